What follows belongs to an exercise in optimizing a design on an open flow for small area, a short achievable clock period and few clock cycles; a production flow would make more cautious choices.
At most, simulation tests tie the RTL to the original design; equivalence was not proved.
Runs are listed by start time; runs that overlapped did not see each other's results, and the first one shown may already differ from the original design.
The series may have gaps, and a smaller design here may also do less where the tests do not look.
Function not checked in run 9: the RTL went through the layout flow alone.

==> design.v <==
`timescale 1ns/1ps
module rsa_core #(
    parameter WIDTH = 32
)(
    input  wire                 clk,
    input  wire                 rst,
    input  wire                 start,     
    input  wire [WIDTH-1:0]     m_in,      
    input  wire [WIDTH-1:0]     e_in,      
    input  wire [WIDTH-1:0]     n_in,      
    output reg  [WIDTH-1:0]     out,       
    output reg                  busy,
    output reg                  done
);
reg [WIDTH-1:0] base;
reg [WIDTH-1:0] exp;
reg [WIDTH-1:0] result;
reg [WIDTH-1:0] n_r;   
reg [7:0] state;  
localparam IDLE = 0, RUN = 1, FIN = 2;
wire [2*WIDTH-1:0] n_ext   = {{WIDTH{1'b0}}, n_r};
wire [2*WIDTH-1:0] prod_rb = result * base;
wire [2*WIDTH-1:0] prod_bb = base * base;
wire [2*WIDTH-1:0] mod_rb  = prod_rb % n_ext;
wire [2*WIDTH-1:0] mod_bb  = prod_bb % n_ext;
always @(posedge clk) begin
    if (rst) begin
        state <= IDLE;
        busy <= 0;
        done <= 0;
        out <= 0;
    end else begin
        case (state)
            IDLE: begin
                done <= 0;
                busy <= 0;
                if (start) begin
                    n_r <= n_in;
                    base <= m_in % n_in;
                    exp <= e_in;
                    result <= 1 % n_in;
                    busy <= 1;
                    state <= RUN;
                end
            end
            RUN: begin
                if (exp == 0) begin
                    out <= result;
                    busy <= 0;
                    done <= 1;
                    state <= FIN;
                end else begin
                    if (exp[0]) begin
                        result <= mod_rb[WIDTH-1:0];
                    end
                    base <= mod_bb[WIDTH-1:0];
                    exp <= exp >> 1;
                end
            end
            FIN: begin
                if (!start) begin
                    done <= 0;
                    state <= IDLE;
                end
            end
            default: state <= IDLE;
        endcase
    end
end
endmodule
==> run.sh <==
#!/bin/bash
# synth_recipe.tcl (not shown) runs the flow's synth.tcl, then flattens the netlist and writes it again
# the make line also repeats each setting of config.mk as NAME=value (left out here)
make -C /OpenROAD-flow-scripts/flow DESIGN_CONFIG=/design/flow/config.mk WORK_HOME=/design/flow/orfs CLKGATE_MAP_FILE= SYNTH_SCRIPT=/design/flow/synth_recipe.tcl finish
==> config.mk <==
export PLATFORM = sky130hd
export DESIGN_NAME = rsa_core
export DESIGN_NICKNAME = rsa_core
export VERILOG_FILES = /design/flow/design.v
export SDC_FILE = /design/flow/constraint.sdc
export NUM_CORES = 8
export LEC_CHECK = 0
export CAP_MARGIN = 30
export CORE_MARGIN = 2
export CORE_UTILIZATION = 40
export SETUP_SLACK_MARGIN = 5
export SLEW_MARGIN = 30
==> constraint.sdc <==
create_clock -name core_clock -period 375.0 [get_ports {clk}]
set_input_delay 75.0000 -clock core_clock [delete_from_list [all_inputs] [get_ports {clk}]]
set_output_delay 75.0000 -clock core_clock [all_outputs]
set_load 0.01 [all_outputs]
==> impl_metrics.yaml, run 1 <==
grt:
  gr-total-overflow: 0
  grt_usage: 0.3087
  grt_pass1_vias: 309800
  antenna_found_initial: 81
  grt_pass1_wl_um: 1881000
  grt_max_degree: 110
floorplanning:
  die_y_um: 882.5
  start_util: 0.4013
  die_w_um: 882.5
  ios: 133
  die-area_sq_um: 778700
  num_rows: 322
  core_region_area_sq_um: 769100
flow_run:
  max_cap_violations: 0
min_path:
  hold_depth: 2
  hold_path_end: "out[4]$_SDFFE_PP0P_"
  hold_class: "reg -> reg"
  min_from: "out[4]$_SDFFE_PP0P_"
logic_synthesis:
  ys.flop_type: "edfxtp_1"
  yosysSeqAreaShare: 0.01479
  synth_cell_types: 214
  synth_cells: 42540
  async_reset_ff_frac: 0
  synth_top_cell_area_share: 0.1893
  avgSynthCellArea_sq_um: 7.256
  yosys_warnings: 1
  yosys-top-cells-area: "ha_1 (19%), fa_1 (11%), a21oi_1 (5.8%)"
  synth_seq_cells: 164
  synth_edf_count: 128
  synth_area_sq_um: 308700
  yosysTopAreaCell: "ha_1"
critical_path:
  path_class: "reg -> reg"
  cp.depth: 756
  reg2reg_from: "base[4]$_DFFE_PP_"
  cp_slowest_cell: "mux2i_2"
  path_delay_family: "compound AO/OA/AOI/OAI gates"
  endpoint: "result[21]$_DFFE_PP_"
  reg2reg_slack_ns: 27.93
  r2r_end: "result[21]$_DFFE_PP_"
  cp-end-kind: "flip-flop"
  crit_buf_inv: 44
  cp-start-kind: "flip-flop"
  crit_start: "base[4]$_DFFE_PP_"
  crit_top_cell: "o21a_1"
  cp_max_fo: 57
  max_stage_delay_ns: 1.03
  reg2reg_depth: 1458
  worstPathRequired_ns: 375.25
  crit_arrival_ns: 347.33
detailed_routing:
  post-route-drc-count: 0
  drt_iter0_drc: 26650
  vias: 320300
  wl_per_cell_um: 24.07
  ant_nets: 0
  routed_wl_um: 1255000
  drt-pass1-iter-count: 6
  vias_per_cell: 6.143
clock_network:
  clk_pin_slew_worst_paths_ns: 0.08
  clk_latency_ns: 0.63
  clock-root-buffer: "clkbuf_16"
  h-tree-depth: 4
  tritoncts: "done"
  cts.sinks: 164
  cts_inserted_buffers: 25
  cts_max_path_buffers: 3
  cts_setup_buffers: 0
  cts_hold_buffers: 0
timing:
  min_period_over_period: 0.9255
  fin_setup_tns_ns: 0
  slew_viol_final: 0
  fmax_mhz: 2.881
  setup_viol: 0
  rsz0062_at_grt: "false"
  worst_pin_slew_ns: 1.258
  hold_viol: 0
  slew_headroom: 0.1607
  period_needed_ns: 347.07
  fin_skew_ns: 0.06650
final_layout:
  final_nets: 48360
  multi_input_area_sq_um: 286300
  nFillCells: 79050
  syn_to_final_growth_pct: 4.654
  final_common_cell: "ha_1"
  regArea_sq_um: 4564
  drive_above_1_share: 0.08176
  layout_common_cells: "ha_1 (4671), nor2_1 (3992), nand2_1 (3768)"
placement:
  hpwl_um: 1028000
  globalplace.congestion: 1.027
  portBuffers: 132
outcome:
  outcome: "no timing/DRC/antenna violations"
## per-layer routing
metal | up-vias | part of all wire | global-route usage
met1 | 154900 | 0.42 | 0.3980
met3 | 2275 | 0.073 | 0.04365
met2 | 11250 | 0.45 | 0.5051
li1 | 151900 | - | -
met5 | - | 0.00022 | 0
met4 | 40 | 0.059 | 0.1516
## area by class of cell
| cell class | count | area share |
|---|---|---|
| inverters | 3140 | 0.03711 |
| clock inverters | 7 | 0.0001859 |
| flip-flops and latches | 164 | 0.01413 |
| well taps | 10210 | 0.03953 |
| repair buffers | 804 | 0.02038 |
| multi-input cells | 37740 | 0.8862 |
| diodes | 52 | 0.0004028 |
| clock buffers | 26 | 0.002014 |
## sequential cells by signal (all words and copies together) (netlist names), named ones only
name and flops:
exp 32, n_r 32, out 32, result 32, base 31, state 2
busy 1, done 1
## logic make-up after synthesis
logic type      share of synthesized area
flops                             0.01479
buf+inv                           0.06326
fa+ha+maj                          0.3009
xor+xnor                          0.07250
compound gates                     0.2619
other cells                    0.00001215
simple gates                       0.2499
mux                               0.03677
## synth_stat cells, types with 89 or more instances
cell type,number
a41oi_1,93
a21boi_0,93
mux2_2,765
o21a_1,2141
a21o_1,861
nor4_1,211
o21bai_1,223
a31oi_1,338
nor2_1,4013
buf_6,89
edfxtp_1,128
inv_1,3134
or2_2,705
and3_1,213
o21ai_0,1696
o2111ai_1,113
and2_1,1054
clkbuf_1,998
nand4_1,534
a21oi_1,3570
mux2i_1,254
xor2_1,1182
nand2_1,3778
a211oi_1,297
xnor2_1,1335
o211ai_1,241
buf_1,165
nor3_1,2223
o22ai_1,98
nand3_1,779
nand2b_1,473
o31ai_1,835
nor2b_1,445
ha_1,4671
fa_1,1717
or3_1,282
## timing repair
action | 4_1_cts | 5_1_grt
endpoints found under the setup margin | 0 | 1
hold endpoints to repair | 0 | 0
gates resized for setup | 0 | 1
## per-stage QoR
stage	hold slack, ns	utilization	std cells	setup slack [ns]	instance area (sq um)
after floorplan	0.4761	-	42540	63.95	308700
after global placement	0.4383	0.4181	52040	38.43	321500
after detailed placement	0.4479	0.4186	52050	36.23	322000
after CTS	0.4562	0.4196	52080	34.42	322700
after global routing	0.4687	0.4198	52090	5.073	322900
final	0.4548	0.4200	52140	27.93	323000
Testbench counts, summed over its fixed seeds: cycles 8,698.
Power of run 1 is not shown: the default activity estimate is doubtful for this run.
==> run 2, diff against run 1 <==
==> design.v (replaced) <==
`timescale 1ns/1ps
module rsa_core #(
    parameter WIDTH = 32
)(
    input  wire                 clk,
    input  wire                 rst,
    input  wire                 start,
    input  wire [WIDTH-1:0]     m_in,
    input  wire [WIDTH-1:0]     e_in,
    input  wire [WIDTH-1:0]     n_in,
    output reg  [WIDTH-1:0]     out,
    output reg                  busy,
    output reg                  done
);
localparam [3:0] IDLE = 4'd0, DBL = 4'd1, CHAIN = 4'd2, CONV = 4'd3,
                 SKIP = 4'd4, P1 = 4'd5, P2 = 4'd6, SQ = 4'd7, SQ2 = 4'd8,
                 MUL = 4'd9, MUL3 = 4'd10, FIN = 4'd11;
reg [3:0]  state;
reg [31:0] m3_r;     
reg [31:0] n_r;      
reg [31:0] m_r;      
reg [32:0] ex;       
reg [5:0]  cnt;
wire last = (ex[31:0] == 32'd0);    
wire pair = ex[31] & (ex[30:0] != 31'd0);
wire fin_op = ((state == SQ) | (state == P1)) & last;
wire sel_r = ((state == CHAIN) | (state == SQ) | (state == SQ2) | (state == P1)) & ~fin_op;
wire sel_m = (state == CONV) | (state == MUL) | (state == P2);
wire sel_3 = (state == MUL3);
wire [31:0] A = ({32{sel_r}} & out) | ({32{sel_m}} & m_r) | ({32{sel_3}} & m3_r) |
                {31'd0, fin_op};
wire [31:0] B = out;
wire [31:0] N = n_r;
wire [32:0] D;
wire [32:0] dc;
assign D[0]  = ~B[0];           
assign dc[1] = B[0];
genvar i, j;
generate
    for (j = 1; j < 32; j = j + 1) begin : g_d
        assign D[j]    = B[j] ^ N[j] ^ dc[j];
        assign dc[j+1] = (B[j] & N[j]) | ((B[j] ^ N[j]) & dc[j]);
    end
endgenerate
assign D[32] = dc[32];
wire [32:0] nS [0:32];
assign nS[0] = {33{1'b1}};
generate
    for (i = 0; i < 32; i = i + 1) begin : g_row
        wire q  = ~nS[i][0] ^ (A[i] & B[0]);
        wire sb = A[i] & ~q;
        wire sn = ~A[i] & q;
        wire sd = A[i] & q;
        wire [32:0] nX;
        wire [33:0] nc;
        wire [33:0] nT;
        rsa_sel u_sel (.sb(sb), .sn(sn), .sd(sd), .B(B), .N(N), .D(D), .nX(nX));
        assign nT[0] = 1'b1;
        assign nc[1] = nS[i][0];
        for (j = 1; j < 33; j = j + 1) begin : g_fa
            assign nT[j]   = (nS[i][j] ^ nX[j]) ^ nc[j];
            assign nc[j+1] = (nS[i][j] & nX[j]) | ((nS[i][j] ^ nX[j]) & nc[j]);
        end
        assign nT[33] = nc[33];
        assign nS[i+1] = nT[33:1];
    end
endgenerate
wire [32:0] nV = (state == DBL)  ? ~{out, 1'b0} :
                 (state == SKIP) ? ~33'd1 :
                                   nS[32];
wire [33:0] unc;
wire [32:0] nU;
wire [32:0] Nx = {1'b0, N};
assign unc[0] = 1'b0;
generate
    for (j = 0; j < 33; j = j + 1) begin : g_sub
        assign nU[j]    = nV[j] ^ Nx[j] ^ unc[j];
        assign unc[j+1] = (nV[j] & Nx[j]) | ((nV[j] ^ Nx[j]) & unc[j]);
    end
endgenerate
wire [31:0] red = unc[33] ? ~nV[31:0] : ~nU[31:0];
wire shift_skip = ~ex[32];
always @(posedge clk) begin
    if (rst) begin
        state <= IDLE;
        busy  <= 1'b0;
        done  <= 1'b0;
    end else begin
        case (state)
            IDLE:  if (start) begin
                       busy  <= 1'b1;
                       state <= DBL;
                   end
            DBL:   if (cnt == 6'd0) state <= CHAIN;
            CHAIN: if (cnt == 6'd0) state <= CONV;
            CONV:  state <= (ex[32] && !last) ? P1 : SKIP;
            SKIP:  if (ex[32]) begin
                       if (last) begin
                           busy  <= 1'b0;
                           done  <= 1'b1;
                           state <= FIN;
                       end else begin
                           state <= P1;
                       end
                   end
            P1:    if (last) begin
                       busy  <= 1'b0;
                       done  <= 1'b1;
                       state <= FIN;
                   end else begin
                       state <= P2;
                   end
            P2:    state <= SQ;
            SQ:    if (last) begin
                       busy  <= 1'b0;
                       done  <= 1'b1;
                       state <= FIN;
                   end else if (ex[32]) begin
                       state <= pair ? SQ2 : MUL;
                   end
            SQ2:   state <= MUL3;
            MUL:   state <= SQ;
            MUL3:  state <= SQ;
            FIN:   if (!start) begin
                       done  <= 1'b0;
                       state <= IDLE;
                   end
            default: state <= IDLE;
        endcase
    end
end
always @(posedge clk) begin
    case (state)
        IDLE: begin
            n_r <= n_in;
            m_r <= m_in;
            ex  <= {e_in, 1'b1};
            out <= n_in[31] ? {~n_in[31:1], 1'b1} : 32'd1;
            cnt <= n_in[31] ? 6'd0 : 6'd32;
        end
        DBL: begin
            out <= red;
            if (shift_skip) ex <= {ex[31:0], 1'b0};
            cnt <= (cnt == 6'd0) ? 6'd4 : cnt - 6'd1;
        end
        CHAIN: begin
            out <= red;
            if (shift_skip) ex <= {ex[31:0], 1'b0};
            cnt <= cnt - 6'd1;
        end
        CONV: begin
            out <= red;
            m_r <= red;
            if (shift_skip || !last) ex <= {ex[31:0], 1'b0};
        end
        SKIP: begin
            if (ex[32] && last) out <= red;      
            if (shift_skip || !last) ex <= {ex[31:0], 1'b0};
        end
        P1: begin
            out <= red;
        end
        P2: begin
            m3_r <= red;
            if (ex[32]) out <= red;
            ex <= {ex[31:0], 1'b0};
        end
        SQ: begin
            out <= red;
            if (!ex[32] || pair) ex <= {ex[31:0], 1'b0};
        end
        SQ2: begin
            out <= red;
        end
        MUL, MUL3: begin
            out <= red;
            ex  <= {ex[31:0], 1'b0};
        end
        default: ;
    endcase
end
endmodule
module rsa_sel (
    input  wire        sb,
    input  wire        sn,
    input  wire        sd,
    input  wire [31:0] B,
    input  wire [31:0] N,
    input  wire [32:0] D,
    output wire [32:0] nX
);
assign nX[0] = 1'b1;
genvar j;
generate
    for (j = 1; j < 32; j = j + 1) begin : g_x
        assign nX[j] = ~((sb & B[j]) | (sn & N[j]) | (sd & D[j]));
    end
endgenerate
assign nX[32] = ~(sd & D[32]);
endmodule
--- a/config.mk
+++ b/config.mk
@@ -11,2 +11,3 @@
 export SETUP_SLACK_MARGIN = 5
 export SLEW_MARGIN = 30
+export SYNTH_HIERARCHICAL = 1
==> run 2 against run 1 <==
Maximum frequency grew to 4.5 times the previous value. Sequential share of layout area grew 9.6 points. Global-route usage shrank 1.3 points. Worst setup slack gained 270 ns. Clock skew shrank 0.055 ns. Die area shrank 86%. Utilization grew 1.0 points. Register-to-register slack gained 270 ns. Via count shrank 88%. Critical endpoint is now out[14].
==> impl_metrics.yaml, run 2 <==
outcome:
  outcome: "no timing/DRC/antenna violations"
critical_path:
  crit_start: "out[14]$_DFFE_PP_"
  crit_arrival_ns: 2.16
  cp.depth: 2
  worstPathCellList: "buf_4, clkdlybuf4s50_1"
  path_class: "reg -> out"
  worstPathRequired_ns: 300.00
  max_stage_delay_ns: 0.69
  reg2reg_from: "state[2]$_SDFFE_PP0P_"
  reg2reg_slack_ns: 300.58
  r2r_end: "m_r[10]$_DFFE_PP_"
  path_delay_family: "buffers and inverters"
  cp-end-kind: "output port"
  cp-start-kind: "flip-flop"
  endpoint: "out[14]"
  cp_max_fo: 12
  cp_slowest_cell: "edfxtp_1"
  reg2reg_depth: 174
  crit_buf_inv: 2
grt:
  grt_pass1_vias: 40010
  grt_max_degree: 66
  antenna_found_initial: 2
  grt_usage: 0.2957
  grt_pass1_wl_um: 251200
  gr-total-overflow: 0
final_layout:
  final_nets: 4542
  largest_register_ffs: 33
  finish.utilization: 0.4303
  nFillCells: 9972
  stdcell_area_sq_um: 46710
  layout_common_cells: "fa_1 (1052), a222oi_1 (1023), buf_4 (217)"
  drive_above_1_share: 0.1086
  top_register: "ex"
  final_common_cell: "fa_1"
  syn_to_final_growth_pct: 7.107
detailed_routing:
  post-route-drc-count: 0
  vias: 37520
  routed_wl_um: 165800
  drt_iter0_drc: 9042
  wl_per_cell_um: 34.44
  drt-pass1-iter-count: 20
  vias_per_cell: 7.795
  ant_nets: 0
placement:
  globalplace.congestion: 0.9929
  dpl_cell_area_sq_um: 46060
  portBuffers: 132
  hpwl_um: 120100
  pre_cts_ws_ns: 298.24
floorplanning:
  die-area_sq_um: 111700
  die_w_um: 334.2
  start_util: 0.4017
  ios: 133
  die_y_um: 334.2
  num_rows: 121
  core_region_area_sq_um: 108600
timing:
  fin_ws_ns: 297.84
  hold_viol: 0
  slew_viol_final: 0
  period_needed_ns: 77.16
  fin_setup_tns_ns: 0
  rsz0062_at_grt: "false"
  fmax_mhz: 12.96
  worst_pin_slew_ns: 0.9643
  min_period_over_period: 0.2058
  setup_viol: 0
  slew_headroom: 0.3564
  fin_skew_ns: 0.01122
min_path:
  hold_class: "reg -> reg"
clock_network:
  cts_hold_buffers: 0
  cts_setup_buffers: 0
  postCtsResizedCells: 0
  clock-root-buffer: "clkbuf_16"
  tritoncts: "done"
  cts.sinks: 173
  cts_max_path_buffers: 2
  cts_inserted_buffers: 17
  h-tree-depth: 4
  clk_latency_ns: 0.47
  clk_pin_slew_worst_paths_ns: 0.07
flow_run:
  max_cap_violations: 0
logic_synthesis:
  synth_area_sq_um: 43610
  yosys_warnings: 7
  synth_cells: 3362
  avgSynthCellArea_sq_um: 12.97
-- run 2: final cells by class --
class / count / area (sq um) / area share
clock buffer: 20 / 456.7 / 0.009778
inverter: 207 / 777.0 / 0.01664
sequential: 173 / 5135 / 0.1099
multi-input combinational: 2631 / 35390 / 0.7578
tap: 1414 / 1769 / 0.03788
antenna: 1 / 2.502 / 0.00005358
clock inverter: 12 / 180.2 / 0.003858
timing repair buffer: 356 / 2992 / 0.06405
-- run 2: through the flow --
step                      std cells  hold WS, ns
after global placement         4773       0.5361
after detailed placement       4781       0.5250
final                          4814       0.5253
after global routing           4813       0.5723
after CTS                      4813       0.5394
after floorplan                3365       0.5175
-- run 2: how the worst min path moves through the flow --
stage | startpoint | to | slack, ns | depth (start not counted)
floorplan | done$_SDFFE_PP0P_ | done$_SDFFE_PP0P_ | 0.52 | 2
global route | done$_SDFFE_PP0P_ | done$_SDFFE_PP0P_ | 0.57 | 2
detailed placement | done$_SDFFE_PP0P_ | done$_SDFFE_PP0P_ | 0.52 | 2
global placement | done$_SDFFE_PP0P_ | done$_SDFFE_PP0P_ | 0.54 | 2
finish | done$_SDFFE_PP0P_ | done$_SDFFE_PP0P_ | 0.53 | 2
CTS | done$_SDFFE_PP0P_ | done$_SDFFE_PP0P_ | 0.54 | 2
-- run 2: worst min-delay path, delay by kind of cell (launching register included) --
kind,cells,cell delay [ns]
DFF,1,0.33
and+or+nand+nor,2,0.15
-- run 2: routing by layer --
layer	wire length [um]	global-route usage	vias up	part of all wire
li1	-	-	14350	-
met1	53630	0.3420	19660	0.32
met2	82980	0.5047	2880	0.50
met3	17170	0.05503	627	0.10
met4	11970	0.1897	2	0.072
met5	20	0	-	0.00012
Testbench counts for the RTL of run 2, summed over its fixed seeds: cycles 12,946.
Power of run 2 is left out: the tool's default activity adds up to more than one toggle a clock period on the data nets, which glitch-free logic cannot reach.
==> run 3, diff against run 2 <==
--- a/design.v
+++ b/design.v
@@ -17,5 +17,5 @@
                  MUL = 4'd9, MUL3 = 4'd10, FIN = 4'd11;
 reg [3:0]  state;
-reg [31:0] m3_r;     
+reg [31:0] r;        
 reg [31:0] n_r;      
 reg [31:0] m_r;      
@@ -28,7 +28,7 @@
 wire sel_m = (state == CONV) | (state == MUL) | (state == P2);
 wire sel_3 = (state == MUL3);
-wire [31:0] A = ({32{sel_r}} & out) | ({32{sel_m}} & m_r) | ({32{sel_3}} & m3_r) |
+wire [31:0] A = ({32{sel_r}} & r) | ({32{sel_m}} & m_r) | ({32{sel_3}} & out) |
                 {31'd0, fin_op};
-wire [31:0] B = out;
+wire [31:0] B = r;
 wire [31:0] N = n_r;
 wire [32:0] D;
@@ -48,12 +48,15 @@
 generate
     for (i = 0; i < 32; i = i + 1) begin : g_row
-        wire q  = ~nS[i][0] ^ (A[i] & B[0]);
-        wire sb = A[i] & ~q;
-        wire sn = ~A[i] & q;
-        wire sd = A[i] & q;
+        wire sb, sn, sd;
         wire [32:0] nX;
         wire [33:0] nc;
         wire [33:0] nT;
-        rsa_sel u_sel (.sb(sb), .sn(sn), .sd(sd), .B(B), .N(N), .D(D), .nX(nX));
+        rsa_ctl  u_ctl  (.ns0(nS[i][0]), .a(A[i]), .b0(B[0]),
+                         .sb(sb), .sn(sn), .sd(sd));
+        rsa_sel1 u_sel1 (.ns0(nS[i][0]), .a(A[i]), .b0(B[0]),
+                         .b(B[1]), .n(N[1]), .d(D[1]), .nx(nX[1]));
+        rsa_sel  u_sel  (.sb(sb), .sn(sn), .sd(sd), .B(B[31:2]), .N(N[31:2]),
+                         .D(D[32:2]), .nX(nX[32:2]));
+        assign nX[0] = 1'b1;            
         assign nT[0] = 1'b1;
         assign nc[1] = nS[i][0];
@@ -66,5 +69,5 @@
     end
 endgenerate
-wire [32:0] nV = (state == DBL)  ? ~{out, 1'b0} :
+wire [32:0] nV = (state == DBL)  ? ~{r, 1'b0} :
                  (state == SKIP) ? ~33'd1 :
                                    nS[32];
@@ -130,49 +133,51 @@
     end
 end
+always @(posedge clk) n_r <= n_in;
 always @(posedge clk) begin
     case (state)
         IDLE: begin
-            n_r <= n_in;
             m_r <= m_in;
             ex  <= {e_in, 1'b1};
-            out <= n_in[31] ? {~n_in[31:1], 1'b1} : 32'd1;
+            r   <= n_in[31] ? {~n_in[31:1], 1'b1} : 32'd1;
             cnt <= n_in[31] ? 6'd0 : 6'd32;
         end
         DBL: begin
-            out <= red;
+            r <= red;
             if (shift_skip) ex <= {ex[31:0], 1'b0};
             cnt <= (cnt == 6'd0) ? 6'd4 : cnt - 6'd1;
         end
         CHAIN: begin
-            out <= red;
+            r <= red;
             if (shift_skip) ex <= {ex[31:0], 1'b0};
             cnt <= cnt - 6'd1;
         end
         CONV: begin
-            out <= red;
+            r <= red;
             m_r <= red;
             if (shift_skip || !last) ex <= {ex[31:0], 1'b0};
         end
         SKIP: begin
-            if (ex[32] && last) out <= red;      
+            if (ex[32] && last) out <= red;    
             if (shift_skip || !last) ex <= {ex[31:0], 1'b0};
         end
         P1: begin
+            if (last) out <= red;            
+            else      r   <= red;
+        end
+        P2: begin
             out <= red;
-        end
-        P2: begin
-            m3_r <= red;
-            if (ex[32]) out <= red;
+            if (ex[32]) r <= red;
             ex <= {ex[31:0], 1'b0};
         end
         SQ: begin
-            out <= red;
+            if (last) out <= red;            
+            else      r   <= red;
             if (!ex[32] || pair) ex <= {ex[31:0], 1'b0};
         end
         SQ2: begin
-            out <= red;
+            r <= red;
         end
         MUL, MUL3: begin
-            out <= red;
+            r <= red;
             ex  <= {ex[31:0], 1'b0};
         end
@@ -180,4 +185,17 @@
     endcase
 end
+endmodule
+module rsa_ctl (
+    input  wire ns0,    
+    input  wire a,      
+    input  wire b0,     
+    output wire sb,
+    output wire sn,
+    output wire sd
+);
+wire q = ~ns0 ^ (a & b0);
+assign sb = a & ~q;
+assign sn = ~a & q;
+assign sd = a & q;
 endmodule
 module rsa_sel (
@@ -185,13 +203,12 @@
     input  wire        sn,
     input  wire        sd,
-    input  wire [31:0] B,
-    input  wire [31:0] N,
-    input  wire [32:0] D,
-    output wire [32:0] nX
-);
-assign nX[0] = 1'b1;
+    input  wire [31:2] B,
+    input  wire [31:2] N,
+    input  wire [32:2] D,
+    output wire [32:2] nX
+);
 genvar j;
 generate
-    for (j = 1; j < 32; j = j + 1) begin : g_x
+    for (j = 2; j < 32; j = j + 1) begin : g_x
         assign nX[j] = ~((sb & B[j]) | (sn & N[j]) | (sd & D[j]));
     end
@@ -199,2 +216,14 @@
 assign nX[32] = ~(sd & D[32]);
 endmodule
+module rsa_sel1 (
+    input  wire ns0,
+    input  wire a,
+    input  wire b0,
+    input  wire b,
+    input  wire n,
+    input  wire d,
+    output wire nx
+);
+wire q = ~ns0 ^ (a & b0);
+assign nx = ~(q ? (a ? d : n) : (a & b));
+endmodule
==> run 3 against run 2 <==
Count of clock-buffer cells in the layout shrank 3. Final cell count grew 2.8%. Hold slack lost 0.056 ns. Sequential share of layout area shrank 0.74 points. Largest cell class unchanged. Now fails the layout checks on max-slew violations. Critical path type unchanged. Cell area grew 0.55%. Non-clock buffer count shrank 4. Worst setup slack gained 0.76 ns.
==> impl_metrics.yaml, run 3 <==
grt:
  grt_pass1_wl_um: 219100
  grt_pass1_vias: 36780
  gr-total-overflow: 0
  grt_usage: 0.2421
  antenna_found_initial: 3
  grt_max_degree: 66
critical_path:
  worstPathCellList: "clkdlybuf4s50_1"
  path_class: "reg -> out"
  crit_buf_inv: 1
  cp-end-kind: "output port"
  worstPathRequired_ns: 300.00
  reg2reg_from: "state[3]$_SDFFE_PP0P_"
  cp_slowest_cell: "clkdlybuf4s50_1"
  reg2reg_slack_ns: 315.20
  r2r_end: "m_r[31]$_DFFE_PP_"
  endpoint: "out[5]"
  reg2reg_depth: 169
  cp.depth: 1
  crit_start: "out[5]$_DFFE_PP_"
  path_delay_family: "buffers and inverters"
  crit_arrival_ns: 1.40
  cp_max_fo: 2
  max_stage_delay_ns: 0.55
  cp-start-kind: "flip-flop"
floorplanning:
  ios: 133
  die_w_um: 333.4
  die-area_sq_um: 111200
  start_util: 0.4043
  die_y_um: 333.4
  num_rows: 120
  core_region_area_sq_um: 107400
final_layout:
  drive_above_1_share: 0.1098
  stdcell_area_sq_um: 46960
  final_nets: 4686
  syn_to_final_growth_pct: 8.207
  finalNonFillerCells: 4947
  top_register: "ex"
  layout_common_cells: "fa_1 (1052), a222oi_1 (960), inv_1 (240)"
  largest_register_ffs: 33
  nFillCells: 10050
  final_common_cell: "fa_1"
clock_network:
  h-tree-depth: 4
  cts_max_path_buffers: 2
  postCtsResizedCells: 0
  clk_pin_slew_worst_paths_ns: 0.08
  tritoncts: "done"
  clk_latency_ns: 0.47
  cts_inserted_buffers: 17
  cts_hold_buffers: 0
  clock-root-buffer: "clkbuf_16"
  cts.sinks: 173
  cts_setup_buffers: 0
timing:
  rsz0062_at_grt: "false"
  slew_viol_final: 31
  hold_viol: 0
  min_period_over_period: 0.2037
  worst_pin_slew_ns: 2.651
  fin_skew_ns: 0.01457
  fmax_mhz: 13.09
  period_needed_ns: 76.40
  fin_setup_tns_ns: 0
  setup_viol: 0
  slew_headroom: -0.7742
logic_synthesis:
  yosys_warnings: 7
  ys.flop_type: "edfxtp_1"
  yosys-top-cells-area: "fa_1 (49%), a222oi_1 (22%), edfxtp_1 (9.3%)"
  yosysMostFrequentCell: "fa_1"
  yosysTopAreaCell: "fa_1"
  synth_seq_cells: 173
  synth_area_sq_um: 43400
  avgSynthCellArea_sq_um: 12.41
  yosys-top-cells-count: "fa_1 (1053), a222oi_1 (960), inv_1 (241), buf_2 (207), edfxtp_1 (135)"
  async_reset_ff_frac: 0
  synth_cell_types: 65
  synth_cells: 3497
  yosysSeqAreaShare: 0.1109
  synth_top_cell_area_share: 0.4857
  synth_edf_count: 135
detailed_routing:
  vias: 34990
  drt_iter0_drc: 8173
  wl_per_cell_um: 27.06
  post-route-drc-count: 0
  drt-pass1-iter-count: 20
  ant_nets: 0
  vias_per_cell: 7.073
  routed_wl_um: 133900
flow_run:
  max_cap_violations: 0
placement:
  portBuffers: 132
  hpwl_um: 108900
  globalplace.congestion: 0.9261
  dpl_cell_area_sq_um: 46380
  dp.cells: 4914
outcome:
  outcome: "failed layout checks"
  failed_checks: "max-slew violations"
min_path:
  hold_class: "reg -> reg"
  hold_depth: 1
[run 3: cell count changes in the layout (fill, tap and decap cells not counted), moves of 30 or more]
cell      change
edfxtp_1     -32
dfxtp_1      +32
inv_1        +33
a22o_1       +30
nor2_2       +49
nor2b_4      -39
mux2_1       +32
xor2_1       +32
a22oi_1      +33
o21ai_1      +46
a221oi_1     -30
o21ai_0      -45
a222oi_1     -63
[run 3: how the worst min path moves through the flow]
stage	from	to	slack, ns
2_1_floorplan	busy$_SDFFE_PP0P_	busy$_SDFFE_PP0P_	0.51
3_3_place_gp	busy$_SDFFE_PP0P_	busy$_SDFFE_PP0P_	0.46
3_5_place_dp	busy$_SDFFE_PP0P_	busy$_SDFFE_PP0P_	0.45
4_1_cts	busy$_SDFFE_PP0P_	busy$_SDFFE_PP0P_	0.47
5_1_grt	busy$_SDFFE_PP0P_	busy$_SDFFE_PP0P_	0.50
6_report	busy$_SDFFE_PP0P_	busy$_SDFFE_PP0P_	0.47
[run 3: cell type report]
type,instances,area [sq um],share of cell area
Multi-Input combinational cell,2745,35940,0.7653
Sequential cell,173,4815,0.1025
Timing Repair Buffer,352,2973,0.06330
Tap cell,1403,1755,0.03738
Inverter,241,904.6,0.01926
Clock buffer,17,425.4,0.009058
Clock inverter,15,148.9,0.003170
Antenna cell,1,2.502,0.00005328
[run 3: stage by stage]
stage	util	hold WS (ns)	setup slack, ns
after floorplan	-	0.5091	299.08
after global placement	0.4314	0.4629	298.53
after detailed placement	0.4320	0.4541	298.50
after CTS	0.4374	0.4726	298.57
after global routing	0.4374	0.4974	298.55
final	0.4375	0.4691	298.60
[run 3: cell families after synthesis]
| kind of cell | share of synthesized area |
|---|---|
| adders and majority gates | 0.4869 |
| DFF | 0.1109 |
| AOI/OAI and AO/OA | 0.2669 |
| and+or+nand+nor | 0.03405 |
| buffers and inverters | 0.06789 |
| muxes | 0.01920 |
| other | 0.00008640 |
| xor gates and xnor gates | 0.01413 |
[run 3: per-module statistics from Yosys, one instance, submodules excluded]
module | cells inside | flops+latches
rsa_sel1 | 4 | 0
rsa_core | 1929 | 173
rsa_ctl | 5 | 0
rsa_sel | 40 | 0
[run 3: per-layer routing]
layer / vias up / routed length, um / global-route usage
met5: - / 0 / 0
met4: 0 / 4713 / 0.07663
met3: 178 / 11220 / 0.03279
met2: 1811 / 63230 / 0.3937
met1: 18410 / 54700 / 0.3357
li1: 14590 / - / -
Testbench counts for the RTL of run 3, summed over its fixed seeds: cycles 12,946.
Power of run 3 is left out for the same reason.
==> run 4, diff against run 3 <==
--- a/design.v
+++ b/design.v
@@ -83,4 +83,15 @@
 endgenerate
 wire [31:0] red = unc[33] ? ~nV[31:0] : ~nU[31:0];
+wire n_16 = &n_in[31:27];                               
+wire n_4  = n_in[31] & n_in[30] & (n_in[29] | n_in[28]);  
+wire n_2  = n_in[31] & (n_in[30] | n_in[29]);           
+wire n_big = n_2;
+wire [31:0] r_init = n_16 ? {~n_in[27:1], 1'b1, 4'd0} :    
+                     n_4  ? {~n_in[29:1], 1'b1, 2'd0} :    
+                     n_2  ? {~n_in[30:1], 1'b1, 1'b0} :    
+                     n_in[31] ? {~n_in[31:1], 1'b1} :      
+                                32'd1;
+wire [5:0] cnt_init = n_16 ? 6'd2 : n_4 ? 6'd3 : n_2 ? 6'd4 :
+                      n_in[31] ? 6'd0 : 6'd32;
 wire shift_skip = ~ex[32];
 always @(posedge clk) begin
@@ -93,5 +104,5 @@
             IDLE:  if (start) begin
                        busy  <= 1'b1;
-                       state <= DBL;
+                       state <= n_big ? CHAIN : DBL;
                    end
             DBL:   if (cnt == 6'd0) state <= CHAIN;
@@ -139,6 +150,6 @@
             m_r <= m_in;
             ex  <= {e_in, 1'b1};
-            r   <= n_in[31] ? {~n_in[31:1], 1'b1} : 32'd1;
-            cnt <= n_in[31] ? 6'd0 : 6'd32;
+            r   <= r_init;
+            cnt <= cnt_init;
         end
         DBL: begin
==> run 4 against run 3 <==
Still fails the layout checks on max-slew violations. Synthesized cell count up 3.3%. Die area up 1.3%. Utilization down 0.34 points. Critical endpoint is now r[6]$_DFFE_PP_.
==> impl_metrics.yaml, run 4 <==
clock_network:
  clock-root-buffer: "clkbuf_16"
  postCtsResizedCells: 0
  cts_setup_buffers: 0
  cts_max_path_buffers: 2
  cts_inserted_buffers: 17
  clk_pin_slew_worst_paths_ns: 0.07
  clk_latency_ns: 0.45
  cts.sinks: 173
  h-tree-depth: 4
  tritoncts: "done"
  cts_hold_buffers: 0
timing:
  min_period_over_period: 0.2055
  setup_viol: 0
  period_needed_ns: 77.06
  slew_viol_final: 31
  hold_viol: 0
  fin_setup_tns_ns: 0
  fin_skew_ns: 0.01397
  rsz0062_at_grt: "false"
  fmax_mhz: 12.98
  worst_pin_slew_ns: 2.467
  slew_headroom: -0.6508
detailed_routing:
  routed_wl_um: 138500
  drt-pass1-iter-count: 19
  wl_per_cell_um: 27.56
  post-route-drc-count: 0
  vias: 35770
  ant_nets: 0
  vias_per_cell: 7.118
  drt_iter0_drc: 8042
final_layout:
  final_nets: 4752
  regArea_sq_um: 4815
  syn_to_final_growth_pct: 7.617
  multi_input_area_sq_um: 36580
  layout_common_cells: "fa_1 (1053), a222oi_1 (960), inv_1 (222)"
  largest_register_ffs: 33
  stdcell_area_sq_um: 47320
  drive_above_1_share: 0.1000
  nFillCells: 10300
  final_common_cell: "fa_1"
  top_register: "ex"
grt:
  grt_max_degree: 55
  grt_pass1_wl_um: 225400
  grt_usage: 0.2478
  grt_pass1_vias: 37300
  gr-total-overflow: 0
  antenna_found_initial: 2
critical_path:
  cp-start-kind: "primary input"
  worstPathRequired_ns: 375.17
  worstPathCellList: "clkdlybuf4s50_1, or2_2, nand3_1, o22ai_1, a2111oi_0, a21oi_1"
  path_class: "in -> reg"
  crit_arrival_ns: 77.23
  cp_max_fo: 19
  cp_slowest_cell: "clkdlybuf4s50_1"
  max_stage_delay_ns: 0.61
  cp-end-kind: "flip-flop"
floorplanning:
  core_region_area_sq_um: 109000
  die-area_sq_um: 112600
  ios: 133
  die_w_um: 335.6
  num_rows: 121
  die_y_um: 335.6
  start_util: 0.4034
outcome:
  failed_checks: "max-slew violations"
  outcome: "failed layout checks"
flow_run:
  max_cap_violations: 0
logic_synthesis:
  synth_area_sq_um: 43970
  async_reset_ff_frac: 0
  synth_cell_types: 70
  synth_seq_cells: 173
  yosysSeqAreaShare: 0.1095
  yosysTopAreaCell: "fa_1"
  synth_cells: 3613
  yosys-top-cells-area: "fa_1 (48%), a222oi_1 (22%), edfxtp_1 (9.2%)"
  yosys-top-cells-count: "fa_1 (1053), a222oi_1 (960), inv_1 (222), buf_2 (207), nor2_1 (176)"
  yosys_warnings: 7
  ys.flop_type: "edfxtp_1"
  synth_edf_count: 135
  synth_top_cell_area_share: 0.4794
  avgSynthCellArea_sq_um: 12.17
  yosysMostFrequentCell: "fa_1"
placement:
  portBuffers: 132
  dpl_cell_area_sq_um: 46690
  hpwl_um: 111300
  globalplace.congestion: 0.8691
min_path:
  hold_class: "reg -> reg"
-- run 4: critical path: cells and delay by family --
kind	cells	cell delay [ns]
AND/OR/NAND/NOR	2	1.04
buffers and inverters	1	0.61
AO/OA/AOI/OAI	3	0.58
-- run 4: area by class of cell --
class                           count  area share
Clock buffer                       18    0.009281
Inverter                          223     0.01769
Timing Repair Buffer              315     0.05703
Antenna cell                        1  0.00005288
Multi-Input combinational cell   2867      0.7729
Sequential cell                   173      0.1017
Tap cell                         1414     0.03739
Clock inverter                     14    0.003887
-- run 4: path summary, 6_finish.rpt --
path / startpoint / end / slack, ns / depth (start not counted)
hold reg to reg: done$_SDFFE_PP0P_ / done$_SDFFE_PP0P_ / 0.55 / 2
setup reg to reg: state[1]$_SDFFE_PP0P_ / m_r[2]$_DFFE_PP_ / 316.36 / 169
setup / recovery: n_in[29] / r[6]$_DFFE_PP_ / 297.94 / 6
hold / removal: done$_SDFFE_PP0P_ / done$_SDFFE_PP0P_ / 0.55 / 2
-- run 4: metrics by stage --
stage	hold WS (ns)	worst slack [ns]	utilization	cells
after floorplan	0.5378	298.32	-	3616
after global placement	0.5460	297.55	0.4275	4991
after detailed placement	0.5471	297.53	0.4283	4992
after CTS	0.5603	298.01	0.4340	5024
after global routing	0.5918	297.78	0.4341	5024
final	0.5537	297.94	0.4341	5025
-- run 4: metal layers --
| metal | track usage | routed length (um) | vias to the layer above |
|---|---|---|---|
| met1 | 0.3504 | 56190 | 18800 |
| met4 | 0.06889 | 4233 | 0 |
| met2 | 0.4066 | 67020 | 1814 |
| met5 | 0 | 0 | - |
| li1 | - | - | 14960 |
| met3 | 0.02333 | 11060 | 193 |
-- run 4: cells by family (layout without fill, tap and decap cells) --
logic type                 count (synthesis)  count (layout)  synth area share
buffers and inverters                    576             570           0.06624
and+or+nand+nor                          400             400           0.04191
DFF                                      173             173            0.1095
adders and majority gates               1056            1056            0.4803
AOI/OAI and AO/OA                       1256            1256            0.2677
muxes                                     80              80           0.02003
xor gates and xnor gates                  71              71           0.01431
other                                      1               5        0.00008528
-- run 4: Yosys stat by module (local to each module, per instance) --
module | flip-flops and latches | times used | cell area, sq um
rsa_sel1 | 0 | 32 | 31.28
rsa_sel | 0 | 32 | 360.3
rsa_ctl | 0 | 32 | 26.28
rsa_core | 173 | 1 | 30600
Testbench counts for the RTL of run 4, summed over its fixed seeds: cycles 12,652.
Power of run 4 is left out for the same reason.
==> run 5, diff against run 4 <==
--- a/design.v
+++ b/design.v
@@ -34,18 +34,26 @@
 wire [32:0] D;
 wire [32:0] dc;
-assign D[0]  = ~B[0];           
+assign D[0]  = ~B[0];
 assign dc[1] = B[0];
 genvar i, j;
 generate
     for (j = 1; j < 32; j = j + 1) begin : g_d
-        assign D[j]    = B[j] ^ N[j] ^ dc[j];
-        assign dc[j+1] = (B[j] & N[j]) | ((B[j] ^ N[j]) & dc[j]);
+        rsa_fa u_fa (.a(B[j]), .b(N[j]), .c(dc[j]), .s(D[j]), .co(dc[j+1]));
     end
 endgenerate
 assign D[32] = dc[32];
 wire [32:0] nS [0:32];
-assign nS[0] = {33{1'b1}};
-generate
-    for (i = 0; i < 32; i = i + 1) begin : g_row
+generate
+    if (1) begin : g_row0
+        wire sb0 = A[0] & ~B[0];
+        wire sd0 = A[0] & B[0];
+        wire [32:1] nX0;
+        for (j = 1; j < 32; j = j + 1) begin : g_x
+            assign nX0[j] = ~((sb0 & B[j]) | (sd0 & D[j]));
+        end
+        assign nX0[32] = ~(sd0 & D[32]);
+        assign nS[1] = {1'b1, nX0[32:1]};
+    end
+    for (i = 1; i < 32; i = i + 1) begin : g_row
         wire sb, sn, sd;
         wire [32:0] nX;
@@ -59,12 +67,20 @@
                          .D(D[32:2]), .nX(nX[32:2]));
         assign nX[0] = 1'b1;            
-        assign nT[0] = 1'b1;
-        assign nc[1] = nS[i][0];
-        for (j = 1; j < 33; j = j + 1) begin : g_fa
-            assign nT[j]   = (nS[i][j] ^ nX[j]) ^ nc[j];
-            assign nc[j+1] = (nS[i][j] & nX[j]) | ((nS[i][j] ^ nX[j]) & nc[j]);
-        end
-        assign nT[33] = nc[33];
-        assign nS[i+1] = nT[33:1];
+        if (1) begin : g_add
+            assign nc[1] = nS[i][0];    
+            for (j = 1; j < 32; j = j + 1) begin : g_fa
+                rsa_fa u_fa (.a(nS[i][j]), .b(nX[j]), .c(nc[j]),
+                             .s(nT[j]), .co(nc[j+1]));
+            end
+            if (i == 1) begin : g_top1
+                assign nT[32] = ~(nX[32] ^ nc[32]);
+                assign nc[33] = nX[32] | nc[32];
+            end else begin : g_top
+                rsa_fa u_fa (.a(nS[i][32]), .b(nX[32]), .c(nc[32]),
+                             .s(nT[32]), .co(nc[33]));
+            end
+            assign nT[33] = nc[33];
+            assign nS[i+1] = nT[33:1];
+        end
     end
 endgenerate
@@ -74,12 +90,13 @@
 wire [33:0] unc;
 wire [32:0] nU;
-wire [32:0] Nx = {1'b0, N};
-assign unc[0] = 1'b0;
-generate
-    for (j = 0; j < 33; j = j + 1) begin : g_sub
-        assign nU[j]    = nV[j] ^ Nx[j] ^ unc[j];
-        assign unc[j+1] = (nV[j] & Nx[j]) | ((nV[j] ^ Nx[j]) & unc[j]);
-    end
-endgenerate
+assign nU[0]  = ~nV[0];          
+assign unc[1] = nV[0];
+generate
+    for (j = 1; j < 32; j = j + 1) begin : g_sub
+        rsa_fa u_fa (.a(nV[j]), .b(N[j]), .c(unc[j]), .s(nU[j]), .co(unc[j+1]));
+    end
+endgenerate
+assign nU[32]  = nV[32] ^ unc[32];
+assign unc[33] = nV[32] & unc[32];
 wire [31:0] red = unc[33] ? ~nV[31:0] : ~nU[31:0];
 wire n_16 = &n_in[31:27];                               
@@ -239,2 +256,12 @@
 assign nx = ~(q ? (a ? d : n) : (a & b));
 endmodule
+module rsa_fa (
+    input  wire a,
+    input  wire b,
+    input  wire c,
+    output wire s,
+    output wire co
+);
+assign s  = (a ^ b) ^ c;
+assign co = (a & b) | ((a ^ b) & c);
+endmodule
==> run 5 against run 4 <==
Now clean on timing, DRC and antenna. First-iteration DRC count down 16%. Highest routed layer is now met5. Worst setup slack worse by 0.26 ns. Wire length down 11%. Critical endpoint is now r[5]$_DFFE_PP_. Clock skew is essentially flat. Maximum frequency decreased by 0.34%. Cell area fell by 1.6%. Count of clock-buffer cells in the layout grew 1.
==> impl_metrics.yaml, run 5 <==
timing:
  fin_skew_ns: 0.01446
  slew_viol_final: 0
  hold_viol: 0
  worst_pin_slew_ns: 0.9669
  fin_ws_ns: 297.68
  fin_setup_tns_ns: 0
  min_period_over_period: 0.2062
  hold_ws_ns: 0.5233
  period_needed_ns: 77.32
  rsz0062_at_grt: "false"
  fmax_mhz: 12.93
  setup_viol: 0
  slew_headroom: 0.3538
placement:
  pre_cts_ws_ns: 297.34
  globalplace.congestion: 0.8920
  hpwl_um: 107400
  portBuffers: 131
final_layout:
  final_common_cell: "fa_1"
  top_register: "ex"
  final_nets: 4604
  nFillCells: 9915
  finish.utilization: 0.4351
  syn_to_final_growth_pct: 7.845
  drive_above_1_share: 0.1040
  largest_register_ffs: 33
  layout_common_cells: "fa_1 (1037), a222oi_1 (930), buf_4 (178)"
grt:
  grt_max_degree: 64
  grt_pass1_wl_um: 198500
  grt_usage: 0.2197
  antenna_found_initial: 3
  grt_pass1_vias: 35080
  gr-total-overflow: 0
flow_run:
  max_cap_violations: 0
critical_path:
  worstPathRequired_ns: 375.19
  cp-start-kind: "primary input"
  cp_max_fo: 24
  reg2reg_depth: 167
  max_stage_delay_ns: 0.86
  cp-end-kind: "flip-flop"
  cp_slowest_cell: "clkdlybuf4s50_1"
  path_class: "in -> reg"
  crit_arrival_ns: 77.51
  reg2reg_slack_ns: 315.38
  worstPathCellList: "clkdlybuf4s50_1, nor2_1, nand2_1, o22ai_1, nor4_1, a21oi_1"
logic_synthesis:
  post_synth_and_or_nand_nor_area_fraction: 0.04896
  synth_compound_area_frac: 0.2664
  synthXorXnorAreaFrac: 0.01399
  synth_area_sq_um: 43190
  synth_top_family_by_area: "adder cells"
  ys.flop_type: "edfxtp_1"
  synth_cell_types: 68
  synthAdderAreaFrac: 0.4887
  yosys-top-cells-area: "fa_1 (49%), a222oi_1 (22%), edfxtp_1 (9.4%)"
  synth_cells: 3468
  yosysTopAreaCell: "fa_1"
  yosys_warnings: 7
  yosysSeqAreaShare: 0.1110
  synth_edf_count: 135
  yosys-top-cells-count: "fa_1 (1053), a222oi_1 (930), buf_2 (197), nor2_1 (163), nand2_1 (157)"
  muxShareOfSynthArea: 0.01796
  synth_seq_cells: 172
  yosysMostFrequentCell: "fa_1"
  async_reset_ff_frac: 0
  avgSynthCellArea_sq_um: 12.45
  synth_top_cell_area_share: 0.4881
floorplanning:
  die_w_um: 332.6
  num_rows: 120
  start_util: 0.4034
  ios: 133
  die_y_um: 332.6
  core_region_area_sq_um: 107100
  die-area_sq_um: 110600
detailed_routing:
  ant_nets: 0
  drt_iter0_drc: 6722
  vias_per_cell: 6.890
  highest_layer: "met5"
  met2_length_um: 62850
  vias: 33530
  post-route-drc-count: 0
  met3_length_um: 7440
  drt-pass1-iter-count: 14
  routed_wl_um: 122800
  wl_met1_um: 48280
  wl_per_cell_um: 25.24
clock_network:
  postCtsResizedCells: 0
  cts.sinks: 172
  h-tree-depth: 4
  clk_pin_slew_worst_paths_ns: 0.07
  cts_inserted_buffers: 17
  cts_hold_buffers: 0
  clk_latency_ns: 0.46
  tritoncts: "done"
  cts_max_path_buffers: 2
  clock-root-buffer: "clkbuf_16"
  cts_setup_buffers: 0
min_path:
  hold_depth: 2
  hold_class: "reg -> reg"
outcome:
  outcome: "no timing/DRC/antenna violations"
==> run 5: cell types whose count changed after synthesis, moves of 13 or more <==
cell       delta
nor2_1       -13
a21o_1       -14
mux2_2       -23
o311ai_0     +13
a222oi_1     -30
a21oi_1      +16
o21ai_0      -34
nand2_1      +76
inv_1       -162
a2bb2oi_1    +15
==> run 5: cell families (layout without fill, tap and decap cells) <==
logic type | Yosys count | in the layout
other | 0 | 1
XOR/XNOR | 69 | 69
multiplexers | 68 | 68
AND/OR/NAND/NOR | 465 | 465
AO/OA/AOI/OAI | 1229 | 1229
flip-flops | 172 | 172
buffers and inverters | 410 | 405
adder cells (fa/ha/maj) | 1055 | 1055
==> run 5: cell type report <==
type | count | area (sq um) | area share
Antenna cell | 1 | 2.502 | 0.00005373
Clock buffer | 19 | 442.9 | 0.009509
Clock inverter | 13 | 131.4 | 0.002821
Inverter | 62 | 235.2 | 0.005050
Multi-Input combinational cell | 2886 | 36540 | 0.7844
Sequential cell | 172 | 4795 | 0.1029
Tap cell | 1403 | 1755 | 0.03769
Timing Repair Buffer | 311 | 2679 | 0.05751
==> run 5: metal layers <==
layer  global-route usage  up-vias
li1                     -    14600
met1               0.2755    17650
met2               0.3912     1166
met3              0.02787      106
met4              0.07215        6
met5                    0        -
==> run 5: modules after synthesis, one instance, submodules excluded <==
module | area [sq um] | cells | copies in the design | flip-flops and latches
rsa_sel | 360.3 | 40 | 31 | 0
rsa_ctl | 26.28 | 5 | 31 | 0
rsa_core | 9154 | 896 | 1 | 172
rsa_sel1 | 31.28 | 4 | 31 | 0
rsa_fa | 20.02 | 1 | 1053 | 0
==> run 5: through the flow <==
stage	area, sq um	cells
after global routing	46570	4866
after floorplan	43190	3468
after global placement	45800	4833
after detailed placement	45970	4834
after CTS	46540	4866
final	46580	4867
==> run 5: final timing paths <==
check	from	endpoint
setup / recovery	n_in[30]	r[5]$_DFFE_PP_
hold / removal	done$_SDFFE_PP0P_	done$_SDFFE_PP0P_
setup reg to reg	ex[7]$_DFFE_PP_	m_r[3]$_DFFE_PP_
hold reg to reg	done$_SDFFE_PP0P_	done$_SDFFE_PP0P_
==> run 5: worst max-delay path: cells and delay by family <==
| family | cells | cell delay, ns |
|---|---|---|
| AND/OR/NAND/NOR | 3 | 1.40 |
| AO/OA/AOI/OAI | 2 | 0.22 |
| buffers and inverters | 1 | 0.86 |
Testbench counts for the RTL of run 5, summed over its fixed seeds: cycles 12,652.
Power of run 5 is left out for the same reason.
==> run 6, diff against run 5 <==
==> flow/run.sh (new file) <==
#!/bin/bash
set -euo pipefail
export BUFFER_PORTS_ARGS="-buffer_cell sky130_fd_sc_hd__buf_1"
bash standard.sh synth > synth.log 2>&1
bash standard.sh finish > layout.log 2>&1
==> standard.sh (new file) <==
#!/bin/bash
# synth_recipe.tcl (not shown) runs the flow's synth.tcl, then flattens the netlist and writes it again
# the make line also repeats each setting of config.mk as NAME=value (left out here)
make -C /OpenROAD-flow-scripts/flow DESIGN_CONFIG=/design/flow/config.mk WORK_HOME=/design/flow/orfs CLKGATE_MAP_FILE= SYNTH_SCRIPT=/design/flow/synth_recipe.tcl "${@:-finish}"
removed: run.sh
==> run 6 against run 5 <==
Still clean on timing, DRC and antenna. Die area stayed put. Via count down 0.37%. Global-route usage fell by 0.51 points. Synthesized cell count is the same. Critical path depth unchanged. Final cell count about the same. Area after synthesis unchanged. Flip-flop and latch count did not move. Largest cell class unchanged.
==> impl_metrics.yaml, run 6 <==
critical_path:
  cp_max_fo: 24
  max_stage_delay_ns: 0.74
  path_class: "in -> reg"
  worstPathCellList: "buf_1, nor2_1, nand2_1, o22ai_1, nor4_1, a21oi_1"
  cp-end-kind: "flip-flop"
  path_delay_family: "simple AND/OR/NAND/NOR gates"
  worstPathRequired_ns: 375.17
  reg2reg_from: "ex[7]$_DFFE_PP_"
  crit_start: "n_in[30]"
  cp-start-kind: "primary input"
  crit_buf_inv: 1
  crit_arrival_ns: 77.21
  cp_slowest_cell: "nand2_1"
logic_synthesis:
  yosys-top-cells-count: "fa_1 (1053), a222oi_1 (930), buf_2 (197), nor2_1 (163), nand2_1 (157)"
  yosysTopAreaCell: "fa_1"
  yosysSeqAreaShare: 0.1110
  synth_edf_count: 135
  synth_cells: 3468
  ys.flop_type: "edfxtp_1"
  yosys_warnings: 7
  async_reset_ff_frac: 0
  yosysMostFrequentCell: "fa_1"
  synth_seq_cells: 172
  synth_area_sq_um: 43190
  avgSynthCellArea_sq_um: 12.45
  synth_cell_types: 68
  synth_top_cell_area_share: 0.4881
  yosys-top-cells-area: "fa_1 (49%), a222oi_1 (22%), edfxtp_1 (9.4%)"
timing:
  period_needed_ns: 77.05
  fin_skew_ns: 0.01251
  setup_viol: 0
  hold_viol: 0
  fin_setup_tns_ns: 0
  slew_viol_final: 0
  slew_headroom: 0.3809
  min_period_over_period: 0.2055
  rsz0062_at_grt: "false"
  worst_pin_slew_ns: 0.9264
  fmax_mhz: 12.98
clock_network:
  cts.sinks: 172
  cts_hold_buffers: 0
  clk_pin_slew_worst_paths_ns: 0.07
  cts_max_path_buffers: 2
  cts_setup_buffers: 0
  clock-root-buffer: "clkbuf_16"
  clk_latency_ns: 0.43
  h-tree-depth: 4
  postCtsResizedCells: 0
  cts_inserted_buffers: 17
  tritoncts: "done"
final_layout:
  nFillCells: 9968
  finish.utilization: 0.4275
  regArea_sq_um: 4796
  final_nets: 4607
  syn_to_final_growth_pct: 5.968
  largest_register_ffs: 33
  multi_input_area_sq_um: 36540
  final_common_cell: "fa_1"
  layout_common_cells: "fa_1 (1038), a222oi_1 (930), buf_4 (178)"
  drive_above_1_share: 0.1021
  top_register: "ex"
detailed_routing:
  post-route-drc-count: 0
  routed_wl_um: 121700
  vias_per_cell: 6.860
  drt_iter0_drc: 6594
  ant_nets: 0
  wl_per_cell_um: 24.99
  vias: 33410
  drt-pass1-iter-count: 15
placement:
  portBuffers: 131
  hpwl_um: 107100
  globalplace.congestion: 0.9084
floorplanning:
  start_util: 0.4034
  die-area_sq_um: 110600
  die_w_um: 332.6
  core_region_area_sq_um: 107100
  ios: 133
  die_y_um: 332.6
  num_rows: 120
outcome:
  outcome: "no timing/DRC/antenna violations"
flow_run:
  max_cap_violations: 0
grt:
  antenna_found_initial: 0
  gr-total-overflow: 0
  grt_max_degree: 51
  grt_pass1_vias: 34330
  grt_usage: 0.2146
  grt_pass1_wl_um: 194300
min_path:
  min_from: "busy$_SDFFE_PP0P_"
  hold_class: "reg -> reg"
## run 6: cells by family after synthesis
| group | Yosys count | synth area share |
|---|---|---|
| buffers and inverters | 410 | 0.05305 |
| muxes | 68 | 0.01796 |
| adders and majority gates | 1055 | 0.4887 |
| DFF | 172 | 0.1110 |
| and+or+nand+nor | 465 | 0.04896 |
| AOI/OAI and AO/OA | 1229 | 0.2664 |
| xor gates and xnor gates | 69 | 0.01399 |
## run 6: metrics by stage
stage	hold WS, ns	setup WS [ns]	instance area (sq um)	cells
3_3_place_gp	0.5046	297.76	44960	4832
4_1_cts	0.5283	298.12	45730	4869
2_1_floorplan	0.5044	298.34	43190	3468
6_report	0.5223	297.95	45770	4870
3_5_place_dp	0.5183	297.66	45190	4837
5_1_grt	0.5639	297.86	45760	4869
## run 6: final cells by class
type / instances / share of cell area
multi-input combinational: 2886 / 0.7983
antenna: 1 / 0.00005468
timing repair buffer: 314 / 0.04153
sequential: 172 / 0.1048
clock buffer: 25 / 0.01039
tap: 1403 / 0.03836
clock inverter: 7 / 0.001449
inverter: 62 / 0.005140
## run 6: per-layer routing
metal	vias to the layer above	GRT usage	share of wire
li1	14600	-	-
met1	17540	0.2742	0.40
met2	1160	0.3745	0.50
met3	109	0.01802	0.054
met4	0	0.08926	0.046
met5	-	0	0
## run 6: worst min-delay path: stages (launching register included)
cell      delay [ns]
dfxtp_1         0.34
inv_1           0.06
a221oi_1        0.06
## run 6: modules after synthesis (local to each module, per instance)
module | cells inside | area [sq um] | flops+latches
rsa_ctl | 5 | 26.28 | 0
rsa_sel | 40 | 360.3 | 0
rsa_core | 896 | 9154 | 172
rsa_fa | 1 | 20.02 | 0
rsa_sel1 | 4 | 31.28 | 0
## run 6: worst paths after layout
path,slack [ns],cells past startpoint,to
min reg2reg,0.52,2,busy$_SDFFE_PP0P_
max reg2reg,315.44,168,m_r[3]$_DFFE_PP_
max,297.95,6,r[5]$_DFFE_PP_
min,0.52,2,busy$_SDFFE_PP0P_
Power of run 6 is left out for the same reason.
==> run 7, diff against run 6 <==
--- a/design.v
+++ b/design.v
@@ -20,8 +20,10 @@
 reg [31:0] n_r;      
 reg [31:0] m_r;      
-reg [32:0] ex;       
+reg [5:0]  p;
+reg        cb, nb;
 reg [5:0]  cnt;
-wire last = (ex[31:0] == 32'd0);    
-wire pair = ex[31] & (ex[30:0] != 31'd0);
+wire last = p[5];                   
+wire cur  = cb | last;              
+wire pair = nb;                     
 wire fin_op = ((state == SQ) | (state == P1)) & last;
 wire sel_r = ((state == CHAIN) | (state == SQ) | (state == SQ2) | (state == P1)) & ~fin_op;
@@ -100,16 +102,26 @@
 assign unc[33] = nV[32] & unc[32];
 wire [31:0] red = unc[33] ? ~nV[31:0] : ~nU[31:0];
-wire n_16 = &n_in[31:27];                               
-wire n_4  = n_in[31] & n_in[30] & (n_in[29] | n_in[28]);  
-wire n_2  = n_in[31] & (n_in[30] | n_in[29]);           
+wire n_16 = &n_in[31:27];                                  
+wire n_4  = n_in[31] & n_in[30] & (n_in[29] | n_in[28]);   
+wire n_2  = n_in[31] & (n_in[30] | n_in[29]);              
 wire n_big = n_2;
-wire [31:0] r_init = n_16 ? {~n_in[27:1], 1'b1, 4'd0} :    
-                     n_4  ? {~n_in[29:1], 1'b1, 2'd0} :    
-                     n_2  ? {~n_in[30:1], 1'b1, 1'b0} :    
-                     n_in[31] ? {~n_in[31:1], 1'b1} :      
-                                32'd1;
+wire s16 = n_16;                     
+wire s4  = n_4 & ~n_in[27] |         
+           n_4 & ~(n_in[29] & n_in[28]);
+wire s2  = n_2 & ~n_4;               
+wire s1  = n_in[31] & ~n_2;          
+wire s0  = ~n_in[31];                
+wire [35:0] cx = {~n_in[31:1], 1'b1, 4'd0};    
+wire [31:0] r_init;
+generate
+    for (j = 0; j < 32; j = j + 1) begin : g_init
+        assign r_init[j] = (s16 & cx[j])     | (s4 & cx[j + 2]) |
+                           (s2 & cx[j + 3])  | (s1 & cx[j + 4]) |
+                           ((j == 0) ? s0 : 1'b0);
+    end
+endgenerate
 wire [5:0] cnt_init = n_16 ? 6'd2 : n_4 ? 6'd3 : n_2 ? 6'd4 :
                       n_in[31] ? 6'd0 : 6'd32;
-wire shift_skip = ~ex[32];
+wire shift_skip = ~cur;
 always @(posedge clk) begin
     if (rst) begin
@@ -125,6 +137,6 @@
             DBL:   if (cnt == 6'd0) state <= CHAIN;
             CHAIN: if (cnt == 6'd0) state <= CONV;
-            CONV:  state <= (ex[32] && !last) ? P1 : SKIP;
-            SKIP:  if (ex[32]) begin
+            CONV:  state <= (cur && !last) ? P1 : SKIP;
+            SKIP:  if (cur) begin
                        if (last) begin
                            busy  <= 1'b0;
@@ -147,5 +159,5 @@
                        done  <= 1'b1;
                        state <= FIN;
-                   end else if (ex[32]) begin
+                   end else if (cur) begin
                        state <= pair ? SQ2 : MUL;
                    end
@@ -162,9 +174,25 @@
 end
 always @(posedge clk) n_r <= n_in;
+wire shift = ((state == DBL) | (state == CHAIN)) & shift_skip |
+             ((state == CONV) | (state == SKIP)) & (shift_skip | ~last) |
+             (state == P2) | (state == MUL) | (state == MUL3) |
+             (state == SQ) & (shift_skip | pair);
+wire [4:0] p2 = p[4:0] - 5'd2;
+wire nb_next = e_in[p2] & ~p[5] & (p[4:1] != 4'd0);    
+always @(posedge clk) begin
+    if (state == IDLE) begin
+        p  <= 6'd31;
+        cb <= e_in[31];
+        nb <= e_in[30];
+    end else if (shift) begin
+        p  <= p - 6'd1;
+        cb <= nb;
+        nb <= nb_next;
+    end
+end
 always @(posedge clk) begin
     case (state)
         IDLE: begin
             m_r <= m_in;
-            ex  <= {e_in, 1'b1};
             r   <= r_init;
             cnt <= cnt_init;
@@ -172,10 +200,8 @@
         DBL: begin
             r <= red;
-            if (shift_skip) ex <= {ex[31:0], 1'b0};
             cnt <= (cnt == 6'd0) ? 6'd4 : cnt - 6'd1;
         end
         CHAIN: begin
             r <= red;
-            if (shift_skip) ex <= {ex[31:0], 1'b0};
             cnt <= cnt - 6'd1;
         end
@@ -183,9 +209,7 @@
             r <= red;
             m_r <= red;
-            if (shift_skip || !last) ex <= {ex[31:0], 1'b0};
         end
         SKIP: begin
-            if (ex[32] && last) out <= red;    
-            if (shift_skip || !last) ex <= {ex[31:0], 1'b0};
+            if (cur && last) out <= red;    
         end
         P1: begin
@@ -195,11 +219,9 @@
         P2: begin
             out <= red;
-            if (ex[32]) r <= red;
-            ex <= {ex[31:0], 1'b0};
+            if (cur) r <= red;
         end
         SQ: begin
             if (last) out <= red;            
             else      r   <= red;
-            if (!ex[32] || pair) ex <= {ex[31:0], 1'b0};
         end
         SQ2: begin
@@ -208,5 +230,4 @@
         MUL, MUL3: begin
             r <= red;
-            ex  <= {ex[31:0], 1'b0};
         end
         default: ;
==> flow/run.sh (replaced) <==
#!/bin/bash
set -euo pipefail
export BUFFER_PORTS_ARGS="-buffer_cell sky130_fd_sc_hd__buf_2"
bash standard.sh synth > synth.log 2>&1
bash standard.sh finish > layout.log 2>&1
==> run 7 against run 6 <==
Critical endpoint unchanged. Sequential share of layout area down 1.7 points. First-iteration DRC count up 0.53%. Maximum frequency up 0.65%. Utilization about the same. Final cell count down 0.25%. Wire length down 3.4%. Hold slack worse by 0.023 ns.
==> impl_metrics.yaml, run 7 <==
clock_network:
  clk_pin_slew_worst_paths_ns: 0.07
  cts_max_path_buffers: 2
  cts.sinks: 147
  clock-root-buffer: "clkbuf_16"
  cts_inserted_buffers: 17
  clk_latency_ns: 0.43
  cts_hold_buffers: 0
  postCtsResizedCells: 0
  h-tree-depth: 4
  cts_setup_buffers: 0
  tritoncts: "done"
critical_path:
  reg2reg_from: "state[0]$_SDFFE_PP0P_"
  reg2reg_depth: 167
  worstPathRequired_ns: 375.15
  cp_max_fo: 28
  cp-start-kind: "primary input"
  path_delay_family: "simple AND/OR/NAND/NOR gates"
  cp-end-kind: "flip-flop"
  crit_buf_inv: 1
  cp_slowest_cell: "or2_2"
  r2r_end: "m_r[7]$_DFFE_PP_"
  reg2reg_slack_ns: 314.59
  path_class: "in -> reg"
  crit_start: "n_in[29]"
  max_stage_delay_ns: 0.63
  crit_arrival_ns: 76.70
  cp.depth: 6
  worstPathCellList: "buf_2, o211ai_1, or2_2, o22ai_1, nor4_1, a21oi_1"
  endpoint: "r[5]$_DFFE_PP_"
timing:
  setup_viol: 0
  hold_ws_ns: 0.4993
  fin_setup_tns_ns: 0
  min_period_over_period: 0.2041
  fmax_mhz: 13.06
  hold_viol: 0
  period_needed_ns: 76.55
  worst_pin_slew_ns: 0.9425
  slew_headroom: 0.3708
  rsz0062_at_grt: "false"
  fin_skew_ns: 0.01184
  slew_viol_final: 0
logic_synthesis:
  synth_cells: 3508
  synth_cell_types: 66
  yosys-top-cells-count: "fa_1 (1053), a222oi_1 (931), buf_2 (221), nor2_1 (163), nand2_1 (148)"
  synth_top_cell_area_share: 0.4943
  yosys_warnings: 7
  yosysTopAreaCell: "fa_1"
  yosysSeqAreaShare: 0.09342
  yosysMostFrequentCell: "fa_1"
  async_reset_ff_frac: 0
  avgSynthCellArea_sq_um: 12.16
  ys.flop_type: "edfxtp_1"
  synth_edf_count: 104
  synth_area_sq_um: 42640
  synth_seq_cells: 147
  yosys-top-cells-area: "fa_1 (49%), a222oi_1 (22%), edfxtp_1 (7.3%)"
detailed_routing:
  vias: 33130
  post-route-drc-count: 0
  vias_per_cell: 6.821
  wl_per_cell_um: 24.20
  ant_nets: 0
  drt_iter0_drc: 6629
  routed_wl_um: 117600
  drt-pass1-iter-count: 20
final_layout:
  layout_common_cells: "fa_1 (1029), a222oi_1 (931), buf_4 (149)"
  num_antenna_cells: 0
  final_common_cell: "fa_1"
  finish.utilization: 0.4278
  drive_above_1_share: 0.1324
  syn_to_final_growth_pct: 5.889
  top_regs: "m_r x32, out x32, r x32"
  final_nets: 4611
grt:
  grt_pass1_wl_um: 188900
  gr-total-overflow: 0
  grt_usage: 0.2119
  grt_pass1_vias: 34810
  grt_max_degree: 65
  antenna_found_initial: 0
min_path:
  hold_class: "reg -> reg"
  hold_depth: 1
placement:
  globalplace.congestion: 0.8628
  hpwl_um: 103200
  portBuffers: 131
floorplanning:
  start_util: 0.4040
  num_rows: 119
  die_w_um: 330.5
  ios: 133
  core_region_area_sq_um: 105600
  die_y_um: 330.5
  die-area_sq_um: 109200
outcome:
  outcome: "no timing/DRC/antenna violations"
flow_run:
  max_cap_violations: 0
[run 7: cell count changes in the layout (fill, tap and decap cells not counted), moves of 17 or more]
cell,previous run,this run
nor2b_1,40,5
a221o_1,31,0
mux2i_1,19,46
a22o_1,32,5
a22oi_1,63,93
buf_4,178,149
buf_2,0,131
buf_1,131,0
inv_1,60,138
o22ai_1,28,60
a2bb2oi_1,15,32
edfxtp_1,135,104
[run 7: area by class of cell]
class / instances / area, sq um
multi-input combinational: 2869 / 36490
tap: 1391 / 1740
sequential: 147 / 3985
timing repair buffer: 281 / 1785
inverter: 138 / 518.0
fill: 9825 / 60410
clock inverter: 7 / 77.57
clock buffer: 25 / 560.5
[run 7: logic make-up after synthesis]
group           share of synthesized area
compound gates                     0.2688
xor+xnor                          0.01479
fa+ha+maj                          0.4958
buf+inv                           0.06185
flops                             0.09342
mux                               0.02242
simple gates                      0.04290
[run 7: metal layers]
layer | vias up | track usage | routed length (um)
li1 | 14530 | - | -
met1 | 17470 | 0.2529 | 45340
met2 | 1042 | 0.3959 | 62180
met3 | 96 | 0.02138 | 5824
met4 | 0 | 0.07210 | 4222
met5 | - | 0 | 0
[run 7: Yosys stat by module (local to each module, per instance)]
| module | cell area (sq um) | flip-flops and latches |
|---|---|---|
| rsa_core | 8610 | 147 |
| rsa_ctl | 26.28 | 0 |
| rsa_fa | 20.02 | 0 |
| rsa_sel | 360.3 | 0 |
| rsa_sel1 | 31.28 | 0 |
[run 7: worst register-to-register path: cells and delay by family (launching register included)]
kind / cells / cell delay, ns
DFF: 1 / 0.84
and+or+nand+nor: 2 / 0.53
muxes: 31 / 10.57
AOI/OAI and AO/OA: 38 / 10.08
xor gates and xnor gates: 31 / 6.97
adders and majority gates: 62 / 30.05
buffers and inverters: 3 / 1.04
[run 7: how the worst min path moves through the flow]
stage	start	to
CTS	p[2]$_SDFFE_PP1P_	p[2]$_SDFFE_PP1P_
detailed placement	p[2]$_SDFFE_PP1P_	p[2]$_SDFFE_PP1P_
finish	p[2]$_SDFFE_PP1P_	p[2]$_SDFFE_PP1P_
global placement	p[4]$_SDFFE_PP1P_	p[4]$_SDFFE_PP1P_
global route	p[4]$_SDFFE_PP1P_	p[4]$_SDFFE_PP1P_
floorplan	p[4]$_SDFFE_PP1P_	p[4]$_SDFFE_PP1P_
[run 7: through the flow]
stage | setup slack, ns | cell area [sq um] | cells
floorplan | 298.52 | 42640 | 3508
global placement | 297.96 | 44260 | 4825
detailed placement | 298.09 | 44470 | 4825
CTS | 298.50 | 45110 | 4857
global route | 298.41 | 45160 | 4858
finish | 298.45 | 45160 | 4858
Testbench counts for the RTL of run 7, summed over its fixed seeds: cycles 12,652.
Power of run 7 is left out for the same reason.
==> run 8, diff against run 7 <==
--- a/design.v
+++ b/design.v
@@ -107,6 +107,5 @@
 wire n_big = n_2;
 wire s16 = n_16;                     
-wire s4  = n_4 & ~n_in[27] |         
-           n_4 & ~(n_in[29] & n_in[28]);
+wire s4  = n_4 & ~n_16;              
 wire s2  = n_2 & ~n_4;               
 wire s1  = n_in[31] & ~n_2;          
@@ -115,8 +114,13 @@
 wire [31:0] r_init;
 generate
-    for (j = 0; j < 32; j = j + 1) begin : g_init
+    for (j = 0; j < 8; j = j + 1) begin : g_init
         assign r_init[j] = (s16 & cx[j])     | (s4 & cx[j + 2]) |
                            (s2 & cx[j + 3])  | (s1 & cx[j + 4]) |
                            ((j == 0) ? s0 : 1'b0);
+    end
+    for (j = 8; j < 32; j = j + 8) begin : g_init8
+        rsa_init8 u_init (.top(n_in[31:27]), .n0(n_in[j+7:j]),
+                          .n1(n_in[j+6:j-1]), .n2(n_in[j+5:j-2]),
+                          .n4(n_in[j+3:j-4]), .r(r_init[j+7:j]));
     end
 endgenerate
@@ -287,2 +291,20 @@
 assign co = (a & b) | ((a ^ b) & c);
 endmodule
+module rsa_init8 (
+    input  wire [4:0] top,    
+    input  wire [7:0] n0,
+    input  wire [7:0] n1,
+    input  wire [7:0] n2,
+    input  wire [7:0] n4,
+    output wire [7:0] r
+);
+wire n_16 = &top;
+wire n_4  = top[4] & top[3] & (top[2] | top[1]);
+wire n_2  = top[4] & (top[3] | top[2]);
+wire s16 = n_16;
+wire s4  = n_4 & ~n_16;
+wire s2  = n_2 & ~n_4;
+wire s1  = top[4] & ~n_2;
+assign r = ~(({8{s16}} & n4) | ({8{s4}} & n2) | ({8{s2}} & n1) | ({8{s1}} & n0)) &
+           {8{top[4]}};
+endmodule
==> run 8 against run 7 <==
Count of clock-buffer cells in the layout shrank 7. Clock skew shrank 0.0015 ns. Maximum frequency is essentially flat. Critical path depth is the same. Non-clock buffer count grew 5. Sequential share of layout area is essentially flat. Area after synthesis shrank 0.20%. Die area shrank 0.20%. First-iteration DRC count grew 6.5%. Via count shrank 1.1%. Global-route usage shrank 0.72 points. Wire length shrank 3.8%. Critical path type unchanged. Largest cell class unchanged.
==> impl_metrics.yaml, run 8 <==
grt:
  grt_pass1_wl_um: 184300
  grt_max_degree: 66
  grt_pass1_vias: 33980
  antenna_found_initial: 0
  gr-total-overflow: 0
  grt_usage: 0.2047
placement:
  globalplace.congestion: 0.9000
  hpwl_um: 98270
  pre_cts_ws_ns: 297.95
  portBuffers: 131
floorplanning:
  die-area_sq_um: 109000
  die_w_um: 330.2
  ios: 133
  num_rows: 119
  core_region_area_sq_um: 105400
  start_util: 0.4037
  die_y_um: 330.2
critical_path:
  reg2reg_slack_ns: 314.78
  reg2reg_depth: 168
  cp.depth: 6
  r2r_end: "r[31]$_DFFE_PP_"
  crit_buf_inv: 1
  cp_max_fo: 30
  cp-end-kind: "flip-flop"
  crit_arrival_ns: 76.75
  worstPathRequired_ns: 375.16
  endpoint: "r[5]$_DFFE_PP_"
  max_stage_delay_ns: 0.52
  reg2reg_from: "state[3]$_SDFFE_PP0P_"
  cp_slowest_cell: "buf_2"
  cp-start-kind: "primary input"
  path_class: "in -> reg"
  crit_start: "n_in[29]"
  worstPathCellList: "buf_2, nor3b_1, o21ai_1, nor2_1, nor4_1, a21oi_1"
  path_delay_family: "simple AND/OR/NAND/NOR gates"
clock_network:
  cts.sinks: 147
  cts_setup_buffers: 0
  postCtsResizedCells: 0
  clk_pin_slew_worst_paths_ns: 0.06
  cts_max_path_buffers: 2
  clock-root-buffer: "clkbuf_16"
  clk_latency_ns: 0.44
  cts_inserted_buffers: 17
  cts_hold_buffers: 0
  h-tree-depth: 4
  tritoncts: "done"
final_layout:
  drive_above_1_share: 0.1499
  final_common_cell: "fa_1"
  final_nets: 4507
  layout_common_cells: "fa_1 (1030), a222oi_1 (961), buf_2 (144)"
  top_regs: "m_r x32, out x32, r x32"
  num_antenna_cells: 0
  syn_to_final_growth_pct: 5.894
logic_synthesis:
  synth_edf_count: 104
  avgSynthCellArea_sq_um: 12.59
  yosys_warnings: 7
  yosysTopAreaCell: "fa_1"
  yosys-top-cells-count: "fa_1 (1053), a222oi_1 (961), buf_2 (203), nor2_1 (127), inv_1 (111)"
  synth_area_sq_um: 42560
  yosysMostFrequentCell: "fa_1"
  ys.flop_type: "edfxtp_1"
  synth_top_cell_area_share: 0.4953
  async_reset_ff_frac: 0
  synth_cells: 3380
  yosysSeqAreaShare: 0.09361
  synth_seq_cells: 147
  yosys-top-cells-area: "fa_1 (50%), a222oi_1 (23%), edfxtp_1 (7.3%)"
  synth_cell_types: 74
detailed_routing:
  vias_per_cell: 6.892
  drt_iter0_drc: 7057
  ant_nets: 0
  drt-pass1-iter-count: 22
  vias: 32760
  post-route-drc-count: 0
  wl_per_cell_um: 23.79
  routed_wl_um: 113100
timing:
  min_period_over_period: 0.2043
  period_needed_ns: 76.60
  fmax_mhz: 13.06
  hold_viol: 0
  slew_viol_final: 0
  rsz0062_at_grt: "false"
  slew_headroom: 0.3586
  setup_viol: 0
  fin_skew_ns: 0.01032
  fin_ws_ns: 298.41
  worst_pin_slew_ns: 0.9608
  fin_setup_tns_ns: 0
flow_run:
  max_cap_violations: 0
outcome:
  outcome: "no timing/DRC/antenna violations"
min_path:
  hold_class: "reg -> reg"
[run 8: changes by cell type after synthesis, moves of 30 or more]
| cell | previous run | this run |
|---|---|---|
| nor2_1 | 163 | 127 |
| a22oi_1 | 93 | 62 |
| mux2i_1 | 46 | 12 |
| a222oi_1 | 931 | 961 |
| o22ai_1 | 60 | 9 |
| nand2_1 | 148 | 107 |
[run 8: how the worst min path moves through the flow]
| stage | cells after the start | endpoint | from | slack (ns) |
|---|---|---|---|---|
| detailed placement | 1 | p[4]$_SDFFE_PP1P_ | p[4]$_SDFFE_PP1P_ | 0.49 |
| floorplan | 1 | p[4]$_SDFFE_PP1P_ | p[4]$_SDFFE_PP1P_ | 0.46 |
| CTS | 1 | p[4]$_SDFFE_PP1P_ | p[4]$_SDFFE_PP1P_ | 0.51 |
| global placement | 1 | p[2]$_SDFFE_PP1P_ | p[2]$_SDFFE_PP1P_ | 0.49 |
| global route | 1 | p[4]$_SDFFE_PP1P_ | p[4]$_SDFFE_PP1P_ | 0.54 |
| finish | 1 | p[4]$_SDFFE_PP1P_ | p[4]$_SDFFE_PP1P_ | 0.50 |
[run 8: per-layer routing]
metal	up-vias	GRT usage	share of wire
met5	-	0	0
met4	0	0.04122	0.017
met3	47	0.01147	0.053
met2	1086	0.3737	0.52
met1	17310	0.2689	0.41
li1	14320	-	-
[run 8: worst reg2reg max path, delay by kind of cell, from the launching register on]
kind / cells / cell delay [ns]
flops: 1 / 0.95
compound gates: 39 / 9.76
mux: 31 / 10.57
fa+ha+maj: 62 / 30.06
xor+xnor: 31 / 6.90
simple gates: 2 / 0.69
buf+inv: 3 / 1.08
[run 8: kinds of logic (layout without fill, tap and decap cells)]
group / after synthesis / count (layout) / share of synthesized area
xor+xnor: 71 / 71 / 0.01479
flops: 147 / 147 / 0.09361
simple gates: 331 / 331 / 0.03616
mux: 80 / 80 / 0.02469
buf+inv: 447 / 430 / 0.05800
fa+ha+maj: 1058 / 1058 / 0.4968
compound gates: 1246 / 1246 / 0.2760
[run 8: metrics by stage]
stage	instances	utilization	cell area (sq um)	hold slack, ns
finish	4754	0.4275	45070	0.5020
global route	4754	0.4275	45070	0.5401
CTS	4752	0.4270	45020	0.5050
detailed placement	4720	0.4214	44430	0.4867
global placement	4705	0.4186	44130	0.4874
floorplan	3380	-	42560	0.4600
[run 8: modules after synthesis, one instance, submodules excluded]
| module | flops+latches | times used | area [sq um] |
|---|---|---|---|
| rsa_init8 | 0 | 3 | 225.2 |
| rsa_ctl | 0 | 31 | 26.28 |
| rsa_core | 147 | 1 | 7849 |
| rsa_fa | 0 | 1053 | 20.02 |
| rsa_sel | 0 | 31 | 360.3 |
| rsa_sel1 | 0 | 31 | 31.28 |
[run 8: cell type report]
cell class | instances | area (sq um)
clock buffers | 18 | 429.2
clock inverters | 14 | 161.4
fillers | 9799 | 60350
inverters | 112 | 420.4
multi-input cells | 2786 | 36540
flip-flops and latches | 147 | 3986
well taps | 1391 | 1740
repair buffers | 286 | 1790
Testbench counts for the RTL of run 8, summed over its fixed seeds: cycles 12,652.
Power of run 8 is left out for the same reason.
==> run 9, diff against run 8 <==
--- a/design.v
+++ b/design.v
@@ -58,11 +58,11 @@
     end
     for (i = 1; i < 32; i = i + 1) begin : g_row
-        wire sb, sn, sd;
+        wire sb, sn, sd, t;
         wire [32:0] nX;
         wire [33:0] nc;
         wire [33:0] nT;
         rsa_ctl  u_ctl  (.ns0(nS[i][0]), .a(A[i]), .b0(B[0]),
-                         .sb(sb), .sn(sn), .sd(sd));
-        rsa_sel1 u_sel1 (.ns0(nS[i][0]), .a(A[i]), .b0(B[0]),
+                         .sb(sb), .sn(sn), .sd(sd), .t(t));
+        rsa_sel1 u_sel1 (.ns0(nS[i][0]), .a(A[i]), .t(t),
                          .b(B[1]), .n(N[1]), .d(D[1]), .nx(nX[1]));
         rsa_sel  u_sel  (.sb(sb), .sn(sn), .sd(sd), .B(B[31:2]), .N(N[31:2]),
@@ -245,10 +245,11 @@
     output wire sb,
     output wire sn,
-    output wire sd
+    output wire sd,
+    output wire t
 );
-wire q = ~ns0 ^ (a & b0);
-assign sb = a & ~q;
-assign sn = ~a & q;
-assign sd = a & q;
+assign t  = ns0 ^ b0;
+assign sb = a & t;
+assign sd = a & ~t;
+assign sn = ~a & ~ns0;
 endmodule
 module rsa_sel (
@@ -272,5 +273,5 @@
     input  wire ns0,
     input  wire a,
-    input  wire b0,
+    input  wire t,
     input  wire b,
     input  wire n,
@@ -278,16 +279,5 @@
     output wire nx
 );
-wire q = ~ns0 ^ (a & b0);
-assign nx = ~(q ? (a ? d : n) : (a & b));
-endmodule
-module rsa_fa (
-    input  wire a,
-    input  wire b,
-    input  wire c,
-    output wire s,
-    output wire co
-);
-assign s  = (a ^ b) ^ c;
-assign co = (a & b) | ((a ^ b) & c);
+assign nx = ~(a ? (t ? b : d) : (~ns0 & n));
 endmodule
 module rsa_init8 (
@@ -309,2 +299,12 @@
            {8{top[4]}};
 endmodule
+module rsa_fa (
+    input  wire a,
+    input  wire b,
+    input  wire c,
+    output wire s,
+    output wire co
+);
+assign s  = (a ^ b) ^ c;
+assign co = (a & b) | ((a ^ b) & c);
+endmodule
--- a/config.mk
+++ b/config.mk
@@ -9,4 +9,5 @@
 export CORE_MARGIN = 2
 export CORE_UTILIZATION = 40
+export CTS_BUF_LIST = sky130_fd_sc_hd__clkbuf_4 sky130_fd_sc_hd__clkbuf_8
 export SETUP_SLACK_MARGIN = 5
 export SLEW_MARGIN = 30
==> run 9 against run 8 <==
Maximum frequency about the same. Die area down 0.54%. Synthesized cell count down 0.92%. Utilization down 0.28 points. Cell area down 0.92%. Final cell count down 0.59%. Flip-flop and latch count unchanged. First-iteration DRC count down 7.3%. Register-to-register slack worse by 1.0 ns. Largest cell class unchanged.
==> impl_metrics.yaml, run 9 <==
timing:
  slew_viol_final: 0
  rsz0062_at_grt: "false"
  worst_pin_slew_ns: 1.007
  fmax_mhz: 13.07
  min_period_over_period: 0.2041
  slew_headroom: 0.3260
  fin_ws_ns: 298.47
  fin_setup_tns_ns: 0
  hold_ws_ns: 0.5143
  hold_viol: 0
  period_needed_ns: 76.53
  fin_skew_ns: 0.01918
  setup_viol: 0
placement:
  pre_cts_ws_ns: 298.06
  hpwl_um: 98490
  portBuffers: 131
  globalplace.congestion: 0.8971
floorplanning:
  ios: 133
  core_region_area_sq_um: 105100
  die-area_sq_um: 108400
  start_util: 0.4027
  num_rows: 119
  die_w_um: 329.3
  die_y_um: 329.3
clock_network:
  cts_inserted_buffers: 17
  h-tree-depth: 4
  cts_hold_buffers: 0
  clk_latency_ns: 0.49
  clock-root-buffer: "clkbuf_8"
  clk_pin_slew_worst_paths_ns: 0.10
  tritoncts: "done"
  cts.sinks: 147
  cts_setup_buffers: 0
  cts_max_path_buffers: 2
  postCtsResizedCells: 0
logic_synthesis:
  yosysSeqAreaShare: 0.09412
  synth_edf_count: 104
  yosys-top-cells-count: "fa_1 (1053), a222oi_1 (961), buf_2 (203), inv_1 (111), nand2_1 (107)"
  yosys_warnings: 7
  synth_seq_cells: 147
  avgSynthCellArea_sq_um: 12.64
  async_reset_ff_frac: 0
  yosys-top-cells-area: "fa_1 (50%), a222oi_1 (23%), edfxtp_1 (7.4%)"
  yosysTopAreaCell: "fa_1"
  yosysMostFrequentCell: "fa_1"
  synth_top_cell_area_share: 0.4980
  synth_cells: 3349
  synth_cell_types: 74
  ys.flop_type: "edfxtp_1"
  synth_area_sq_um: 42330
final_layout:
  final_nets: 4479
  drive_above_1_share: 0.1523
  final_common_cell: "fa_1"
  layout_common_cells: "fa_1 (1029), a222oi_1 (961), buf_4 (146)"
  syn_to_final_growth_pct: 5.492
  num_antenna_cells: 0
  top_regs: "m_r x32, out x32, r x32"
  nFillCells: 9818
min_path:
  min_from: "p[2]$_SDFFE_PP1P_"
  hold_class: "reg -> reg"
  hold_depth: 1
grt:
  grt_max_degree: 66
  antenna_found_initial: 2
  grt_usage: 0.2077
  grt_pass1_wl_um: 188000
  grt_pass1_vias: 34690
  gr-total-overflow: 0
detailed_routing:
  drt_iter0_drc: 6544
  ant_nets: 0
  vias: 32950
  drt-pass1-iter-count: 19
  vias_per_cell: 6.972
  routed_wl_um: 113800
  wl_per_cell_um: 24.08
  post-route-drc-count: 0
critical_path:
  reg2reg_depth: 169
  cp-end-kind: "flip-flop"
  crit_start: "n_in[29]"
  cp_max_fo: 30
  cp-start-kind: "primary input"
  path_class: "in -> reg"
  crit_arrival_ns: 76.72
  worstPathRequired_ns: 375.19
  reg2reg_from: "state[0]$_SDFFE_PP0P_"
flow_run:
  max_cap_violations: 0
outcome:
  outcome: "no timing/DRC/antenna violations"
run 9: cell families after synthesis:
group / share of synthesized area
buffers and inverters: 0.05832
multiplexers: 0.02483
flip-flops: 0.09412
AO/OA/AOI/OAI: 0.2757
adder cells (fa/ha/maj): 0.4995
XOR/XNOR: 0.008454
AND/OR/NAND/NOR: 0.03911
run 9: metrics by stage:
stage / std cells / utilization / cell area, sq um
2_1_floorplan: 3349 / - / 42330
3_5_place_dp: 4693 / 0.4207 / 44220
3_3_place_gp: 4681 / 0.4181 / 43950
4_1_cts: 4725 / 0.4244 / 44610
6_report: 4726 / 0.4248 / 44650
5_1_grt: 4726 / 0.4248 / 44650
run 9: worst max-delay path, cell delays in order:
cell and delay (ns):
buf_2 0.53, nor3b_1 0.12, o21ai_1 0.49, nor2_1 0.08, a211oi_1 0.39, a21oi_1 0.08
run 9: worst paths after layout:
path                       end  slack [ns]
max             r[4]$_DFFE_PP_      298.47
min          p[2]$_SDFFE_PP1P_        0.51
max reg2reg   m_r[9]$_DFFE_PP_      313.76
min reg2reg  p[2]$_SDFFE_PP1P_        0.51
run 9: per-module statistics from Yosys, one instance, submodules excluded:
module / copies in the design / flops+latches / cells
rsa_sel: 31 / 0 / 40
rsa_core: 1 / 147 / 733
rsa_sel1: 31 / 0 / 3
rsa_fa: 1053 / 0 / 1
rsa_ctl: 31 / 0 / 5
rsa_init8: 3 / 0 / 25
run 9: final cells by class:
cell class / instances / area (sq um) / area share
Timing Repair Buffer: 289 / 1841 / 0.04122
Inverter: 112 / 420.4 / 0.009415
Sequential cell: 147 / 3984 / 0.08922
Multi-Input combinational cell: 2755 / 36280 / 0.8125
Clock buffer: 18 / 247.7 / 0.005548
Tap cell: 1391 / 1740 / 0.03898
Clock inverter: 14 / 141.4 / 0.003166
run 9: routing by layer:
metal / GRT usage / wire, um / vias to the layer above
met2: 0.3758 / 58960 / 1172
met1: 0.2734 / 46210 / 17480
met3: 0.01548 / 6498 / 74
met5: 0 / 8 / -
li1: - / - / 14230
met4: 0.04180 / 2138 / 2
Power of run 9 is left out for the same reason.
==> run 10, diff against run 9 <==
--- a/design.v
+++ b/design.v
@@ -87,6 +87,7 @@
     end
 endgenerate
-wire [32:0] nV = (state == DBL)  ? ~{r, 1'b0} :
-                 (state == SKIP) ? ~33'd1 :
+wire load1 = (state == SKIP) | (state == DBL) & (cnt == 6'd33);
+wire [32:0] nV = load1           ? ~33'd1 :
+                 (state == DBL)  ? ~{r, 1'b0} :
                                    nS[32];
 wire [33:0] unc;
@@ -102,29 +103,20 @@
 assign unc[33] = nV[32] & unc[32];
 wire [31:0] red = unc[33] ? ~nV[31:0] : ~nU[31:0];
-wire n_16 = &n_in[31:27];                                  
 wire n_4  = n_in[31] & n_in[30] & (n_in[29] | n_in[28]);   
 wire n_2  = n_in[31] & (n_in[30] | n_in[29]);              
+wire s4 = n_4;                       
+wire s2 = n_2 & ~n_4;                
+wire s1 = n_in[31] & ~n_2;           
+wire [31:0] r_init;
+assign r_init[0] = s1;
+assign r_init[1] = s2 | (s1 & ~n_in[1]);
+assign r_init[2] = ~((s2 & n_in[1]) | (s1 & n_in[2]));
+generate
+    for (j = 3; j < 32; j = j + 1) begin : g_init
+        assign r_init[j] = ~((s4 & n_in[j-2]) | (s2 & n_in[j-1]) | (s1 & n_in[j]));
+    end
+endgenerate
+wire [5:0] cnt_init = n_4 ? 6'd3 : n_2 ? 6'd4 : n_in[31] ? 6'd0 : 6'd33;
 wire n_big = n_2;
-wire s16 = n_16;                     
-wire s4  = n_4 & ~n_16;              
-wire s2  = n_2 & ~n_4;               
-wire s1  = n_in[31] & ~n_2;          
-wire s0  = ~n_in[31];                
-wire [35:0] cx = {~n_in[31:1], 1'b1, 4'd0};    
-wire [31:0] r_init;
-generate
-    for (j = 0; j < 8; j = j + 1) begin : g_init
-        assign r_init[j] = (s16 & cx[j])     | (s4 & cx[j + 2]) |
-                           (s2 & cx[j + 3])  | (s1 & cx[j + 4]) |
-                           ((j == 0) ? s0 : 1'b0);
-    end
-    for (j = 8; j < 32; j = j + 8) begin : g_init8
-        rsa_init8 u_init (.top(n_in[31:27]), .n0(n_in[j+7:j]),
-                          .n1(n_in[j+6:j-1]), .n2(n_in[j+5:j-2]),
-                          .n4(n_in[j+3:j-4]), .r(r_init[j+7:j]));
-    end
-endgenerate
-wire [5:0] cnt_init = n_16 ? 6'd2 : n_4 ? 6'd3 : n_2 ? 6'd4 :
-                      n_in[31] ? 6'd0 : 6'd32;
 wire shift_skip = ~cur;
 always @(posedge clk) begin
@@ -195,21 +187,23 @@
     end
 end
+wire r_we = (state == IDLE) | (state == DBL) | (state == CHAIN) |
+            (state == CONV) | ((state == P1) | (state == SQ)) & ~last |
+            (state == P2) & cur | (state == SQ2) | (state == MUL) |
+            (state == MUL3);
+wire [31:0] r_d = (state == IDLE) ? r_init : red;
+always @(posedge clk) if (r_we) r <= r_d;
 always @(posedge clk) begin
     case (state)
         IDLE: begin
             m_r <= m_in;
-            r   <= r_init;
             cnt <= cnt_init;
         end
         DBL: begin
-            r <= red;
             cnt <= (cnt == 6'd0) ? 6'd4 : cnt - 6'd1;
         end
         CHAIN: begin
-            r <= red;
             cnt <= cnt - 6'd1;
         end
         CONV: begin
-            r <= red;
             m_r <= red;
         end
@@ -219,19 +213,10 @@
         P1: begin
             if (last) out <= red;            
-            else      r   <= red;
         end
         P2: begin
             out <= red;
-            if (cur) r <= red;
         end
         SQ: begin
             if (last) out <= red;            
-            else      r   <= red;
-        end
-        SQ2: begin
-            r <= red;
-        end
-        MUL, MUL3: begin
-            r <= red;
         end
         default: ;
@@ -281,22 +266,4 @@
 assign nx = ~(a ? (t ? b : d) : (~ns0 & n));
 endmodule
-module rsa_init8 (
-    input  wire [4:0] top,    
-    input  wire [7:0] n0,
-    input  wire [7:0] n1,
-    input  wire [7:0] n2,
-    input  wire [7:0] n4,
-    output wire [7:0] r
-);
-wire n_16 = &top;
-wire n_4  = top[4] & top[3] & (top[2] | top[1]);
-wire n_2  = top[4] & (top[3] | top[2]);
-wire s16 = n_16;
-wire s4  = n_4 & ~n_16;
-wire s2  = n_2 & ~n_4;
-wire s1  = top[4] & ~n_2;
-assign r = ~(({8{s16}} & n4) | ({8{s4}} & n2) | ({8{s2}} & n1) | ({8{s1}} & n0)) &
-           {8{top[4]}};
-endmodule
 module rsa_fa (
     input  wire a,
--- a/config.mk
+++ b/config.mk
@@ -9,5 +9,4 @@
 export CORE_MARGIN = 2
 export CORE_UTILIZATION = 40
-export CTS_BUF_LIST = sky130_fd_sc_hd__clkbuf_4 sky130_fd_sc_hd__clkbuf_8
 export SETUP_SLACK_MARGIN = 5
 export SLEW_MARGIN = 30
==> run 10 against run 9 <==
Still clean. Count of clock-buffer cells in the layout fell by 1. Wire length decreased by 2.3%. Maximum frequency is 0.62% higher. Non-clock buffer count up 16. Flip-flop and latch count stayed put.
==> impl_metrics.yaml, run 10 <==
outcome:
  outcome: "no timing/DRC/antenna violations"
detailed_routing:
  ant_nets: 0
  drt-pass1-iter-count: 15
  vias: 32670
  routed_wl_um: 111200
  vias_per_cell: 6.824
  post-route-drc-count: 0
  drt_iter0_drc: 6144
  wl_per_cell_um: 23.22
logic_synthesis:
  synth_cells: 3424
  synth_seq_cells: 147
  yosys_warnings: 7
  synth_edf_count: 104
  synth_area_sq_um: 41920
  ys.flop_type: "edfxtp_1"
  yosys-top-cells-area: "fa_1 (50%), a222oi_1 (23%), edfxtp_1 (7.4%)"
  yosys-top-cells-count: "fa_1 (1053), a222oi_1 (963), buf_2 (210), nand2_1 (167), a21oi_1 (143)"
  yosysTopAreaCell: "fa_1"
  synth_cell_types: 51
  synth_top_cell_area_share: 0.5028
  yosysSeqAreaShare: 0.09502
  avgSynthCellArea_sq_um: 12.24
  async_reset_ff_frac: 0
  yosysMostFrequentCell: "fa_1"
grt:
  antenna_found_initial: 1
  gr-total-overflow: 0
  grt_pass1_vias: 34410
  grt_usage: 0.2012
  grt_pass1_wl_um: 179700
  grt_max_degree: 65
clock_network:
  clock-root-buffer: "clkbuf_16"
  cts_setup_buffers: 0
  cts_hold_buffers: 0
  clk_pin_slew_worst_paths_ns: 0.07
  tritoncts: "done"
  cts_inserted_buffers: 17
  clk_latency_ns: 0.43
  h-tree-depth: 4
  cts_max_path_buffers: 2
  cts.sinks: 147
  postCtsResizedCells: 0
floorplanning:
  ios: 133
  core_region_area_sq_um: 103800
  start_util: 0.4039
  num_rows: 118
  die_w_um: 327.7
  die_y_um: 327.7
  die-area_sq_um: 107400
critical_path:
  cp-end-kind: "flip-flop"
  max_stage_delay_ns: 0.65
  path_delay_family: "compound AO/OA/AOI/OAI gates"
  path_class: "in -> reg"
  crit_buf_inv: 1
  cp-start-kind: "primary input"
  worstPathCellList: "buf_2, o211a_2, a221oi_1, nand2_1, o21ai_0"
  cp_slowest_cell: "o211a_2"
  cp_max_fo: 28
  worstPathRequired_ns: 375.17
  crit_arrival_ns: 76.23
timing:
  slew_viol_final: 0
  period_needed_ns: 76.06
  fin_skew_ns: 0.01779
  fmax_mhz: 13.15
  hold_viol: 0
  fin_setup_tns_ns: 0
  rsz0062_at_grt: "false"
  slew_headroom: 0.3910
  worst_pin_slew_ns: 0.9104
  hold_ws_ns: 0.4907
  min_period_over_period: 0.2028
  setup_viol: 0
final_layout:
  drive_above_1_share: 0.1441
  layout_common_cells: "fa_1 (1029), a222oi_1 (963), buf_4 (173)"
  final_common_cell: "fa_1"
  stdcell_area_sq_um: 44520
  top_regs: "m_r x32, out x32, r x32"
  syn_to_final_growth_pct: 6.184
  final_nets: 4554
  num_antenna_cells: 0
placement:
  dpl_cell_area_sq_um: 43930
  portBuffers: 131
  hpwl_um: 99160
  globalplace.congestion: 0.8869
flow_run:
  max_cap_violations: 0
min_path:
  hold_class: "reg -> reg"
## run 10: layout make-up
type	count	area, sq um
clock buffers	17	425.4
clock inverters	15	123.9
fillers	9569	59280
inverters	107	401.6
multi-input cells	2817	35890
flip-flops and latches	147	3984
well taps	1380	1727
repair buffers	305	1969
## run 10: cells by family after synthesis
kind of cell             count (synthesis)  share of synthesized area
AO/OA/AOI/OAI                         1260                     0.2735
adder cells (fa/ha/maj)               1060                     0.5049
buffers and inverters                  460                    0.05945
AND/OR/NAND/NOR                        407                    0.04420
flip-flops                             147                    0.09503
multiplexers                            47                    0.01394
XOR/XNOR                                43                   0.008983
## run 10: per-module statistics from Yosys (local to each module, per instance)
module,flip-flops and latches,copies in the design,cell area [sq um],cells
rsa_fa,0,1053,20.02,1
rsa_sel1,0,31,23.77,3
rsa_ctl,0,31,26.28,5
rsa_core,147,1,8122,883
rsa_sel,0,31,360.3,40
## run 10: final timing paths
kind / to / startpoint / depth (start not counted) / slack (ns)
max: r[15]$_DFFE_PP_ / n_in[31] / 5 / 298.94
min: done$_SDFFE_PP0P_ / done$_SDFFE_PP0P_ / 2 / 0.49
min reg2reg: done$_SDFFE_PP0P_ / done$_SDFFE_PP0P_ / 2 / 0.49
max reg2reg: m_r[0]$_DFFE_PP_ / state[1]$_SDFFE_PP0P_ / 169 / 313.63
## run 10: metrics by stage
step	cells	setup WS (ns)	util
CTS	4788	298.78	0.4285
finish	4788	298.94	0.4289
global route	4788	298.83	0.4289
global placement	4755	298.32	0.4213
floorplan	3424	298.71	-
detailed placement	4756	298.34	0.4232
## run 10: layer usage
layer	vias to the layer above	global-route usage	routed length [um]
met1	17180	0.2411	42810
met2	1089	0.3840	59410
met4	0	0.05654	3185
met3	73	0.01528	5789
met5	-	0	0
li1	14330	-	-
## run 10: worst register-to-register path, delay by kind of cell, from the launching register on
family	cells	cell delay [ns]
adder cells (fa/ha/maj)	62	29.12
multiplexers	30	10.58
XOR/XNOR	32	10.28
AO/OA/AOI/OAI	36	7.73
AND/OR/NAND/NOR	6	1.56
buffers and inverters	3	0.96
flip-flops	1	0.85
Testbench counts for the RTL of run 10, summed over its fixed seeds: cycles 12,664.
Power of run 10 is left out for the same reason.
==> run 11, diff against run 10 <==
--- a/config.mk
+++ b/config.mk
@@ -9,4 +9,5 @@
 export CORE_MARGIN = 2
 export CORE_UTILIZATION = 40
+export CTS_BUF_LIST = sky130_fd_sc_hd__clkbuf_4 sky130_fd_sc_hd__clkbuf_8
 export SETUP_SLACK_MARGIN = 5
 export SLEW_MARGIN = 30
==> run 11 against run 10 <==
Count of clock-buffer cells in the layout unchanged. Maximum frequency about the same. Clock skew up 0.0093 ns. Area after synthesis unchanged. Utilization down 0.18 points. Wire length about the same. Sequential share of layout area about the same. Final cell count unchanged. First-iteration DRC count up 2.1%. Critical path type is now reg -> out. Critical endpoint is now out[0].
==> impl_metrics.yaml, run 11 <==
outcome:
  outcome: "no timing/DRC/antenna violations"
logic_synthesis:
  synth_edf_count: 104
  yosys_warnings: 7
  synth_area_sq_um: 41920
  synth_cells: 3424
  yosys-top-cells-count: "fa_1 (1053), a222oi_1 (963), buf_2 (210), nand2_1 (167), a21oi_1 (143)"
  synth_top_cell_area_share: 0.5028
  ys.flop_type: "edfxtp_1"
  synth_seq_cells: 147
  yosysMostFrequentCell: "fa_1"
  avgSynthCellArea_sq_um: 12.24
  yosys-top-cells-area: "fa_1 (50%), a222oi_1 (23%), edfxtp_1 (7.4%)"
  yosysSeqAreaShare: 0.09502
  async_reset_ff_frac: 0
  synth_cell_types: 51
  yosysTopAreaCell: "fa_1"
timing:
  worst_pin_slew_ns: 0.9205
  hold_viol: 0
  slew_headroom: 0.3843
  fin_skew_ns: 0.02709
  min_period_over_period: 0.2029
  hold_ws_ns: 0.4975
  fin_setup_tns_ns: 0
  slew_viol_final: 0
  period_needed_ns: 76.07
  rsz0062_at_grt: "false"
  setup_viol: 0
  fmax_mhz: 13.15
final_layout:
  finalNonFillerCells: 4788
  num_antenna_cells: 0
  nFillCells: 9586
  drive_above_1_share: 0.1441
  syn_to_final_growth_pct: 5.727
  layout_common_cells: "fa_1 (1029), a222oi_1 (963), buf_4 (173)"
  top_regs: "m_r x32, out x32, r x32"
  finish.utilization: 0.4271
  final_common_cell: "fa_1"
  final_nets: 4554
grt:
  antenna_found_initial: 1
  grt_usage: 0.2009
  grt_pass1_vias: 34340
  gr-total-overflow: 0
  grt_max_degree: 65
  grt_pass1_wl_um: 179500
critical_path:
  worstPathCellList: "buf_2"
  max_stage_delay_ns: 0.45
  path_class: "reg -> out"
  cp_max_fo: 2
  cp-end-kind: "output port"
  crit_arrival_ns: 1.07
  reg2reg_from: "state[1]$_SDFFE_PP0P_"
  crit_buf_inv: 1
  path_delay_family: "flip-flops"
  cp_slowest_cell: "edfxtp_1"
  cp-start-kind: "flip-flop"
  worstPathRequired_ns: 300.00
  r2r_end: "m_r[0]$_DFFE_PP_"
  reg2reg_slack_ns: 313.63
  reg2reg_depth: 169
flow_run:
  max_cap_violations: 0
clock_network:
  cts_inserted_buffers: 17
  h-tree-depth: 4
  cts_setup_buffers: 0
  cts_hold_buffers: 0
  cts_max_path_buffers: 2
  postCtsResizedCells: 0
  clk_latency_ns: 0.47
  clk_pin_slew_worst_paths_ns: 0.10
  tritoncts: "done"
  clock-root-buffer: "clkbuf_8"
  cts.sinks: 147
detailed_routing:
  ant_nets: 0
  post-route-drc-count: 0
  routed_wl_um: 111200
  wl_per_cell_um: 23.23
  drt_iter0_drc: 6272
  vias_per_cell: 6.799
  vias: 32550
  drt-pass1-iter-count: 17
floorplanning:
  die_y_um: 327.7
  die-area_sq_um: 107400
  die_w_um: 327.7
  ios: 133
  num_rows: 118
  core_region_area_sq_um: 103800
  start_util: 0.4039
min_path:
  hold_path_end: "done$_SDFFE_PP0P_"
  hold_class: "reg -> reg"
  min_from: "done$_SDFFE_PP0P_"
  hold_depth: 2
placement:
  hpwl_um: 99160
  portBuffers: 131
  dp.cells: 4756
  globalplace.congestion: 0.8869
[run 11: cell counts after synthesis]
Identical to the previous run, type by type.
[run 11: per-module statistics from Yosys (local to each module, per instance)]
module | flip-flops and latches | area [sq um] | cells inside
rsa_sel1 | 0 | 23.77 | 3
rsa_core | 147 | 8122 | 883
rsa_fa | 0 | 20.02 | 1
rsa_ctl | 0 | 26.28 | 5
rsa_sel | 0 | 360.3 | 40
[run 11: cell families (layout without fill, tap and decap cells)]
| group | Yosys count | in the layout | share of synthesized area |
|---|---|---|---|
| compound gates | 1260 | 1260 | 0.2735 |
| fa+ha+maj | 1060 | 1060 | 0.5049 |
| buf+inv | 460 | 444 | 0.05945 |
| simple gates | 407 | 407 | 0.04420 |
| flops | 147 | 147 | 0.09503 |
| mux | 47 | 47 | 0.01394 |
| xor+xnor | 43 | 43 | 0.008983 |
[run 11: how the worst max path moves through the flow]
stage	from	to	slack [ns]	cells after the start
after global placement	n_in[31]	r[3]$_DFFE_PP_	298.32	5
final	out[0]$_DFFE_PP_	out[0]	298.93	1
after floorplan	n_in[30]	r[10]$_DFFE_PP_	298.71	6
after detailed placement	n_in[31]	r[18]$_DFFE_PP_	298.34	5
after global routing	out[0]$_DFFE_PP_	out[0]	298.87	1
after CTS	n_in[31]	r[18]$_DFFE_PP_	298.82	5
[run 11: worst reg2reg max path: cells and delay by family, from the launching register on]
family | cells | cell delay (ns)
flip-flops | 1 | 0.85
XOR/XNOR | 32 | 10.29
adder cells (fa/ha/maj) | 62 | 29.14
multiplexers | 30 | 10.58
AND/OR/NAND/NOR | 6 | 1.57
buffers and inverters | 3 | 0.95
AO/OA/AOI/OAI | 36 | 7.74
[run 11: per-stage QoR]
stage | setup WS [ns] | area, sq um
6_report | 298.93 | 44330
5_1_grt | 298.87 | 44330
4_1_cts | 298.82 | 44290
3_5_place_dp | 298.34 | 43930
3_3_place_gp | 298.32 | 43730
2_1_floorplan | 298.71 | 41920
[run 11: area by class of cell]
type,instances,area (sq um),area share
clock buffers,17,234.0,0.005279
clock inverters,15,123.9,0.002795
inverters,107,401.6,0.009061
multi-input cells,2817,35890,0.8096
flip-flops and latches,147,3984,0.08988
well taps,1380,1727,0.03895
repair buffers,305,1969,0.04443
[run 11: metal layers]
layer | track usage | wire (um) | vias up
li1 | - | - | 14330
met1 | 0.2420 | 43510 | 17140
met2 | 0.3844 | 59400 | 1025
met3 | 0.01365 | 5261 | 62
met4 | 0.05415 | 3038 | 0
met5 | 0 | 0 | -
Power of run 11 is left out for the same reason.
==> run 12, diff against run 11 <==
==> flow/run.sh (replaced) <==
#!/bin/bash
set -euo pipefail
export BUFFER_PORTS_ARGS="-buffer_cell sky130_fd_sc_hd__buf_1"
bash standard.sh synth > synth.log 2>&1
bash standard.sh finish > layout.log 2>&1
==> run 12 against run 11 <==
First-iteration DRC count shrank 3.6%. Via count shrank 0.13%. Critical path depth grew 7. Synthesized cell count is the same. Hold slack gained 0.017 ns. Global-route usage shrank 0.40 points. Flip-flop and latch count is the same. Utilization shrank 0.099 points. Worst setup slack lost 0.084 ns. Largest cell class unchanged.
==> impl_metrics.yaml, run 12 <==
outcome:
  outcome: "no timing/DRC/antenna violations"
critical_path:
  crit_buf_inv: 2
  worstPathCellList: "buf_1, nor2b_1, a21oi_1, nor2b_2, buf_4, nand2_1, nand2_1, o21ai_0"
  cp_slowest_cell: "buf_4"
  cp-start-kind: "primary input"
  crit_top_cell: "nand2_1"
  crit_arrival_ns: 76.34
  cp_max_fo: 30
  path_class: "in -> reg"
  cp-end-kind: "flip-flop"
  path_delay_family: "buffers and inverters"
  max_stage_delay_ns: 0.34
  worstPathRequired_ns: 375.19
placement:
  globalplace.congestion: 0.8868
  hpwl_um: 98880
  portBuffers: 131
  pre_cts_ws_ns: 298.11
detailed_routing:
  vias: 32510
  post-route-drc-count: 0
  wl_per_cell_um: 22.96
  vias_per_cell: 6.790
  drt-pass1-iter-count: 15
  routed_wl_um: 109900
  ant_nets: 0
  drt_iter0_drc: 6044
clock_network:
  cts_max_path_buffers: 2
  clk_pin_slew_worst_paths_ns: 0.09
  h-tree-depth: 4
  cts.sinks: 147
  clk_latency_ns: 0.46
  clock-root-buffer: "clkbuf_8"
  tritoncts: "done"
  cts_inserted_buffers: 17
  postCtsResizedCells: 0
  cts_hold_buffers: 0
  cts_setup_buffers: 0
floorplanning:
  die_w_um: 327.7
  die_y_um: 327.7
  num_rows: 118
  core_region_area_sq_um: 103800
  ios: 133
  die-area_sq_um: 107400
  start_util: 0.4039
logic_synthesis:
  synth_seq_cells: 147
  synth_area_sq_um: 41920
  yosys_warnings: 7
  yosys-top-cells-count: "fa_1 (1053), a222oi_1 (963), buf_2 (210), nand2_1 (167), a21oi_1 (143)"
  async_reset_ff_frac: 0
  synth_cell_types: 51
  synth_top_cell_area_share: 0.5028
  yosysTopAreaCell: "fa_1"
  yosysMostFrequentCell: "fa_1"
  synth_cells: 3424
  avgSynthCellArea_sq_um: 12.24
  yosys-top-cells-area: "fa_1 (50%), a222oi_1 (23%), edfxtp_1 (7.4%)"
  synth_edf_count: 104
  ys.flop_type: "edfxtp_1"
  yosysSeqAreaShare: 0.09502
timing:
  slew_viol_final: 0
  fin_ws_ns: 298.84
  period_needed_ns: 76.16
  rsz0062_at_grt: "false"
  fin_setup_tns_ns: 0
  hold_viol: 0
  setup_viol: 0
  slew_headroom: 0.3856
  fmax_mhz: 13.13
  min_period_over_period: 0.2031
  worst_pin_slew_ns: 0.9185
  fin_skew_ns: 0.02050
min_path:
  hold_class: "reg -> reg"
final_layout:
  final_common_cell: "fa_1"
  finish.utilization: 0.4261
  syn_to_final_growth_pct: 5.482
  final_nets: 4553
  layout_common_cells: "fa_1 (1028), a222oi_1 (963), buf_4 (171)"
  top_regs: "m_r x32, out x32, r x32"
  drive_above_1_share: 0.1054
grt:
  grt_pass1_vias: 33970
  grt_pass1_wl_um: 176200
  grt_usage: 0.1969
  antenna_found_initial: 3
  gr-total-overflow: 0
  grt_max_degree: 65
flow_run:
  max_cap_violations: 0
## run 12: cell types whose count changed in the layout (fill, tap and decap cells not counted), sizes merged
cell and delta:
inv -6, buf -1, diode +1, clkinv +1, clkinvlp -1, bufinv +3, clkbuf +3
## run 12: layout make-up
| type | instances | area [sq um] |
|---|---|---|
| multi-input cells | 2817 | 35890 |
| fillers | 9606 | 59570 |
| inverters | 107 | 401.6 |
| repair buffers | 304 | 1805 |
| clock buffers | 20 | 256.5 |
| well taps | 1380 | 1727 |
| diodes | 1 | 2.502 |
| flip-flops and latches | 147 | 3984 |
| clock inverters | 12 | 157.7 |
## run 12: through the flow
| stage | hold slack [ns] | instances | area [sq um] |
|---|---|---|---|
| 6_report | 0.5150 | 4788 | 44220 |
| 5_1_grt | 0.5364 | 4787 | 44220 |
| 4_1_cts | 0.5194 | 4786 | 44170 |
| 3_5_place_dp | 0.4970 | 4754 | 43750 |
| 3_3_place_gp | 0.4756 | 4753 | 43550 |
| 2_1_floorplan | 0.4606 | 3424 | 41920 |
## run 12: Yosys stat by module (local to each module, per instance)
module    flops+latches  times used  cells  cell area (sq um)
rsa_core            147           1    883               8122
rsa_sel               0          31     40              360.3
rsa_ctl               0          31      5              26.28
rsa_sel1              0          31      3              23.77
rsa_fa                0        1053      1              20.02
## run 12: cell families after synthesis
logic type,after synthesis,synth area share
AO/OA/AOI/OAI,1260,0.2735
multiplexers,47,0.01394
buffers and inverters,460,0.05945
AND/OR/NAND/NOR,407,0.04420
XOR/XNOR,43,0.008983
adder cells (fa/ha/maj),1060,0.5049
flip-flops,147,0.09503
## run 12: layer usage
metal / share of wire / track usage / up-vias
li1: - / - / 14320
met1: 0.39 / 0.2314 / 17170
met2: 0.53 / 0.3765 / 949
met3: 0.042 / 0.01353 / 73
met4: 0.038 / 0.06811 / 2
met5: 0.00012 / 0 / -
## run 12: final timing paths
path	start	to	slack (ns)	cells after the start
setup / recovery	n_in[30]	r[4]$_DFFE_PP_	298.84	8
hold / removal	done$_SDFFE_PP0P_	done$_SDFFE_PP0P_	0.51	2
setup reg to reg	state[0]$_SDFFE_PP0P_	m_r[0]$_DFFE_PP_	313.53	170
hold reg to reg	done$_SDFFE_PP0P_	done$_SDFFE_PP0P_	0.51	2
## run 12: tightest hold or removal path: stages, from the launching register on
cell     delay, ns
dfxtp_1       0.35
a21oi_1       0.06
nor2_1        0.07
Power of run 12 is left out for the same reason.
==> run 13, diff against run 12 <==
--- a/config.mk
+++ b/config.mk
@@ -8,5 +8,5 @@
 export CAP_MARGIN = 30
 export CORE_MARGIN = 2
-export CORE_UTILIZATION = 40
+export CORE_UTILIZATION = 55
 export CTS_BUF_LIST = sky130_fd_sc_hd__clkbuf_4 sky130_fd_sc_hd__clkbuf_8
 export SETUP_SLACK_MARGIN = 5
==> run 13 against run 12 <==
Critical path type unchanged. Clock skew fell by 0.00093 ns. Register-to-register slack got worse by 0.16 ns. Area after synthesis did not move. Cell area fell by 1.0%. Sequential share of layout area rose by 0.095 points. Critical path depth fell by 3.
==> impl_metrics.yaml, run 13 <==
critical_path:
  cp_max_fo: 28
  max_stage_delay_ns: 0.71
  crit_arrival_ns: 76.39
  worstPathCellList: "buf_1, o211a_2, a221oi_1, nand2_1, o21ai_0"
  crit_buf_inv: 1
  cp-end-kind: "flip-flop"
  reg2reg_depth: 171
  path_class: "in -> reg"
  cp_slowest_cell: "o211a_2"
  worstPathRequired_ns: 375.20
  path_delay_family: "compound AO/OA/AOI/OAI gates"
  cp.depth: 5
  cp-start-kind: "primary input"
logic_synthesis:
  ys.flop_type: "edfxtp_1"
  async_reset_ff_frac: 0
  yosysTopAreaCell: "fa_1"
  yosysSeqAreaShare: 0.09502
  synth_area_sq_um: 41920
  synth_cells: 3424
  synth_seq_cells: 147
  yosys-top-cells-count: "fa_1 (1053), a222oi_1 (963), buf_2 (210), nand2_1 (167), a21oi_1 (143)"
  yosys-top-cells-area: "fa_1 (50%), a222oi_1 (23%), edfxtp_1 (7.4%)"
  yosysMostFrequentCell: "fa_1"
  yosys_warnings: 7
  synth_edf_count: 104
  avgSynthCellArea_sq_um: 12.24
  synth_top_cell_area_share: 0.5028
  synth_cell_types: 51
floorplanning:
  start_util: 0.5538
  core_region_area_sq_um: 75700
  num_rows: 101
  die_w_um: 280.1
  die_y_um: 280.1
  ios: 133
  die-area_sq_um: 78450
clock_network:
  cts_inserted_buffers: 17
  clk_pin_slew_worst_paths_ns: 0.08
  cts_setup_buffers: 0
  tritoncts: "done"
  clk_latency_ns: 0.48
  cts_hold_buffers: 0
  cts.sinks: 147
  postCtsResizedCells: 0
  h-tree-depth: 4
  clock-root-buffer: "clkbuf_8"
  cts_max_path_buffers: 2
final_layout:
  nFillCells: 6408
  num_antenna_cells: 0
  stdcell_area_sq_um: 43760
  final_common_cell: "fa_1"
  syn_to_final_growth_pct: 4.384
  layout_common_cells: "fa_1 (1032), a222oi_1 (963), nand2_1 (166)"
  final_nets: 4556
  top_regs: "m_r x32, out x32, r x32"
  drive_above_1_share: 0.1038
placement:
  portBuffers: 131
  dpl_cell_area_sq_um: 43320
  hpwl_um: 99650
  globalplace.congestion: 0.9294
detailed_routing:
  drt_iter0_drc: 7461
  post-route-drc-count: 0
  drt-pass1-iter-count: 17
  vias_per_cell: 7.513
  routed_wl_um: 112700
  wl_per_cell_um: 25.69
  ant_nets: 0
  vias: 32970
outcome:
  outcome: "no timing/DRC/antenna violations"
timing:
  fin_skew_ns: 0.01957
  worst_pin_slew_ns: 1.065
  fin_setup_tns_ns: 0
  min_period_over_period: 0.2032
  fmax_mhz: 13.13
  period_needed_ns: 76.19
  slew_headroom: 0.2902
  hold_viol: 0
  setup_viol: 0
  slew_viol_final: 0
  rsz0062_at_grt: "false"
grt:
  grt_max_degree: 65
  grt_usage: 0.2875
  gr-total-overflow: 0
  grt_pass1_vias: 34670
  antenna_found_initial: 2
  grt_pass1_wl_um: 187100
min_path:
  hold_depth: 2
  hold_class: "reg -> reg"
flow_run:
  max_cap_violations: 0
## run 13: metal layers
| metal | vias to the layer above | wire length (um) | global-route usage |
|---|---|---|---|
| met5 | - | 0 | 0 |
| met4 | 0 | 3132 | 0.07596 |
| met3 | 95 | 7176 | 0.02806 |
| met2 | 1385 | 55380 | 0.4896 |
| met1 | 17150 | 47030 | 0.3964 |
| li1 | 14330 | - | - |
## run 13: worst paths after layout
check / startpoint / end / slack (ns)
worst max-delay path: n_in[31] / r[11]$_DFFE_PP_ / 298.81
worst max register to register: state[1]$_SDFFE_PP0P_ / m_r[31]$_DFFE_PP_ / 313.37
worst min register to register: done$_SDFFE_PP0P_ / done$_SDFFE_PP0P_ / 0.49
worst min-delay path: done$_SDFFE_PP0P_ / done$_SDFFE_PP0P_ / 0.49
## run 13: stage by stage
step | setup WS (ns) | std cells | utilization | hold slack (ns)
3_5_place_dp | 298.21 | 4356 | 0.5723 | 0.4827
2_1_floorplan | 298.71 | 3424 | - | 0.4606
3_3_place_gp | 298.26 | 4333 | 0.5669 | 0.4729
5_1_grt | 298.77 | 4388 | 0.5781 | 0.5368
4_1_cts | 298.71 | 4388 | 0.5780 | 0.5013
6_report | 298.81 | 4388 | 0.5781 | 0.4943
## run 13: layout make-up
class                   count  area (sq um)  area share
clock inverters            14         178.9    0.004089
repair buffers            307          1838     0.04200
flip-flops and latches    147          3984     0.09103
well taps                 978          1224     0.02796
multi-input cells        2817         35890      0.8201
clock buffers              18         247.7    0.005661
inverters                 107         401.6    0.009178
## run 13: tightest hold or removal path, stage by stage (launching register included)
cell,delay [ns]
dfxtp_1,0.33
a21oi_1,0.06
nor2_1,0.07
## run 13: cell families (layout without fill, tap and decap cells)
kind of cell,after synthesis,in the layout,synth area share
buffers and inverters,460,446,0.05945
adders and majority gates,1060,1060,0.5049
AOI/OAI and AO/OA,1260,1260,0.2735
muxes,47,47,0.01394
and+or+nand+nor,407,407,0.04420
DFF,147,147,0.09503
xor gates and xnor gates,43,43,0.008983
## run 13: per-module statistics from Yosys, one instance, submodules excluded
| module | flip-flops and latches | area, sq um |
|---|---|---|
| rsa_core | 147 | 8122 |
| rsa_ctl | 0 | 26.28 |
| rsa_fa | 0 | 20.02 |
| rsa_sel | 0 | 360.3 |
| rsa_sel1 | 0 | 23.77 |
Power of run 13 is left out for the same reason.
==> run 14, diff against run 13 <==
--- a/config.mk
+++ b/config.mk
@@ -8,5 +8,5 @@
 export CAP_MARGIN = 30
 export CORE_MARGIN = 2
-export CORE_UTILIZATION = 55
+export CORE_UTILIZATION = 65
 export CTS_BUF_LIST = sky130_fd_sc_hd__clkbuf_4 sky130_fd_sc_hd__clkbuf_8
 export SETUP_SLACK_MARGIN = 5
==> run 14 against run 13 <==
Sequential share of layout area grew 0.081 points. Die area shrank 15%. Cell area shrank 0.85%. Global-route usage grew 3.8 points. Critical endpoint is now r[14]$_DFFE_PP_. Largest cell class unchanged. Count of clock-buffer cells in the layout grew 2. Critical path type unchanged. Still clean. Hold slack gained 0.019 ns. Final cell count shrank 3.4%. Wire length shrank 3.4%.
==> impl_metrics.yaml, run 14 <==
timing:
  worst_pin_slew_ns: 1.107
  slew_headroom: 0.2623
  fin_skew_ns: 0.01472
  rsz0062_at_grt: "false"
  fmax_mhz: 13.13
  hold_viol: 0
  period_needed_ns: 76.17
  slew_viol_final: 0
  min_period_over_period: 0.2031
  fin_setup_tns_ns: 0
  setup_viol: 0
clock_network:
  clock-root-buffer: "clkbuf_8"
  clk_latency_ns: 0.46
  h-tree-depth: 4
  postCtsResizedCells: 0
  cts_max_path_buffers: 2
  cts_hold_buffers: 0
  cts.sinks: 147
  cts_inserted_buffers: 17
  clk_pin_slew_worst_paths_ns: 0.08
  tritoncts: "done"
  cts_setup_buffers: 0
floorplanning:
  start_util: 0.6539
  die_w_um: 258.0
  die-area_sq_um: 66550
  num_rows: 93
  die_y_um: 258.0
  core_region_area_sq_um: 64120
  ios: 133
logic_synthesis:
  avgSynthCellArea_sq_um: 12.24
  synth_cell_types: 51
  ys.flop_type: "edfxtp_1"
  synth_cells: 3424
  synth_top_cell_area_share: 0.5028
  yosys_warnings: 7
  yosys-top-cells-count: "fa_1 (1053), a222oi_1 (963), buf_2 (210), nand2_1 (167), a21oi_1 (143)"
  async_reset_ff_frac: 0
  yosysMostFrequentCell: "fa_1"
  yosysTopAreaCell: "fa_1"
  yosys-top-cells-area: "fa_1 (50%), a222oi_1 (23%), edfxtp_1 (7.4%)"
  synth_seq_cells: 147
  synth_edf_count: 104
  synth_area_sq_um: 41920
  yosysSeqAreaShare: 0.09502
critical_path:
  worstPathCellList: "buf_1, o211a_2, a221oi_1, nand2_1, o21ai_0"
  crit_arrival_ns: 76.35
  crit_buf_inv: 1
  worstPathRequired_ns: 375.19
  max_stage_delay_ns: 0.70
  path_class: "in -> reg"
  cp-start-kind: "primary input"
  cp-end-kind: "flip-flop"
  path_delay_family: "compound AO/OA/AOI/OAI gates"
  cp_slowest_cell: "o211a_2"
  cp_max_fo: 28
placement:
  hpwl_um: 94360
  globalplace.congestion: 0.9168
  portBuffers: 131
detailed_routing:
  vias: 33700
  post-route-drc-count: 0
  ant_nets: 0
  drt_iter0_drc: 7538
  routed_wl_um: 108900
  vias_per_cell: 7.951
  wl_per_cell_um: 25.69
  drt-pass1-iter-count: 22
final_layout:
  final_nets: 4526
  layout_common_cells: "fa_1 (1026), a222oi_1 (963), nand2_1 (166)"
  top_regs: "m_r x32, out x32, r x32"
  nFillCells: 4825
  drive_above_1_share: 0.09970
  final_common_cell: "fa_1"
  syn_to_final_growth_pct: 3.495
outcome:
  outcome: "no timing/DRC/antenna violations"
grt:
  grt_pass1_wl_um: 181100
  grt_max_degree: 68
  grt_usage: 0.3257
  gr-total-overflow: 0
  antenna_found_initial: 3
  grt_pass1_vias: 34480
flow_run:
  max_cap_violations: 0
min_path:
  hold_class: "reg -> reg"
-- run 14: routing by layer --
metal / vias to the layer above / track usage / wire length [um]
met5: - / 0 / 13
met3: 146 / 0.03043 / 8820
met1: 17490 / 0.4571 / 43550
met4: 2 / 0.07803 / 2674
met2: 1790 / 0.5553 / 53790
li1: 14270 / - / -
-- run 14: kinds of logic (layout without fill, tap and decap cells) --
family                   Yosys count  in the layout  share of synthesized area
AO/OA/AOI/OAI                   1260           1260                     0.2735
XOR/XNOR                          43             43                   0.008983
adder cells (fa/ha/maj)         1060           1060                     0.5049
buffers and inverters            460            416                    0.05945
flip-flops                       147            147                    0.09503
multiplexers                      47             47                    0.01394
other                              0              3                          0
AND/OR/NAND/NOR                  407            407                    0.04420
-- run 14: through the flow --
step	util	hold WS, ns	area (sq um)	setup slack (ns)	std cells
after detailed placement	0.6694	0.4993	42920	298.22	4203
final	0.6767	0.5132	43390	298.83	4238
after CTS	0.6760	0.5179	43340	298.70	4235
after floorplan	-	0.4606	41920	298.71	3424
after global placement	0.6623	0.4720	42460	298.26	4171
after global routing	0.6766	0.5545	43380	298.73	4235
-- run 14: worst register-to-register path: cells and delay by family, from the launching register on --
| family | cells | cell delay [ns] |
|---|---|---|
| AND/OR/NAND/NOR | 7 | 1.70 |
| XOR/XNOR | 31 | 10.27 |
| buffers and inverters | 4 | 1.01 |
| adder cells (fa/ha/maj) | 62 | 29.47 |
| flip-flops | 1 | 0.89 |
| multiplexers | 30 | 10.73 |
| AO/OA/AOI/OAI | 37 | 8.57 |
-- run 14: Yosys stat by module (local to each module, per instance) --
module / area (sq um) / flops+latches / times used
rsa_core: 8122 / 147 / 1
rsa_ctl: 26.28 / 0 / 31
rsa_sel1: 23.77 / 0 / 31
rsa_sel: 360.3 / 0 / 31
rsa_fa: 20.02 / 0 / 1053
-- run 14: cell type report --
class                   instances  area [sq um]  area share
diodes                          3         7.507   0.0001730
clock buffers                  20         262.8    0.006056
clock inverters                12         156.4    0.003605
inverters                     107         401.6    0.009257
multi-input cells            2817         35960      0.8288
flip-flops and latches        147          3985     0.09184
well taps                     855          1070     0.02466
repair buffers                277          1546     0.03564
-- run 14: final timing paths --
| kind | end | start | cells after the start | slack [ns] |
|---|---|---|---|---|
| max | r[14]$_DFFE_PP_ | n_in[31] | 5 | 298.83 |
| min | done$_SDFFE_PP0P_ | done$_SDFFE_PP0P_ | 2 | 0.51 |
| max reg2reg | r[31]$_DFFE_PP_ | state[0]$_SDFFE_PP0P_ | 171 | 312.15 |
| min reg2reg | done$_SDFFE_PP0P_ | done$_SDFFE_PP0P_ | 2 | 0.51 |
Power of run 14 is left out for the same reason.
==> run 15, diff against run 14 <==
--- a/config.mk
+++ b/config.mk
@@ -8,5 +8,5 @@
 export CAP_MARGIN = 30
 export CORE_MARGIN = 2
-export CORE_UTILIZATION = 65
+export CORE_UTILIZATION = 75
 export CTS_BUF_LIST = sky130_fd_sc_hd__clkbuf_4 sky130_fd_sc_hd__clkbuf_8
 export SETUP_SLACK_MARGIN = 5
==> run 15 against run 14 <==
Still clean on timing, DRC and antenna. Die area is 13% lower. Non-clock buffer count shrank 20. Count of clock-buffer cells in the layout is 2 higher. Clock skew rose by 0.00089 ns. Flip-flop and latch count stayed put. Global-route usage increased by 7.7 points. Maximum frequency shrank 0.14%. Utilization rose by 11 points. Via count increased by 5.3%.
==> impl_metrics.yaml, run 15 <==
grt:
  antenna_found_initial: 7
  grt_pass1_wl_um: 187900
  grt_usage: 0.4025
  gr-total-overflow: 0
  grt_max_degree: 68
  grt_pass1_vias: 36870
placement:
  pre_cts_ws_ns: 298.12
  globalplace.congestion: 0.9188
  hpwl_um: 94050
  portBuffers: 131
detailed_routing:
  drt_iter0_drc: 9463
  routed_wl_um: 115000
  vias_per_cell: 8.631
  vias: 35490
  post-route-drc-count: 0
  ant_nets: 0
  wl_per_cell_um: 27.97
  drt-pass1-iter-count: 21
floorplanning:
  ios: 133
  core_region_area_sq_um: 55200
  start_util: 0.7595
  die_y_um: 240.4
  num_rows: 86
  die-area_sq_um: 57810
  die_w_um: 240.4
logic_synthesis:
  yosys-top-cells-count: "fa_1 (1053), a222oi_1 (963), buf_2 (210), nand2_1 (167), a21oi_1 (143)"
  async_reset_ff_frac: 0
  yosysSeqAreaShare: 0.09502
  yosys-top-cells-area: "fa_1 (50%), a222oi_1 (23%), edfxtp_1 (7.4%)"
  yosys_warnings: 7
  synth_seq_cells: 147
  yosysMostFrequentCell: "fa_1"
  synth_edf_count: 104
  synth_top_cell_area_share: 0.5028
  synth_cells: 3424
  yosysTopAreaCell: "fa_1"
  synth_cell_types: 51
  avgSynthCellArea_sq_um: 12.24
  synth_area_sq_um: 41920
  ys.flop_type: "edfxtp_1"
timing:
  setup_viol: 0
  slew_viol_final: 0
  fin_ws_ns: 298.73
  min_period_over_period: 0.2034
  hold_viol: 0
  worst_pin_slew_ns: 0.8916
  period_needed_ns: 76.27
  slew_headroom: 0.4042
  fmax_mhz: 13.11
  fin_skew_ns: 0.01561
  fin_setup_tns_ns: 0
  rsz0062_at_grt: "false"
clock_network:
  cts_hold_buffers: 0
  h-tree-depth: 4
  postCtsResizedCells: 0
  cts_max_path_buffers: 2
  cts_inserted_buffers: 17
  clk_pin_slew_worst_paths_ns: 0.08
  clk_latency_ns: 0.47
  clock-root-buffer: "clkbuf_8"
  tritoncts: "done"
  cts_setup_buffers: 0
  cts.sinks: 147
critical_path:
  worstPathRequired_ns: 375.20
  cp_slowest_cell: "o211a_2"
  cp_max_fo: 28
  crit_start: "n_in[31]"
  max_stage_delay_ns: 0.74
  endpoint: "r[15]$_DFFE_PP_"
  crit_arrival_ns: 76.47
  worstPathCellList: "buf_1, o211a_2, a221oi_1, nand2_1, o21ai_0"
  path_class: "in -> reg"
  reg2reg_slack_ns: 310.35
  reg2reg_from: "state[0]$_SDFFE_PP0P_"
  reg2reg_depth: 171
  cp-start-kind: "primary input"
  r2r_end: "m_r[1]$_DFFE_PP_"
  cp-end-kind: "flip-flop"
flow_run:
  max_cap_violations: 0
min_path:
  hold_class: "reg -> reg"
final_layout:
  top_regs: "m_r x32, out x32, r x32"
  final_common_cell: "fa_1"
  drive_above_1_share: 0.09405
  final_nets: 4506
  layout_common_cells: "fa_1 (1026), a222oi_1 (963), nand2_1 (167)"
  syn_to_final_growth_pct: 3.002
outcome:
  outcome: "no timing/DRC/antenna violations"
run 15: cell counts after synthesis:
No cell type changed its count.
run 15: how the worst min path moves through the flow:
| stage | startpoint | endpoint | cells past startpoint |
|---|---|---|---|
| after floorplan | p[4]$_SDFFE_PP1P_ | p[4]$_SDFFE_PP1P_ | 1 |
| after global placement | done$_SDFFE_PP0P_ | done$_SDFFE_PP0P_ | 2 |
| after detailed placement | done$_SDFFE_PP0P_ | done$_SDFFE_PP0P_ | 2 |
| after CTS | done$_SDFFE_PP0P_ | done$_SDFFE_PP0P_ | 2 |
| after global routing | busy$_SDFFE_PP0P_ | busy$_SDFFE_PP0P_ | 2 |
| final | done$_SDFFE_PP0P_ | done$_SDFFE_PP0P_ | 2 |
run 15: critical path, delay by kind of cell:
kind / cells / cell delay, ns
buffers and inverters: 1 / 0.29
AO/OA/AOI/OAI: 3 / 1.05
AND/OR/NAND/NOR: 1 / 0.11
run 15: logic make-up after synthesis:
| kind of cell | Yosys count | synth area share |
|---|---|---|
| flops | 147 | 0.09503 |
| simple gates | 407 | 0.04420 |
| mux | 47 | 0.01394 |
| xor+xnor | 43 | 0.008983 |
| buf+inv | 460 | 0.05945 |
| compound gates | 1260 | 0.2735 |
| fa+ha+maj | 1060 | 0.5049 |
run 15: layer usage:
layer | routed length, um | GRT usage
met1 | 39280 | 0.5223
met2 | 56510 | 0.6677
met3 | 13730 | 0.06636
met4 | 5447 | 0.1929
met5 | 48 | 0
run 15: layout make-up:
| type | count | area (sq um) |
|---|---|---|
| fill | 3560 | 12020 |
| sequential | 147 | 3986 |
| timing repair buffer | 257 | 1370 |
| inverter | 107 | 401.6 |
| tap | 748 | 935.9 |
| clock buffer | 22 | 271.5 |
| clock inverter | 10 | 158.9 |
| antenna | 4 | 10.01 |
| multi-input combinational | 2817 | 36050 |
run 15: Yosys stat by module (local to each module, per instance):
module	area (sq um)	flip-flops and latches	cells inside	times used
rsa_fa	20.02	0	1	1053
rsa_core	8122	147	883	1
rsa_sel	360.3	0	40	31
rsa_ctl	26.28	0	5	31
rsa_sel1	23.77	0	3	31
run 15: metrics by stage:
| stage | util | instances | hold WS [ns] | area (sq um) |
|---|---|---|---|---|
| final | 0.7823 | 4112 | 0.4989 | 43180 |
| after global routing | 0.7821 | 4108 | 0.5449 | 43170 |
| after CTS | 0.7814 | 4108 | 0.5023 | 43130 |
| after detailed placement | 0.7736 | 4076 | 0.4834 | 42700 |
| after global placement | 0.7641 | 4044 | 0.4724 | 42180 |
| after floorplan | - | 3424 | 0.4606 | 41920 |
Power of run 15 is left out for the same reason.
==> run 16, diff against run 15 <==
--- a/design.v
+++ b/design.v
@@ -64,6 +64,11 @@
         rsa_ctl  u_ctl  (.ns0(nS[i][0]), .a(A[i]), .b0(B[0]),
                          .sb(sb), .sn(sn), .sd(sd), .t(t));
-        rsa_sel1 u_sel1 (.ns0(nS[i][0]), .a(A[i]), .t(t),
-                         .b(B[1]), .n(N[1]), .d(D[1]), .nx(nX[1]));
+        if (i % 2 == 1) begin : g_fast
+            rsa_sel1 u_sel1 (.ns0(nS[i][0]), .a(A[i]), .t(t),
+                             .b(B[1]), .n(N[1]), .d(D[1]), .nx(nX[1]));
+        end else begin : g_slow
+            rsa_selb u_sel1 (.sb(sb), .sn(sn), .sd(sd), .b(B[1]), .n(N[1]),
+                             .d(D[1]), .nx(nX[1]));
+        end
         rsa_sel  u_sel  (.sb(sb), .sn(sn), .sd(sd), .B(B[31:2]), .N(N[31:2]),
                          .D(D[32:2]), .nX(nX[32:2]));
@@ -276,2 +281,13 @@
 assign co = (a & b) | ((a ^ b) & c);
 endmodule
+module rsa_selb (
+    input  wire sb,
+    input  wire sn,
+    input  wire sd,
+    input  wire b,
+    input  wire n,
+    input  wire d,
+    output wire nx
+);
+assign nx = ~((sb & b) | (sn & n) | (sd & d));
+endmodule
--- a/config.mk
+++ b/config.mk
@@ -8,5 +8,5 @@
 export CAP_MARGIN = 30
 export CORE_MARGIN = 2
-export CORE_UTILIZATION = 75
+export CORE_UTILIZATION = 65
 export CTS_BUF_LIST = sky130_fd_sc_hd__clkbuf_4 sky130_fd_sc_hd__clkbuf_8
 export SETUP_SLACK_MARGIN = 5
==> run 16 against run 15 <==
Critical path type unchanged. Utilization shrank 10 points. Non-clock buffer count up 36. Sequential share of layout area about the same. Hold slack gained 0.018 ns. Still clean on timing, DRC and antenna. Flip-flop and latch count did not move. First-iteration DRC count shrank 11%. Synthesized cell count fell by 0.88%. Die area increased by 15%. Global-route usage is 6.8 points lower. Maximum frequency hardly changed.
==> impl_metrics.yaml, run 16 <==
clock_network:
  clk_latency_ns: 0.46
  clock-root-buffer: "clkbuf_8"
  cts_inserted_buffers: 17
  clk_pin_slew_worst_paths_ns: 0.08
  cts.sinks: 147
  cts_hold_buffers: 0
  postCtsResizedCells: 0
  h-tree-depth: 4
  cts_setup_buffers: 0
  tritoncts: "done"
  cts_max_path_buffers: 2
final_layout:
  regArea_sq_um: 3984
  syn_to_final_growth_pct: 3.572
  nFillCells: 4829
  stdcell_area_sq_um: 43210
  final_nets: 4512
  final_common_cell: "fa_1"
  finish.utilization: 0.6825
  top_regs: "m_r x32, out x32, r x32"
  multi_input_area_sq_um: 35670
  layout_common_cells: "fa_1 (1030), a222oi_1 (978), nand2_1 (166)"
  drive_above_1_share: 0.1028
detailed_routing:
  routed_wl_um: 112400
  drt-pass1-iter-count: 22
  vias: 34100
  drt_iter0_drc: 8391
  ant_nets: 0
  vias_per_cell: 8.091
  post-route-drc-count: 0
  wl_per_cell_um: 26.67
critical_path:
  max_stage_delay_ns: 0.74
  reg2reg_slack_ns: 307.09
  endpoint: "r[3]$_DFFE_PP_"
  cp_slowest_cell: "o211a_2"
  path_class: "in -> reg"
  cp-end-kind: "flip-flop"
  cp_max_fo: 28
  reg2reg_from: "state[0]$_SDFFE_PP0P_"
  worstPathCellList: "buf_1, o211a_2, a221oi_1, nand2_1, o21ai_0"
  cp-start-kind: "primary input"
  worstPathRequired_ns: 375.18
  crit_start: "n_in[31]"
  r2r_end: "r[3]$_DFFE_PP_"
  reg2reg_depth: 171
  crit_arrival_ns: 76.46
placement:
  globalplace.congestion: 0.9226
  hpwl_um: 95310
  dpl_cell_area_sq_um: 42780
  portBuffers: 131
  pre_cts_ws_ns: 298.10
logic_synthesis:
  synth_top_cell_area_share: 0.5053
  synth_cell_types: 51
  synth_seq_cells: 147
  synth_edf_count: 104
  ys.flop_type: "edfxtp_1"
  yosysSeqAreaShare: 0.09550
  yosys-top-cells-area: "fa_1 (51%), a222oi_1 (23%), edfxtp_1 (7.5%)"
  synth_area_sq_um: 41720
  avgSynthCellArea_sq_um: 12.29
  yosys-top-cells-count: "fa_1 (1053), a222oi_1 (978), buf_2 (210), nand2_1 (167)"
  yosys_warnings: 7
  yosysMostFrequentCell: "fa_1"
  yosysTopAreaCell: "fa_1"
  async_reset_ff_frac: 0
  synth_cells: 3394
timing:
  slew_viol_final: 0
  fin_setup_tns_ns: 0
  period_needed_ns: 76.28
  fin_skew_ns: 0.01557
  fin_ws_ns: 298.72
  fmax_mhz: 13.11
  hold_viol: 0
  rsz0062_at_grt: "false"
  min_period_over_period: 0.2034
  worst_pin_slew_ns: 1.075
  setup_viol: 0
  slew_headroom: 0.2834
grt:
  grt_usage: 0.3345
  grt_max_degree: 65
  grt_pass1_wl_um: 184200
  grt_pass1_vias: 35470
  gr-total-overflow: 0
  antenna_found_initial: 4
floorplanning:
  start_util: 0.6589
  core_region_area_sq_um: 63310
  die-area_sq_um: 66220
  num_rows: 92
  die_w_um: 257.3
  ios: 133
  die_y_um: 257.3
outcome:
  outcome: "no timing/DRC/antenna violations"
min_path:
  hold_class: "reg -> reg"
flow_run:
  max_cap_violations: 0
run 16: cell count changes after synthesis:
cell / before / now
mux2_1: 31 / 16
a222oi_1: 963 / 978
a21oi_1: 143 / 128
nor3b_1: 33 / 18
run 16: worst min-delay path by stage:
| stage | endpoint | cells after the start | start |
|---|---|---|---|
| after CTS | busy$_SDFFE_PP0P_ | 2 | busy$_SDFFE_PP0P_ |
| after global routing | busy$_SDFFE_PP0P_ | 2 | busy$_SDFFE_PP0P_ |
| after floorplan | p[4]$_SDFFE_PP1P_ | 1 | p[4]$_SDFFE_PP1P_ |
| after global placement | done$_SDFFE_PP0P_ | 2 | done$_SDFFE_PP0P_ |
| final | busy$_SDFFE_PP0P_ | 2 | busy$_SDFFE_PP0P_ |
| after detailed placement | busy$_SDFFE_PP0P_ | 2 | busy$_SDFFE_PP0P_ |
run 16: area by class of cell:
cell class / count / area share
well taps: 846 / 0.02450
clock inverters: 12 / 0.003012
flip-flops and latches: 147 / 0.09220
clock buffers: 20 / 0.006081
repair buffers: 293 / 0.03921
inverters: 107 / 0.009295
diodes: 2 / 0.0001158
multi-input cells: 2787 / 0.8256
run 16: per-layer routing:
| metal | global-route usage | wire length (um) | vias to the layer above |
|---|---|---|---|
| met1 | 0.4533 | 43300 | 17620 |
| met4 | 0.1007 | 3247 | 4 |
| met5 | 0 | 25 | - |
| met2 | 0.5664 | 55380 | 2051 |
| met3 | 0.04669 | 10450 | 195 |
| li1 | - | - | 14220 |
run 16: logic make-up after synthesis:
| kind of cell | after synthesis | share of synthesized area |
|---|---|---|
| compound gates | 1260 | 0.2766 |
| xor+xnor | 43 | 0.009028 |
| fa+ha+maj | 1060 | 0.5074 |
| buf+inv | 460 | 0.05974 |
| flops | 147 | 0.09550 |
| mux | 32 | 0.009957 |
| simple gates | 392 | 0.04172 |
run 16: stage by stage:
| stage | instances | hold slack, ns |
|---|---|---|
| 3_5_place_dp | 4180 | 0.4992 |
| 2_1_floorplan | 3394 | 0.4606 |
| 5_1_grt | 4212 | 0.5463 |
| 4_1_cts | 4212 | 0.5161 |
| 6_report | 4214 | 0.5168 |
| 3_3_place_gp | 4154 | 0.4713 |
run 16: Yosys stat by module (local to each module, per instance):
module | cells | flip-flops and latches | cell area [sq um]
rsa_sel1 | 3 | 0 | 23.77
rsa_fa | 1 | 0 | 20.02
rsa_sel | 40 | 0 | 360.3
rsa_core | 883 | 147 | 8122
rsa_ctl | 5 | 0 | 26.28
rsa_selb | 1 | 0 | 10.01
run 16: critical path: cells and delay by family:
family,cells,cell delay (ns)
AO/OA/AOI/OAI,3,1.04
AND/OR/NAND/NOR,1,0.09
buffers and inverters,1,0.30
Testbench counts for the RTL of run 16, summed over its fixed seeds: cycles 12,664.
Power of run 16 is left out for the same reason.
==> run 17, diff against run 16 <==
==> run.sh (new file) <==
#!/bin/bash
# synth_recipe.tcl (not shown) runs the flow's synth.tcl, then flattens the netlist and writes it again
# the make line also repeats each setting of config.mk as NAME=value (left out here)
make -C /OpenROAD-flow-scripts/flow DESIGN_CONFIG=/design/flow/config.mk WORK_HOME=/design/flow/orfs CLKGATE_MAP_FILE= SYNTH_SCRIPT=/design/flow/synth_recipe.tcl finish
removed: flow/run.sh
removed: standard.sh
==> run 17 against run 16 <==
Still clean on timing, DRC and antenna. Sequential share of layout area shrank 0.17 points. Register-to-register slack got worse by 0.49 ns. Die area stayed put. Flip-flop and latch count did not move. Final cell count about the same. Largest cell class unchanged.
==> impl_metrics.yaml, run 17 <==
outcome:
  outcome: "no timing/DRC/antenna violations"
grt:
  grt_pass1_wl_um: 187000
  grt_usage: 0.3413
  antenna_found_initial: 4
  grt_max_degree: 65
  gr-total-overflow: 0
  grt_pass1_vias: 35660
logic_synthesis:
  synth_cells: 3394
  synth_cell_types: 51
  yosysMostFrequentCell: "fa_1"
  yosys-top-cells-area: "fa_1 (51%), a222oi_1 (23%), edfxtp_1 (7.5%)"
  yosysSeqAreaShare: 0.09550
  synth_area_sq_um: 41720
  yosysTopAreaCell: "fa_1"
  synth_top_cell_area_share: 0.5053
  yosys_warnings: 7
  ys.flop_type: "edfxtp_1"
  synth_edf_count: 104
  synth_seq_cells: 147
  yosys-top-cells-count: "fa_1 (1053), a222oi_1 (978), buf_2 (210), nand2_1 (167)"
  async_reset_ff_frac: 0
  avgSynthCellArea_sq_um: 12.29
timing:
  slew_viol_final: 0
  worst_pin_slew_ns: 1.002
  setup_viol: 0
  hold_viol: 0
  slew_headroom: 0.3321
  fmax_mhz: 13.06
  rsz0062_at_grt: "false"
  period_needed_ns: 76.56
  min_period_over_period: 0.2042
  hold_ws_ns: 0.5049
  fin_skew_ns: 0.01837
  fin_setup_tns_ns: 0
final_layout:
  nFillCells: 4633
  finish.utilization: 0.6956
  drive_above_1_share: 0.1035
  layout_common_cells: "fa_1 (1026), a222oi_1 (978), nand2_1 (166)"
  final_common_cell: "fa_1"
  final_nets: 4509
  stdcell_area_sq_um: 44040
  top_regs: "m_r x32, out x32, r x32"
  syn_to_final_growth_pct: 5.564
clock_network:
  cts_inserted_buffers: 17
  clk_latency_ns: 0.48
  clk_pin_slew_worst_paths_ns: 0.08
  cts.sinks: 147
  h-tree-depth: 4
  cts_max_path_buffers: 2
  postCtsResizedCells: 0
  cts_setup_buffers: 0
  cts_hold_buffers: 0
  tritoncts: "done"
  clock-root-buffer: "clkbuf_8"
critical_path:
  cp_slowest_cell: "o211a_2"
  cp-end-kind: "flip-flop"
  cp_max_fo: 28
  crit_arrival_ns: 76.77
  cp-start-kind: "primary input"
  path_class: "in -> reg"
  worstPathRequired_ns: 375.21
  max_stage_delay_ns: 0.70
  worstPathCellList: "clkdlybuf4s50_1, o211a_2, a221oi_1, nand2_1, o21ai_0"
floorplanning:
  die_y_um: 257.3
  die_w_um: 257.3
  core_region_area_sq_um: 63310
  num_rows: 92
  start_util: 0.6589
  ios: 133
  die-area_sq_um: 66220
detailed_routing:
  drt_iter0_drc: 8283
  wl_per_cell_um: 26.85
  vias: 34250
  post-route-drc-count: 0
  routed_wl_um: 113000
  drt-pass1-iter-count: 22
  ant_nets: 0
  vias_per_cell: 8.135
placement:
  dpl_cell_area_sq_um: 43580
  globalplace.congestion: 0.8821
  portBuffers: 131
  hpwl_um: 95550
flow_run:
  max_cap_violations: 0
min_path:
  hold_class: "reg -> reg"
## run 17: cell counts after synthesis
Identical to the previous run, type by type.
## run 17: critical path, delay by kind of cell
| kind | cells | cell delay, ns |
|---|---|---|
| compound gates | 3 | 1.03 |
| buf+inv | 1 | 0.61 |
| simple gates | 1 | 0.10 |
## run 17: final cells by class
cell class / instances / area (sq um) / share of cell area
Inverter: 107 / 401.6 / 0.009120
Tap cell: 846 / 1059 / 0.02404
Timing Repair Buffer: 290 / 2467 / 0.05603
Clock buffer: 19 / 249.0 / 0.005654
Sequential cell: 147 / 3984 / 0.09046
Antenna cell: 1 / 2.502 / 0.00005682
Clock inverter: 13 / 173.9 / 0.003949
Multi-Input combinational cell: 2787 / 35700 / 0.8107
## run 17: kinds of logic after synthesis
logic type / count (synthesis) / share of synthesized area
AOI/OAI and AO/OA: 1260 / 0.2766
xor gates and xnor gates: 43 / 0.009028
adders and majority gates: 1060 / 0.5074
buffers and inverters: 460 / 0.05974
DFF: 147 / 0.09550
muxes: 32 / 0.009957
and+or+nand+nor: 392 / 0.04172
## run 17: path summary, 6_finish.rpt
kind	startpoint	slack, ns	end	cells past startpoint
setup / recovery	n_in[31]	298.44	r[17]$_DFFE_PP_	5
hold reg to reg	done$_SDFFE_PP0P_	0.50	done$_SDFFE_PP0P_	2
hold / removal	done$_SDFFE_PP0P_	0.50	done$_SDFFE_PP0P_	2
setup reg to reg	state[0]$_SDFFE_PP0P_	306.60	m_r[1]$_DFFE_PP_	171
## run 17: stage by stage
step | instances | setup WS, ns
after floorplan | 3394 | 298.71
after global placement | 4149 | 297.89
after detailed placement | 4177 | 297.82
after CTS | 4209 | 298.32
after global routing | 4209 | 298.36
final | 4210 | 298.44
## run 17: Yosys stat by module (local to each module, per instance)
module / flops+latches / cells inside
rsa_sel: 0 / 40
rsa_ctl: 0 / 5
rsa_selb: 0 / 1
rsa_fa: 0 / 1
rsa_sel1: 0 / 3
rsa_core: 147 / 883
## run 17: metal layers
layer / global-route usage / routed length, um / part of all wire / vias to the layer above
met4: 0.1073 / 3454 / 0.031 / 2
met3: 0.04807 / 11300 / 0.10 / 184
met5: 0 / 8 / 0.000071 / -
met1: 0.4593 / 42510 / 0.38 / 17730
met2: 0.5790 / 55740 / 0.49 / 2106
li1: - / - / - / 14230
Power of run 17 is left out for the same reason.
==> run 18, diff against run 17 <==
==> flow/run.sh (new file) <==
#!/bin/bash
set -euo pipefail
export BUFFER_PORTS_ARGS="-buffer_cell sky130_fd_sc_hd__buf_2"
bash standard.sh synth > synth.log 2>&1
bash standard.sh finish > layout.log 2>&1
==> standard.sh (new file) <==
#!/bin/bash
# synth_recipe.tcl (not shown) runs the flow's synth.tcl, then flattens the netlist and writes it again
# the make line also repeats each setting of config.mk as NAME=value (left out here)
make -C /OpenROAD-flow-scripts/flow DESIGN_CONFIG=/design/flow/config.mk WORK_HOME=/design/flow/orfs CLKGATE_MAP_FILE= SYNTH_SCRIPT=/design/flow/synth_recipe.tcl "${@:-finish}"
removed: run.sh
==> run 18 against run 17 <==
Area after synthesis unchanged. Highest routed layer is now met4. Still clean on timing, DRC and antenna. Maximum frequency up 0.58%. Largest cell class unchanged. Cell area down 1.4%.
==> impl_metrics.yaml, run 18 <==
timing:
  fin_ws_ns: 298.88
  rsz0062_at_grt: "false"
  slew_viol_final: 0
  slew_headroom: 0.3361
  period_needed_ns: 76.12
  worst_pin_slew_ns: 0.9958
  min_period_over_period: 0.2030
  fin_skew_ns: 0.01951
  hold_viol: 0
  setup_viol: 0
  fin_setup_tns_ns: 0
  fmax_mhz: 13.14
detailed_routing:
  drt_iter0_drc: 8336
  vias: 34090
  ant_nets: 0
  routed_wl_um: 112700
  vias_per_cell: 8.086
  drt-pass1-iter-count: 20
  post-route-drc-count: 0
  wl_per_cell_um: 26.73
critical_path:
  reg2reg_from: "state[0]$_SDFFE_PP0P_"
  worstPathRequired_ns: 375.19
  cp-start-kind: "primary input"
  r2r_end: "r[6]$_DFFE_PP_"
  max_stage_delay_ns: 0.68
  endpoint: "r[21]$_DFFE_PP_"
  worstPathCellList: "buf_2, o211a_2, a221oi_1, nand2_1, o21ai_0"
  cp_max_fo: 28
  path_class: "in -> reg"
  crit_arrival_ns: 76.30
  reg2reg_slack_ns: 307.27
  cp_slowest_cell: "o211a_2"
  cp-end-kind: "flip-flop"
  crit_start: "n_in[31]"
  reg2reg_depth: 171
floorplanning:
  die-area_sq_um: 66220
  die_y_um: 257.3
  ios: 133
  die_w_um: 257.3
  core_region_area_sq_um: 63310
  start_util: 0.6589
  num_rows: 92
clock_network:
  postCtsResizedCells: 0
  tritoncts: "done"
  cts_setup_buffers: 0
  clk_latency_ns: 0.46
  cts_inserted_buffers: 17
  h-tree-depth: 4
  cts_max_path_buffers: 2
  clock-root-buffer: "clkbuf_8"
  cts_hold_buffers: 0
  clk_pin_slew_worst_paths_ns: 0.09
  cts.sinks: 147
min_path:
  hold_class: "reg -> reg"
final_layout:
  final_nets: 4514
  drive_above_1_share: 0.1419
  nFillCells: 4738
  syn_to_final_growth_pct: 4.046
  layout_common_cells: "fa_1 (1029), a222oi_1 (978), nand2_1 (167)"
  stdcell_area_sq_um: 43410
  final_common_cell: "fa_1"
  top_regs: "m_r x32, out x32, r x32"
grt:
  antenna_found_initial: 1
  grt_pass1_vias: 35660
  grt_usage: 0.3395
  grt_pass1_wl_um: 186000
  grt_max_degree: 65
  gr-total-overflow: 0
placement:
  globalplace.congestion: 0.9124
  dpl_cell_area_sq_um: 42960
  pre_cts_ws_ns: 298.31
  portBuffers: 131
  hpwl_um: 96630
flow_run:
  max_cap_violations: 0
logic_synthesis:
  ys.flop_type: "edfxtp_1"
  yosys-top-cells-area: "fa_1 (51%), a222oi_1 (23%), edfxtp_1 (7.5%)"
  yosysMostFrequentCell: "fa_1"
  yosys-top-cells-count: "fa_1 (1053), a222oi_1 (978), buf_2 (210), nand2_1 (167)"
  synth_area_sq_um: 41720
  yosysTopAreaCell: "fa_1"
  synth_seq_cells: 147
  synth_top_cell_area_share: 0.5053
  yosysSeqAreaShare: 0.09550
  async_reset_ff_frac: 0
  synth_edf_count: 104
  synth_cell_types: 51
  yosys_warnings: 7
  synth_cells: 3394
  avgSynthCellArea_sq_um: 12.29
outcome:
  outcome: "no timing/DRC/antenna violations"
## run 18: cell count changes in the layout (fill, tap and decap cells not counted), sizes merged
| cell | previous run | this run |
|---|---|---|
| buf | 159 | 295 |
| clkinv | 1 | 6 |
| diode | 1 | 2 |
| inv | 111 | 109 |
| clkdlybuf4s50 | 131 | 0 |
| clkinvlp | 5 | 2 |
## run 18: cell type report
cell class              instances  area [sq um]  share of cell area
well taps                     846          1059             0.02439
diodes                          2         5.005           0.0001153
clock inverters                13         158.9            0.003661
clock buffers                  19         249.0            0.005736
inverters                     107         401.6            0.009253
flip-flops and latches        147          3984             0.09178
multi-input cells            2787         35690              0.8221
repair buffers                295          1863             0.04292
## run 18: stage by stage
stage | util | hold slack, ns | std cells
floorplan | - | 0.4606 | 3394
global placement | 0.6725 | 0.4683 | 4154
detailed placement | 0.6786 | 0.4847 | 4182
CTS | 0.6850 | 0.5069 | 4214
global route | 0.6855 | 0.5393 | 4214
finish | 0.6856 | 0.5120 | 4216
## run 18: per-module statistics from Yosys (local to each module, per instance)
| module | flip-flops and latches | cells | times used | cell area (sq um) |
|---|---|---|---|---|
| rsa_core | 147 | 883 | 1 | 8122 |
| rsa_ctl | 0 | 5 | 31 | 26.28 |
| rsa_sel1 | 0 | 3 | 16 | 23.77 |
| rsa_selb | 0 | 1 | 15 | 10.01 |
| rsa_sel | 0 | 40 | 31 | 360.3 |
| rsa_fa | 0 | 1 | 1053 | 20.02 |
## run 18: worst min path at each step
| stage | startpoint | endpoint | slack (ns) | depth (start not counted) |
|---|---|---|---|---|
| after floorplan | p[4]$_SDFFE_PP1P_ | p[4]$_SDFFE_PP1P_ | 0.46 | 1 |
| after global placement | done$_SDFFE_PP0P_ | done$_SDFFE_PP0P_ | 0.47 | 2 |
| after detailed placement | done$_SDFFE_PP0P_ | done$_SDFFE_PP0P_ | 0.48 | 2 |
| after CTS | done$_SDFFE_PP0P_ | done$_SDFFE_PP0P_ | 0.51 | 2 |
| after global routing | p[4]$_SDFFE_PP1P_ | p[4]$_SDFFE_PP1P_ | 0.54 | 1 |
| final | p[4]$_SDFFE_PP1P_ | p[4]$_SDFFE_PP1P_ | 0.51 | 1 |
## run 18: worst max-delay path: cells and delay by family
| family | cells | cell delay, ns |
|---|---|---|
| buffers and inverters | 1 | 0.19 |
| and+or+nand+nor | 1 | 0.10 |
| AOI/OAI and AO/OA | 3 | 0.99 |
## run 18: cells by family (layout without fill, tap and decap cells)
group,count (synthesis),after routing,synth area share
DFF,147,147,0.09550
AOI/OAI and AO/OA,1260,1260,0.2766
xor gates and xnor gates,43,43,0.009028
muxes,32,32,0.009957
other,0,2,0
adders and majority gates,1060,1060,0.5074
buffers and inverters,460,434,0.05974
and+or+nand+nor,392,392,0.04172
## run 18: metal layers
| metal | up-vias | track usage | routed length (um) |
|---|---|---|---|
| met5 | - | 0 | 0 |
| met4 | 0 | 0.1203 | 4064 |
| met3 | 163 | 0.03714 | 10200 |
| met2 | 2039 | 0.5752 | 55460 |
| met1 | 17660 | 0.4591 | 42960 |
| li1 | 14230 | - | - |
Power of run 18 is left out for the same reason.

==> what the ideal ports hide <==
Ports are ideal in the flow. The routed layouts listed here were re-timed in OpenROAD.
Step 1 assumes that a clkbuf_16 drives the clock port and a buf_2 every other input.
Step 2 times the ports against the registers' clock, not the clock port: input delays grow and output delays shrink by t, the midpoint of the rising clock arrivals with the driver on.
Three values: no drivers, after step 1, after step 2; two values: the first two.
run	shift t [ns]	setup slack, ns	worst setup path at the end	worst slew at a driven data input, ns	cell pins on the clock port's net
run 1	0.695	27.928 / 27.928 / 27.928	register to register	0.66	1
run 2	0.516	297.842 / 297.787 / 298.239	input to register	0.08	1
run 3	0.517	298.598 / 298.542 / 298.409	input to register	0.06	1
run 4	0.500	297.940 / 297.975 / 297.475	input to register	0.07	1
run 5	0.506	297.679 / 297.706 / 297.200	input to register	0.08	1
run 6	0.480	297.954 / 297.974 / 297.494	input to register	0.06	1
run 7	0.479	298.450 / 298.482 / 298.002	input to register	0.04	1
run 8	0.488	298.405 / 298.433 / 297.945	input to register	0.05	1
run 9	0.522	298.468 / 298.488 / 297.965	input to register	0.06	1
run 10	0.473	298.937 / 298.903 / 298.475	input to register	0.07	1
run 11	0.496	298.926 / 298.885 / 298.485	input to register	0.07	1
run 12	0.488	298.842 / 298.843 / 298.354	input to register	0.06	1
run 13	0.522	298.811 / 298.814 / 298.293	input to register	0.06	1
run 14	0.490	298.834 / 298.824 / 298.334	input to register	0.06	1
run 15	0.507	298.727 / 298.750 / 298.243	input to register	0.10	1
run 16	0.491	298.722 / 298.739 / 298.247	input to register	0.05	1
run 17	0.519	298.441 / 298.461 / 297.942	input to register	0.04	1
run 18	0.500	298.884 / 298.897 / 298.402	input to register	0.04	1
For run 13, which loses most, drivers alone change the setup slack by +0.003 ns; drivers and shift together by -0.518 ns.
